Background: an optimization exercise with open tools, aiming at small area. Do not read the settings as production practice. RTL that was checked went through simulation tests only; none was proved equivalent to the original. Order is by start time. A run may have started before the one above it ended, and the first run may already hold edits. Not every run is shown, and edits may drop behaviour that the tests do not exercise. Function not checked in run 1: the RTL went through the layout flow alone.

## flow/config.mk

```make
export PLATFORM = sky130hd
export DESIGN_NAME = cpu
export DESIGN_NICKNAME = cpu
export VERILOG_FILES = /design/flow/design.v
export SDC_FILE = /design/flow/constraint.sdc
export NUM_CORES = 4
export LEC_CHECK = 0
export CAP_MARGIN = 20
export CORE_MARGIN = 2
export CORE_UTILIZATION = 40
export PLACE_DENSITY = 0.6
export SLEW_MARGIN = 20
```

## flow/constraint.sdc

```tcl
create_clock -name core_clock -period 14.0 [get_ports {clk_from_external}]
set_input_delay 2.8000 -clock core_clock [delete_from_list [all_inputs] [get_ports {clk_from_external}]]
set_output_delay 2.8000 -clock core_clock [all_outputs]
set_load 0.01 [all_outputs]
```

## flow/design.v

```verilog
`timescale 1ns / 1ps
module mux
(
input [31:0] inputdata_0 , 
input [31:0] inputdata_1 , 
input selecter ,
output reg [31:0] outputdata 
);
always @ (*) begin
if (selecter) begin 
outputdata <= inputdata_1;
end  
else begin 
outputdata <= inputdata_0;
end 
end 
endmodule
`timescale 1ns / 1ps
module cpu_alu( 
	input [31:0]rs1,    
	input [31:0]rs2,    
	input [3:0] alu_control,
	input [31:0] offset,    
	input input_alu_mux_select,  
	input shamt,
	input [31:0] pc,
	input LUI,
	input AUIPC,
	output reg zero ,
	output reg [31:0]result
);
	wire [31:0] input_2 ;
	wire signed [31:0] rs1_signed ;
	wire signed [31:0] input_2_signed;
	wire [4:0]shamt_imm ;
	localparam ADD = 4'b0001;
	localparam SUB  = 4'b0010;
	localparam AND = 4'b0011;
	localparam OR   = 4'b0100;
	localparam XOR = 4'b0101;
	localparam SHIFT_lift = 4'b0110;
	localparam SHIFT_right = 4'b0111;
	localparam COMPARE_large = 4'b1000;
	localparam COMPARE_small = 4'b1001;
	localparam COMPARE_equal = 4'b1010;
	localparam COMPARE_large_unsinged = 4'b1011;
	localparam COMPARE_small_unsinged = 4'b1100;
	localparam SHIFT_RIGHT_ARITHMATHIC = 4'b1101;
	localparam COMPARE_NOT_equal = 4'b1110;
	localparam COMPARE_LARGE_equal = 4'b1111;
	localparam COMPARE_LARGE_equal_unsigned = 4'b0000;
	mux input_alu_mux (
		.inputdata_0(rs2), 
		.inputdata_1(offset),   
		.selecter(input_alu_mux_select), 
		.outputdata(input_2)
	);
	assign rs1_signed = rs1;
	assign input_2_signed = input_2;
	assign shamt_imm = input_2[4:0];
	always @ (*) begin 
	result <= 0;
	zero <= 0;
	case (alu_control) 
		ADD : begin 
			if(LUI) begin
			result <= input_2_signed ;
			zero <= 0 ;
			end 
			else if (AUIPC) begin
			result <= pc + input_2_signed ;
			zero <= 0 ;
			end 
			else begin
			result <= rs1_signed + input_2_signed ; 
			zero <= 0 ;
			end 
		end 
		SUB : begin 
		result <= rs1_signed - input_2_signed ;
		zero <= 0 ;
		end 
		AND : begin 
		result <= rs1 & input_2 ;
		zero <= 0 ;
		end 
		OR : begin 
		result <= rs1 | input_2 ;
		zero <= 0 ;
		end 
		XOR : begin 
		result <= rs1 ^ input_2;
		zero <= 0 ;
		end 
		SHIFT_lift : begin 
			if (shamt) begin
			result <= ( rs1 << (shamt_imm) );
			zero <= 0 ;
			end
			else begin
			result <= ( rs1 << (input_2) );			
			zero <= 0 ;
			end 
		end 
		SHIFT_right : begin 
			if (shamt) begin		
			result <= ( rs1 >> (shamt_imm) );
			zero <= 0 ;
			end
			else begin
			result <= ( rs1 >> (input_2) );			
			zero <= 0 ;
			end 
		end 
		COMPARE_large : begin 
			if (rs1_signed > input_2_signed) begin
			result <= 1;
			zero <= 1 ;
			end 
			else begin 
			result <= 0;
			zero <= 0 ;
			end 
		end 
		COMPARE_LARGE_equal : begin 
			if (rs1_signed >= input_2_signed) begin
			result <= 1;
			zero <= 1 ;
			end 
			else begin 
			result <= 0;
			zero <= 0 ;
			end 
		end 
		COMPARE_LARGE_equal_unsigned : begin 
			if (rs1 >= input_2) begin
			result <= 1;
			zero <= 1 ;
			end 
			else begin 
			result <= 0;
			zero <= 0 ;
			end 
		end 
		COMPARE_small : begin 
			if (rs1_signed < input_2_signed) begin
			result <= 1;
			zero <= 1 ;
			end 
			else begin 
			result <= 0;
			zero <= 0 ;
			end 
		end 
		COMPARE_equal : begin 
			if (rs1_signed == input_2_signed) begin
			result <= 1;
			zero <= 1 ;
			end 
			else begin 
			result <= 0;
			zero <= 0 ;
			end 
		end 
		COMPARE_NOT_equal : begin 
			if (rs1_signed != input_2_signed) begin
			result <= 1 ;
			zero <= 1 ;
			end 
			else begin 
			result <= 0;
			zero <= 0 ;
			end 
		end 
		COMPARE_large_unsinged : begin 
			if (rs1 > input_2) begin
			result <= 1;
			zero <= 1 ;
			end 
			else begin 
			result <= 0;
			zero <= 0 ;
			end 
		end 
		COMPARE_small_unsinged : begin 
			if (rs1 < input_2) begin
			result <= 1;
			zero <= 1 ;
			end 
			else begin 
			result <= 0;
			zero <= 0 ;
			end 
		end 
		SHIFT_RIGHT_ARITHMATHIC : begin
			if (shamt) begin
			result <= ( rs1 >>> (shamt_imm) );
			zero <= 0 ;
			end
			else begin
			result <= ( rs1 >>> (input_2) );			
			zero <= 0 ;
			end 		
		end 
		endcase 	
	end 
endmodule
`timescale 1ns / 1ps
module cpu_control 
(
input [31:0] instruction,
output reg branch,
output reg WB,     
output reg jal,      
output reg jalr,
output reg reg_write,     
output reg reg_wirte_mux,   
output reg mem_write,       
output reg alu_input_mux,    
output reg store,
output reg load,
output reg I_type,
output reg S_type,
output reg B_type,
output reg U_type,
output reg J_type,
output reg shamt,
output reg LUI,
output reg AUIPC,
output reg[3:0] alu_control
);
wire[6:0] opcode;
wire[6:0] funct7;
wire[2:0] funct3;  
localparam LUI_opcode = 7'b0110111 ;
localparam AUIPC_opcode = 7'b0010111 ;
localparam BRANCH = 7'b1100011 ;
localparam STORE = 7'b0100011 ;
localparam IMMADIATE = 7'b0010011;
localparam JAL = 7'b1101111 ;
localparam JALR = 7'b1100111 ;
localparam NEED2var = 7'b0110011 ;    
localparam LOAD = 7'b0000011 ;
localparam FENCE = 7'b0001111 ;
localparam CSR_group = 7'b1110011 ;
assign opcode = instruction [6:0] ;
assign funct7  = instruction [31:25] ;
assign funct3 = instruction [14:12] ; 
always @ (*) begin 
	load <= 0;
	shamt <= 0;
	LUI <= 0;
	AUIPC <= 0;
	alu_control <= 4'b0001;
	case(opcode) 
		LUI_opcode : begin 
			branch<= 0;
			WB<= 0;     
			jal<= 0;      
			jalr<= 0;
			reg_write<= 1;     
			reg_wirte_mux<= 1;   
			mem_write<= 0;       
			alu_input_mux<= 1;    
			store<= 0;
			load <= 0;
			I_type<= 0;
			S_type<= 0;
			B_type<= 0;
			U_type<= 0;
			J_type<= 0;
			shamt <= 0;
			LUI <= 1;
			AUIPC <= 0;
			alu_control <= 4'b0001;
		end 
		AUIPC_opcode : begin 
			branch<= 0;
			WB<= 0;     
			jal<= 0;      
			jalr<= 0;
			reg_write<= 1;     
			reg_wirte_mux<= 1;   
			mem_write<= 0;       
			alu_input_mux<= 1;    
			store<= 0;
			load <= 0;
			I_type<= 0;
			S_type<= 1;
			B_type<= 0;
			U_type<= 0;
			J_type<= 0;
			shamt <= 0;
			LUI <= 0 ;
			AUIPC <= 1;
			alu_control <= 4'b0001;
		end 
		BRANCH :  begin  
			branch<= 1;
			WB<= 0;     
			jal<= 0;      
			jalr<= 0;
			reg_write<= 0;     
			reg_wirte_mux<= 0;   
			mem_write<= 0;       
			alu_input_mux<= 1;    
			store<= 0;
			I_type<= 0;
			S_type<= 0;
			B_type<= 1;
			U_type<= 0;
			J_type<= 0;
			shamt <= 0;
			LUI <= 0 ;
			AUIPC <= 0;
			if(funct3 == 3'b000)  begin    
			alu_control <= 4'b1010;
			end 
			else if (funct3 == 3'b001) begin   
			alu_control <= 4'b1110;
			end 
			else if (funct3 == 3'b100) begin     
			alu_control <= 4'b1001;
			end 
			else if (funct3 == 3'b101) begin   
			alu_control <= 4'b1111;
			end 
			else if (funct3 == 3'b110 ) begin   
			alu_control <= 4'b1100;
			end 
			else if (funct3 == 3'b111) begin   
			alu_control <= 4'b0000;
			end 
		end
		STORE : begin 
			branch<= 0;
			WB<= 1;     
			jal<= 0;      
			jalr<= 0;
			reg_write<= 0;     
			reg_wirte_mux<= 0;   
			mem_write<= 1;       
			alu_input_mux<= 1;    
			store<= 1;
			load <= 0;
			I_type<= 0;
			S_type<= 1;
			B_type<= 0;
			U_type<= 0;
			J_type<= 0;
			shamt <= 0;
			LUI <= 0 ;
			AUIPC <= 0;
			alu_control <= 4'b0001;
		end  
		IMMADIATE : begin
			branch<= 0;
			WB<= 0;     
			jal<= 0;      
			jalr<= 0;
			reg_write<= 1;     
			reg_wirte_mux<= 1;   
			mem_write<= 0;       
			alu_input_mux<= 1;    
			store<= 0;
			load <= 0;
			I_type<= 1;
			S_type<= 0;
			B_type<= 0;
			U_type<= 0;
			J_type<= 0;
			LUI <= 0 ;
			AUIPC <= 0;
			if (funct3 == 3'b001 ) begin  
			shamt <= 1;	 		
			alu_control <= 4'b0110;
			end 
			else if (funct3 == 3'b101 ) begin 
			shamt <= 1;	 		
				if (funct7 == 7'b0000000) begin   
				alu_control <= 4'b0111;
				end 
				else if (funct7 == 7'b0100000) begin  
				alu_control <= 4'b1101 ;
				end 
			end 
			else if (funct3 == 3'b000) begin    
			alu_control <= 4'b0001;
			end 
			else if (funct3 == 3'b010) begin   
			alu_control <= 4'b1001;
			end
			else if (funct3 == 3'b011) begin   
			alu_control <= 4'b1100;
			end 
			else if (funct3 == 3'b100) begin   
			alu_control <= 4'b0101;
			end 
			else if (funct3 == 3'b110) begin    
			alu_control <= 4'b0100;
			end 
			else if (funct3 == 3'b111) begin    
			alu_control <= 4'b0011;
			end 
		end 
		JAL : begin
			branch<= 0;
			WB<= 0;     
			jal<= 1;      
			jalr<= 0;
			reg_write<= 1;     
			reg_wirte_mux<= 0;   
			mem_write<= 0;       
			alu_input_mux<= 0;    
			store<= 0;
			I_type<= 0;
			S_type<= 0;
			B_type<= 0;
			U_type<= 0;
			J_type<= 1;
			shamt <= 0;
			LUI <= 0 ;
			LUI <= 0 ;
			AUIPC <= 0;
			alu_control <= 4'b0001;   
		end 
		JALR : begin
			branch<= 0;
			WB<= 0;     
			jal<= 0;      
			jalr<= 1;
			reg_write<= 1;     
			reg_wirte_mux<= 0;   
			mem_write<= 0;       
			alu_input_mux<= 0 ;    
			store<= 0;
			I_type<= 1;
			S_type<= 0;
			B_type<= 0;
			U_type<= 0;
			J_type<= 0;
			shamt <= 0;
			LUI <= 0 ;
			AUIPC <= 0;
			alu_control <= 4'b0001;
		end 
		NEED2var : begin
			branch<= 0;
			WB<= 0;     
			jal<= 0;      
			jalr<= 0;
			reg_write<= 1;     
			reg_wirte_mux<= 1;   
			mem_write<= 0;       
			alu_input_mux<= 0;    
			store<= 0;
			I_type<= 0;      
			S_type<= 0;
			B_type<= 0;
			U_type<= 0;
			J_type<= 0;
			shamt <= 0;
			LUI <= 0 ;
			AUIPC <= 0;
			if(funct3 == 3'b000) begin
				if(funct7 == 7'b0000000) begin   
				alu_control <= 4'b0001;
				end 
				else if(funct7 == 7'b0100000) begin   
				alu_control <= 4'b00010;
				end 	
			end 
			else if (funct3 == 3'b001 ) begin  
			alu_control <= 4'b0110; 
			end 
			else if (funct3 == 3'b010 ) begin   
			alu_control <= 4'b1001;
			end 
			else if (funct3 == 3'b011 ) begin   
			alu_control <= 4'b0110;
			end
			else if (funct3 == 3'b100) begin   
			alu_control <= 4'b0101;    
			end 
			else if (funct3 == 3'b101) begin   
			alu_control <= 4'b0111;    
			end 
			else if (funct3 == 3'b101) begin   
			alu_control <= 4'b1101;    
			end 
			else if(funct3 == 3'b110) begin  
			alu_control <= 4'b0100;
			end 
			else if(funct3 == 3'b111) begin  
			alu_control <= 4'b0011;
			end 
		end 
		LOAD : begin
			branch<= 0;
			WB<= 1;     
			jal<= 0;      
			jalr<= 0;
			reg_write<= 0;     
			reg_wirte_mux<= 1;   
			mem_write<= 0;       
			alu_input_mux<= 1;    
			store<= 0;
			load <= 1;
			I_type<= 1;
			S_type<= 0;
			B_type<= 0;
			U_type<= 0;
			J_type<= 0;
			shamt <= 0;
			LUI <= 0 ;
			AUIPC <= 0;
			alu_control <= 4'b0001;
		end 
		FENCE : begin
			branch<= 1;
			WB<= 0;     
			jal<= 0;      
			jalr<= 0;
			reg_write<= 0;     
			reg_wirte_mux<= 1;   
			mem_write<= 0;       
			alu_input_mux<= 1;    
			store<= 0;
			I_type<= 0;
			S_type<= 0;
			B_type<= 0;
			U_type<= 0;
			J_type<= 0;
			shamt <= 0;
			LUI <= 0 ;
			AUIPC <= 0;
		end 
		CSR_group : begin
			branch<= 0;
			WB<= 0;     
			jal<= 0;      
			jalr<= 0;
			reg_write<= 1;     
			reg_wirte_mux<= 1;   
			mem_write<= 0;       
			alu_input_mux<= 1;    
			store<= 0;
			I_type<= 0;
			S_type<= 0;
			B_type<= 0;
			U_type<= 0;
			J_type<= 0;
			shamt <= 0;
			LUI <= 0 ;
			AUIPC <= 0;
		end 
		default begin 
			branch<= 0;
			WB<= 0;     
			jal<= 0;      
			jalr<= 0;
			reg_write<= 0;     
			reg_wirte_mux<= 0;   
			mem_write<= 0;       
			alu_input_mux<= 0;    
			store<= 0;
			I_type<= 0;
			S_type<= 0;
			B_type<= 0;
			U_type<= 0;
			J_type<= 0;
			shamt <= 0;
			LUI <= 0 ;
			AUIPC <= 0;
		end 
	endcase 
end 
endmodule
`timescale 1ns / 1ps
module cpu_make_offset(
	input [31:0] instruction,
	input I_type,
	input S_type,
	input B_type,
	input U_type,
	input J_type,
	input LUI,
	input AUIPC,
	output reg [31:0] offset	
);
	wire [2:0] funct3 = instruction[14:12]; 
	wire [31:0] B_type_imm_merge;
	wire [31:0] S_type_imm_merge;
	wire [31:0] J_type_imm_merge;
	wire [31:0] U_type_imm_merge;
	wire [31:0] I_type_imm_merge;
	assign B_type_imm_merge = { {20{instruction[31]}},instruction[7],instruction[30:25],instruction[11:8],1'b0} ;
	assign S_type_imm_merge = {{21{instruction[31]}},instruction[30:25],instruction[11:8],instruction[7]} ;
	assign U_type_imm_merge = {instruction[31],instruction[30:21],instruction[19:12],{12{1'b0}}};  
	assign J_type_imm_merge = { {12{instruction[31]}},instruction[19:12],instruction[20],instruction[30:25],instruction[24:21],1'b0};
	assign I_type_imm_merge = {{21{instruction[31]}},instruction[30:20]};
	always @ ( * ) begin 
		if (I_type) begin 
		offset <= I_type_imm_merge ;
		end
		else if (U_type) begin
		offset <= U_type_imm_merge ;
		end 
		else if (S_type) begin		
		offset <= S_type_imm_merge ;		
		end 
		else if (J_type) begin
		offset <=  J_type_imm_merge;
		end 
		else if (B_type) begin
		offset <= B_type_imm_merge ;
		end 
		else if (LUI | AUIPC) begin
		offset <= {instruction[31:12],{(12){1'b0}}};
		end 
		else begin 
		offset <=0;
		end 
	end 
endmodule
`timescale 1ns / 1ps
module cpu_reg( 
input clk,
input write_strobe,
input [4:0] reg1,
input [4:0] reg2,
input [4:0] write_reg,
input [31:0] write_data,
input write,
input reset,
input load,
input store,
input [2:0] funct3,
output reg [31:0] read1,
output reg [31:0] read2
);
reg [31:0]register[31:0];
integer i;
wire [31:0] register_for_store; 
assign register_for_store = register[reg2] ;
	always @ ( * ) begin 
		read1 = register[reg1];
		if ( store ) begin
			if(funct3 == 3'b000 ) begin       
			read2 = { {(24){register_for_store[31]}} , {register_for_store[7:0]} };
			end 
			else if(funct3 == 3'b001 ) begin    
			read2 = { {(16){register_for_store[31]}} , {register_for_store[15:0]} };
			end 
			else  begin   
			read2 = register_for_store;
			end 
		end 
		else begin
		read2 = register[reg2];
		end 
	end 
	always @ ( posedge clk ) begin 
		if (reset) begin
			for(i=0 ; i<32 ; i = i+1) begin
			register[i] <= 32'b00000000_00000000_00000000_00000000 ;
			end
		end
		else if ( write && write_strobe ) begin
			if(load) begin
				if(funct3 == 3'b000 ) begin       
				register[write_reg] <= { {(24){write_data[31]}} , {write_data[7:0]} } ;
				end 
				else if(funct3 == 3'b001 ) begin    
				register[write_reg] <= { {(16){write_data[31]}} , {write_data[15:0]} } ;
				end 
				else if(funct3 == 3'b100 ) begin   
				register[write_reg] <= { {(24){1'b0}} , {write_data[7:0]} } ;				
				end 
				else if(funct3 == 3'b101 ) begin    
				register[write_reg] <= { {(16){1'b0}} , {write_data[15:0]} } ;				
				end 		
				else  begin    
				register[write_reg] <=  write_data ;				
				end 
			end 				
			else begin
			register[write_reg] <= write_data;
			end 				
		end 
	end 
endmodule
`timescale 1ns / 1ps
module cpu_io(
	input clk,
	input[31:0] address_from_pc,
	input[31:0] address_from_alu,
	input[31:0] data_from_register_value_2,
	input[31:0] data_from_bus,
	input store,
	input load,
	input reset,
	input interrupt,
	output reg [31:0] address_to_bus, 
	output reg [31:0] data_to_bus,
	output reg [31:0] data_to_cpu,
	output reg [3:0]control_to_bus
    );
	reg [2:0] counter ;
	reg [2:0] counter_for_interrupt;
	always @ ( posedge clk ) begin	
		if (reset) begin 		
		address_to_bus <= 0;
		data_to_bus <= 0 ;
		data_to_cpu <= 0;
		control_to_bus <= 0 ;
		counter <= 0 ;		
		counter_for_interrupt <= 0;
		end 		
		else begin
			if (interrupt) begin
			counter_for_interrupt <= counter_for_interrupt + 3'b001;	
				if (counter_for_interrupt == 3'b111 ) begin          
					data_to_bus <= data_from_register_value_2 ;   
					control_to_bus <= 4'b0100;   
					counter_for_interrupt <= 3'b000;		
				end 
				else if (counter_for_interrupt == 3'b000 ) begin        
					control_to_bus <= 4'b1100 ;  			
				end 
				else if (counter_for_interrupt == 3'b001 ) begin     
					control_to_bus <= 4'b1100;   
				end 
				else if (counter_for_interrupt == 3'b010 ) begin      
					data_to_cpu <= data_from_bus ;			
					control_to_bus <= 4'b0100;   
				end 	 	
				else if (counter_for_interrupt == 3'b011 ) begin          
					data_to_bus <= address_from_alu ;   
					control_to_bus <= 4'b0100;   
				end 
				else if (counter_for_interrupt == 3'b100 ) begin        
					control_to_bus <= 4'b1100 ;  			
				end 
				else if (counter_for_interrupt == 3'b101 ) begin     
					control_to_bus <= 4'b1100;   
				end 
				else if (counter_for_interrupt == 3'b110 ) begin      
					data_to_cpu <= data_from_bus ;			
					control_to_bus <= 4'b0100;   
				end 	 	
			end 
			else begin
			counter <= counter + 3'b001;
				if (counter == 3'b101 ) begin          
				counter <=  2'b00;
					if(load) begin
					control_to_bus <= 4'b0001 ;
					data_to_cpu <= data_from_bus;	  
					end 
					else begin
					control_to_bus <= 4'b0000;					
					end 
				end 
				else if (counter == 3'b011 ) begin        
					if(store) begin      
					address_to_bus <= address_from_alu ;
					data_to_bus <= data_from_register_value_2 ;
					control_to_bus <= 4'b0011 ;   
					end 				
					else if(load) begin    
					address_to_bus <= address_from_alu ;  
					control_to_bus <= 4'b0001 ;    
					end 		
					else begin
					control_to_bus <= 4'b0000;
					end 
				end 
				else if (counter == 3'b010 ) begin     
				data_to_cpu <= data_from_bus ;
				control_to_bus <= 4'b1111 ;		
				end 
				else if (counter == 3'b000 ) begin      
				address_to_bus <= address_from_pc ;
				control_to_bus <= 4'b0001;  
				end 	 	
				else if (counter == 3'b001 ) begin     
				end 
				else if (counter == 3'b100 ) begin     
				end 
			end 	
		end	
	end 	
endmodule
`timescale 1ns / 1ps
module cpu_pc( 
input clk,
input signed [31:0] offset,
input reset ,
input interrupt,
input branch,
input zero,
input jal,
input jalr,
input signed [31:0] result_from_alu,
output reg [31:0] pc,  
output reg interrupt_grant,
output write_strobe
);
reg [2:0] counter ;   
reg [1:0] counter_for_interrupt;
assign write_strobe = (counter == 3'b011) & ~interrupt;
			always @ (posedge clk) begin 			
				if (reset) begin 
				pc <= 0 ;
				counter <= 0 ;				
				counter_for_interrupt <= 0 ;
				interrupt_grant <= 0 ;
				end 
				else begin      
					if (interrupt) begin    
						counter_for_interrupt <=  counter_for_interrupt+ 2'b01 ;
						if (counter_for_interrupt == 2'b01 )begin      
						interrupt_grant <= 0 ;
						end 
						else if(counter_for_interrupt == 2'b00) begin    
						interrupt_grant <= 1 ;
						end 
						else if (counter_for_interrupt == 2'b11 )begin      
						counter_for_interrupt <= 2'b00;						
						interrupt_grant <= 0 ;
						end 
						else begin   
						interrupt_grant <= 0 ;
						end 	
					end 
					 else begin   
						counter <= counter + 3'b001 ;
						if(counter == 3'b000) begin            
						interrupt_grant <= 1 ;								
						end 
						else if (counter == 3'b001) begin           
						interrupt_grant <= 0 ;
						end 
						else if (counter == 3'b010) begin           
						interrupt_grant <= 0 ;
						end 
						else if (counter == 3'b011) begin         
						interrupt_grant <= 0 ;
							if (branch) begin
							pc <= (branch & zero)  ?  pc+offset   :  pc + 4  ;
							end 
							else if (jal) begin
							pc <= pc + offset; 
							end 
							else if (jalr) begin 
							pc <= pc+ result_from_alu;
							end 
							else begin
							pc <= pc  + 4 ;
							end 
						end 
						else if (counter == 3'b100) begin           
						interrupt_grant <= 0 ;
						end 
						else if (counter == 3'b101 )begin        
						interrupt_grant <= 0 ;
						counter <= 3'b000;
						end 
					end 
				end
			end
endmodule
`timescale 1ns / 1ps
module cpu(
input clk_from_external,
input [31:0] inputdata_from_external_bus,
input reset_from_external,
input interrupt_from_external,
output  [31:0] outputdata_to_external_bus,
output  [31:0] address_to_external_bus_from_cpu,
output  [3:0] control_output_to_external_bus,
output  interrupt_grant_from_pc
);
wire [31:0] pc_4;
wire reg_write_strobe;
wire [31:0] address_from_pc;
assign pc_4 = address_from_pc + 32'b00000000_00000000_00000000_00000100;
wire [31:0] address_to_bus_for_cpu_io;
wire [31:0] data_to_bus_for_cpu_io;
wire [31:0] data_to_cpu_for_cpu_io;
wire [3:0] control_to_bus_for_cpu_io;
wire [31:0]register_value_1;
wire [31:0]register_value_2;
wire [31:0] offset;
wire [3:0] alu_control_from_control;
wire [31:0]result_from_alu;
wire [31:0]regwrite_mux_dataout;
wire [31:0] load_mux_dataout;
assign address_to_external_bus_from_cpu = address_to_bus_for_cpu_io ;
assign  outputdata_to_external_bus = data_to_bus_for_cpu_io ;
assign  control_output_to_external_bus = control_to_bus_for_cpu_io ;
	cpu_pc cpu_pc_module (
		.clk(clk_from_external), 
		.offset(offset),
		.reset(reset_from_external),
		.interrupt(interrupt_from_external),
		.branch(branch_from_control),
		.zero(zero),
		.jal(jal_from_control),
		.jalr(jalr_from_control),
		.result_from_alu(result_from_alu),
		.pc(address_from_pc),
		.interrupt_grant(interrupt_grant_from_pc),
		.write_strobe(reg_write_strobe)
	);
	mux regwrite_mux (
			.inputdata_0(pc_4), 
			.inputdata_1(load_mux_dataout),    
			.selecter(reg_write_mux_from_control), 
			.outputdata(regwrite_mux_dataout)
		);
	cpu_io cpu_io_module (
		.clk(clk_from_external),   
		.address_from_pc(address_from_pc),    
		.address_from_alu(result_from_alu),     
		.data_from_register_value_2(register_value_2),   
		.data_from_bus(inputdata_from_external_bus),   
		.store(store_from_control),   
		.load(load_from_control),
		.reset(reset_from_external),
		.interrupt(interrupt_from_external),
		.address_to_bus(address_to_bus_for_cpu_io),   
		.data_to_bus(data_to_bus_for_cpu_io),   
		.data_to_cpu(data_to_cpu_for_cpu_io),   
		.control_to_bus(control_to_bus_for_cpu_io)  
	);
	cpu_reg register (
		.clk(clk_from_external),
		.write_strobe(reg_write_strobe),
		.reg1(data_to_cpu_for_cpu_io [19:15]), 
		.reg2(data_to_cpu_for_cpu_io [24:20]), 
		.write_reg(data_to_cpu_for_cpu_io[11:7]), 
		.write(reg_write_from_control),   
		.reset(reset_from_external), 
		.write_data(regwrite_mux_dataout),    
		.store(store_from_control),
		.load(load_from_control),
		.funct3(data_to_cpu_for_cpu_io[14:12]),
		.read1(register_value_1), 
		.read2(register_value_2)
	);
	cpu_control cpu_control_module (
		.instruction(data_to_cpu_for_cpu_io [31:0]), 
		.branch(branch_from_control), 
		.WB(wb_from_control), 
		.jal(jal_from_control), 
		.jalr(jalr_from_control),
		.reg_write(reg_write_from_control), 
		.reg_wirte_mux(reg_write_mux_from_control), 
		.mem_write(mem_write_from_control), 
		.alu_input_mux(alu_input_mux_from_control), 
		.store(store_from_control), 
		.load(load_from_control),
		.I_type(i_type_from_control), 
		.S_type(s_type_from_control), 
		.B_type(b_type_from_control), 
		.U_type(u_type_from_control), 
		.J_type(j_type_from_control),
		.alu_control(alu_control_from_control),
		.shamt(shamt_from_control),
		.LUI(LUI_from_control),
		.AUIPC(AUIPC_from_control)
	);
	cpu_make_offset makeoffset (
		.instruction(data_to_cpu_for_cpu_io [31:0]), 
		.I_type(i_type_from_control), 
		.S_type(s_type_from_control), 
		.B_type(b_type_from_control), 
		.U_type(u_type_from_control), 
		.J_type(j_type_from_control), 
		.LUI(LUI_from_control),
		.AUIPC(AUIPC_from_control),
		.offset(offset)
	);
	cpu_alu alu (
		.rs1(register_value_1), 
		.rs2(register_value_2), 
		.alu_control(alu_control_from_control),
		.offset(offset),
		.input_alu_mux_select(alu_input_mux_from_control),
		.shamt(shamt_from_control),
		.pc(address_from_pc),
		.LUI(LUI_from_control),
		.AUIPC(AUIPC_from_control),
		.zero(zero), 
		.result(result_from_alu)
	);
	mux load_mux (
		.inputdata_0(result_from_alu), 
		.inputdata_1(data_to_cpu_for_cpu_io), 
		.selecter(wb_from_control), 
		.outputdata(load_mux_dataout)
	);
endmodule
```

## flow/run.sh

```bash
#!/bin/bash
# synth_recipe.tcl (not shown) runs the flow's synth.tcl, then flattens the netlist and writes it again
# the make line also repeats each setting of config.mk as NAME=value (left out here)
make -C /OpenROAD-flow-scripts/flow DESIGN_CONFIG=/design/flow/config.mk WORK_HOME=/design/flow/orfs CLKGATE_MAP_FILE= SYNTH_SCRIPT=/design/flow/synth_recipe.tcl finish
```

==> results of run 1 <==
==> cell families (layout without fill, tap and decap cells) <==
family | Yosys count | in the layout | synth area share
simple gates | 2492 | 2492 | 0.148
mux | 945 | 945 | 0.179
compound gates | 1592 | 1592 | 0.141
other cells | 0 | 16 | 0
xor+xnor | 124 | 124 | 0.0140
buf+inv | 801 | 849 | 0.0473
fa+ha+maj | 212 | 212 | 0.0347
flops | 1178 | 1178 | 0.436
==> flip-flops by register name, indices dropped and copies added, names as in the netlist, 3 cells and up, named ones only <==
signal	flops
cpu_io_module.address_to_bus	32
cpu_io_module.data_to_bus	32
cpu_io_module.counter_for_interrupt	3
register.register	1024
cpu_io_module.counter	3
cpu_io_module.data_to_cpu	32
cpu_pc_module.pc	32
cpu_io_module.control_to_bus	4
cpu_pc_module.counter	3
==> Yosys cell counts, types with 46 or more instances <==
cell / instances
a211oi_1: 93
a21o_1: 71
a21oi_1: 348
a22oi_1: 224
a31oi_1: 70
and3_1: 55
buf_2: 179
buf_4: 60
clkbuf_1: 335
dfxtp_1: 154
edfxtp_1: 1024
ha_1: 207
inv_1: 152
mux2i_1: 567
mux4_2: 345
nand2_1: 406
nand2b_1: 57
nand3_1: 152
nor2_1: 1259
nor3_1: 193
nor3_2: 63
o211ai_1: 60
o21ai_0: 244
xnor2_1: 78
xor2_1: 46
==> per-layer routing <==
layer / track usage / vias to the layer above / share of wire
met2: 0.574 / 6277 / 0.42
met5: 0.00122 / - / 0.00031
met4: 0.330 / 18 / 0.10
li1: - / 27700 / -
met3: 0.139 / 1662 / 0.14
met1: 0.481 / 34700 / 0.34
==> final cells by class <==
cell class,count,area [µm²],share of cell area
antenna,16,40.0,0.000463
inverter,163,612,0.00708
tap,2526,3160,0.0366
multi-input combinational,5365,40700,0.471
clock inverter,73,663,0.00767
timing repair buffer,436,3700,0.0429
sequential,1178,33900,0.392
clock buffer,177,3640,0.0421
==> path summary, 6_finish.rpt <==
path / start / end / depth (start not counted)
worst max-delay path: flip-flop / cpu_pc_module.pc[28] / 36
worst min-delay path: cpu_io_module.data_to_bus[26] / cpu_io_module.data_to_bus[26] / 2
worst max register to register: flip-flop / cpu_pc_module.pc[28] / 36
worst min register to register: cpu_io_module.data_to_bus[26] / cpu_io_module.data_to_bus[26] / 2
==> worst register-to-register path, delay by kind of cell (launching register included) <==
family	cells	cell delay, ns
AOI/OAI and AO/OA	16	4.73
and+or+nand+nor	11	3.72
buffers and inverters	4	1.29
adders and majority gates	3	1.18
DFF	1	0.85
muxes	1	0.15
xor gates and xnor gates	1	0.11
==> stage by stage <==
| stage | util | hold WS [ns] |
|---|---|---|
| final | 0.449 | 0.455 |
| after floorplan | - | 0.476 |
| after detailed placement | 0.425 | 0.452 |
| after CTS | 0.448 | 0.459 |
| after global routing | 0.449 | 0.479 |
| after global placement | 0.425 | 0.443 |
==> placed cells by master (no fill, tap or decap), drive strengths merged, types with 25 or more instances in the layout <==
cell	synthesis	routed
o22ai	42	42
a21o	71	71
or2	25	25
o31ai	33	33
clkbuf	337	177
dfxtp	154	154
o211ai	61	61
inv	160	171
o21ai	265	265
a31oi	75	75
nand2b	57	57
nor2b	45	45
mux4	348	348
o21a	33	33
nor2	1263	1263
xor2	46	46
or3	29	29
ha	207	207
nand3	154	154
a211oi	98	98
clkdlybuf4s50	0	102
a21oi	352	352
a22oi	224	224
nor4	39	39
nor3	256	256
mux2i	568	568
a221oi	34	34
o21bai	27	27
mux2	29	29
a22o	45	45
nand2	407	407
nand4	44	44
xnor2	78	78
clkinv	3	59
a311oi	42	42
buf	301	334
and2	48	48
and3	55	55
edfxtp	1024	1024
==> out/qor.yml, run 1 <==
status: "no timing/DRC/antenna violations"
async_reset_ff_frac: 0
crit_buf_inv: 4
die_x_um: 444
pin_count: 104
rows: 161
synth_largest_area_cell: "edfxtp_1"
r2r_slack_ns: 1.92
worst-slew-pin-transition_ns: 1.40
numClockSinks: 1178
synth_area_leaders: "edfxtp_1 (40%), mux4_2 (10%), mux2i_1 (7.3%)"
grt_usage: 0.399
critical_path.top_delay_family: "compound AO/OA/AOI/OAI gates"
fp.coreArea_um2: 193000
cp-start-kind: "flip-flop"
critPathArrivalTime_ns: 12.85
ys_warn_count: 26
design_area_um2: 86400
cpPeakStageDelay_ns: 0.88
synth-main-ff-cell: "edfxtp_1"
finalNetCount: 7528
finClkSkew_ns: 0.0938
crit_path_end_kind: "flip-flop"
vias: 70400
globalplace.congestion: 1.10
htreeDepth: 4
cts-buffers-inserted: 137
cts_tree: "done"
pre_cts_slack_ns: 2.50
setup_violations: 0
syn_avg_cell_area_um2: 10.6
fp.dieArea_um2: 197000
cts_resized: 0
crit_fanout: 101
final_hold_viol_count: 0
rsz0062_at_grt: "false"
hpwl_um: 275000
min_path_type: "flip-flop to flip-flop"
synth_top_area_frac: 0.396
grt_start_max_net_pins: 102
synth_cell_type_count: 122
maxCapViolCount: 0
fillers: 18000
dr.pass1.iters: 9
ys_seq_area_frac: 0.436
fmax_mhz: 82.8
finalWorstSetupSlack_ns: 1.92
clk_path_buf_depth: 3
postCtsSetupRepairBufs: 0
clk_latency_ns: 0.88
slew_violations: 0
die_height_um: 444
syn_inst: 7344
grt_first_pass_wirelength_um: 547000
setup_tns_ns: 0
drt_iter0_drc: 12900
hold_buffers: 0
layout_min_cycle_time_ns: 12.08
relSlewSlack: 0.0582
grt_antenna_before_repair: 23
wirelength_um: 405000
netlist_area_um2: 77600
placed_area_um2: 81900
area_growth_pct: 11.4
drive_above_1_share: 0.163
initial_core_util: 0.403
drcViolationCount: 0
root_buffer: "clkbuf_16"
wl_per_cell_um: 40.8
slowest_stage: "a41oi_1"
instances_no_fill: 9934
synth_enable_flop_cells: 1024
grt_pass1_vias: 65600
io_buffers: 103
period_share: 0.863
path_clk_slew_ns: 0.06
ant_nets: 0
path_class: "flip-flop to flip-flop"
yosys_register_bits: 1178
grt-ovfl-total: 0
routed_via_density: 7.08
dp_cells: 9661
worstPathRequired_ns: 14.77
Power of run 1 is not shown: the default activity estimate is doubtful for this run.
==> run 2, diff against run 1 <==
==> flow/design.v (replaced) <==
module cpu_rca #(parameter W = 32) (
	input [W-1:0] a,
	input [W-1:0] b,
	input ci,
	output [W-1:0] s,
	output co
);
	wire [W:0] c;
	assign c[0] = ci;
	genvar i;
	generate for (i = 0; i < W; i = i + 1) begin : bitn
		assign s[i] = a[i] ^ b[i] ^ c[i];
		assign c[i+1] = (a[i] & b[i]) | (c[i] & (a[i] ^ b[i]));
	end endgenerate
	assign co = c[W];
endmodule
module cpu_inc #(parameter W = 30) (
	input [W-1:0] a,
	output [W-1:0] s
);
	wire [W:0] c;
	assign c[0] = 1'b1;
	genvar i;
	generate for (i = 0; i < W; i = i + 1) begin : bitn
		assign s[i] = a[i] ^ c[i];
		assign c[i+1] = a[i] & c[i];
	end endgenerate
endmodule
module cpu_reg(
	input clk,
	input reset,
	input we,
	input [4:0] waddr,
	input [31:0] wdata,
	input [4:0] raddr,
	output [31:0] rdata
);
	localparam [31:0] WSLOT = (32'b1 << 0) | (32'b1 << 6) | (32'b1 << 12) |
	                          (32'b1 << 18) | (32'b1 << 24) | (32'b1 << 29);
	reg [31:0] slot [0:31];
	reg [4:0] rot;
	reg [31:0] valid;
	reg pvalid;
	reg [4:0] prd;
	reg [31:0] pdata;
	wire [4:0] pslot = prd + rot + 5'd1;
	genvar g;
	generate for (g = 0; g < 32; g = g + 1) begin : ring
		if (WSLOT[g]) begin : wr
			always @(posedge clk)
				slot[g] <= (pvalid && pslot == g) ? pdata : slot[(g + 31) % 32];
		end else begin : sh
			always @(posedge clk)
				slot[g] <= slot[(g + 31) % 32];
		end
	end endgenerate
	always @(posedge clk) begin
		if (reset) begin
			rot <= 5'd0;
			valid <= 32'b0;
			pvalid <= 1'b0;
		end else begin
			rot <= rot + 5'd1;
			if (we) valid <= valid | (32'b1 << waddr);
			if (we) pvalid <= 1'b1;
			else if (pvalid && WSLOT[pslot]) pvalid <= 1'b0;
		end
		if (we) begin
			prd <= waddr;
			pdata <= wdata;
		end
	end
	wire [4:0] rs = raddr + rot;
	wire [31:0] rslot = slot[rs];
	assign rdata = (pvalid && prd == raddr) ? pdata : (valid[raddr] ? rslot : 32'b0);
endmodule
module cpu(
	input clk_from_external,
	input [31:0] inputdata_from_external_bus,
	input reset_from_external,
	input interrupt_from_external,
	output reg [31:0] outputdata_to_external_bus,
	output reg [31:0] address_to_external_bus_from_cpu,
	output reg [3:0] control_output_to_external_bus,
	output reg interrupt_grant_from_pc
);
	wire clk = clk_from_external;
	wire reset = reset_from_external;
	wire irq = interrupt_from_external;
	wire [31:0] bus = inputdata_from_external_bus;
	reg [2:0] cnt;
	reg [2:0] icnt;
	reg [31:0] pc;
	reg [31:0] ir;
	reg [31:0] rs1_val;
	wire [6:0] opc = ir[6:0];
	wire [2:0] f3 = ir[14:12];
	wire [6:0] f7 = ir[31:25];
	wire is_lui   = opc == 7'b0110111;
	wire is_auipc = opc == 7'b0010111;
	wire is_br    = opc == 7'b1100011;
	wire is_st    = opc == 7'b0100011;
	wire is_opi   = opc == 7'b0010011;
	wire is_jal   = opc == 7'b1101111;
	wire is_jalr  = opc == 7'b1100111;
	wire is_op    = opc == 7'b0110011;
	wire is_ld    = opc == 7'b0000011;
	wire is_fence = opc == 7'b0001111;
	wire is_sys   = opc == 7'b1110011;
	wire reg_write = is_lui | is_auipc | is_opi | is_jal | is_jalr | is_op | is_sys;
	wire use_imm = is_lui | is_auipc | is_br | is_st | is_opi | is_ld | is_fence | is_sys;
	wire [31:0] imm_i = {{21{ir[31]}}, ir[30:20]};
	wire [31:0] imm_s = {{21{ir[31]}}, ir[30:25], ir[11:7]};
	wire [31:0] imm_b = {{20{ir[31]}}, ir[7], ir[30:25], ir[11:8], 1'b0};
	wire [31:0] imm_j = {{12{ir[31]}}, ir[19:12], ir[20], ir[30:21], 1'b0};
	wire [31:0] imm_u = {ir[31:12], 12'b0};
	reg [31:0] offset;
	always @(*) begin
		if (is_opi | is_jalr | is_ld) offset = imm_i;
		else if (is_auipc | is_st) offset = imm_s;
		else if (is_jal) offset = imm_j;
		else if (is_br) offset = imm_b;
		else if (is_lui) offset = imm_u;
		else offset = 32'b0;
	end
	localparam OP_ADD = 4'd0, OP_SUB = 4'd1, OP_AND = 4'd2, OP_OR = 4'd3, OP_XOR = 4'd4,
	           OP_SLL = 4'd5, OP_SRL = 4'd6, OP_LT = 4'd7, OP_GE = 4'd8, OP_LTU = 4'd9,
	           OP_GEU = 4'd10, OP_EQ = 4'd11, OP_NE = 4'd12;
	reg [3:0] aop;
	always @(*) begin
		aop = OP_ADD;
		if (is_br) begin
			case (f3)
				3'b000: aop = OP_EQ;
				3'b001: aop = OP_NE;
				3'b100: aop = OP_LT;
				3'b101: aop = OP_GE;
				3'b110: aop = OP_LTU;
				3'b111: aop = OP_GEU;
				default: aop = OP_ADD;
			endcase
		end else if (is_opi) begin
			case (f3)
				3'b001: aop = OP_SLL;
				3'b101: aop = (f7 == 7'b0000000 || f7 == 7'b0100000) ? OP_SRL : OP_ADD;
				3'b010: aop = OP_LT;
				3'b011: aop = OP_LTU;
				3'b100: aop = OP_XOR;
				3'b110: aop = OP_OR;
				3'b111: aop = OP_AND;
				default: aop = OP_ADD;
			endcase
		end else if (is_op) begin
			case (f3)
				3'b000: aop = (f7 == 7'b0100000) ? OP_SUB : OP_ADD;
				3'b001: aop = OP_SLL;
				3'b010: aop = OP_LT;
				3'b011: aop = OP_SLL;
				3'b100: aop = OP_XOR;
				3'b101: aop = OP_SRL;
				3'b110: aop = OP_OR;
				default: aop = OP_AND;
			endcase
		end
	end
	wire ir_load = irq ? (icnt[1:0] == 2'b10) : ((cnt == 3'd2) | ((cnt == 3'd5) & is_ld));
	wire step3 = ~irq & (cnt == 3'd3);
	wire we = step3 & reg_write;
	wire [31:0] rp;
	wire [31:0] wdata;
	cpu_reg register (
		.clk(clk),
		.reset(reset),
		.we(we),
		.waddr(ir[11:7]),
		.wdata(wdata),
		.raddr(ir_load ? bus[19:15] : ir[24:20]),
		.rdata(rp)
	);
	always @(posedge clk) begin
		if (ir_load) rs1_val <= rp;
		else if (we && ir[11:7] == ir[19:15]) rs1_val <= wdata;
	end
	reg [31:0] read2;
	always @(*) begin
		read2 = rp;
		if (is_st) begin
			if (f3 == 3'b000) read2 = {{24{rp[31]}}, rp[7:0]};
			else if (f3 == 3'b001) read2 = {{16{rp[31]}}, rp[15:0]};
		end
	end
	wire [31:0] in2 = use_imm ? offset : read2;
	wire sub = (aop == OP_SUB) | (aop == OP_LT) | (aop == OP_GE) | (aop == OP_LTU) | (aop == OP_GEU);
	wire [31:0] add_a = is_lui ? 32'b0 : (is_auipc ? pc : rs1_val);
	wire [31:0] add_b = sub ? ~in2 : in2;
	wire [31:0] sum;
	wire geu;
	cpu_rca #(32) alu_add (.a(add_a), .b(add_b), .ci(sub), .s(sum), .co(geu));
	wire lt = (rs1_val[31] ^ in2[31]) ? rs1_val[31] : ~geu;
	wire [31:0] xr = rs1_val ^ in2;
	wire eq = ~|xr;
	wire big = is_op & |in2[31:5];
	wire left = (aop == OP_SLL);
	wire [31:0] sh_in, sh_out;
	wire [31:0] sh_r = sh_in >> in2[4:0];
	genvar b;
	generate for (b = 0; b < 32; b = b + 1) begin : shrev
		assign sh_in[b] = left ? rs1_val[31 - b] : rs1_val[b];
		assign sh_out[b] = ~big & (left ? sh_r[31 - b] : sh_r[b]);
	end endgenerate
	reg cmp;
	reg [31:0] alu;
	always @(*) begin
		cmp = 1'b0;
		case (aop)
			OP_LT:  cmp = lt;
			OP_GE:  cmp = ~lt;
			OP_LTU: cmp = ~geu;
			OP_GEU: cmp = geu;
			OP_EQ:  cmp = eq;
			OP_NE:  cmp = ~eq;
			default: cmp = 1'b0;
		endcase
		case (aop)
			OP_ADD, OP_SUB: alu = sum;
			OP_AND: alu = rs1_val & in2;
			OP_OR:  alu = rs1_val | in2;
			OP_XOR: alu = xr;
			OP_SLL, OP_SRL: alu = sh_out;
			default: alu = {31'b0, cmp};
		endcase
	end
	wire [31:0] pc_4;
	assign pc_4[1:0] = pc[1:0];
	cpu_inc #(30) pc_inc (.a(pc[31:2]), .s(pc_4[31:2]));
	wire [31:0] pc_add;
	wire pc_add_co;
	assign pc_add = pc + (is_jalr ? alu : offset);
	wire take = (is_br & cmp) | is_jal | is_jalr;
	wire [31:0] pc_next = take ? pc_add : pc_4;
	assign wdata = (is_jal | is_jalr) ? pc_4 : alu;
	always @(posedge clk) begin
		if (reset) begin
			cnt <= 3'd0;
			icnt <= 3'd0;
			pc <= 32'b0;
			interrupt_grant_from_pc <= 1'b0;
			address_to_external_bus_from_cpu <= 32'b0;
			outputdata_to_external_bus <= 32'b0;
			control_output_to_external_bus <= 4'b0;
		end else if (irq) begin
			icnt <= icnt + 3'd1;
			interrupt_grant_from_pc <= (icnt[1:0] == 2'b00);
			case (icnt)
				3'd7: begin
					outputdata_to_external_bus <= read2;
					control_output_to_external_bus <= 4'b0100;
				end
				3'd2, 3'd6: begin
					ir <= bus;
					control_output_to_external_bus <= 4'b0100;
				end
				3'd3: begin
					outputdata_to_external_bus <= alu;
					control_output_to_external_bus <= 4'b0100;
				end
				default: control_output_to_external_bus <= 4'b1100;
			endcase
		end else begin
			cnt <= (cnt == 3'd5) ? 3'd0 : cnt + 3'd1;
			interrupt_grant_from_pc <= (cnt == 3'd0);
			case (cnt)
				3'd0: begin
					address_to_external_bus_from_cpu <= pc;
					control_output_to_external_bus <= 4'b0001;
				end
				3'd2: begin
					ir <= bus;
					control_output_to_external_bus <= 4'b1111;
				end
				3'd3: begin
					pc <= pc_next;
					if (is_st) begin
						address_to_external_bus_from_cpu <= alu;
						outputdata_to_external_bus <= read2;
						control_output_to_external_bus <= 4'b0011;
					end else if (is_ld) begin
						address_to_external_bus_from_cpu <= alu;
						control_output_to_external_bus <= 4'b0001;
					end else begin
						control_output_to_external_bus <= 4'b0000;
					end
				end
				3'd5: begin
					if (is_ld) begin
						ir <= bus;
						control_output_to_external_bus <= 4'b0001;
					end else begin
						control_output_to_external_bus <= 4'b0000;
					end
				end
				default: ;
			endcase
		end
	end
endmodule
--- a/flow/config.mk
+++ b/flow/config.mk
@@ -9,4 +9,4 @@
 export CORE_MARGIN = 2
-export CORE_UTILIZATION = 40
-export PLACE_DENSITY = 0.6
+export CORE_UTILIZATION = 65
+export PLACE_DENSITY = 0.75
 export SLEW_MARGIN = 20
==> out/qor.yml, run 2 <==
finalWorstSetupSlack_ns: -7.96  # was 1.92 ns
path_class: "primary input to flip-flop"  # was flip-flop to flip-flop
routed_via_density: 7.07  # was 7.08
final_cell_mix: "dfxtp_1 (1,169), buf_4 (759), nand2_1 (400), nor2_1 (276), a22oi_1 (274)"  # was nor2_1 (1,254), edfxtp_1 (1,024), mux2i_1 (567), mux4_2 (345), nand2_1 (345)
crit_start: "interrupt_from_external"
violatedChecks: "setup timing"
rsz0062_at_grt: "true"  # was false
r2r-start: "ir[2]"
drive_above_1_share: 0.274  # was 0.163
cts_tree: "done"  # unchanged
hold-path-endpoint: "register.slot[16][19]"  # was cpu_io_module.data_to_bus[26]
setup_violations: 89  # was 0
yosys_register_bits: 1270  # was 1,178
timing.critical_path.mode_cell: "fa_2"
pre_cts_slack_ns: -9.12  # was 2.50 ns
worst-slew-pin-transition_ns: 1.11  # was 1.40 ns
cts-buffers-inserted: 116  # was 137
worstPathRequired_ns: 14.60  # was 14.77 ns
pin_count: 104  # unchanged
fmax_mhz: 45.5  # was 82.8 MHz
die_x_um: 282  # was 444 µm
numClockSinks: 1270  # was 1,178
slowest_stage: "fa_2"  # was a41oi_1
hold_buffers: 0  # unchanged
r2r_slack_ns: -6.70  # was 1.92 ns
syn_inst: 4888  # was 7,344
crit_fanout: 5  # was 101
hpwl_um: 142000  # was 275,000 µm
instances_no_fill: 6744  # was 9,934
min_path_cells: 0  # was 2
finalNetCount: 5811  # was 7,528
ys_seq_area_frac: 0.526  # was 0.436
dp_cells: 6476  # was 9,661
min_path_type: "flip-flop to flip-flop"  # unchanged
register_area_um2: 26400  # was 33,900 µm²
finClkSkew_ns: 0.0756  # was 0.0938 ns
layout_min_cycle_time_ns: 21.96  # was 12.08 ns
io_buffers: 103  # unchanged
root_buffer: "clkbuf_16"  # unchanged
rows: 101  # was 161
period_share: 1.57  # was 0.863
grt_start_max_net_pins: 62  # was 102
ant_nets: 0  # unchanged
rr_worst_depth: 83  # was 36
grt-ovfl-total: 0  # unchanged
area_growth_pct: 26.2  # was 11.4%
maxCapViolCount: 0  # unchanged
initial_core_util: 0.660  # was 0.403
cp-start-kind: "primary input"  # was flip-flop
clk_latency_ns: 0.77  # was 0.88 ns
grt_antenna_before_repair: 10  # was 23
die_height_um: 282  # was 444 µm
synth_largest_area_cell: "dfxtp_1"  # was edfxtp_1
dr.pass1.iters: 10  # was 9
htreeDepth: 3  # was 4
status: "finished with violations"  # was no timing/DRC/antenna violations
netlist_area_um2: 50300  # was 77,600 µm²
fp.dieArea_um2: 79600  # was 197,000 µm²
regMostFlops: "register.slot"  # was register.register
synth-main-ff-cell: "dfxtp_1"  # was edfxtp_1
final_hold_viol_count: 0  # unchanged
wl_per_cell_um: 31.7  # was 40.8 µm
synth_commonest_cells: "dfxtp_1 (1,169), nand2_1 (420), a21oi_1 (308)"  # was nor2_1 (1,259), edfxtp_1 (1,024), mux2i_1 (567)
relSlewSlack: 0.259  # was 0.0582
grt_usage: 0.524  # was 0.399
ys_warn_count: 3  # was 26
fillers: 4168  # was 18,000
synth_cell_type_count: 106  # was 122
async_reset_ff_frac: 0  # unchanged
largest_reg_flops: 1024  # unchanged
synth_enable_flop_cells: 101  # was 1,024
drt_iter0_drc: 7761  # was 12,900
crit_path_end_kind: "flip-flop"  # unchanged
fp.coreArea_um2: 76200  # was 193,000 µm²
syn_avg_cell_area_um2: 10.3  # was 10.6 µm²
drcViolationCount: 0  # unchanged
grt_first_pass_wirelength_um: 305000  # was 547,000 µm
reg2reg_to: "pc[30]"  # was cpu_pc_module.pc[28]
final_common_cell: "dfxtp_1"  # was nor2_1
cpPeakStageDelay_ns: 0.46  # was 0.88 ns
synth_top_area_frac: 0.466  # was 0.396
path_clk_slew_ns: 0.07  # was 0.06 ns
synthMostInstantiatedCell: "dfxtp_1"  # was nor2_1
clk_path_buf_depth: 3  # unchanged
hold_start: "register.slot[15][19]"  # was cpu_io_module.data_to_bus[26]
grt_pass1_vias: 46600  # was 65,600
globalplace.congestion: 1.11  # was 1.10
synth_area_leaders: "dfxtp_1 (47%), edfxtp_1 (6.0%), mux2_2 (5.0%)"  # was edfxtp_1 (40%), mux4_2 (10%), mux2i_1 (7.3%)
critPathArrivalTime_ns: 22.55  # was 12.85 ns
wirelength_um: 214000  # was 405,000 µm
vias: 47700  # was 70,400
slew_violations: 0  # unchanged
multi_input_area_um2: 23600  # was 40,700 µm²
run 2: cell types whose count changed in the layout (fill, tap and decap cells not counted), sizes merged, moves of 68 or more:
cell | before | now
dfxtp | 154 | 1169
mux4 | 348 | 5
mux2i | 568 | 87
ha | 207 | 139
buf | 334 | 821
mux2 | 29 | 230
nor3 | 256 | 114
nor2 | 1263 | 294
edfxtp | 1024 | 101
run 2: area by class of cell:
class / count / area share
Antenna cell: 8 / 0.000316
Timing Repair Buffer: 922 / 0.118
Inverter: 114 / 0.00682
Tap cell: 1030 / 0.0203
Clock inverter: 46 / 0.00929
Multi-Input combinational cell: 3179 / 0.372
Clock buffer: 175 / 0.0559
Sequential cell: 1270 / 0.417
run 2: worst max-delay path by stage:
stage                  end
finish              pc[30]
global route        pc[30]
CTS                 pc[30]
detailed placement  pc[30]
global placement    pc[30]
floorplan           pc[30]
run 2: stage by stage:
step / setup TNS, ns / utilization / cell area (µm²) / hold WS (ns)
3_3_place_gp: -445.22 / 0.759 / 57900 / 0.327
2_1_floorplan: -373.24 / - / 50700 / 0.323
3_5_place_dp: -465.47 / 0.759 / 57900 / 0.334
5_1_grt: -372.47 / 0.832 / 63400 / 0.317
4_1_cts: -326.72 / 0.826 / 62900 / 0.317
6_report: -347.27 / 0.833 / 63400 / 0.317
run 2: logic make-up after synthesis:
group           Yosys count  share of synthesized area
mux                     322                     0.0713
fa+ha+maj               173                     0.0481
simple gates           1173                      0.108
xor+xnor                 91                     0.0159
compound gates         1420                      0.197
buf+inv                 439                     0.0339
flops                  1270                      0.526
run 2: timing repair:
action | CTS | global route
resized for setup | 147 | 113
setup endpoints to repair | 96 | 91
pin swaps | 73 | 71
setup buffers | 50 | 33
run 2: routing by layer:
layer	track usage	vias to the layer above	part of all wire
met1	0.615	22500	0.34
met4	0.463	8	0.11
li1	-	19600	-
met5	0.00488	-	0.00029
met3	0.161	1259	0.13
met2	0.775	4376	0.42
run 2: critical path: cells and delay by family:
kind                     cells  cell delay (ns)
adder cells (fa/ha/maj)     35            12.23
AO/OA/AOI/OAI               29             4.86
AND/OR/NAND/NOR              9             1.40
multiplexers                 3             0.74
buffers and inverters        6             0.48
Power of run 2 is not shown: the default activity estimate is doubtful for this run.
==> run 3, diff against run 2 <==
==> flow/design.v (replaced) <==
module cpu_alu (
	input [31:0] a,         
	input [31:0] rs1,
	input [31:0] in2,
	input sub,
	input sel_sum,
	input sel_and,
	input sel_or,
	input sel_xor,
	input sel_sh,
	input left,
	input big,              
	input c_lt,
	input c_ge,
	input c_ltu,
	input c_geu,
	input c_eq,
	input c_ne,
	output [31:0] result,
	output cmp
);
	wire [31:0] b = in2 ^ {32{sub}};
	wire [31:0] p = a ^ b;
	wire [31:0] g = a & b;
	wire [32:0] c;
	cpu_cla carry (.p(p), .g(g), .cin(sub), .c(c));
	wire [31:0] sum = p ^ c[31:0];
	wire geu = c[32];
	wire eq = &p;
	wire lt = (rs1[31] ^ in2[31]) ? rs1[31] : ~geu;
	assign cmp = (c_lt & lt) | (c_ge & ~lt) | (c_ltu & ~geu) | (c_geu & geu) |
	             (c_eq & eq) | (c_ne & ~eq);
	wire [31:0] sh;
	cpu_shift shifter (.x(rs1), .n(in2[4:0]), .left(left), .zero(big), .y(sh));
	assign result = ({32{sel_sum}} & sum) | ({32{sel_and | sel_or}} & g) |
	                ({32{sel_xor | sel_or}} & p) | ({32{sel_sh}} & sh) |
	                {31'b0, cmp};
endmodule
module cpu_shift (
	input [31:0] x,
	input [4:0] n,
	input left,
	input zero,
	output [31:0] y
);
	wire [31:0] xi, yr;
	assign yr = xi >> n;
	genvar b;
	generate for (b = 0; b < 32; b = b + 1) begin : rev
		assign xi[b] = left ? x[31 - b] : x[b];
		assign y[b] = ~zero & (left ? yr[31 - b] : yr[b]);
	end endgenerate
endmodule
module cpu_cla (
	input [31:0] p,
	input [31:0] g,
	input cin,
	output [32:0] c
);
	assign c[0] = cin;
	genvar k;
	generate for (k = 0; k < 8; k = k + 1) begin : grp
		wire [3:0] gp = p[4*k+3:4*k];
		wire [3:0] gg = g[4*k+3:4*k];
		assign c[4*k+1] = gg[0] | (gp[0] & c[4*k]);
		assign c[4*k+2] = gg[1] | (gp[1] & c[4*k+1]);
		assign c[4*k+3] = gg[2] | (gp[2] & c[4*k+2]);
		wire G = gg[3] | (gp[3] & gg[2]) | (gp[3] & gp[2] & gg[1]) | (gp[3] & gp[2] & gp[1] & gg[0]);
		wire P = &gp;
		assign c[4*k+4] = G | (P & c[4*k]);
	end endgenerate
endmodule
module cpu_add (
	input [31:0] a,
	input [31:0] b,
	output [31:0] s
);
	wire [31:0] p = a ^ b;
	wire [32:0] c;
	cpu_cla carry (.p(p), .g(a & b), .cin(1'b0), .c(c));
	assign s = p ^ c[31:0];
endmodule
module cpu_inc #(parameter W = 30) (
	input [W-1:0] a,
	output [W-1:0] s
);
	wire [W:0] c;
	assign c[0] = 1'b1;
	genvar i;
	generate for (i = 0; i < W; i = i + 1) begin : bitn
		assign s[i] = a[i] ^ c[i];
		assign c[i+1] = a[i] & c[i];
	end endgenerate
endmodule
module cpu_control (
	input [31:0] ir,
	output is_st,
	output is_ld,
	output is_br,
	output is_jal,
	output is_jalr,
	output is_lui,
	output is_auipc,
	output is_op,
	output reg_write,
	output use_imm,
	output reg [31:0] offset,
	output sub,         
	output sel_sum,
	output sel_and,
	output sel_or,
	output sel_xor,
	output sel_sh,
	output left,        
	output c_lt,        
	output c_ge,
	output c_ltu,
	output c_geu,
	output c_eq,
	output c_ne
);
	wire [6:0] opc = ir[6:0];
	wire [2:0] f3 = ir[14:12];
	wire [6:0] f7 = ir[31:25];
	assign is_lui   = opc == 7'b0110111;
	assign is_auipc = opc == 7'b0010111;
	assign is_br    = opc == 7'b1100011;
	assign is_st    = opc == 7'b0100011;
	wire   is_opi   = opc == 7'b0010011;
	assign is_jal   = opc == 7'b1101111;
	assign is_jalr  = opc == 7'b1100111;
	assign is_op    = opc == 7'b0110011;
	assign is_ld    = opc == 7'b0000011;
	wire   is_fence = opc == 7'b0001111;
	wire   is_sys   = opc == 7'b1110011;
	assign reg_write = is_lui | is_auipc | is_opi | is_jal | is_jalr | is_op | is_sys;
	assign use_imm = is_lui | is_auipc | is_br | is_st | is_opi | is_ld | is_fence | is_sys;
	always @(*) begin
		if (is_opi | is_jalr | is_ld) offset = {{21{ir[31]}}, ir[30:20]};
		else if (is_auipc | is_st) offset = {{21{ir[31]}}, ir[30:25], ir[11:7]};
		else if (is_jal) offset = {{12{ir[31]}}, ir[19:12], ir[20], ir[30:21], 1'b0};
		else if (is_br) offset = {{20{ir[31]}}, ir[7], ir[30:25], ir[11:8], 1'b0};
		else if (is_lui) offset = {ir[31:12], 12'b0};
		else offset = 32'b0;
	end
	wire br_eq  = is_br & (f3 == 3'b000);
	wire br_ne  = is_br & (f3 == 3'b001);
	wire br_lt  = is_br & (f3 == 3'b100);
	wire br_ge  = is_br & (f3 == 3'b101);
	wire br_ltu = is_br & (f3 == 3'b110);
	wire br_geu = is_br & (f3 == 3'b111);
	wire opi_srl = is_opi & (f3 == 3'b101) & (f7 == 7'b0000000 || f7 == 7'b0100000);
	wire rr = is_opi | is_op;    
	wire r_sll = (is_opi & (f3 == 3'b001)) | (is_op & (f3 == 3'b001 || f3 == 3'b011));
	wire r_srl = opi_srl | (is_op & (f3 == 3'b101));
	wire r_slt = rr & (f3 == 3'b010);
	wire r_sltu = is_opi & (f3 == 3'b011);
	wire r_xor = rr & (f3 == 3'b100);
	wire r_or  = rr & (f3 == 3'b110);
	wire r_and = rr & (f3 == 3'b111);
	wire r_sub = is_op & (f3 == 3'b000) & (f7 == 7'b0100000);
	assign c_lt  = br_lt | r_slt;
	assign c_ge  = br_ge;
	assign c_ltu = br_ltu | r_sltu;
	assign c_geu = br_geu;
	assign c_eq  = br_eq;
	assign c_ne  = br_ne;
	wire cmp_op = c_lt | c_ge | c_ltu | c_geu | c_eq | c_ne;
	assign sub = r_sub | cmp_op;
	assign sel_sh = r_sll | r_srl;
	assign left = r_sll;
	assign sel_and = r_and;
	assign sel_or = r_or;
	assign sel_xor = r_xor;
	assign sel_sum = ~(cmp_op | sel_sh | r_and | r_or | r_xor);
endmodule
module cpu_reg(
	input clk,
	input reset,
	input we,
	input [4:0] waddr,
	input [31:0] wdata,
	input [4:0] raddr,
	output [31:0] rdata
);
	localparam [31:0] WSLOT = (32'b1 << 0) | (32'b1 << 6) | (32'b1 << 12) |
	                          (32'b1 << 18) | (32'b1 << 24) | (32'b1 << 29);
	reg [31:0] slot [0:31];
	reg [4:0] rot;
	reg [31:0] valid;
	reg pvalid;
	reg [4:0] prd;
	reg [31:0] pdata;
	wire [4:0] pslot = prd + rot + 5'd1;
	genvar g;
	generate for (g = 0; g < 32; g = g + 1) begin : ring
		if (WSLOT[g]) begin : wr
			always @(posedge clk)
				slot[g] <= (pvalid && pslot == g) ? pdata : slot[(g + 31) % 32];
		end else begin : sh
			always @(posedge clk)
				slot[g] <= slot[(g + 31) % 32];
		end
	end endgenerate
	always @(posedge clk) begin
		if (reset) begin
			rot <= 5'd0;
			valid <= 32'b0;
			pvalid <= 1'b0;
		end else begin
			rot <= rot + 5'd1;
			if (we) valid <= valid | (32'b1 << waddr);
			if (we) pvalid <= 1'b1;
			else if (pvalid && WSLOT[pslot]) pvalid <= 1'b0;
		end
		if (we) begin
			prd <= waddr;
			pdata <= wdata;
		end
	end
	wire [4:0] rs = raddr + rot;
	wire [31:0] rsel = 32'b1 << rs;
	wire [31:0] rslot;
	genvar q, z;
	generate for (q = 0; q < 32; q = q + 1) begin : rd
		wire [31:0] col;
		for (z = 0; z < 32; z = z + 1) begin : c
			assign col[z] = slot[z][q];
		end
		cpu_rmux m (.d(col), .sel(rsel), .y(rslot[q]));
	end endgenerate
	assign rdata = (pvalid && prd == raddr) ? pdata : (valid[raddr] ? rslot : 32'b0);
endmodule
module cpu_rmux (
	input [31:0] d,
	input [31:0] sel,
	output y
);
	assign y = |(d & sel);
endmodule
module cpu(
	input clk_from_external,
	input [31:0] inputdata_from_external_bus,
	input reset_from_external,
	input interrupt_from_external,
	output reg [31:0] outputdata_to_external_bus,
	output reg [31:0] address_to_external_bus_from_cpu,
	output reg [3:0] control_output_to_external_bus,
	output reg interrupt_grant_from_pc
);
	wire clk = clk_from_external;
	wire reset = reset_from_external;
	wire irq = interrupt_from_external;
	wire [31:0] bus = inputdata_from_external_bus;
	reg [2:0] cnt;        
	reg [2:0] icnt;       
	reg [31:0] pc;
	reg [31:0] ir;
	reg [31:0] rs1_val;
	wire is_st, is_ld, is_br, is_jal, is_jalr, is_lui, is_auipc, is_op;
	wire reg_write, use_imm;
	wire [31:0] offset;
	wire sub, sel_sum, sel_and, sel_or, sel_xor, sel_sh, left;
	wire c_lt, c_ge, c_ltu, c_geu, c_eq, c_ne;
	cpu_control control (
		.ir(ir),
		.is_st(is_st), .is_ld(is_ld), .is_br(is_br), .is_jal(is_jal),
		.is_jalr(is_jalr), .is_lui(is_lui), .is_auipc(is_auipc), .is_op(is_op),
		.reg_write(reg_write), .use_imm(use_imm), .offset(offset),
		.sub(sub), .sel_sum(sel_sum), .sel_and(sel_and), .sel_or(sel_or),
		.sel_xor(sel_xor), .sel_sh(sel_sh), .left(left),
		.c_lt(c_lt), .c_ge(c_ge), .c_ltu(c_ltu), .c_geu(c_geu), .c_eq(c_eq), .c_ne(c_ne)
	);
	wire ir_load = irq ? (icnt[1:0] == 2'b10) : ((cnt == 3'd2) | ((cnt == 3'd5) & is_ld));
	wire step3 = ~irq & (cnt == 3'd3);
	wire we = step3 & reg_write;
	wire [31:0] rp;
	wire [31:0] wdata;
	cpu_reg register (
		.clk(clk),
		.reset(reset),
		.we(we),
		.waddr(ir[11:7]),
		.wdata(wdata),
		.raddr(ir_load ? bus[19:15] : ir[24:20]),
		.rdata(rp)
	);
	always @(posedge clk) begin
		if (ir_load) rs1_val <= rp;
		else if (we && ir[11:7] == ir[19:15]) rs1_val <= wdata;
	end
	wire sb = is_st & (ir[14:12] == 3'b000);
	wire sh = is_st & (ir[14:12] == 3'b001);
	wire [31:0] read2 = {sb | sh ? {16{rp[31]}} : rp[31:16], sb ? {8{rp[31]}} : rp[15:8], rp[7:0]};
	wire [31:0] in2 = use_imm ? offset : read2;
	wire [31:0] add_a = is_lui ? 32'b0 : (is_auipc ? pc : rs1_val);
	wire big = is_op & |in2[31:5];
	wire [31:0] alu;
	wire cmp;
	cpu_alu alu_unit (
		.a(add_a), .rs1(rs1_val), .in2(in2),
		.sub(sub), .sel_sum(sel_sum), .sel_and(sel_and), .sel_or(sel_or),
		.sel_xor(sel_xor), .sel_sh(sel_sh), .left(left), .big(big),
		.c_lt(c_lt), .c_ge(c_ge), .c_ltu(c_ltu), .c_geu(c_geu), .c_eq(c_eq), .c_ne(c_ne),
		.result(alu), .cmp(cmp)
	);
	wire [31:0] pc_4;
	assign pc_4[1:0] = pc[1:0];
	cpu_inc #(30) pc_inc (.a(pc[31:2]), .s(pc_4[31:2]));
	wire [31:0] pc_add;
	cpu_add pc_adder (.a(pc), .b(is_jalr ? alu : offset), .s(pc_add));
	wire take = (is_br & cmp) | is_jal | is_jalr;
	wire [31:0] pc_next = take ? pc_add : pc_4;
	assign wdata = (is_jal | is_jalr) ? pc_4 : alu;
	always @(posedge clk) begin
		if (reset) begin
			cnt <= 3'd0;
			icnt <= 3'd0;
			pc <= 32'b0;
			interrupt_grant_from_pc <= 1'b0;
			address_to_external_bus_from_cpu <= 32'b0;
			outputdata_to_external_bus <= 32'b0;
			control_output_to_external_bus <= 4'b0;
		end else if (irq) begin
			icnt <= icnt + 3'd1;
			interrupt_grant_from_pc <= (icnt[1:0] == 2'b00);
			case (icnt)
				3'd7: begin
					outputdata_to_external_bus <= read2;
					control_output_to_external_bus <= 4'b0100;
				end
				3'd2, 3'd6: begin
					ir <= bus;
					control_output_to_external_bus <= 4'b0100;
				end
				3'd3: begin
					outputdata_to_external_bus <= alu;
					control_output_to_external_bus <= 4'b0100;
				end
				default: control_output_to_external_bus <= 4'b1100;
			endcase
		end else begin
			cnt <= (cnt == 3'd5) ? 3'd0 : cnt + 3'd1;
			interrupt_grant_from_pc <= (cnt == 3'd0);
			case (cnt)
				3'd0: begin
					address_to_external_bus_from_cpu <= pc;
					control_output_to_external_bus <= 4'b0001;
				end
				3'd2: begin
					ir <= bus;
					control_output_to_external_bus <= 4'b1111;
				end
				3'd3: begin
					pc <= pc_next;
					if (is_st) begin
						address_to_external_bus_from_cpu <= alu;
						outputdata_to_external_bus <= read2;
						control_output_to_external_bus <= 4'b0011;
					end else if (is_ld) begin
						address_to_external_bus_from_cpu <= alu;
						control_output_to_external_bus <= 4'b0001;
					end else begin
						control_output_to_external_bus <= 4'b0000;
					end
				end
				3'd5: begin
					if (is_ld) begin
						ir <= bus;
						control_output_to_external_bus <= 4'b0001;
					end else begin
						control_output_to_external_bus <= 4'b0000;
					end
				end
				default: ;
			endcase
		end
	end
endmodule
--- a/flow/config.mk
+++ b/flow/config.mk
@@ -12 +12,3 @@
 export SLEW_MARGIN = 20
+export SYNTH_HIERARCHICAL = 1
+export SYNTH_MINIMUM_KEEP_SIZE = 0
==> out/qor.yml, run 3 <==
wirelength_um: 167000  # was 214,000 µm
cp-start-kind: "primary input"  # unchanged
largest_reg_flops: 1024  # unchanged
finClkSkew_ns: 0.0566  # was 0.0756 ns
path_clk_slew_ns: 0.06  # was 0.07 ns
final_hold_viol_count: 0  # unchanged
vias: 38900  # was 47,700
ant_nets: 0  # unchanged
final_cell_mix: "dfxtp_1 (1,169), a22oi_1 (497), nor2_1 (276), mux2_2 (269), nand2_1 (254)"  # was dfxtp_1 (1,169), buf_4 (759), nand2_1 (400), nor2_1 (276), a22oi_1 (274)
finalWorstSetupSlack_ns: 0.400  # was -7.96 ns
busiest_layer: "met2"  # unchanged
syn_avg_cell_area_um2: 11.3  # was 10.3 µm²
rr_worst_depth: 46  # was 83
grt_start_max_net_pins: 84  # was 62
die_height_um: 278  # was 282 µm
crit_start: "interrupt_from_external"  # unchanged
grt_pass1_vias: 37300  # was 46,600
status: "no timing/DRC/antenna violations"  # was finished with violations
routed_via_density: 6.95  # was 7.07
dr.pass1.iters: 10  # unchanged
cpPeakStageDelay_ns: 0.55  # was 0.46 ns
clk_path_buf_depth: 3  # unchanged
area_growth_pct: 14.9  # was 26.2%
reg2reg_to: "pc[26]"  # was pc[30]
timing.critical_path.mode_cell: "xor2_1"  # was fa_2
fmax_mhz: 73.5  # was 45.5 MHz
grt_usage: 0.422  # was 0.524
hpwl_um: 115000  # was 142,000 µm
regMostFlops: "register.slot"  # unchanged
fillers: 5017  # was 4,168
cts-buffers-inserted: 118  # was 116
setup_violations: 0  # was 89
crit_fanout: 15  # was 5
netlist_area_um2: 48700  # was 50,300 µm²
fp.coreArea_um2: 74300  # was 76,200 µm²
crit_path_end_kind: "flip-flop"  # unchanged
cts_tree: "done"  # unchanged
clk_latency_ns: 0.72  # was 0.77 ns
finalNetCount: 4669  # was 5,811
syn_inst: 4318  # was 4,888
final_common_cell: "dfxtp_1"  # unchanged
worstPathRequired_ns: 14.57  # was 14.60 ns
hold_buffers: 0  # unchanged
io_buffers: 103  # unchanged
initial_core_util: 0.656  # was 0.660
grt-ovfl-total: 0  # unchanged
grt_antenna_before_repair: 7  # was 10
r2r-start: "ir[2]"  # unchanged
whs_ns: 0.321  # was 0.317 ns
grt_first_pass_wirelength_um: 244000  # was 305,000 µm
path_class: "primary input to flip-flop"  # unchanged
die_x_um: 278  # was 282 µm
htreeDepth: 3  # unchanged
ys_warn_count: 10  # was 3
numClockSinks: 1270  # unchanged
root_buffer: "clkbuf_16"  # unchanged
pin_count: 104  # unchanged
met2_usage: 0.646  # was 0.775
fp.dieArea_um2: 77200  # was 79,600 µm²
maxCapViolCount: 0  # unchanged
period_share: 0.971  # was 1.57
drcViolationCount: 0  # unchanged
wl_per_cell_um: 29.8  # was 31.7 µm
worst-slew-pin-transition_ns: 1.17  # was 1.11 ns
critPathCapture: "pc[26]"  # was pc[30]
critPathArrivalTime_ns: 14.17  # was 22.55 ns
relSlewSlack: 0.210  # was 0.259
drt_iter0_drc: 5609  # was 7,761
pre_cts_slack_ns: -0.299  # was -9.12 ns
use_met1: 0.543  # was 0.615
grt_use_met3: 0.0981  # was 0.161
globalplace.congestion: 1.16  # was 1.11
drive_above_1_share: 0.174  # was 0.274
min_path_type: "flip-flop to flip-flop"  # unchanged
r2r_slack_ns: 1.10  # was -6.70 ns
slowest_stage: "clkdlybuf4s50_1"  # was fa_2
layout_min_cycle_time_ns: 13.60  # was 21.96 ns
slew_violations: 0  # unchanged
rows: 100  # was 101
fin_util: 0.753  # was 0.833
[run 3: area by class of cell]
| cell class | count | area (µm²) | area share |
|---|---|---|---|
| Sequential cell | 1270 | 26400 | 0.472 |
| Multi-Input combinational cell | 2821 | 21700 | 0.387 |
| Clock buffer | 166 | 3450 | 0.0615 |
| Timing Repair Buffer | 273 | 2380 | 0.0425 |
| Tap cell | 969 | 1210 | 0.0217 |
| Clock inverter | 56 | 706 | 0.0126 |
| Inverter | 41 | 154 | 0.00275 |
| Antenna cell | 3 | 7.51 | 0.000134 |
[run 3: per-layer routing]
metal,up-vias,part of all wire
met5,-,0.00015
met4,4,0.078
met3,710,0.11
met2,2656,0.44
met1,18800,0.38
li1,16800,-
[run 3: worst max-delay path: cells and delay by family]
kind                     cells  cell delay (ns)
multiplexers                 5             1.53
adder cells (fa/ha/maj)      4             1.42
XOR/XNOR                     3             0.84
buffers and inverters        3             1.11
AO/OA/AOI/OAI               17             3.88
AND/OR/NAND/NOR             10             2.53
[run 3: repair_timing]
| item | in CTS | in global routing |
|---|---|---|
| endpoints found under the setup margin | 0 | 19 |
| resized for setup | 0 | 16 |
| setup buffers | 0 | 19 |
[run 3: how the worst min path moves through the flow]
stage | startpoint | to | slack [ns] | depth (start not counted)
floorplan | register.slot[13][0] | register.slot[14][0] | 0.33 | 0
global placement | register.slot[1][14] | register.slot[2][14] | 0.33 | 0
detailed placement | register.slot[16][19] | register.slot[17][19] | 0.34 | 0
CTS | register.slot[30][25] | register.slot[31][25] | 0.32 | 0
global route | register.slot[18][24] | register.slot[19][24] | 0.33 | 0
finish | register.slot[22][23] | register.slot[23][23] | 0.32 | 0
[run 3: stage by stage]
step                setup TNS, ns  cell area [µm²]  cells
global route              -0.0978            56000   5596
finish                          0            56000   5599
global placement            -1.33            51600   5355
floorplan                       0            48700   4319
CTS                             0            55800   5577
detailed placement          -2.55            51600   5355
Power of run 3 is not shown: the default activity estimate is doubtful for this run.
==> run 4, diff against run 3 <==
--- a/flow/config.mk
+++ b/flow/config.mk
@@ -9,4 +9,5 @@
 export CORE_MARGIN = 2
-export CORE_UTILIZATION = 65
-export PLACE_DENSITY = 0.75
+export CORE_UTILIZATION = 60
+export CTS_BUF_LIST = sky130_fd_sc_hd__clkbuf_4
+export PLACE_DENSITY = 0.7
 export SLEW_MARGIN = 20
==> out/qor.yml, run 4 <==
status: "no timing/DRC/antenna violations"  # unchanged
globalplace.congestion: 1.07  # was 1.16
postCtsSetupRepairBufs: 0  # unchanged
hold_buffers: 0  # unchanged
rr_worst_depth: 47  # was 46
final_common_cell: "dfxtp_1"  # unchanged
io_buffers: 103  # unchanged
fillers: 6187  # was 5,017
relSlewSlack: 0.161  # was 0.210
root_buffer: "clkbuf_4"  # was clkbuf_16
hold-path-endpoint: "register.slot[31][7]"  # was register.slot[23][23]
r2r-start: "ir[3]"  # was ir[2]
grt-ovfl-total: 0  # unchanged
reg2reg_to: "pc[23]"  # was pc[26]
path_class: "flip-flop to flip-flop"  # was primary input to flip-flop
crit_path_end_kind: "flip-flop"  # unchanged
final_cell_mix: "dfxtp_1 (1,169), a22oi_1 (497), clkbuf_4 (455), nor2_1 (276), mux2_2 (269)"  # was dfxtp_1 (1,169), a22oi_1 (497), nor2_1 (276), mux2_2 (269), nand2_1 (254)
clk_path_buf_depth: 4  # was 3
r2r_slack_ns: 0.59  # was 1.10 ns
drt_iter0_drc: 4753  # was 5,609
die_x_um: 289  # was 278 µm
wl_per_cell_um: 29.0  # was 29.8 µm
finClkSkew_ns: 0.141  # was 0.0566 ns
cp-start-kind: "flip-flop"  # was primary input
grt_first_pass_wirelength_um: 250000  # was 244,000 µm
netlist_area_um2: 48700  # unchanged
slew_violations: 0  # unchanged
worst-slew-pin-transition_ns: 1.25  # was 1.17 ns
cts-buffers-inserted: 323  # was 118
drive_above_1_share: 0.208  # was 0.174
regMostFlops: "register.slot"  # unchanged
routed_via_density: 6.62  # was 6.95
drcViolationCount: 0  # unchanged
worstPathRequired_ns: 15.05  # was 14.57 ns
grt_usage: 0.407  # was 0.422
hpwl_um: 114000  # was 115,000 µm
cts_resized: 0  # unchanged
fp.coreArea_um2: 80400  # was 74,300 µm²
die_height_um: 289  # was 278 µm
vias: 39500  # was 38,900
maxCapViolCount: 0  # unchanged
syn_inst: 4318  # unchanged
area_growth_pct: 14.2  # was 14.9%
cpPeakStageDelay_ns: 0.95  # was 0.55 ns
design_area_um2: 55600  # was 56,000 µm²
layout_min_cycle_time_ns: 13.41  # was 13.60 ns
rsz0062_at_grt: "false"
cts_tree: "done"  # unchanged
largest_reg_flops: 1024  # unchanged
min_path_cells: 0  # unchanged
path_clk_slew_ns: 0.06  # about the same
fmax_mhz: 74.6  # was 73.5 MHz
setup_violations: 0  # unchanged
min_path_type: "flip-flop to flip-flop"  # unchanged
hold_start: "register.slot[30][7]"  # was register.slot[22][23]
critPathArrivalTime_ns: 14.45  # was 14.17 ns
grt_pass1_vias: 38700  # was 37,300
wirelength_um: 173000  # was 167,000 µm
placed_area_um2: 51800  # was 51,600 µm²
grt_start_max_net_pins: 84  # unchanged
fp.dieArea_um2: 83500  # was 77,200 µm²
slowest_stage: "nor3_1"  # was clkdlybuf4s50_1
pin_count: 104  # unchanged
htreeDepth: 5  # was 3
rows: 104  # was 100
syn_avg_cell_area_um2: 11.3  # unchanged
ys_warn_count: 10  # unchanged
ant_nets: 0  # unchanged
period_share: 0.958  # was 0.971
crit_fanout: 15  # unchanged
numClockSinks: 1270  # unchanged
grt_antenna_before_repair: 5  # was 7
finalNetCount: 4836  # was 4,669
dr.pass1.iters: 7  # was 10
final_hold_viol_count: 0  # unchanged
initial_core_util: 0.606  # was 0.656
clk_latency_ns: 1.25  # was 0.72 ns
-- run 4: worst max path at each step --
stage,startpoint,end,slack (ns)
after detailed placement,interrupt_from_external,pc[31],-0.11
after global placement,interrupt_from_external,pc[28],-0.03
after floorplan,interrupt_from_external,pc[28],0.65
after CTS,ir[3],pc[31],1.09
after global routing,ir[2],pc[31],0.31
final,ir[3],pc[23],0.59
-- run 4: metal layers --
layer  track usage  share of wire  vias to the layer above
met4         0.263          0.069                        2
met3        0.0913           0.10                      631
met5             0       0.000081                        -
met1         0.517           0.39                    19100
li1              -              -                    17300
met2         0.629           0.44                     2475
-- run 4: area by class of cell --
cell class	count	area (µm²)	share of cell area
sequential	1270	26400	0.475
inverter	41	154	0.00277
clock inverter	79	383	0.00688
multi-input combinational	2821	21600	0.388
tap	1060	1330	0.0238
antenna	7	17.5	0.000315
timing repair buffer	235	2310	0.0415
clock buffer	455	3420	0.0614
-- run 4: stage by stage --
stage           util  hold WS [ns]  TNS [ns]  setup slack [ns]  std cells
5_1_grt        0.692         0.269         0             0.311       5965
6_report       0.692         0.240         0             0.595       5968
3_5_place_dp   0.644         0.335    -0.612            -0.112       5427
2_1_floorplan      -         0.332         0             0.654       4319
3_3_place_gp   0.644         0.333   -0.0288           -0.0288       5427
4_1_cts        0.691         0.242         0              1.09       5961
-- run 4: worst max-delay path, delay by kind of cell (launching register included) --
kind / cells / cell delay, ns
AO/OA/AOI/OAI: 21 / 5.38
XOR/XNOR: 3 / 0.55
adder cells (fa/ha/maj): 5 / 1.51
buffers and inverters: 1 / 0.29
flip-flops: 1 / 0.55
multiplexers: 5 / 1.02
AND/OR/NAND/NOR: 12 / 3.92
Power of run 4 is not shown: the default activity estimate is doubtful for this run.
==> run 5, diff against run 4 <==
--- a/flow/design.v
+++ b/flow/design.v
@@ -238,3 +238,16 @@
 );
-	assign y = |(d & sel);
+	wire [10:0] t;
+	genvar k;
+	generate for (k = 0; k < 10; k = k + 1) begin : grp
+		cpu_aoi222 a (.d(d[3*k+2:3*k]), .s(sel[3*k+2:3*k]), .yn(t[k]));
+	end endgenerate
+	assign t[10] = ~((d[30] & sel[30]) | (d[31] & sel[31]));
+	assign y = ~&t;
+endmodule
+module cpu_aoi222 (
+	input [2:0] d,
+	input [2:0] s,
+	output yn
+);
+	assign yn = ~((d[0] & s[0]) | (d[1] & s[1]) | (d[2] & s[2]));
 endmodule
--- a/flow/config.mk
+++ b/flow/config.mk
@@ -7,8 +7,9 @@
 export LEC_CHECK = 0
-export CAP_MARGIN = 20
+export CAP_MARGIN = 0
 export CORE_MARGIN = 2
 export CORE_UTILIZATION = 60
-export CTS_BUF_LIST = sky130_fd_sc_hd__clkbuf_4
+export CTS_BUF_LIST = sky130_fd_sc_hd__clkbuf_8
+export CTS_CLUSTER_SIZE = 30
 export PLACE_DENSITY = 0.7
-export SLEW_MARGIN = 20
+export SLEW_MARGIN = 0
 export SYNTH_HIERARCHICAL = 1
==> out/qor.yml, run 5 <==
finalNetCount: 4556  # was 4,836
crit_fanout: 10  # was 15
htreeDepth: 4  # was 5
grt_pass1_vias: 36700  # was 38,700
grt_start_max_net_pins: 70  # was 84
fmax_mhz: 75.4  # was 74.6 MHz
syn_avg_cell_area_um2: 11.6  # was 11.3 µm²
maxCapViolCount: 0  # unchanged
setup_tns_ns: 0  # unchanged
path_clk_slew_ns: 0.06  # about the same
slowest_stage: "clkdlybuf4s50_1"  # was nor3_1
root_buffer: "clkbuf_8"  # was clkbuf_4
die_height_um: 287  # was 289 µm
regMostFlops: "register.slot"  # unchanged
wirelength_um: 167000  # was 173,000 µm
path_depth: 40  # was 47
hpwl_um: 117000  # was 114,000 µm
rr_worst_depth: 45  # was 47
pin_count: 104  # unchanged
grt_first_pass_wirelength_um: 245000  # was 250,000 µm
fin_util: 0.698  # was 0.692
ys_warn_count: 10  # unchanged
die_x_um: 287  # was 289 µm
fp.coreArea_um2: 79100  # was 80,400 µm²
numClockSinks: 1270  # unchanged
rows: 103  # was 104
fillers: 5874  # was 6,187
final_cell_mix: "dfxtp_1 (1,169), a222oi_1 (354), nand2_1 (286), nor2_1 (276), mux2_2 (269)"  # was dfxtp_1 (1,169), a22oi_1 (497), clkbuf_4 (455), nor2_1 (276), mux2_2 (269)
relSlewSlack: 0.167  # was 0.161
fp.dieArea_um2: 82400  # was 83,500 µm²
cts_tree: "done"  # unchanged
status: "no timing/DRC/antenna violations"  # unchanged
area_growth_pct: 15.0  # was 14.2%
finalWorstSetupSlack_ns: 0.735  # was 0.595 ns
largest_reg_flops: 1024  # unchanged
critPathArrivalTime_ns: 14.03  # was 14.45 ns
layout_min_cycle_time_ns: 13.26  # was 13.41 ns
crit_buf_inv: 4  # was 1
cpPeakStageDelay_ns: 0.54  # was 0.95 ns
routed_via_density: 6.75  # was 6.62
grt_antenna_before_repair: 7  # was 5
min_path_cells: 0  # unchanged
dr.pass1.iters: 12  # was 7
clk_latency_ns: 0.88  # was 1.25 ns
critical_path.top_delay_family: "compound AO/OA/AOI/OAI gates"  # unchanged
globalplace.congestion: 1.12  # was 1.07
final_hold_viol_count: 0  # unchanged
drive_above_1_share: 0.192  # was 0.208
cp-start-kind: "primary input"  # was flip-flop
drcViolationCount: 0  # unchanged
initial_core_util: 0.607  # was 0.606
path_class: "primary input to flip-flop"  # was flip-flop to flip-flop
wl_per_cell_um: 29.8  # was 29.0 µm
grt_usage: 0.399  # was 0.407
grt-ovfl-total: 0  # unchanged
pre_cts_slack_ns: 0.102  # was -0.112 ns
clk_path_buf_depth: 3  # was 4
syn_inst: 4126  # was 4,318
worstPathRequired_ns: 14.77  # was 15.05 ns
vias: 37900  # was 39,500
final_common_cell: "dfxtp_1"  # unchanged
rsz0062_at_grt: "false"  # unchanged
min_path_type: "flip-flop to flip-flop"  # unchanged
finClkSkew_ns: 0.0705  # was 0.141 ns
period_share: 0.947  # was 0.958
ant_nets: 0  # unchanged
worst-slew-pin-transition_ns: 1.24  # was 1.25 ns
netlist_area_um2: 48000  # was 48,700 µm²
io_buffers: 103  # unchanged
slew_violations: 0  # unchanged
setup_violations: 0  # unchanged
crit_path_end_kind: "flip-flop"  # unchanged
cts-buffers-inserted: 188  # was 323
drt_iter0_drc: 5866  # was 4,753
run 5: metrics by stage:
stage	area, µm²	std cells	hold WS (ns)
final	55200	5616	0.304
after floorplan	48000	4127	0.330
after global routing	55200	5615	0.304
after CTS	55200	5614	0.297
after global placement	51200	5272	0.331
after detailed placement	51200	5272	0.336
run 5: worst paths after layout:
path	startpoint	to	slack, ns
max reg2reg	ir[3]	pc[30]	1.83
min	register.slot[8][23]	register.slot[9][23]	0.30
min reg2reg	register.slot[8][23]	register.slot[9][23]	0.30
max	interrupt_from_external	pc[30]	0.74
run 5: cell type report:
class,count,area (µm²),share of cell area
Sequential cell,1270,26400,0.479
Timing Repair Buffer,282,2380,0.0432
Clock buffer,233,3210,0.0581
Clock inverter,109,825,0.0149
Tap cell,1050,1310,0.0238
Inverter,41,154,0.00279
Multi-Input combinational cell,2629,20900,0.379
Antenna cell,2,5.00,0.0000906
run 5: timing repair:
item | in CTS | in global routing
gates resized for setup | 0 | 1
setup endpoints to repair | 0 | 3
hold buffers | 0 | 0
hold endpoints to repair | 0 | 0
setup buffers | 0 | 0
run 5: layer usage:
metal  track usage  share of wire  vias to the layer above  wire (µm)
li1              -              -                    16600          -
met4         0.224          0.063                        2      10500
met3        0.0917           0.11                      487      17600
met2         0.603           0.43                     2339      72300
met1         0.530           0.40                    18500      66900
met5             0       0.000060                        -         10
Power of run 5 is not shown: the default activity estimate is doubtful for this run.
==> run 6, diff against run 5 <==
==> flow/flow/run.sh (new file) <==
#!/bin/bash
# Layout flow: the standard flow (standard.sh), with two settings added to
# its config.mk: ports buffered with the smallest buffer cell, and clock tree
# synthesis without dummy loads. Each tool's output goes to its own log.
set -e
cp standard.sh standard_sh.txt
cat >> config.mk <<'EOC'
export BUFFER_PORTS_ARGS = -buffer_cell sky130_fd_sc_hd__buf_1
export CTS_ARGS = -sink_clustering_enable -repair_clock_nets -dont_use_dummy_load -buf_list sky130_fd_sc_hd__clkbuf_8 -sink_clustering_size 30
EOC
cp config.mk config_mk.txt
bash standard.sh > standard.log 2>&1
==> flow/standard.sh (new file) <==
#!/bin/bash
# synth_recipe.tcl (not shown) runs the flow's synth.tcl, then flattens the netlist and writes it again
# the make line also repeats each setting of config.mk as NAME=value (left out here)
make -C /OpenROAD-flow-scripts/flow DESIGN_CONFIG=/design/flow/config.mk WORK_HOME=/design/flow/orfs CLKGATE_MAP_FILE= SYNTH_SCRIPT=/design/flow/synth_recipe.tcl "${@:-finish}"
==> flow/config.mk (replaced) <==
export PLATFORM = sky130hd
export DESIGN_NAME = cpu
export DESIGN_NICKNAME = cpu
export VERILOG_FILES = /design/flow/design.v
export SDC_FILE = /design/flow/constraint.sdc
export NUM_CORES = 4
export LEC_CHECK = 0
export CAP_MARGIN = 20
export CORE_MARGIN = 2
export CORE_UTILIZATION = 60
export PLACE_DENSITY = 0.7
export SLEW_MARGIN = 20
export SYNTH_HIERARCHICAL = 1
export SYNTH_MINIMUM_KEEP_SIZE = 0
export BUFFER_PORTS_ARGS = -buffer_cell sky130_fd_sc_hd__buf_1
export CTS_ARGS = -sink_clustering_enable -repair_clock_nets -dont_use_dummy_load -buf_list sky130_fd_sc_hd__clkbuf_8 -sink_clustering_size 30
removed: flow/run.sh
==> out/qor.yml, run 6 <==
setup_tns_ns: 0  # unchanged
drive_above_1_share: 0.174  # was 0.192
fillers: 6102  # was 5,874
final_common_cell: "dfxtp_1"  # unchanged
maxCapViolCount: 0  # unchanged
numClockSinks: 1270  # unchanged
initial_core_util: 0.607  # unchanged
drt_iter0_drc: 5411  # was 5,866
grt_pass1_vias: 35900  # was 36,700
regMostFlops: "register.slot"  # unchanged
ant_nets: 0  # unchanged
slowest_stage: "nor4b_1"  # was clkdlybuf4s50_1
r2r_slack_ns: 1.06  # was 1.83 ns
setup_violations: 0  # unchanged
relSlewSlack: 0.241  # was 0.167
vias: 37200  # was 37,900
critPathArrivalTime_ns: 14.31  # was 14.03 ns
rsz0062_at_grt: "false"  # unchanged
wirelength_um: 163000  # was 167,000 µm
wl_per_cell_um: 30.0  # was 29.8 µm
grt_antenna_before_repair: 2  # was 7
root_buffer: "clkbuf_8"  # unchanged
timing.critical_path.mode_cell: "buf_4"
worst-slew-pin-transition_ns: 1.14  # was 1.24 ns
reg2reg_to: "pc[26]"  # was pc[30]
rows: 103  # unchanged
drcViolationCount: 0  # unchanged
dr.pass1.iters: 12  # unchanged
cts_tree: "done"  # unchanged
cts_resized: 0  # unchanged
r2r-start: "ir[3]"  # unchanged
clk_latency_ns: 0.86  # was 0.88 ns
syn_inst: 4126  # unchanged
pin_count: 104  # unchanged
period_share: 0.974  # was 0.947
htreeDepth: 4  # unchanged
final_hold_viol_count: 0  # unchanged
grt_start_max_net_pins: 89  # was 70
syn_avg_cell_area_um2: 11.6  # unchanged
globalplace.congestion: 1.07  # was 1.12
io_buffers: 103  # unchanged
status: "no timing/DRC/antenna violations"  # unchanged
die_height_um: 287  # unchanged
grt_usage: 0.389  # was 0.399
cts-buffers-inserted: 186  # was 188
netlist_area_um2: 48000  # unchanged
worstPathRequired_ns: 14.68  # was 14.77 ns
dp_cells: 5251  # was 5,272
layout_min_cycle_time_ns: 13.63  # was 13.26 ns
grt-ovfl-total: 0  # unchanged
finalNetCount: 4533  # was 4,556
fp.coreArea_um2: 79100  # unchanged
instances_no_fill: 5439  # was 5,616
cp-start-kind: "primary input"  # unchanged
rr_worst_depth: 46  # was 45
finClkSkew_ns: 0.113  # was 0.0705 ns
grt_first_pass_wirelength_um: 238000  # was 245,000 µm
die_x_um: 287  # unchanged
hpwl_um: 115000  # was 117,000 µm
routed_via_density: 6.83  # was 6.75
fmax_mhz: 73.4  # was 75.4 MHz
design_area_um2: 52900  # was 55,200 µm²
final_cell_mix: "dfxtp_1 (1,169), a222oi_1 (354), nand2_1 (286), nor2_1 (276), mux2_2 (269)"  # unchanged
hold-path-endpoint: "register.slot[2][16]"  # was register.slot[9][23]
hold_buffers: 0  # unchanged
largest_reg_flops: 1024  # unchanged
path_class: "primary input to flip-flop"  # unchanged
area_growth_pct: 10.2  # was 15.0%
crit_fanout: 9  # was 10
clk_path_buf_depth: 3  # unchanged
path_clk_slew_ns: 0.06  # about the same
fp.dieArea_um2: 82400  # unchanged
slew_violations: 0  # unchanged
cpPeakStageDelay_ns: 0.92  # was 0.54 ns
hold_start: "register.slot[1][16]"  # was register.slot[8][23]
min_path_cells: 0  # unchanged
postCtsSetupRepairBufs: 0  # unchanged
min_path_type: "flip-flop to flip-flop"  # unchanged
ys_warn_count: 10  # unchanged
crit_path_end_kind: "flip-flop"  # unchanged
fin_util: 0.669  # was 0.698
placed_area_um2: 50400  # was 51,200 µm²
==> run 6: cell types whose count changed in the layout (fill, tap and decap cells not counted), moves of 3 or more <==
cell             delta
clkbuf_8           -47
inv_12              -3
buf_4              -21
inv_16              -5
inv_1              -67
clkdlybuf4s50_1   -102
buf_1             +102
bufinv_16           -7
clkinv_2           -19
==> run 6: layout make-up <==
| cell class | count | area (µm²) | share of cell area |
|---|---|---|---|
| flip-flops and latches | 1270 | 26400 | 0.499 |
| multi-input cells | 2629 | 20900 | 0.395 |
| clock buffers | 186 | 2560 | 0.0483 |
| repair buffers | 261 | 1580 | 0.0298 |
| well taps | 1050 | 1310 | 0.0248 |
| inverters | 41 | 154 | 0.00291 |
| diodes | 2 | 5.00 | 0.0000945 |
==> run 6: how the worst max path moves through the flow <==
| stage | from | to | cells past startpoint |
|---|---|---|---|
| 6_report | interrupt_from_external | pc[26] | 41 |
| 5_1_grt | interrupt_from_external | pc[26] | 41 |
| 4_1_cts | interrupt_from_external | pc[26] | 41 |
| 3_5_place_dp | interrupt_from_external | pc[26] | 41 |
| 3_3_place_gp | interrupt_from_external | pc[31] | 41 |
| 2_1_floorplan | interrupt_from_external | pc[28] | 44 |
==> run 6: stage by stage <==
| step | setup slack, ns | hold WS (ns) |
|---|---|---|
| 2_1_floorplan | 1.30 | 0.330 |
| 6_report | 0.368 | 0.274 |
| 3_3_place_gp | 0.221 | 0.332 |
| 4_1_cts | 0.847 | 0.276 |
| 3_5_place_dp | 0.151 | 0.335 |
| 5_1_grt | 0.327 | 0.264 |
==> run 6: routing by layer <==
| metal | share of wire | up-vias | track usage |
|---|---|---|---|
| met4 | 0.062 | 0 | 0.223 |
| met3 | 0.099 | 446 | 0.0763 |
| met5 | 0 | - | 0 |
| met2 | 0.43 | 2143 | 0.585 |
| met1 | 0.41 | 18200 | 0.525 |
| li1 | - | 16400 | - |
==> run 6: critical path, delay by kind of cell <==
family	cells	cell delay, ns
adders and majority gates	2	0.76
and+or+nand+nor	12	4.07
xor gates and xnor gates	2	0.31
buffers and inverters	6	1.22
AOI/OAI and AO/OA	15	4.00
muxes	4	1.10
Power of run 6 is not shown: the default activity estimate is doubtful for this run.
==> run 7, diff against run 6 <==
--- a/flow/flow/run.sh
+++ b/flow/flow/run.sh
@@ -8,3 +8,3 @@
 export BUFFER_PORTS_ARGS = -buffer_cell sky130_fd_sc_hd__buf_1
-export CTS_ARGS = -sink_clustering_enable -repair_clock_nets -dont_use_dummy_load -buf_list sky130_fd_sc_hd__clkbuf_8 -sink_clustering_size 30
+export CTS_ARGS = -sink_clustering_enable -repair_clock_nets -dont_use_dummy_load -buf_list sky130_fd_sc_hd__clkbuf_8 -sink_clustering_size 13 -sink_clustering_max_diameter 80 -sink_buffer_max_cap_derate 0.3
 EOC
--- a/flow/config.mk
+++ b/flow/config.mk
@@ -15,2 +15,2 @@
 export BUFFER_PORTS_ARGS = -buffer_cell sky130_fd_sc_hd__buf_1
-export CTS_ARGS = -sink_clustering_enable -repair_clock_nets -dont_use_dummy_load -buf_list sky130_fd_sc_hd__clkbuf_8 -sink_clustering_size 30
+export CTS_ARGS = -sink_clustering_enable -repair_clock_nets -dont_use_dummy_load -buf_list sky130_fd_sc_hd__clkbuf_8 -sink_clustering_size 13 -sink_clustering_max_diameter 80 -sink_buffer_max_cap_derate 0.3
==> out/qor.yml, run 7 <==
clk_latency_ns: 0.80  # was 0.86 ns
numClockSinks: 1270  # unchanged
slew_violations: 0  # unchanged
final_cell_mix: "dfxtp_1 (1,169), a222oi_1 (354), nand2_1 (286), nor2_1 (276), mux2_2 (269)"  # unchanged
cp-start-kind: "primary input"  # unchanged
path_class: "primary input to flip-flop"  # unchanged
cpPeakStageDelay_ns: 0.87  # was 0.92 ns
fmax_mhz: 73.2  # was 73.4 MHz
root_buffer: "clkbuf_8"  # unchanged
rows: 103  # unchanged
area_growth_pct: 7.97  # was 10.2%
hold_buffers: 0  # unchanged
maxCapViolCount: 0  # unchanged
min_path_type: "flip-flop to flip-flop"  # unchanged
rr_worst_depth: 46  # unchanged
dr.pass1.iters: 10  # was 12
routed_via_density: 6.88  # was 6.83
cts_tree: "done"  # unchanged
relSlewSlack: 0.235  # was 0.241
r2r_slack_ns: 1.09  # was 1.06 ns
pre_cts_slack_ns: 0.151  # unchanged
die_height_um: 287  # unchanged
critPathArrivalTime_ns: 14.31  # about the same
crit_start: "interrupt_from_external"  # unchanged
layout_min_cycle_time_ns: 13.66  # was 13.63 ns
io_buffers: 103  # unchanged
cts-buffers-inserted: 108  # was 186
wirelength_um: 162000  # was 163,000 µm
final_hold_viol_count: 0  # unchanged
hpwl_um: 115000  # unchanged
critPathCapture: "pc[29]"  # was pc[26]
grt_first_pass_wirelength_um: 236000  # was 238,000 µm
vias: 36900  # was 37,200
crit_path_end_kind: "flip-flop"  # unchanged
setup_violations: 0  # unchanged
worstPathRequired_ns: 14.65  # was 14.68 ns
grt_antenna_before_repair: 3  # was 2
fp.coreArea_um2: 79100  # unchanged
finalWorstSetupSlack_ns: 0.343  # was 0.368 ns
setup_tns_ns: 0  # unchanged
drcViolationCount: 0  # unchanged
grt_pass1_vias: 35300  # was 35,900
grt_usage: 0.384  # was 0.389
regMostFlops: "register.slot"  # unchanged
ant_nets: 0  # unchanged
cts_resized: 0  # unchanged
grt_start_max_net_pins: 89  # unchanged
htreeDepth: 3  # was 4
globalplace.congestion: 1.07  # unchanged
path_clk_slew_ns: 0.08  # was 0.06 ns
rsz0062_at_grt: "false"  # unchanged
ys_warn_count: 10  # unchanged
crit_fanout: 9  # unchanged
reg2reg_to: "pc[29]"  # was pc[26]
worst-slew-pin-transition_ns: 1.15  # was 1.14 ns
clk_path_buf_depth: 3  # unchanged
fp.dieArea_um2: 82400  # unchanged
timing.critical_path.mode_cell: "buf_4"  # unchanged
crit_buf_inv: 6  # unchanged
syn_inst: 4126  # unchanged
wl_per_cell_um: 30.2  # was 30.0 µm
path_depth: 41  # unchanged
r2r-start: "ir[3]"  # unchanged
finalNetCount: 4455  # was 4,533
critical_path.top_delay_family: "simple AND/OR/NAND/NOR gates"  # unchanged
finClkSkew_ns: 0.177  # was 0.113 ns
period_share: 0.975  # was 0.974
slowest_stage: "nor4b_1"  # unchanged
status: "no timing/DRC/antenna violations"  # unchanged
fin_util: 0.656  # was 0.669
drive_above_1_share: 0.159  # was 0.174
fillers: 6213  # was 6,102
initial_core_util: 0.607  # unchanged
final_common_cell: "dfxtp_1"  # unchanged
die_x_um: 287  # unchanged
postCtsSetupRepairBufs: 0  # unchanged
netlist_area_um2: 48000  # unchanged
syn_avg_cell_area_um2: 11.6  # unchanged
pin_count: 104  # unchanged
drt_iter0_drc: 5369  # was 5,411
grt-ovfl-total: 0  # unchanged
largest_reg_flops: 1024  # unchanged
## run 7: final cells by class
cell class,instances,area (µm²),area share
Sequential cell,1270,26400,0.510
Inverter,41,154,0.00297
Tap cell,1050,1310,0.0253
Multi-Input combinational cell,2629,20900,0.403
Timing Repair Buffer,261,1580,0.0304
Clock buffer,108,1490,0.0287
Antenna cell,1,2.50,0.0000482
## run 7: worst min path at each step
stage	from	end	slack, ns	depth (start not counted)
6_report	register.slot[12][21]	register.slot[13][21]	0.27	0
5_1_grt	register.slot[7][24]	register.slot[8][24]	0.27	0
4_1_cts	register.slot[14][26]	register.slot[15][26]	0.26	0
3_5_place_dp	register.slot[15][14]	register.slot[16][14]	0.33	0
3_3_place_gp	register.slot[18][23]	register.slot[19][23]	0.33	0
2_1_floorplan	register.slot[9][0]	register.slot[10][0]	0.33	0
## run 7: worst reg2reg max path, delay by kind of cell, from the launching register on
family | cells | cell delay [ns]
buffers and inverters | 6 | 1.27
AND/OR/NAND/NOR | 16 | 4.75
XOR/XNOR | 2 | 0.34
AO/OA/AOI/OAI | 16 | 4.34
adder cells (fa/ha/maj) | 2 | 0.76
multiplexers | 4 | 0.82
flip-flops | 1 | 0.57
## run 7: routing by layer
| metal | GRT usage | wire length (µm) |
|---|---|---|
| met1 | 0.527 | 66200 |
| met2 | 0.578 | 70000 |
| met3 | 0.0656 | 16000 |
| met4 | 0.211 | 9650 |
| met5 | 0 | 0 |
## run 7: through the flow
stage	hold WS (ns)	cell area [µm²]	cells
2_1_floorplan	0.330	48000	4127
3_3_place_gp	0.332	50400	5251
3_5_place_dp	0.335	50400	5251
4_1_cts	0.262	51900	5359
5_1_grt	0.274	51900	5360
6_report	0.273	51900	5360
Power of run 7 is not shown: the default activity estimate is doubtful for this run.
==> run 8, diff against run 7 <==
--- a/flow/flow/run.sh
+++ b/flow/flow/run.sh
@@ -8,3 +8,3 @@
 export BUFFER_PORTS_ARGS = -buffer_cell sky130_fd_sc_hd__buf_1
-export CTS_ARGS = -sink_clustering_enable -repair_clock_nets -dont_use_dummy_load -buf_list sky130_fd_sc_hd__clkbuf_8 -sink_clustering_size 13 -sink_clustering_max_diameter 80 -sink_buffer_max_cap_derate 0.3
+export CTS_ARGS = -sink_clustering_enable -repair_clock_nets -dont_use_dummy_load -buf_list sky130_fd_sc_hd__clkbuf_16 -sink_clustering_size 24 -sink_clustering_max_diameter 100 -sink_buffer_max_cap_derate 0.3
 EOC
--- a/flow/config.mk
+++ b/flow/config.mk
@@ -15,2 +15,2 @@
 export BUFFER_PORTS_ARGS = -buffer_cell sky130_fd_sc_hd__buf_1
-export CTS_ARGS = -sink_clustering_enable -repair_clock_nets -dont_use_dummy_load -buf_list sky130_fd_sc_hd__clkbuf_8 -sink_clustering_size 13 -sink_clustering_max_diameter 80 -sink_buffer_max_cap_derate 0.3
+export CTS_ARGS = -sink_clustering_enable -repair_clock_nets -dont_use_dummy_load -buf_list sky130_fd_sc_hd__clkbuf_16 -sink_clustering_size 24 -sink_clustering_max_diameter 100 -sink_buffer_max_cap_derate 0.3
==> out/qor.yml, run 8 <==
fillers: 6197  # was 6,213
htreeDepth: 2  # was 3
pin_count: 104  # unchanged
grt_start_max_net_pins: 89  # unchanged
r2r-start: "ir[3]"  # unchanged
grt-ovfl-total: 0  # unchanged
wirelength_um: 161000  # was 162,000 µm
grt_pass1_vias: 34900  # was 35,300
finalNetCount: 4407  # was 4,455
final_common_cell: "dfxtp_1"  # unchanged
hold_start: "register.slot[10][31]"  # was register.slot[12][21]
syn_avg_cell_area_um2: 11.6  # unchanged
final_cell_mix: "dfxtp_1 (1,169), a222oi_1 (354), nand2_1 (286), nor2_1 (276), mux2_2 (269)"  # unchanged
crit_fanout: 9  # unchanged
status: "no timing/DRC/antenna violations"  # unchanged
fmax_mhz: 73.5  # was 73.2 MHz
ant_nets: 0  # unchanged
regMostFlops: "register.slot"  # unchanged
cpPeakStageDelay_ns: 0.88  # was 0.87 ns
finClkSkew_ns: 0.126  # was 0.177 ns
cts_resized: 0  # unchanged
grt_use_met3: 0.0600  # was 0.0656
relSlewSlack: 0.241  # was 0.235
crit_path_end_kind: "flip-flop"  # unchanged
busiest_layer: "met2"  # unchanged
cts-buffers-inserted: 60  # was 108
worst-slew-pin-transition_ns: 1.14  # was 1.15 ns
vias: 36700  # was 36,900
use_met1: 0.526  # was 0.527
ys_warn_count: 10  # unchanged
grt_first_pass_wirelength_um: 235000  # was 236,000 µm
slowest_stage: "nor4b_1"  # unchanged
drive_above_1_share: 0.150  # was 0.159
drcViolationCount: 0  # unchanged
path_clk_slew_ns: 0.09  # was 0.08 ns
root_buffer: "clkbuf_16"  # was clkbuf_8
initial_core_util: 0.607  # unchanged
dr.pass1.iters: 10  # unchanged
met2_usage: 0.583  # was 0.578
setup_violations: 0  # unchanged
fp.dieArea_um2: 82400  # unchanged
grt_antenna_before_repair: 2  # was 3
maxCapViolCount: 0  # unchanged
wl_per_cell_um: 30.4  # was 30.2 µm
io_buffers: 103  # unchanged
multi_input_area_um2: 20900  # unchanged
drt_iter0_drc: 5415  # was 5,369
netlist_area_um2: 48000  # unchanged
layout_min_cycle_time_ns: 13.61  # was 13.66 ns
fp.coreArea_um2: 79100  # unchanged
min_path_type: "flip-flop to flip-flop"  # unchanged
cts_tree: "done"  # unchanged
syn_inst: 4126  # unchanged
numClockSinks: 1270  # unchanged
hold_buffers: 0  # unchanged
rsz0062_at_grt: "false"  # unchanged
clk_latency_ns: 0.71  # was 0.80 ns
critPathArrivalTime_ns: 14.16  # was 14.31 ns
area_growth_pct: 8.00  # was 7.97%
clk_path_buf_depth: 3  # unchanged
cp-start-kind: "primary input"  # unchanged
largest_reg_flops: 1024  # unchanged
timing.critical_path.mode_cell: "buf_4"  # unchanged
globalplace.congestion: 1.07  # unchanged
worstPathRequired_ns: 14.55  # was 14.65 ns
final_hold_viol_count: 0  # unchanged
path_class: "primary input to flip-flop"  # unchanged
routed_via_density: 6.90  # was 6.88
die_x_um: 287  # unchanged
whs_ns: 0.289  # was 0.273 ns
rows: 103  # unchanged
hpwl_um: 115000  # unchanged
setup_tns_ns: 0  # unchanged
period_share: 0.972  # was 0.975
postCtsSetupRepairBufs: 0  # unchanged
grt_usage: 0.382  # was 0.384
register_area_um2: 26400  # unchanged
crit_start: "interrupt_from_external"  # unchanged
die_height_um: 287  # unchanged
slew_violations: 0  # unchanged
[run 8: per-layer routing]
metal,vias up,wire length (µm)
li1,16100,-
met1,18000,66000
met2,2112,70400
met3,388,15300
met4,2,9700
met5,-,11
[run 8: through the flow]
step	util	cell area, µm²	setup WS [ns]	cells
finish	0.656	51900	0.393	5312
global route	0.656	51900	0.156	5311
CTS	0.656	51900	0.730	5311
detailed placement	0.637	50400	0.151	5251
global placement	0.637	50400	0.221	5251
floorplan	-	48000	1.30	4127
[run 8: final timing paths]
path / depth (start not counted) / endpoint / slack (ns)
worst min-delay path: 0 / register.slot[11][31] / 0.29
worst max register to register: 46 / pc[29] / 1.26
worst min register to register: 0 / register.slot[11][31] / 0.29
worst max-delay path: 41 / pc[29] / 0.39
[run 8: layout make-up]
| class | instances | share of cell area |
|---|---|---|
| flip-flops and latches | 1270 | 0.509 |
| multi-input cells | 2629 | 0.403 |
| repair buffers | 261 | 0.0304 |
| clock buffers | 60 | 0.0289 |
| well taps | 1050 | 0.0253 |
| inverters | 41 | 0.00297 |
| diodes | 1 | 0.0000482 |
[run 8: critical path, delay by kind of cell]
kind                       cells  cell delay (ns)
adders and majority gates      2             0.76
and+or+nand+nor               12             4.00
muxes                          4             1.12
buffers and inverters          6             1.23
xor gates and xnor gates       2             0.34
AOI/OAI and AO/OA             15             3.87
Power of run 8 is not shown: the default activity estimate is doubtful for this run.
==> run 9, diff against run 8 <==
--- a/flow/design.v
+++ b/flow/design.v
@@ -4,2 +4,4 @@
 	input [31:0] in2,
+	input [31:0] pc_4,
+	input sel_pc4,
 	input sub,
@@ -19,2 +21,3 @@
 	output [31:0] result,
+	output [31:0] sum,
 	output cmp
@@ -26,3 +29,3 @@
 	cpu_cla carry (.p(p), .g(g), .cin(sub), .c(c));
-	wire [31:0] sum = p ^ c[31:0];
+	assign sum = p ^ c[31:0];
 	wire geu = c[32];
@@ -35,3 +38,3 @@
 	assign result = ({32{sel_sum}} & sum) | ({32{sel_and | sel_or}} & g) |
-	                ({32{sel_xor | sel_or}} & p) | ({32{sel_sh}} & sh) |
+	                ({32{sel_xor | sel_or}} & p) | ({32{sel_sh}} & sh) | ({32{sel_pc4}} & pc_4) |
 	                {31'b0, cmp};
@@ -311,18 +314,20 @@
 	wire [31:0] alu;
+	wire [31:0] sum;
 	wire cmp;
+	wire [31:0] pc_4;
+	wire link = (is_jal | is_jalr) & ~irq;
 	cpu_alu alu_unit (
 		.a(add_a), .rs1(rs1_val), .in2(in2),
-		.sub(sub), .sel_sum(sel_sum), .sel_and(sel_and), .sel_or(sel_or),
+		.pc_4(pc_4), .sel_pc4(link),
+		.sub(sub), .sel_sum(sel_sum & ~link), .sel_and(sel_and), .sel_or(sel_or),
 		.sel_xor(sel_xor), .sel_sh(sel_sh), .left(left), .big(big),
 		.c_lt(c_lt), .c_ge(c_ge), .c_ltu(c_ltu), .c_geu(c_geu), .c_eq(c_eq), .c_ne(c_ne),
-		.result(alu), .cmp(cmp)
+		.result(alu), .sum(sum), .cmp(cmp)
 	);
-	wire [31:0] pc_4;
 	assign pc_4[1:0] = pc[1:0];
 	cpu_inc #(30) pc_inc (.a(pc[31:2]), .s(pc_4[31:2]));
-	wire [31:0] pc_add;
-	cpu_add pc_adder (.a(pc), .b(is_jalr ? alu : offset), .s(pc_add));
-	wire take = (is_br & cmp) | is_jal | is_jalr;
-	wire [31:0] pc_next = take ? pc_add : pc_4;
-	assign wdata = (is_jal | is_jalr) ? pc_4 : alu;
+	wire take = (is_br & cmp) | is_jal;
+	wire [31:0] pc_next;
+	cpu_add pc_adder (.a(pc), .b(is_jalr ? sum : (take ? offset : 32'd4)), .s(pc_next));
+	assign wdata = alu;
 	always @(posedge clk) begin
--- a/flow/flow/run.sh
+++ b/flow/flow/run.sh
@@ -8,3 +8,3 @@
 export BUFFER_PORTS_ARGS = -buffer_cell sky130_fd_sc_hd__buf_1
-export CTS_ARGS = -sink_clustering_enable -repair_clock_nets -dont_use_dummy_load -buf_list sky130_fd_sc_hd__clkbuf_16 -sink_clustering_size 24 -sink_clustering_max_diameter 100 -sink_buffer_max_cap_derate 0.3
+export CTS_ARGS = -sink_clustering_enable -repair_clock_nets -dont_use_dummy_load -buf_list sky130_fd_sc_hd__clkbuf_8 -sink_clustering_size 13 -sink_clustering_max_diameter 80 -sink_buffer_max_cap_derate 0.3
 EOC
--- a/flow/config.mk
+++ b/flow/config.mk
@@ -15,2 +15,2 @@
 export BUFFER_PORTS_ARGS = -buffer_cell sky130_fd_sc_hd__buf_1
-export CTS_ARGS = -sink_clustering_enable -repair_clock_nets -dont_use_dummy_load -buf_list sky130_fd_sc_hd__clkbuf_16 -sink_clustering_size 24 -sink_clustering_max_diameter 100 -sink_buffer_max_cap_derate 0.3
+export CTS_ARGS = -sink_clustering_enable -repair_clock_nets -dont_use_dummy_load -buf_list sky130_fd_sc_hd__clkbuf_8 -sink_clustering_size 13 -sink_clustering_max_diameter 80 -sink_buffer_max_cap_derate 0.3
==> out/qor.yml, run 9 <==
final_cell_mix: "dfxtp_1 (1,169), a222oi_1 (354), nand2_1 (315), nor2_1 (248), mux2_2 (209)"  # was dfxtp_1 (1,169), a222oi_1 (354), nand2_1 (286), nor2_1 (276), mux2_2 (269)
area_growth_pct: 8.32  # was 8.00%
path_class: "primary input to flip-flop"  # unchanged
slowest_stage: "or3b_1"  # was nor4b_1
netlist_area_um2: 47500  # was 48,000 µm²
worst-slew-pin-transition_ns: 1.11  # was 1.14 ns
largest_reg_flops: 1024  # unchanged
numClockSinks: 1270  # unchanged
root_buffer: "clkbuf_8"  # was clkbuf_16
clk_latency_ns: 0.78  # was 0.71 ns
io_buffers: 103  # unchanged
postCtsSetupRepairBufs: 0  # unchanged
rr_worst_depth: 48  # was 46
slew_violations: 0  # unchanged
final_hold_viol_count: 0  # unchanged
rsz0062_at_grt: "false"  # unchanged
grt_antenna_before_repair: 2  # unchanged
cts-buffers-inserted: 110  # was 60
hold-path-endpoint: "register.slot[25][27]"  # was register.slot[11][31]
multi_input_area_um2: 20300  # was 20,900 µm²
register_area_um2: 26400  # unchanged
hold_buffers: 0  # unchanged
grt_usage: 0.377  # was 0.382
setup_tns_ns: 0  # unchanged
cp-start-kind: "primary input"  # unchanged
pin_count: 104  # unchanged
finalNetCount: 4437  # was 4,407
fp.dieArea_um2: 81400  # was 82,400 µm²
fp.coreArea_um2: 78600  # was 79,100 µm²
rows: 103  # unchanged
fillers: 6281  # was 6,197
regMostFlops: "register.slot"  # unchanged
maxCapViolCount: 0  # unchanged
cts_tree: "done"  # unchanged
reg2reg_to: "pc[31]"  # was pc[29]
critPathArrivalTime_ns: 13.77  # was 14.16 ns
path_clk_slew_ns: 0.09  # about the same
htreeDepth: 3  # was 2
ys_warn_count: 10  # unchanged
syn_inst: 4098  # was 4,126
fmax_mhz: 76.1  # was 73.5 MHz
final_common_cell: "dfxtp_1"  # unchanged
finClkSkew_ns: 0.133  # was 0.126 ns
setup_violations: 0  # unchanged
r2r-start: "ir[3]"  # unchanged
hold_start: "register.slot[24][27]"  # was register.slot[10][31]
drcViolationCount: 0  # unchanged
min_path_cells: 0  # unchanged
finalWorstSetupSlack_ns: 0.857  # was 0.393 ns
relSlewSlack: 0.257  # was 0.241
initial_core_util: 0.604  # was 0.607
layout_min_cycle_time_ns: 13.14  # was 13.61 ns
worstPathRequired_ns: 14.62  # was 14.55 ns
drt_iter0_drc: 5272  # was 5,415
pre_cts_slack_ns: 0.339  # was 0.151 ns
globalplace.congestion: 1.03  # was 1.07
status: "no timing/DRC/antenna violations"  # unchanged
r2r_slack_ns: 1.43  # was 1.26 ns
grt-ovfl-total: 0  # unchanged
vias: 36600  # was 36,700
grt_first_pass_wirelength_um: 231000  # was 235,000 µm
grt_start_max_net_pins: 83  # was 89
syn_avg_cell_area_um2: 11.6  # about the same
dr.pass1.iters: 10  # unchanged
hpwl_um: 110000  # was 115,000 µm
grt_pass1_vias: 35200  # was 34,900
clk_path_buf_depth: 3  # unchanged
crit_path_end_kind: "flip-flop"  # unchanged
period_share: 0.939  # was 0.972
drive_above_1_share: 0.150  # about the same
timing.critical_path.mode_cell: "a21oi_1"  # was buf_4
crit_fanout: 19  # was 9
die_height_um: 285  # was 287 µm
cts_resized: 0  # unchanged
cpPeakStageDelay_ns: 0.64  # was 0.88 ns
min_path_type: "flip-flop to flip-flop"  # unchanged
routed_via_density: 6.84  # was 6.90
wirelength_um: 158000  # was 161,000 µm
ant_nets: 0  # unchanged
die_x_um: 285  # was 287 µm
wl_per_cell_um: 29.5  # was 30.4 µm
run 9: layout make-up:
cell class	count	area share
repair buffers	269	0.0326
well taps	1050	0.0255
flip-flops and latches	1270	0.514
diodes	5	0.000243
clock buffers	110	0.0294
multi-input cells	2603	0.395
inverters	39	0.00285
run 9: worst max-delay path by stage:
stage	from	end	slack, ns	cells after the start
floorplan	interrupt_from_external	pc[28]	1.06	48
global placement	interrupt_from_external	pc[26]	0.44	47
CTS	interrupt_from_external	pc[31]	1.06	45
finish	interrupt_from_external	pc[31]	0.86	45
detailed placement	interrupt_from_external	pc[26]	0.34	45
global route	interrupt_from_external	pc[25]	0.23	48
run 9: per-stage QoR:
stage	instance area [µm²]	std cells	hold slack, ns	utilization
final	51400	5346	0.269	0.654
after global routing	51400	5343	0.276	0.654
after CTS	51400	5341	0.270	0.654
after detailed placement	49900	5231	0.335	0.635
after global placement	49900	5231	0.332	0.635
after floorplan	47500	4099	0.330	-
run 9: metal layers:
metal,vias up,global-route usage,routed length [µm]
li1,16100,-,-
met1,18000,0.508,64100
met2,2068,0.588,70200
met3,403,0.0654,14900
met4,0,0.186,8420
met5,-,0,0
run 9: worst max-delay path: cells and delay by family:
family / cells / cell delay [ns]
and+or+nand+nor: 11 / 2.41
adders and majority gates: 5 / 1.81
xor gates and xnor gates: 3 / 0.52
buffers and inverters: 4 / 0.70
AOI/OAI and AO/OA: 20 / 4.83
muxes: 2 / 0.67
Power of run 9 is not shown: the default activity estimate is doubtful for this run.
==> run 10, diff against run 9 <==
--- a/flow/config.mk
+++ b/flow/config.mk
@@ -9,4 +9,4 @@
 export CORE_MARGIN = 2
-export CORE_UTILIZATION = 60
-export PLACE_DENSITY = 0.7
+export CORE_UTILIZATION = 70
+export PLACE_DENSITY = 0.85
 export SLEW_MARGIN = 20
==> out/qor.yml, run 10 <==
timing.critical_path.mode_cell: "buf_4"  # was a21oi_1
pin_count: 104  # unchanged
hold_buffers: 0  # unchanged
globalplace.congestion: 1.02  # was 1.03
hold-path-endpoint: "register.slot[9][18]"  # was register.slot[25][27]
cp-start-kind: "primary input"  # unchanged
critPathArrivalTime_ns: 14.17  # was 13.77 ns
relSlewSlack: 0.250  # was 0.257
wirelength_um: 163000  # was 158,000 µm
r2r_slack_ns: 1.03  # was 1.43 ns
io_buffers: 103  # unchanged
root_buffer: "clkbuf_8"  # unchanged
slowest_stage: "nor2_4"  # was or3b_1
crit_path_end_kind: "flip-flop"  # unchanged
rows: 95  # was 103
fmax_mhz: 73.7  # was 76.1 MHz
status: "no timing/DRC/antenna violations"  # unchanged
busiest_layer: "met2"  # unchanged
rr_worst_depth: 50  # was 48
drive_above_1_share: 0.137  # was 0.150
hpwl_um: 106000  # was 110,000 µm
design_area_um2: 50800  # was 51,400 µm²
whs_ns: 0.264  # was 0.269 ns
finClkSkew_ns: 0.163  # was 0.133 ns
finalNetCount: 4377  # was 4,437
hold_start: "register.slot[8][18]"  # was register.slot[24][27]
crit_buf_inv: 6  # was 4
htreeDepth: 3  # unchanged
grt-ovfl-total: 0  # unchanged
maxCapViolCount: 0  # unchanged
grt_start_max_net_pins: 79  # was 83
fp.dieArea_um2: 69900  # was 81,400 µm²
cts-buffers-inserted: 108  # was 110
routed_via_density: 7.51  # was 6.84
syn_inst: 4098  # unchanged
final_hold_viol_count: 0  # unchanged
cpPeakStageDelay_ns: 0.63  # was 0.64 ns
worstPathRequired_ns: 14.59  # was 14.62 ns
setup_violations: 0  # unchanged
slew_violations: 0  # unchanged
use_met1: 0.576  # was 0.508
worst-slew-pin-transition_ns: 1.12  # was 1.11 ns
grt_first_pass_wirelength_um: 237000  # was 231,000 µm
grt_pass1_vias: 36900  # was 35,200
path_class: "primary input to flip-flop"  # unchanged
drcViolationCount: 0  # unchanged
grt_usage: 0.451  # was 0.377
final_common_cell: "dfxtp_1"  # unchanged
syn_avg_cell_area_um2: 11.6  # unchanged
vias: 38300  # was 36,600
ys_warn_count: 10  # unchanged
period_share: 0.970  # was 0.939
clk_path_buf_depth: 3  # unchanged
layout_min_cycle_time_ns: 13.58  # was 13.14 ns
cts_tree: "done"  # unchanged
rsz0062_at_grt: "false"  # unchanged
min_path_cells: 0  # unchanged
fp.coreArea_um2: 67200  # was 78,600 µm²
r2r-start: "ir[3]"  # unchanged
area_growth_pct: 7.01  # was 8.32%
die_x_um: 264  # was 285 µm
grt_use_met3: 0.0948  # was 0.0654
path_clk_slew_ns: 0.09  # about the same
met2_usage: 0.695  # was 0.588
largest_reg_flops: 1024  # unchanged
crit_fanout: 19  # unchanged
dr.pass1.iters: 15  # was 10
multi_input_area_um2: 20300  # about the same
grt_antenna_before_repair: 4  # was 2
final_cell_mix: "dfxtp_1 (1,169), a222oi_1 (354), nand2_1 (315), nor2_1 (248), mux2_2 (209)"  # unchanged
netlist_area_um2: 47500  # unchanged
drt_iter0_drc: 6593  # was 5,272
clk_latency_ns: 0.83  # was 0.78 ns
initial_core_util: 0.707  # was 0.604
fillers: 4223  # was 6,281
register_area_um2: 26400  # unchanged
fin_util: 0.757  # was 0.654
regMostFlops: "register.slot"  # unchanged
setup_tns_ns: 0  # unchanged
placed_area_um2: 49300  # was 49,900 µm²
critical_path.top_delay_family: "compound AO/OA/AOI/OAI gates"  # unchanged
die_height_um: 264  # was 285 µm
wl_per_cell_um: 31.9  # was 29.5 µm
ant_nets: 0  # unchanged
numClockSinks: 1270  # unchanged
min_path_type: "flip-flop to flip-flop"  # unchanged
reg2reg_to: "pc[28]"  # was pc[31]
[run 10: changes by cell type in the layout (fill, tap and decap cells not counted), moves of 2 or more]
| cell | delta |
|---|---|
| diode_2 | -4 |
| nor2_4 | -3 |
| o21ai_1 | +4 |
| o21ai_0 | -3 |
| buf_12 | +8 |
| clkbuf_8 | -2 |
| buf_4 | -67 |
| nor2_2 | +4 |
[run 10: metrics by stage]
stage	worst slack, ns	instances
floorplan	1.06	4099
global placement	0.196	4990
detailed placement	-0.140	4990
CTS	0.543	5098
global route	0.000170	5105
finish	0.424	5105
[run 10: layer usage]
layer  vias to the layer above  routed length (µm)  part of all wire
met2                      3092               71500              0.44
li1                      16000                   -                 -
met4                         4               12400             0.076
met5                         -                  23           0.00014
met1                     18500               59400              0.36
met3                       721               19700              0.12
[run 10: worst max path at each step]
stage | start | to | slack, ns | depth (start not counted)
CTS | interrupt_from_external | pc[28] | 0.54 | 46
global placement | interrupt_from_external | pc[28] | 0.20 | 46
detailed placement | interrupt_from_external | pc[28] | -0.14 | 46
finish | interrupt_from_external | pc[28] | 0.42 | 47
global route | interrupt_from_external | pc[21] | 0.0002 | 45
floorplan | interrupt_from_external | pc[28] | 1.06 | 48
[run 10: layout make-up]
| cell class | count | share of cell area |
|---|---|---|
| multi-input combinational | 2604 | 0.400 |
| inverter | 39 | 0.00288 |
| tap | 873 | 0.0215 |
| antenna | 1 | 0.0000493 |
| sequential | 1270 | 0.520 |
| clock buffer | 108 | 0.0293 |
| timing repair buffer | 210 | 0.0262 |
[run 10: timing repair]
action,4_1_cts,5_1_grt
endpoints found under the setup margin,0,15
buffers inserted,0,5
resized for setup,0,3
Power of run 10 is not shown: the default activity estimate is doubtful for this run.
==> run 11, diff against run 10 <==
--- a/flow/design.v
+++ b/flow/design.v
@@ -224,4 +224,5 @@
 	wire [4:0] rs = raddr + rot;
-	wire [31:0] rsel = 32'b1 << rs;
-	wire [31:0] rslot;
+	wire fwd = pvalid && prd == raddr;
+	wire from_ring = valid[raddr] & ~fwd;
+	wire [31:0] rsel = {32{from_ring}} & (32'b1 << rs);
 	genvar q, z;
@@ -232,5 +233,4 @@
 		end
-		cpu_rmux m (.d(col), .sel(rsel), .y(rslot[q]));
+		cpu_rmux m (.d(col), .sel(rsel), .p(pdata[q]), .fwd(fwd), .y(rdata[q]));
 	end endgenerate
-	assign rdata = (pvalid && prd == raddr) ? pdata : (valid[raddr] ? rslot : 32'b0);
 endmodule
@@ -239,2 +239,4 @@
 	input [31:0] sel,
+	input p,
+	input fwd,
 	output y
@@ -246,3 +248,3 @@
 	end endgenerate
-	assign t[10] = ~((d[30] & sel[30]) | (d[31] & sel[31]));
+	cpu_aoi222 a10 (.d({p, d[31:30]}), .s({fwd, sel[31:30]}), .yn(t[10]));
 	assign y = ~&t;
--- a/flow/config.mk
+++ b/flow/config.mk
@@ -9,4 +9,4 @@
 export CORE_MARGIN = 2
-export CORE_UTILIZATION = 70
-export PLACE_DENSITY = 0.85
+export CORE_UTILIZATION = 60
+export PLACE_DENSITY = 0.7
 export SLEW_MARGIN = 20
==> out/qor.yml, run 11 <==
status: "no timing/DRC/antenna violations"  # unchanged
largest_reg_flops: 1024  # unchanged
pin_count: 104  # unchanged
setup_violations: 0  # unchanged
period_share: 0.921  # was 0.970
regMostFlops: "register.slot"  # unchanged
fin_util: 0.650  # was 0.757
worstPathRequired_ns: 14.58  # was 14.59 ns
syn_inst: 3976  # was 4,098
worst-slew-pin-transition_ns: 1.06  # was 1.12 ns
io_buffers: 103  # unchanged
wl_per_cell_um: 30.2  # was 31.9 µm
finalNetCount: 4248  # was 4,377
globalplace.congestion: 1.07  # was 1.02
setup_tns_ns: 0  # unchanged
fp.dieArea_um2: 80600  # was 69,900 µm²
final_common_cell: "dfxtp_1"  # unchanged
netlist_area_um2: 47000  # was 47,500 µm²
fmax_mhz: 77.5  # was 73.7 MHz
die_x_um: 284  # was 264 µm
layout_min_cycle_time_ns: 12.90  # was 13.58 ns
maxCapViolCount: 0  # unchanged
fillers: 6154  # was 4,223
grt_first_pass_wirelength_um: 226000  # was 237,000 µm
dr.pass1.iters: 12  # was 15
clk_latency_ns: 0.77  # was 0.83 ns
grt-ovfl-total: 0  # unchanged
crit_path_end_kind: "flip-flop"  # unchanged
pre_cts_slack_ns: 0.575  # was -0.140 ns
syn_avg_cell_area_um2: 11.8  # was 11.6 µm²
vias: 36000  # was 38,300
slew_violations: 0  # unchanged
relSlewSlack: 0.290  # was 0.250
drt_iter0_drc: 6009  # was 6,593
slowest_stage: "or3b_1"  # was nor2_4
drive_above_1_share: 0.134  # was 0.137
grt_pass1_vias: 34000  # was 36,900
ant_nets: 0  # unchanged
cts_tree: "done"  # unchanged
finClkSkew_ns: 0.0778  # was 0.163 ns
path_class: "primary input to flip-flop"  # unchanged
grt_usage: 0.373  # was 0.451
initial_core_util: 0.607  # was 0.707
wirelength_um: 156000  # was 163,000 µm
rows: 102  # was 95
htreeDepth: 3  # unchanged
area_growth_pct: 7.14  # was 7.01%
die_height_um: 284  # was 264 µm
routed_via_density: 7.00  # was 7.51
r2r_slack_ns: 2.01  # was 1.03 ns
hpwl_um: 102000  # was 106,000 µm
cts_resized: 0  # unchanged
cp-start-kind: "primary input"  # unchanged
grt_antenna_before_repair: 6  # was 4
final_cell_mix: "dfxtp_1 (1,169), a222oi_1 (386), nor2_1 (255), nand2_1 (215), mux2_2 (210)"  # was dfxtp_1 (1,169), a222oi_1 (354), nand2_1 (315), nor2_1 (248), mux2_2 (209)
postCtsSetupRepairBufs: 0  # unchanged
critPathArrivalTime_ns: 13.48  # was 14.17 ns
cts-buffers-inserted: 108  # unchanged
hold_buffers: 0  # unchanged
clk_path_buf_depth: 3  # unchanged
min_path_type: "flip-flop to flip-flop"  # unchanged
crit_fanout: 35  # was 19
ys_warn_count: 10  # unchanged
path_clk_slew_ns: 0.09  # about the same
root_buffer: "clkbuf_8"  # unchanged
grt_start_max_net_pins: 83  # was 79
finalWorstSetupSlack_ns: 1.10  # was 0.424 ns
final_hold_viol_count: 0  # unchanged
numClockSinks: 1270  # unchanged
rsz0062_at_grt: "false"  # unchanged
drcViolationCount: 0  # unchanged
cpPeakStageDelay_ns: 0.69  # was 0.63 ns
fp.coreArea_um2: 77500  # was 67,200 µm²
run 11: routing by layer:
metal  vias to the layer above  GRT usage  routed length [µm]
li1                      15700          -                   -
met1                     17600      0.505               62500
met2                      2270      0.573               68600
met3                       453     0.0691               15800
met4                         0      0.190                8650
met5                         -          0                   0
run 11: cell type report:
cell class / instances / area [µm²] / share of cell area
Timing Repair Buffer: 193 / 1120 / 0.0222
Multi-Input combinational cell: 2490 / 19900 / 0.394
Tap cell: 1040 / 1300 / 0.0258
Sequential cell: 1270 / 26400 / 0.525
Inverter: 41 / 154 / 0.00306
Antenna cell: 4 / 10.0 / 0.000199
Clock buffer: 108 / 1490 / 0.0295
run 11: final timing paths:
kind                           startpoint                    end  depth (start not counted)
hold reg to reg      register.slot[9][27]  register.slot[10][27]                          0
setup reg to reg                    ir[3]                 pc[28]                         46
setup / recovery  interrupt_from_external                 pc[28]                         43
hold / removal       register.slot[9][27]  register.slot[10][27]                          0
run 11: through the flow:
stage	std cells	instance area, µm²	hold slack (ns)
2_1_floorplan	3977	47000	0.330
3_3_place_gp	5034	48900	0.331
4_1_cts	5142	50400	0.294
3_5_place_dp	5034	48900	0.334
6_report	5146	50400	0.304
5_1_grt	5143	50400	0.294
run 11: worst max-delay path: cells and delay by family:
| kind | cells | cell delay [ns] |
|---|---|---|
| AOI/OAI and AO/OA | 22 | 4.70 |
| buffers and inverters | 5 | 1.29 |
| and+or+nand+nor | 8 | 2.03 |
| xor gates and xnor gates | 3 | 0.84 |
| muxes | 2 | 0.67 |
| adders and majority gates | 3 | 1.07 |
Power of run 11 is not shown: the default activity estimate is doubtful for this run.
==> run 12, diff against run 11 <==
--- a/flow/config.mk
+++ b/flow/config.mk
@@ -9,4 +9,4 @@
 export CORE_MARGIN = 2
-export CORE_UTILIZATION = 60
-export PLACE_DENSITY = 0.7
+export CORE_UTILIZATION = 70
+export PLACE_DENSITY = 0.85
 export SLEW_MARGIN = 20
==> out/qor.yml, run 12 <==
status: "no timing/DRC/antenna violations"  # unchanged
grt-ovfl-total: 0  # unchanged
fp.dieArea_um2: 69200  # was 80,600 µm²
final_hold_viol_count: 0  # unchanged
cts_tree: "done"  # unchanged
postCtsSetupRepairBufs: 0  # unchanged
drt_iter0_drc: 7096  # was 6,009
cts-buffers-inserted: 109  # was 108
cts_resized: 0  # unchanged
fillers: 4475  # was 6,154
area_growth_pct: 6.34  # was 7.14%
final_cell_mix: "dfxtp_1 (1,169), a222oi_1 (386), nor2_1 (255), nand2_1 (215), mux2_2 (210)"  # unchanged
instances_no_fill: 4964  # was 5,146
hold_buffers: 0  # unchanged
grt_antenna_before_repair: 7  # was 6
hpwl_um: 97000  # was 102,000 µm
slowest_stage: "nand4b_1"  # was or3b_1
globalplace.congestion: 1.04  # was 1.07
grt_usage: 0.434  # was 0.373
cpPeakStageDelay_ns: 0.71  # was 0.69 ns
initial_core_util: 0.704  # was 0.607
io_buffers: 103  # unchanged
rsz0062_at_grt: "false"  # unchanged
regMostFlops: "register.slot"  # unchanged
clk_path_buf_depth: 3  # unchanged
slew_violations: 0  # unchanged
syn_avg_cell_area_um2: 11.8  # unchanged
period_share: 0.926  # was 0.921
grt_first_pass_wirelength_um: 228000  # was 226,000 µm
fp.coreArea_um2: 66800  # was 77,500 µm²
cp-start-kind: "primary input"  # unchanged
drive_above_1_share: 0.130  # was 0.134
pin_count: 104  # unchanged
r2r_slack_ns: 1.93  # was 2.01 ns
fmax_mhz: 77.1  # was 77.5 MHz
htreeDepth: 3  # unchanged
root_buffer: "clkbuf_8"  # unchanged
die_height_um: 263  # was 284 µm
wl_per_cell_um: 31.2  # was 30.2 µm
crit_fanout: 20  # was 35
die_x_um: 263  # was 284 µm
routed_via_density: 7.49  # was 7.00
largest_reg_flops: 1024  # unchanged
wirelength_um: 155000  # was 156,000 µm
worstPathRequired_ns: 14.58  # about the same
min_path_type: "flip-flop to flip-flop"  # unchanged
clk_latency_ns: 0.77  # about the same
syn_inst: 3976  # unchanged
dr.pass1.iters: 15  # was 12
grt_pass1_vias: 36400  # was 34,000
drcViolationCount: 0  # unchanged
final_common_cell: "dfxtp_1"  # unchanged
layout_min_cycle_time_ns: 12.97  # was 12.90 ns
relSlewSlack: 0.343  # was 0.290
fin_util: 0.748  # was 0.650
setup_tns_ns: 0  # unchanged
critPathArrivalTime_ns: 13.55  # was 13.48 ns
grt_start_max_net_pins: 84  # was 83
netlist_area_um2: 47000  # unchanged
maxCapViolCount: 0  # unchanged
ant_nets: 0  # unchanged
dp_cells: 4851  # was 5,034
finalNetCount: 4233  # was 4,248
crit_path_end_kind: "flip-flop"  # unchanged
timing.critical_path.mode_cell: "a21oi_1"
ys_warn_count: 10  # unchanged
worst-slew-pin-transition_ns: 0.981  # was 1.06 ns
vias: 37200  # was 36,000
setup_violations: 0  # unchanged
numClockSinks: 1270  # unchanged
path_class: "primary input to flip-flop"  # unchanged
rows: 95  # was 102
path_clk_slew_ns: 0.09  # about the same
finClkSkew_ns: 0.105  # was 0.0778 ns
run 12: area by class of cell:
class	instances	area, µm²	area share
multi-input combinational	2490	19900	0.397
inverter	41	154	0.00308
clock buffer	109	1500	0.0300
antenna	4	10.0	0.000200
timing repair buffer	177	947	0.0189
tap	873	1090	0.0219
sequential	1270	26400	0.529
run 12: final timing paths:
check | start | to | cells past startpoint
worst max-delay path | interrupt_from_external | pc[28] | 42
worst max register to register | ir[3] | pc[28] | 45
worst min register to register | register.slot[15][6] | register.slot[16][6] | 0
worst min-delay path | register.slot[15][6] | register.slot[16][6] | 0
run 12: critical path: cells and delay by family:
family	cells	cell delay, ns
AOI/OAI and AO/OA	20	4.06
and+or+nand+nor	11	3.66
adders and majority gates	4	1.29
muxes	2	0.68
xor gates and xnor gates	3	0.53
buffers and inverters	2	0.48
run 12: through the flow:
stage | cell area (µm²) | setup slack, ns | hold slack (ns)
finish | 50000 | 1.03 | 0.296
global route | 50000 | 0.535 | 0.284
CTS | 50000 | 1.33 | 0.294
detailed placement | 48500 | 0.613 | 0.334
global placement | 48500 | 0.858 | 0.332
floorplan | 47000 | 1.19 | 0.330
run 12: routing by layer:
| layer | vias up | GRT usage | part of all wire |
|---|---|---|---|
| li1 | 15600 | - | - |
| met1 | 18000 | 0.562 | 0.37 |
| met2 | 2884 | 0.666 | 0.44 |
| met3 | 707 | 0.0978 | 0.12 |
| met4 | 0 | 0.264 | 0.067 |
| met5 | - | 0 | 0 |
Power of run 12 is not shown: the default activity estimate is doubtful for this run.
==> run 13, diff against run 12 <==
--- a/flow/flow/run.sh
+++ b/flow/flow/run.sh
@@ -8,3 +8,3 @@
 export BUFFER_PORTS_ARGS = -buffer_cell sky130_fd_sc_hd__buf_1
-export CTS_ARGS = -sink_clustering_enable -repair_clock_nets -dont_use_dummy_load -buf_list sky130_fd_sc_hd__clkbuf_8 -sink_clustering_size 13 -sink_clustering_max_diameter 80 -sink_buffer_max_cap_derate 0.3
+export CTS_ARGS = -sink_clustering_enable -repair_clock_nets -dont_use_dummy_load -buf_list sky130_fd_sc_hd__clkbuf_8 -sink_clustering_size 16 -sink_clustering_max_diameter 80 -sink_buffer_max_cap_derate 0.3
 EOC
--- a/flow/config.mk
+++ b/flow/config.mk
@@ -15,2 +15,2 @@
 export BUFFER_PORTS_ARGS = -buffer_cell sky130_fd_sc_hd__buf_1
-export CTS_ARGS = -sink_clustering_enable -repair_clock_nets -dont_use_dummy_load -buf_list sky130_fd_sc_hd__clkbuf_8 -sink_clustering_size 13 -sink_clustering_max_diameter 80 -sink_buffer_max_cap_derate 0.3
+export CTS_ARGS = -sink_clustering_enable -repair_clock_nets -dont_use_dummy_load -buf_list sky130_fd_sc_hd__clkbuf_8 -sink_clustering_size 16 -sink_clustering_max_diameter 80 -sink_buffer_max_cap_derate 0.3
==> out/qor.yml, run 13 <==
globalplace.congestion: 1.04  # unchanged
die_x_um: 263  # unchanged
fillers: 4493  # was 4,475
clk_path_buf_depth: 3  # unchanged
worst-slew-pin-transition_ns: 0.986  # was 0.981 ns
finalNetCount: 4215  # was 4,233
met1Wirelength_um: 56700  # about the same
highest-signal-layer: "met5"  # was met4
crit_fanout: 20  # unchanged
cpPeakStageDelay_ns: 0.70  # was 0.71 ns
path_clk_slew_ns: 0.11  # was 0.09 ns
setup_tns_ns: 0  # unchanged
ant_nets: 0  # unchanged
cts_tree: "done"  # unchanged
grt_start_max_net_pins: 84  # unchanged
rows: 95  # unchanged
cts_resized: 0  # unchanged
final_hold_viol_count: 0  # unchanged
ys_warn_count: 10  # unchanged
wl_per_cell_um: 31.2  # about the same
postCtsSetupRepairBufs: 0  # unchanged
rsz0062_at_grt: "false"  # unchanged
cts-buffers-inserted: 91  # was 109
layout_min_cycle_time_ns: 12.88  # was 12.97 ns
grt-ovfl-total: 0  # unchanged
period_share: 0.920  # was 0.926
die_height_um: 263  # unchanged
root_buffer: "clkbuf_8"  # unchanged
register_area_um2: 26400  # unchanged
dr.pass1.iters: 11  # was 15
timing.critical_path.mode_cell: "a21oi_1"  # unchanged
fp.dieArea_um2: 69200  # unchanged
drt_iter0_drc: 7128  # was 7,096
htreeDepth: 3  # unchanged
crit_path_end_kind: "flip-flop"  # unchanged
routed_via_density: 7.49  # about the same
multi_input_area_um2: 19900  # unchanged
wl_met2_um: 68300  # was 68,500 µm
drive_above_1_share: 0.126  # was 0.130
clk_latency_ns: 0.75  # was 0.77 ns
fp.coreArea_um2: 66800  # unchanged
min_path_type: "flip-flop to flip-flop"  # unchanged
worstPathRequired_ns: 14.58  # about the same
status: "no timing/DRC/antenna violations"  # unchanged
regMostFlops: "register.slot"  # unchanged
io_buffers: 103  # unchanged
fmax_mhz: 77.6  # was 77.1 MHz
pin_count: 104  # unchanged
path_class: "primary input to flip-flop"  # unchanged
drcViolationCount: 0  # unchanged
grt_first_pass_wirelength_um: 226000  # was 228,000 µm
syn_avg_cell_area_um2: 11.8  # unchanged
syn_inst: 3976  # unchanged
setup_violations: 0  # unchanged
critPathArrivalTime_ns: 13.46  # was 13.55 ns
grt_usage: 0.431  # was 0.434
slowest_stage: "nand4b_1"  # unchanged
finClkSkew_ns: 0.0815  # was 0.105 ns
initial_core_util: 0.704  # unchanged
largest_reg_flops: 1024  # unchanged
vias: 37000  # was 37,200
numClockSinks: 1270  # unchanged
relSlewSlack: 0.340  # was 0.343
grt_pass1_vias: 36000  # was 36,400
hold_buffers: 0  # unchanged
grt_antenna_before_repair: 4  # was 7
maxCapViolCount: 0  # unchanged
slew_violations: 0  # unchanged
hpwl_um: 97000  # unchanged
wirelength_um: 154000  # was 155,000 µm
area_growth_pct: 5.80  # was 6.34%
netlist_area_um2: 47000  # unchanged
final_common_cell: "dfxtp_1"  # unchanged
cp-start-kind: "primary input"  # unchanged
met3_length_um: 18800  # was 19,300 µm
final_cell_mix: "dfxtp_1 (1,169), a222oi_1 (386), nor2_1 (255), nand2_1 (215), mux2_2 (210)"  # unchanged
run 13: routing by layer:
layer  track usage  up-vias
li1              -    15600
met1         0.556    18000
met2         0.667     2770
met3        0.0982      654
met4         0.257        2
met5             0        -
run 13: area by class of cell:
| type | instances | area share |
|---|---|---|
| flip-flops and latches | 1270 | 0.532 |
| multi-input cells | 2490 | 0.399 |
| well taps | 873 | 0.0220 |
| diodes | 1 | 0.0000503 |
| inverters | 41 | 0.00309 |
| clock buffers | 91 | 0.0252 |
| repair buffers | 177 | 0.0190 |
run 13: per-stage QoR:
stage,cell area [µm²],utilization,hold WS [ns],std cells,setup WS (ns)
2_1_floorplan,47000,-,0.330,3977,1.19
3_3_place_gp,48500,0.726,0.332,4851,0.858
3_5_place_dp,48500,0.726,0.334,4851,0.613
4_1_cts,49700,0.744,0.314,4942,1.39
5_1_grt,49700,0.745,0.312,4943,0.646
6_report,49700,0.745,0.316,4943,1.12
run 13: path summary, 6_finish.rpt:
check / to / cells after the start / slack [ns] / start
min: register.slot[25][2] / 0 / 0.32 / register.slot[24][2]
min reg2reg: register.slot[25][2] / 0 / 0.32 / register.slot[24][2]
max reg2reg: pc[28] / 44 / 2.03 / ir[6]
max: pc[28] / 42 / 1.12 / interrupt_from_external
run 13: worst max-delay path, delay by kind of cell:
family	cells	cell delay, ns
compound gates	22	4.45
xor+xnor	3	0.54
fa+ha+maj	4	1.29
buf+inv	2	0.48
mux	2	0.68
simple gates	9	3.20
Power of run 13 is not shown: the default activity estimate is doubtful for this run.
==> run 14, diff against run 13 <==
--- a/flow/config.mk
+++ b/flow/config.mk
@@ -9,4 +9,4 @@
 export CORE_MARGIN = 2
-export CORE_UTILIZATION = 70
-export PLACE_DENSITY = 0.85
+export CORE_UTILIZATION = 75
+export PLACE_DENSITY = 0.9
 export SLEW_MARGIN = 20
==> out/qor.yml, run 14 <==
cts_tree: "done"  # unchanged
status: "no timing/DRC/antenna violations"  # unchanged
routed_via_density: 7.83  # was 7.49
final_cell_mix: "dfxtp_1 (1,169), a222oi_1 (386), nor2_1 (255), nand2_1 (215), mux2_2 (210)"  # unchanged
syn_avg_cell_area_um2: 11.8  # unchanged
wl_per_cell_um: 33.5  # was 31.2 µm
numClockSinks: 1270  # unchanged
grt_antenna_before_repair: 6  # was 4
wirelength_um: 164000  # was 154,000 µm
regMostFlops: "register.slot"  # unchanged
final_common_cell: "dfxtp_1"  # unchanged
critical_path.top_delay_family: "compound AO/OA/AOI/OAI gates"  # unchanged
slowest_stage: "mux2i_1"  # was nand4b_1
vias: 38400  # was 37,000
grt_first_pass_wirelength_um: 239000  # was 226,000 µm
drive_above_1_share: 0.126  # about the same
postCtsSetupRepairBufs: 0  # unchanged
crit_buf_inv: 5  # was 2
maxCapViolCount: 0  # unchanged
rows: 91  # was 95
fp.coreArea_um2: 61800  # was 66,800 µm²
clk_latency_ns: 0.78  # was 0.75 ns
largest_reg_flops: 1024  # unchanged
cpPeakStageDelay_ns: 0.73  # was 0.70 ns
final_hold_viol_count: 0  # unchanged
met1Wirelength_um: 55800  # was 56,700 µm
dr.pass1.iters: 15  # was 11
hold-path-endpoint: "register.slot[4][28]"  # was register.slot[25][2]
ant_nets: 0  # unchanged
grt_pass1_vias: 37700  # was 36,000
finalNetCount: 4215  # unchanged
syn_inst: 3976  # unchanged
hold_buffers: 0  # unchanged
netlist_area_um2: 47000  # unchanged
root_buffer: "clkbuf_8"  # unchanged
die_x_um: 254  # was 263 µm
die_height_um: 254  # was 263 µm
rr_worst_depth: 43  # was 44
cp-start-kind: "primary input"  # unchanged
fmax_mhz: 77.6  # about the same
setup_violations: 0  # unchanged
layout_min_cycle_time_ns: 12.89  # was 12.88 ns
grt_usage: 0.497  # was 0.431
fp.dieArea_um2: 64700  # was 69,200 µm²
relSlewSlack: 0.226  # was 0.340
crit_fanout: 35  # was 20
min_path_cells: 0  # unchanged
area_growth_pct: 5.76  # was 5.80%
path_class: "primary input to flip-flop"  # unchanged
timing.critical_path.mode_cell: "a21oi_1"  # unchanged
path_clk_slew_ns: 0.10  # was 0.11 ns
grt_start_max_net_pins: 84  # unchanged
rsz0062_at_grt: "false"  # unchanged
cts_resized: 0  # unchanged
met3_length_um: 23400  # was 18,800 µm
worstPathRequired_ns: 14.66  # was 14.58 ns
finClkSkew_ns: 0.138  # was 0.0815 ns
wl_met2_um: 70600  # was 68,300 µm
ys_warn_count: 10  # unchanged
io_buffers: 103  # unchanged
slew_violations: 0  # unchanged
pin_count: 104  # unchanged
setup_tns_ns: 0  # unchanged
r2r-start: "ir[2]"  # was ir[6]
drt_iter0_drc: 8482  # was 7,128
crit_path_end_kind: "flip-flop"  # unchanged
drcViolationCount: 0  # unchanged
initial_core_util: 0.760  # was 0.704
cts-buffers-inserted: 91  # unchanged
critPathArrivalTime_ns: 13.55  # was 13.46 ns
highest-signal-layer: "met5"  # unchanged
htreeDepth: 3  # unchanged
reg2reg_to: "pc[27]"  # was pc[28]
clk_path_buf_depth: 3  # unchanged
hpwl_um: 102000  # was 97,000 µm
worst-slew-pin-transition_ns: 1.16  # was 0.986 ns
period_share: 0.921  # was 0.920
globalplace.congestion: 1.07  # was 1.04
fin_util: 0.804  # was 0.745
grt-ovfl-total: 0  # unchanged
hold_start: "register.slot[3][28]"  # was register.slot[24][2]
min_path_type: "flip-flop to flip-flop"  # unchanged
r2r_slack_ns: 1.88  # was 2.03 ns
[run 14: worst reg2reg max path: cells and delay by family (launching register included)]
family                   cells  cell delay (ns)
AND/OR/NAND/NOR             11             2.33
buffers and inverters        2             0.59
AO/OA/AOI/OAI               20             4.64
adder cells (fa/ha/maj)      3             1.11
flip-flops                   1             0.61
XOR/XNOR                     2             0.36
multiplexers                 5             2.43
[run 14: worst max path at each step]
stage	slack, ns	endpoint	cells after the start	start
final	1.11	pc[27]	41	interrupt_from_external
after detailed placement	0.72	pc[28]	43	interrupt_from_external
after CTS	1.42	pc[27]	43	interrupt_from_external
after global routing	0.66	pc[27]	43	interrupt_from_external
after global placement	0.94	pc[28]	44	interrupt_from_external
after floorplan	1.19	pc[28]	45	interrupt_from_external
[run 14: final cells by class]
cell class,instances,area (µm²)
diodes,5,12.5
clock buffers,91,1250
fillers,3424,12100
inverters,41,154
multi-input cells,2490,19900
flip-flops and latches,1270,26400
well taps,837,1050
repair buffers,177,947
[run 14: through the flow]
step | hold slack [ns] | setup WS (ns) | std cells | instance area, µm²
after detailed placement | 0.335 | 0.718 | 4815 | 48400
after floorplan | 0.330 | 1.19 | 3977 | 47000
final | 0.292 | 1.11 | 4911 | 49700
after CTS | 0.278 | 1.42 | 4906 | 49700
after global placement | 0.332 | 0.944 | 4815 | 48400
after global routing | 0.294 | 0.665 | 4909 | 49700
[run 14: layer usage]
layer	vias to the layer above	track usage
met1	18200	0.608
li1	15600	-
met2	3624	0.737
met4	4	0.379
met5	-	0
met3	993	0.155
Power of run 14 is not shown: the default activity estimate is doubtful for this run.

## what the ideal ports hide
In the flow no input, the clock included, has a driving cell. The finished layouts below were timed again as built, in two steps. Step 1: set_driving_cell puts a clkbuf_16 on clk_from_external and a buf_2 on each other input, an assumption about the parent block. Step 2 also shifts input and output timing later by t, the mid clock arrival at the registers, as if the neighbouring blocks saw the same clock. Three values: no drivers, after step 1, after step 2; two values: the first two.
| run | t, ns | slack for setup (ns) | worst setup path after step 2 | worst slew at a driven data input, ns |
|---|---|---|---|---|
| run 1 | 0.918 | 1.916 / 1.916 / 1.916 | register to register | 0.05 |
| run 2 | 0.803 | -7.957 / -7.922 / -8.725 | input to register | 0.05 |
| run 3 | 0.760 | 0.400 / 0.446 / -0.314 | input to register | 0.06 |
| run 4 | 1.248 | 0.595 / 0.595 / -0.554 | input to register | 0.04 |
| run 5 | 0.918 | 0.735 / 0.780 / -0.139 | input to register | 0.06 |
| run 6 | 0.869 | 0.368 / 0.412 / -0.457 | input to register | 0.05 |
| run 7 | 0.777 | 0.343 / 0.388 / -0.390 | input to register | 0.05 |
| run 8 | 0.719 | 0.393 / 0.441 / -0.278 | input to register | 0.05 |
| run 9 | 0.787 | 0.857 / 0.898 / 0.111 | input to register | 0.04 |
| run 10 | 0.823 | 0.424 / 0.473 / -0.350 | input to register | 0.03 |
| run 11 | 0.798 | 1.099 / 1.139 / 0.340 | input to register | 0.04 |
| run 12 | 0.792 | 1.032 / 1.053 / 0.260 | input to register | 0.05 |
| run 13 | 0.787 | 1.119 / 1.125 / 0.338 | input to register | 0.06 |
| run 14 | 0.787 | 1.111 / 1.158 / 0.371 | input to register | 0.05 |
Met with ideal ports but missed after step 2: setup timing in 7 of these runs. For run 4, which loses most, drivers alone change the setup slack by 0.000 ns; drivers and shift together by -1.149 ns.
